Source: an optimization exercise on an open RTL-to-GDS flow (aim: small area). Production flows keep margins and buffers that such runs may drop. Where RTL was checked, it was by simulation tests only, not by an equivalence proof against the original. Runs are listed by start time; runs that overlapped did not see each other's results, and the first one shown may already differ from the original design. Not every run is shown, and edits may drop behaviour that the tests do not exercise. No functional check of the RTL was part of runs 5 and 6. Power and IR drop assume default switching activity.

### design.v
module fsm
(
    input clk, reset,
    input start,
    input pfinish,
    input stop,
	output logic enable,
    output logic sresult,
    output logic rview,
    output logic [3:0] num,
    output logic [3:0] cnt
);
	typedef enum int unsigned {IDLE,
							   START,
                               VIEW,
                               NVIEW,
							   XXX} state_e;
	state_e state, next;
    always_ff @(posedge clk, posedge reset)
        if (reset)
            state <= IDLE;
        else
            state <= next;
    always_comb
    begin
        next = XXX;
        case (state)
            IDLE:       if (start)      next = START;
                        else            next = IDLE;
            START:      if ((pfinish && (num == 4'd9)) || stop)
                                        next = VIEW;
                        else            next = START;
            VIEW:       if (pfinish || stop)
                                        next = NVIEW;
                        else            next = VIEW;
            NVIEW:                      next = VIEW;
            default:                    next = XXX;
        endcase
    end
    always_ff @(posedge clk, posedge reset)
        if (reset)
        begin
            enable <= '0;
            sresult <= '0;
            rview <= '0;
            num <= '0;
            cnt <= '0;
        end
        else
        begin
			enable <= '0;
            sresult <= '0;
            rview <= '0;
			case (next)
				IDLE:		if (start)		    enable <= '1;
				START:		if (pfinish && num < 4'd9)
                                            begin
                                                sresult <= '1;
                                                cnt <= num;
								                num <= num + 1'b1;
                                                enable <= '1;
                                            end
                            else                enable <= '1;
                VIEW:       if ((state == START) && ((pfinish && num == 4'd9) || stop))
                                            begin
                                                sresult <= '1;
                                                cnt <= num;
                                                num <= num + 1'b1;
                                                rview <= '1;
                                            end
                            else                rview <= '1;
                NVIEW:      if (pfinish)    begin
                                                if (cnt == num - 1'b1)
                                                    cnt <= '0;
                                                else
                                                    cnt <= cnt + 1'b1;
                                                rview <= '1;
                                            end
                            else if (stop)  begin
                                                if (cnt == '0)
                                                    cnt <= num - 1'b1;
                                                else
                                                    cnt <= cnt - 1'b1;
                                                rview <= '1;
                                            end
			endcase
		end
endmodule
module counter
#(
	parameter MAX_VAL = 4'd9
)
(
	input logic clk,
	input logic inc_cnt,
	input logic reset,
	input logic enable,
	output logic [3:0] cnt,
	output logic cout
);
	assign cout = enable && inc_cnt && (cnt == MAX_VAL);
	always_ff @(posedge clk, posedge reset)
		if (reset)
			cnt <= '0;
		else
			if (enable && inc_cnt)
				if (cnt == MAX_VAL)
					cnt <= '0;
				else
					cnt <= cnt + 1'b1;
endmodule
module counters
(
	input logic clk,
	input logic tick,
	input logic reset,
	input logic enable,
	output logic [23:0] data
);
	logic cout0, cout1, cout2, cout3, cout4, cout5;
	counter dc0 (.clk(clk), .inc_cnt(tick), .reset(reset), .enable(enable), .cnt(data[3:0]), .cout(cout0));
	counter dc1 (.clk(clk), .inc_cnt(cout0), .reset(reset), .enable(enable), .cnt(data[7:4]), .cout(cout1));
	counter dc2 (.clk(clk), .inc_cnt(cout1), .reset(reset), .enable(enable), .cnt(data[11:8]), .cout(cout2));
	counter #(.MAX_VAL(4'd5)) dc3 (.clk(clk), .inc_cnt(cout2), .reset(reset), .enable(enable), .cnt(data[15:12]), .cout(cout3));
    counter dc4 (.clk(clk), .inc_cnt(cout3), .reset(reset), .enable(enable), .cnt(data[19:16]), .cout(cout4));
    counter #(.MAX_VAL(4'd5)) dc5 (.clk(clk), .inc_cnt(cout4), .reset(reset), .enable(enable), .cnt(data[23:20]), .cout(cout5));
endmodule
module clk_div
(
	input logic clk, reset, enable,
	output logic clk_10ms
);
	localparam T10MS = 19'd9;
	logic [18:0] cnt;
	always_ff @(posedge clk, posedge reset)
        if (reset)
            begin
				cnt <= '0;
				clk_10ms <= '0;
			end
        else
            if (enable)
                if (cnt == T10MS)
                    begin
                        cnt <= '0;
                        clk_10ms <= '1;
                    end
                else
                    begin
                        cnt <= cnt + 1'b1;
                        clk_10ms <= '0;
                    end
endmodule
module blinkgen
(
    input clk,
    input reset,
    output logic blink
);
    logic [7:0] cnt;
    always_ff @(posedge clk, posedge reset)
        if (reset)
            cnt <= '0;
        else
            cnt <= cnt + 1'b1;
    assign blink = cnt[7];
endmodule
module res_mem
(
    input clk,
    input [3:0] addr,
    input [23:0] wrdata,
    input we,
    output [23:0] rddata
);
    logic [23:0] data [0:9];
    always_ff @(posedge clk)
        if (we)
            data[addr] <= wrdata;
    assign rddata = we ? wrdata : data[addr];
endmodule
module view_led
(
    input [3:0] num, cnt,
    input blink,
    input rview,
    output logic [9:0] led
);
    genvar i;
    generate
        for (i = 0; i < 10; i++)
        begin: ledassign
            assign led[i] = num > i ? (rview && (cnt == i) ? blink : '1) : '0;
        end
    endgenerate
endmodule
module dig2seg
(
	input logic [3:0] dig,
	output logic [6:0] seg
);
	always_comb
		begin
			case (dig)
				4'd0: seg[6:0] = ~7'b0111111;
				4'd1: seg[6:0] = ~7'b0000110;
				4'd2: seg[6:0] = ~7'b1011011;
				4'd3: seg[6:0] = ~7'b1001111;
				4'd4: seg[6:0] = ~7'b1100110;
				4'd5: seg[6:0] = ~7'b1101101;
				4'd6: seg[6:0] = ~7'b1111101;
				4'd7: seg[6:0] = ~7'b0000111;
				4'd8: seg[6:0] = ~7'b1111111;
				4'd9: seg[6:0] = ~7'b1101111;
				default: seg[6:0] = 7'h7F;
			endcase
		end
endmodule
module display
(
	input logic [23:0] data,
	output logic [6:0] hex0,
    output logic [6:0] hex1,
    output logic [6:0] hex2,
    output logic [6:0] hex3,
    output logic [6:0] hex4,
    output logic [6:0] hex5
);
	dig2seg ds1 (.dig(data[3:0]), .seg(hex0));
    dig2seg ds2 (.dig(data[7:4]), .seg(hex1));
    dig2seg ds3 (.dig(data[11:8]), .seg(hex2));
    dig2seg ds4 (.dig(data[15:12]), .seg(hex3));
    dig2seg ds5 (.dig(data[19:16]), .seg(hex4));
    dig2seg ds6 (.dig(data[23:20]), .seg(hex5));
endmodule
module stopwatch
(
    input clk,
    input reset,
    input start,
    input pfinish,
    input stop,
    output [6:0] hex0,
    output [6:0] hex1,
    output [6:0] hex2,
    output [6:0] hex3,
    output [6:0] hex4,
    output [6:0] hex5,
    output [9:0] led
);
    logic enable, sresult, chview, rview;
    logic pfinish_ff, stop_ff, blink;
    logic [3:0] num, cnt;
    logic clk_10ms;
    logic [23:0] data;
    logic [23:0] res_data;
    logic [23:0] disp_data;
    always_ff @(posedge clk)
    begin
        pfinish_ff <= pfinish;
        stop_ff <= stop;
    end
    fsm fsm
    (
        .clk(clk),
        .reset(reset),
        .start(start),
        .pfinish(pfinish & ~pfinish_ff),
        .stop(stop & ~stop_ff),
        .enable(enable),
        .sresult(sresult),
        .rview(rview),
        .num(num),
        .cnt(cnt)
    );
    blinkgen bl (.clk(clk), .reset(reset), .blink(blink));
    view_led vl (.num(num), .cnt(cnt), .blink(blink), .rview(rview), .led(led));
    clk_div cdiv (.clk(clk), .reset(reset), .enable(enable), .clk_10ms(clk_10ms));
    counters c (.clk(clk), .tick(clk_10ms), .reset(reset), .enable(enable), .data(data));
    display d (.data(disp_data), .hex0(hex0), .hex1(hex1), .hex2(hex2), .hex3(hex3), .hex4(hex4), .hex5(hex5));
    res_mem rm (.clk(clk), .addr(cnt), .wrdata(data), .we(sresult), .rddata(res_data));
    assign disp_data = rview ? res_data : data;
endmodule
### run.sh
#!/bin/bash
# synth_recipe.tcl (not shown) runs the flow's synth.tcl, then flattens the netlist and writes it again
# the make line also repeats each setting of config.mk as NAME=value (left out here)
make -C /OpenROAD-flow-scripts/flow DESIGN_CONFIG=/design/flow/config.mk WORK_HOME=/design/flow/orfs CLKGATE_MAP_FILE= SYNTH_SCRIPT=/design/flow/synth_recipe.tcl finish
### config.mk
export PLATFORM = sky130hd
export DESIGN_NAME = stopwatch
export DESIGN_NICKNAME = stopwatch
export VERILOG_FILES = /design/flow/design.v
export SDC_FILE = /design/flow/constraint.sdc
export NUM_CORES = 4
export LEC_CHECK = 0
export CAP_MARGIN = 20
export CORE_MARGIN = 2
export CORE_UTILIZATION = 40
export SLEW_MARGIN = 20
### constraint.sdc
create_clock -name core_clock -period 10.0 [get_ports {clk}]
set_input_delay 2.0000 -clock core_clock [delete_from_list [all_inputs] [get_ports {clk}]]
set_output_delay 2.0000 -clock core_clock [all_outputs]
set_load 0.01 [all_outputs]
==> impl_metrics.tcl, run 1 <==
set metrics [dict create \
    fillers 3202 \
    place.gp.congestion 0.800 \
    fin_hold_ws_ps 470 \
    synth.largest_area_cell "edfxtp_1" \
    grt_overflow 0 \
    post_cts_buffers 0 \
    arrival_ps 4530 \
    power.density_nw_per_um2 283 \
    dp_hpwl_mm 18.8 \
    fp.dieH_um 195 \
    synth-main-ff-cell "edfxtp_1" \
    rr_startpoint "fsm.cnt[1]" \
    synthTopCellsByArea "edfxtp_1, dfrtp_1, mux2i_1" \
    utilization 0.466 \
    hold_path_class "register to register" \
    core_area_um2 35700 \
    path_buf_inv 3 \
    holdPathStages 1 \
    slew_headroom 0.380 \
    critical-path-max-stage-delay_ps 980 \
    insertion_delay_ps 500 \
    reg2reg_depth 9 \
    track_usage 0.169 \
    htreeDepth 2 \
    critPathKind "register to output port" \
    max_freq_mhz 153 \
    fin_crit_ps 6530 \
    ir_drop_uv 168 \
    fin_nets 1152 \
    drtIter0Drc 547 \
    firstDrtPassIters 5 \
    row_count 69 \
    grt_start_max_net_pins 67 \
    portBuffers 56 \
    grt_pass1_vias 8594 \
    hold_violations 0 \
    finClkSkew_ps 10.2 \
    ff2ff_setup_slack_ps 6300 \
    die_x_um 195 \
    syn_to_final_growth_pct 14.4 \
    min_from "bl.cnt[0]" \
    cts_root_buffer "clkbuf_16" \
    fin_crit_sh 0.653 \
    timing.rr.end "fsm.cnt[0]" \
    end_kind "output port" \
    path_max_fanout 48 \
    synth_top_area_frac 0.495 \
    numPlacedInstances 1530 \
    routed_wl_mm 32.0 \
    remaining_drc_errors 0 \
    rsz0062_at_grt "no" \
    final.setup.tns_ps 0 \
    cp-start-kind "register" \
    fin_area_um2 16700 \
    crit_path_cell_trace "buf_4 > mux2_2 > nand2_1 > o21ai_0 > o31ai_2 > inv_2 > ha_1 > mux2_1 > mux2i_1 > clkdlybuf4s50_1" \
    setup_violations 0 \
    min_to "bl.cnt[0]" \
    cts_buffer_depth 3 \
    ant_nets 0 \
    cp_data_required_time_ps 8000 \
    vias 8607 \
    synthArstFlopShare 0.214 \
    synth.yosys.seq_area_share 0.611 \
    antenna_found_initial 1 \
    clock-sinks 308 \
    slowest_stage "dfrtp_4" \
    slew_viol_final 0 \
    status "finished clean" \
    tightest_slew_ps 930 \
    cp_top_family "buffers and inverters" \
    wl_per_cell_um 20.1 \
    leakage_nw 5.78 \
    io_pins 57 \
    synth_edf_count 240 \
    drv_cap 0 \
    cts.reportedPaths.clkPinSlew_ps 60 \
    dpl_cell_area_um2 15600 \
    syn_area_um2 14600 \
    die-area_um2 38000 \
    avgSynthCellArea_um2 14.0 \
    cts-resized-gates 0 \
    antenna_cells 0 \
    synth_cell_types 79 \
    cts_buffers 34 \
    ys_ff_latch 308 \
    grt_pass1_wl_mm 49.9 \
    via_per_inst 5.41 \
    cts_tree "built" \
    fin_cells 1591 \
    synth_cells 1039 \
    drive_above_1_share 0.133 \
    hold_buffers 0 \
    yosysWarnings 8 \
    worst-path-stages 10 \
    start_util 0.408 \
]
where the power goes:
| part | switching (mW) | internal (mW) | leakage (nW) | total, mW |
|---|---|---|---|---|
| clock network | 0.480 | 0.711 | 0.519 | 1.19 |
| registers | 0.111 | 1.40 | 2.64 | 1.51 |
| logic | 1.07 | 0.939 | 2.62 | 2.01 |
through the flow:
stage	worst slack, ps	total power [mW]
global placement	3990	3.55
detailed placement	3960	3.57
floorplan	5540	2.87
finish	3470	4.72
CTS	3420	4.76
global route	3190	5.00
routing by layer:
layer | wire [µm] | GRT usage
met4 | 488 | 0.0351
met3 | 1390 | 0.0245
met2 | 15900 | 0.293
met1 | 14200 | 0.228
met5 | 0 | 0
cells in the mapped netlist, types with 4 or more instances:
cell	instances
inv_1	38
a31oi_1	6
nor2_2	6
mux2_2	29
buf_4	8
a22o_1	4
mux4_2	12
a21oi_1	39
o21ai_1	10
mux2_1	5
nand2_1	61
nand2b_1	16
ha_1	42
a211oi_1	5
nor3b_1	7
nand4_1	11
o22ai_1	6
dfrtp_1	66
clkbuf_1	14
nor2b_1	12
mux2i_1	116
a21o_1	4
nand3_1	13
inv_2	4
nand3b_1	4
and3_1	12
xor2_1	17
buf_2	12
edfxtp_1	240
buf_6	9
and2_1	9
a22oi_1	10
a221oi_1	11
nor3_1	10
nor2_1	42
o21ai_0	30
xnor2_1	31
layout make-up:
type                    count  area (µm²)  area share
clock buffers              53         993      0.0596
clock inverters             8        77.6     0.00466
inverters                  43         161     0.00969
multi-input cells         643        5240       0.315
flip-flops and latches    308        8900       0.534
well taps                 461         577      0.0346
repair buffers             75         703      0.0422
flip-flops by register name (all words and copies together) (netlist names):
signal,flops
cdiv.clk_10ms,1
fsm.sresult,1
c.dc4.cnt,4
fsm.state,3
fsm.rview,1
c.dc0.cnt,4
c.dc3.cnt,4
c.dc1.cnt,4
fsm.enable,1
fsm.num,4
bl.cnt,8
stop_ff,1
c.dc5.cnt,4
c.dc2.cnt,4
cdiv.cnt,19
fsm.cnt,4
rm.data,240
pfinish_ff,1
worst reg2reg max path: stages, from the launching register on:
cell     delay [ps]
dfrtp_4         980
buf_4           740
inv_1           180
ha_1            350
nor3b_1         280
nor2_1          150
a21oi_1          50
o22ai_1         160
mux2i_1         110
mux2i_1         530
worst max path at each step:
stage / to / from / slack (ps)
final: hex1[4] / fsm.cnt[1] / 3470
after floorplan: hex0[3] / fsm.cnt[0] / 5540
after global routing: hex1[4] / fsm.cnt[1] / 3190
after detailed placement: hex1[3] / fsm.cnt[1] / 3960
after CTS: hex1[3] / fsm.cnt[1] / 3420
after global placement: hex1[3] / fsm.cnt[1] / 3990
cell families after synthesis:
kind of cell / Yosys count / share of synthesized area
xor gates and xnor gates: 48 / 0.0289
buffers and inverters: 88 / 0.0304
muxes: 162 / 0.125
and+or+nand+nor: 223 / 0.0840
adders and majority gates: 42 / 0.0361
DFF: 308 / 0.611
AOI/OAI and AO/OA: 168 / 0.0853
cell usage in the layout (no fill, tap or decap), types with 35 or more instances in the layout:
cell	instances
a21oi_1	39
clkbuf_16	35
clkdlybuf4s50_1	56
dfrtp_1	64
edfxtp_1	240
ha_1	42
inv_1	37
mux2i_1	116
nand2_1	61
nor2_1	41
==> run 2: changes to the inputs <==
==> design.v (replaced) <==
module stopwatch
(
    input clk,
    input reset,
    input start,
    input pfinish,
    input stop,
    output [6:0] hex0,
    output [6:0] hex1,
    output [6:0] hex2,
    output [6:0] hex3,
    output [6:0] hex4,
    output [6:0] hex5,
    output [9:0] led
);
    logic pf_ff, st_ff;
    always_ff @(posedge clk)
    begin
        pf_ff <= pfinish;
        st_ff <= stop;
    end
    wire pe = pfinish & ~pf_ff;
    wire se = stop & ~st_ff;
    logic run, view, wr;
    logic [3:0] num, cnt;
    wire enable = run & ~view;
    wire num9 = (num == 4'd9);
    wire fin = se | (pe & num9);
    wire last = (cnt + 4'd1 == num);
    always_ff @(posedge clk, posedge reset)
        if (reset)
        begin
            run <= 1'b0;
            view <= 1'b0;
            num <= '0;
            cnt <= '0;
        end
        else
        begin
            if (view)
            begin
                run <= ~run & (pe | se);
                if (~run)
                begin
                    if (pe)
                        cnt <= last ? 4'd0 : cnt + 4'd1;
                    else if (se)
                        cnt <= (cnt == 4'd0) ? num - 4'd1 : cnt - 4'd1;
                end
            end
            else if (run)
            begin
                if (fin)
                begin
                    run <= 1'b0;
                    view <= 1'b1;
                end
                if (fin | pe)
                begin
                    cnt <= num;
                    num <= num + 4'd1;
                end
            end
            else if (start)
            begin
                run <= 1'b1;
                if (pe)
                begin
                    cnt <= num;
                    num <= num + 4'd1;
                end
            end
        end
    always_ff @(posedge clk)
        wr <= ~view & (run | start) & pe & ~(run & fin);
    logic [3:0] d;
    wire tick = d[3] & d[1];
    always_ff @(posedge clk, posedge reset)
        if (reset)
            d <= '0;
        else if (enable)
            d <= tick ? 4'd1 : d + 4'd1;
    logic [3:0] h0, h1, s0, m0;
    logic [2:0] s1, m1;
    wire c0 = enable & tick;
    wire c1 = c0 & (h0 == 4'd9);
    wire c2 = c1 & (h1 == 4'd9);
    wire c3 = c2 & (s0 == 4'd9);
    wire c4 = c3 & (s1 == 3'd5);
    wire c5 = c4 & (m0 == 4'd9);
    always_ff @(posedge clk, posedge reset)
        if (reset)
        begin
            h0 <= '0; h1 <= '0; s0 <= '0; s1 <= '0; m0 <= '0; m1 <= '0;
        end
        else
        begin
            if (c0) h0 <= (h0 == 4'd9) ? 4'd0 : h0 + 4'd1;
            if (c1) h1 <= (h1 == 4'd9) ? 4'd0 : h1 + 4'd1;
            if (c2) s0 <= (s0 == 4'd9) ? 4'd0 : s0 + 4'd1;
            if (c3) s1 <= (s1 == 3'd5) ? 3'd0 : s1 + 3'd1;
            if (c4) m0 <= (m0 == 4'd9) ? 4'd0 : m0 + 4'd1;
            if (c5) m1 <= (m1 == 3'd5) ? 3'd0 : m1 + 3'd1;
        end
    logic [7:0] bc;
    always_ff @(posedge clk, posedge reset)
        if (reset)
            bc <= '0;
        else
            bc <= bc + 8'd1;
    wire blink = bc[7];
    function automatic [6:0] enc7(input [3:0] a, input [3:0] b);
        if (~a[3] & ~b[3])
            enc7 = {1'b0, a[2:0], b[2:0]};
        else if (a[3])
            enc7 = {2'b11, a[0], b[3:0]};
        else
            enc7 = {3'b100, a[2:0], b[0]};
    endfunction
    function automatic [7:0] dec7(input [6:0] c);
        if (~c[6])
            dec7 = {1'b0, c[5:3], 1'b0, c[2:0]};
        else if (c[5])
            dec7 = {3'b100, c[4], c[3:0]};
        else
            dec7 = {1'b0, c[3:1], 3'b100, c[0]};
    endfunction
    function automatic [5:0] enc6(input [2:0] t, input [3:0] u);
        enc6 = u[3] ? {2'b11, t, u[0]} : {t, u[2:0]};
    endfunction
    function automatic [6:0] dec6(input [5:0] c);
        dec6 = (c[5] & c[4]) ? {c[3:1], 3'b100, c[0]} : {c[5:3], 1'b0, c[2:0]};
    endfunction
    wire [18:0] wdata = {enc6(m1, m0), enc6(s1, s0), enc7(h1, h0)};
    logic [18:0] mem [0:8];
    always_ff @(posedge clk)
        for (int i = 0; i < 9; i++)
            if (wr && cnt == i)
                mem[i] <= wdata;
    wire [18:0] rdata = cnt[3] ? mem[8] : mem[cnt[2:0]];
    wire [7:0] rh = dec7(rdata[6:0]);
    wire [6:0] rs = dec6(rdata[12:7]);
    wire [6:0] rm = dec6(rdata[18:13]);
    wire selm = view & ~last;
    wire [3:0] dh0 = selm ? rh[3:0] : h0;
    wire [3:0] dh1 = selm ? rh[7:4] : h1;
    wire [3:0] ds0 = selm ? rs[3:0] : s0;
    wire [2:0] ds1 = selm ? rs[6:4] : s1;
    wire [3:0] dm0 = selm ? rm[3:0] : m0;
    wire [2:0] dm1 = selm ? rm[6:4] : m1;
    function automatic [6:0] seg(input [3:0] dig);
        case (dig)
            4'd0: seg = 7'b1000000;
            4'd1: seg = 7'b1111001;
            4'd2: seg = 7'b0100100;
            4'd3: seg = 7'b0110000;
            4'd4: seg = 7'b0011001;
            4'd5: seg = 7'b0010010;
            4'd6: seg = 7'b0000010;
            4'd7: seg = 7'b1111000;
            4'd8: seg = 7'b0000000;
            4'd9: seg = 7'b0010000;
            default: seg = 7'h7F;
        endcase
    endfunction
    assign hex0 = seg(dh0);
    assign hex1 = seg(dh1);
    assign hex2 = seg(ds0);
    assign hex3 = seg({1'b0, ds1});
    assign hex4 = seg(dm0);
    assign hex5 = seg({1'b0, dm1});
    genvar i;
    generate
        for (i = 0; i < 10; i++)
        begin: ledassign
            assign led[i] = (num > i) & ~(view & (cnt == i) & ~blink);
        end
    endgenerate
endmodule
==> impl_metrics.tcl, run 2 <==
set metrics [dict create \
    place_ws_ps 3100 \
    yosysWarnings 2 \
    dp_hpwl_mm 16.1 \
    drv_cap 0 \
    clock-sinks 218 \
    fillers 2311 \
    hold_path_class "register to register" \
    met1Wirelength_mm 11.4 \
    ir_drop_uv 189 \
    place.gp.congestion 0.812 \
    cts_buffers 24 \
    setup_violations 0 \
    fp.dieH_um 168 \
    p_comb_frac 0.592 \
    ant_nets 0 \
    synth_top_area_frac 0.479 \
    track_usage 0.182 \
    io_pins 57 \
    grt_overflow 0 \
    top_regs "mem x171, bc x8" \
    hold_buffers 0 \
    cts_root_buffer "clkbuf_16" \
    vias 7389 \
    die_x_um 168 \
    fin_area_um2 12300 \
    fin_cells 1293 \
    dpl_cell_area_um2 11600 \
    via_per_inst 5.71 \
    die-area_um2 28100 \
    routed_wl_mm 25.3 \
    utilization 0.471 \
    antenna_found_initial 0 \
    ys_top_cells_by_count "edfxtp_1, nand2_1, nor2_1, o21ai_0, dfrtp_1" \
    p_seq_frac 0.227 \
    synth.largest_area_cell "edfxtp_1" \
    ff2ff_setup_slack_ps 6790 \
    arrival_ps 5450 \
    cp-start-kind "register" \
    max_freq_mhz 134 \
    fin_nets 981 \
    antenna_cells 0 \
    insertion_delay_ps 520 \
    synth-main-ff-cell "edfxtp_1" \
    cts_buffer_depth 3 \
    final.setup.tns_ps 0 \
    top_layer_used "met4" \
    row_count 59 \
    route.met3.wl_mm 1.50 \
    cp_data_required_time_ps 8000 \
    cts.reportedPaths.clkPinSlew_ps 60 \
    ys_ff_latch 218 \
    synth_cell_types 74 \
    fin_crit_sh 0.745 \
    start_util 0.409 \
    slew_headroom 0.292 \
    fin_crit_ps 7450 \
    clock_power_share 0.181 \
    core_area_um2 26200 \
    multi_input_area_um2 4050 \
    tightest_slew_ps 1060 \
    power.density_nw_per_um2 375 \
    layout_setup_ws_ps 2550 \
    end_kind "output port" \
    synth_cells 900 \
    synth.yosys.seq_area_share 0.587 \
    syn_to_final_growth_pct 15.1 \
    portBuffers 56 \
    power.switching_mw 1.84 \
    fin_hold_ws_ps 470 \
    wl_per_cell_um 19.6 \
    critPathKind "register to output port" \
    rsz0062_at_grt "no" \
    grt_pass1_wl_mm 40.2 \
    path_max_fanout 37 \
    final_common_cell "edfxtp_1" \
    largest_register_ffs 171 \
    total_power_mw 4.63 \
    post_cts_buffers 0 \
    cts-resized-gates 0 \
    remaining_drc_errors 0 \
    ff_latch_area_um2 6300 \
    regMostFlops "mem" \
    avgSynthCellArea_um2 11.9 \
    leakage_nw 4.29 \
    grt_pass1_vias 7136 \
    p_sw_frac 0.397 \
    syn_area_um2 10700 \
    firstDrtPassIters 8 \
    slew_viol_final 0 \
    synth_edf_count 171 \
    grt_start_max_net_pins 50 \
    drtIter0Drc 622 \
    synthTopCellsByArea "edfxtp_1, dfrtp_1, ha_1" \
    status "finished clean" \
    final_cell_mix "edfxtp_1, nand2_1, clkdlybuf4s50_1, nor2_1, o21ai_0" \
    numPlacedInstances 1250 \
    cts_tree "built" \
    finClkSkew_ps 15.9 \
    hold_violations 0 \
    yosysMostFrequentCell "edfxtp_1" \
    wl_met2_mm 11.7 \
    drive_above_1_share 0.0950 \
    internal_power_mw 2.79 \
    synthArstFlopShare 0.202 \
    htreeDepth 1 \
]
run 2: cell count changes after synthesis, sizes merged, moves of 13 or more:
cell	before	now
a222oi	2	15
a22oi	10	31
clkbuf	14	35
dfrtp	66	44
edfxtp	240	171
mux2	34	15
mux2i	116	14
nand2	61	80
run 2: worst max-delay path, cell delays in order, from the launching register on:
cell             delay (ps)
dfrtp_1                 580
inv_1                   200
ha_2                    470
buf_4                   470
or3_1                   660
nand3_1                 190
o221ai_1                480
mux2_2                  400
o211ai_1                320
inv_1                   120
ha_1                    330
nand2_1                  60
a21o_1                  110
clkdlybuf4s50_1         530
run 2: power groups by stage:
stage / clock network [mW] / logic [mW] / registers [mW]
6_report: 0.838 / 2.74 / 1.05
5_1_grt: 0.886 / 3.01 / 1.06
4_1_cts: 0.852 / 2.76 / 1.05
3_5_place_dp: 0 / 2.75 / 1.07
3_3_place_gp: 0 / 2.74 / 1.07
2_1_floorplan: 0 / 1.68 / 1.04
run 2: cells by family (layout without fill, tap and decap cells):
group           Yosys count  after routing  synth area share
buf+inv                  94            152            0.0358
simple gates            249            249             0.117
xor+xnor                 27             27            0.0233
compound gates          248            248             0.167
mux                      29             29            0.0288
flops                   218            218             0.587
fa+ha+maj                35             35            0.0408
run 2: worst paths after layout:
path,start,end,depth (start not counted)
max reg2reg,view,m1[1],7
min reg2reg,bc[0],bc[0],1
min in group asynchronous,reset,m1[2],2
max,cnt[1],hex1[1],13
max in group asynchronous,reset,h0[0],3
min,bc[0],bc[0],1
run 2: metal layers:
layer | track usage | vias up
met1 | 0.254 | 3615
met5 | 0 | -
met2 | 0.296 | 234
met3 | 0.0279 | 44
li1 | - | 3496
met4 | 0.0522 | 0
run 2: layout make-up:
cell class | instances | area share
inverters | 39 | 0.0119
clock inverters | 14 | 0.0103
clock buffers | 29 | 0.0502
flip-flops and latches | 218 | 0.510
repair buffers | 70 | 0.0550
well taps | 335 | 0.0340
multi-input cells | 588 | 0.328
==> run 3: changes to the inputs <==
==> design.v (replaced) <==
module fsm
(
    input clk, reset,
    input start,
    input pfinish,
    input stop,
    output logic enable,
    output logic wr,
    output logic view,
    output logic last,
    output logic [3:0] nint,
    output logic [9:0] sel
);
    logic pf_ff, st_ff;
    always_ff @(posedge clk)
    begin
        pf_ff <= pfinish;
        st_ff <= stop;
    end
    wire pe = pfinish & ~pf_ff;
    wire se = stop & ~st_ff;
    logic run;
    logic [3:0] cnt;
    assign enable = run & ~view;
    wire fin = se | (pe & (nint == 4'd9));
    assign last = (cnt == nint);
    wire go = ~view & (run | start);
    wire inter = go & pe & ~(run & fin);
    always_ff @(posedge clk, posedge reset)
        if (reset)
        begin
            run <= 1'b0;
            view <= 1'b0;
            nint <= '0;
            cnt <= '0;
        end
        else
        begin
            if (view)
            begin
                run <= ~run & (pe | se);
                if (~run)
                begin
                    if (pe)
                        cnt <= last ? 4'd0 : cnt + 4'd1;
                    else if (se)
                        cnt <= (cnt == 4'd0) ? nint : cnt - 4'd1;
                end
            end
            else
            begin
                if (run | start)
                    run <= ~fin | ~run;
                if (run & fin)
                    view <= 1'b1;
                if (inter | (run & fin))
                    cnt <= nint;
                if (inter)
                    nint <= nint + 4'd1;
            end
        end
    always_ff @(posedge clk)
        wr <= inter;
    genvar k;
    generate
        for (k = 0; k < 10; k++)
        begin: seldec
            assign sel[k] = (cnt == k);
        end
    endgenerate
endmodule
module enc7
(
    input [3:0] a, b,
    output logic [6:0] c
);
    always_comb
        if (~a[3] & ~b[3])
            c = {1'b0, a[2:0], b[2:0]};
        else if (a[3])
            c = {2'b11, a[0], b[3:0]};
        else
            c = {3'b100, a[2:0], b[0]};
endmodule
module dec7
(
    input [6:0] c,
    output logic [3:0] a, b
);
    always_comb
        if (~c[6])
            {a, b} = {1'b0, c[5:3], 1'b0, c[2:0]};
        else if (c[5])
            {a, b} = {3'b100, c[4], c[3:0]};
        else
            {a, b} = {1'b0, c[3:1], 3'b100, c[0]};
endmodule
module enc6
(
    input [2:0] t,
    input [3:0] u,
    output [5:0] c
);
    assign c = u[3] ? {2'b11, t, u[0]} : {t, u[2:0]};
endmodule
module dec6
(
    input [5:0] c,
    output [2:0] t,
    output [3:0] u
);
    assign {t, u} = (c[5] & c[4]) ? {c[3:1], 3'b100, c[0]} : {c[5:3], 1'b0, c[2:0]};
endmodule
module counters
(
    input logic clk,
    input logic tick,
    input logic reset,
    input logic enable,
    output logic [18:0] code
);
    logic [3:0] h0, h1, s0, m0;
    logic [2:0] s1, m1;
    wire c0 = enable & tick;
    wire c1 = c0 & (h0 == 4'd9);
    wire c2 = c1 & (h1 == 4'd9);
    wire c3 = c2 & (s0 == 4'd9);
    wire c4 = c3 & (s1 == 3'd5);
    wire c5 = c4 & (m0 == 4'd9);
    always_ff @(posedge clk, posedge reset)
        if (reset)
        begin
            h0 <= '0; h1 <= '0; s0 <= '0; s1 <= '0; m0 <= '0; m1 <= '0;
        end
        else
        begin
            if (c0) h0 <= (h0 == 4'd9) ? 4'd0 : h0 + 4'd1;
            if (c1) h1 <= (h1 == 4'd9) ? 4'd0 : h1 + 4'd1;
            if (c2) s0 <= (s0 == 4'd9) ? 4'd0 : s0 + 4'd1;
            if (c3) s1 <= (s1 == 3'd5) ? 3'd0 : s1 + 3'd1;
            if (c4) m0 <= (m0 == 4'd9) ? 4'd0 : m0 + 4'd1;
            if (c5) m1 <= (m1 == 3'd5) ? 3'd0 : m1 + 3'd1;
        end
    enc7 eh (.a(h1), .b(h0), .c(code[6:0]));
    enc6 es (.t(s1), .u(s0), .c(code[12:7]));
    enc6 em (.t(m1), .u(m0), .c(code[18:13]));
endmodule
module clk_div
(
    input logic clk, reset, enable,
    output logic tick
);
    logic [3:0] d;
    assign tick = d[3] & d[1];
    always_ff @(posedge clk, posedge reset)
        if (reset)
            d <= '0;
        else
            d <= ~enable ? 4'd0 : tick ? 4'd1 : d + 4'd1;
endmodule
module blinkgen
(
    input clk,
    input reset,
    output logic blink
);
    logic [6:0] s;
    wire z = (s[5:0] == 6'd0);
    always_ff @(posedge clk, posedge reset)
        if (reset)
        begin
            s <= '0;
            blink <= 1'b0;
        end
        else
        begin
            s <= {s[5:0], s[6] ^ s[5] ^ z};
            if (z & s[6])
                blink <= ~blink;
        end
endmodule
module res_mem
(
    input clk,
    input [9:0] sel,
    input [18:0] wrdata,
    input we,
    input rdmem,
    output logic [18:0] rddata
);
    logic [18:0] data [0:8];
    always_ff @(posedge clk)
        for (int i = 0; i < 9; i++)
            if (we && sel[i])
                data[i] <= wrdata;
    always_comb
    begin
        rddata = rdmem ? 19'd0 : wrdata;
        for (int j = 0; j < 9; j++)
            rddata = rddata | ({19{rdmem & sel[j]}} & data[j]);
    end
endmodule
module view_led
(
    input [3:0] nint,
    input [9:0] sel,
    input blink,
    input view,
    output logic [9:0] led
);
    genvar i;
    generate
        for (i = 0; i < 10; i++)
        begin: ledassign
            assign led[i] = ((nint > i) | (view & (nint == i))) & ~(view & sel[i] & ~blink);
        end
    endgenerate
endmodule
module dig2seg
(
    input logic [3:0] dig,
    output logic [6:0] seg
);
    always_comb
        case (dig)
            4'd0: seg = 7'b1000000;
            4'd1: seg = 7'b1111001;
            4'd2: seg = 7'b0100100;
            4'd3: seg = 7'b0110000;
            4'd4: seg = 7'b0011001;
            4'd5: seg = 7'b0010010;
            4'd6: seg = 7'b0000010;
            4'd7: seg = 7'b1111000;
            4'd8: seg = 7'b0000000;
            4'd9: seg = 7'b0010000;
            default: seg = 7'h7F;
        endcase
endmodule
module display
(
    input logic [18:0] code,
    output logic [6:0] hex0,
    output logic [6:0] hex1,
    output logic [6:0] hex2,
    output logic [6:0] hex3,
    output logic [6:0] hex4,
    output logic [6:0] hex5
);
    logic [3:0] h0, h1, s0, m0;
    logic [2:0] s1, m1;
    dec7 dh (.c(code[6:0]), .a(h1), .b(h0));
    dec6 ds (.c(code[12:7]), .t(s1), .u(s0));
    dec6 dm (.c(code[18:13]), .t(m1), .u(m0));
    dig2seg ds1 (.dig(h0), .seg(hex0));
    dig2seg ds2 (.dig(h1), .seg(hex1));
    dig2seg ds3 (.dig(s0), .seg(hex2));
    dig2seg ds4 (.dig({1'b0, s1}), .seg(hex3));
    dig2seg ds5 (.dig(m0), .seg(hex4));
    dig2seg ds6 (.dig({1'b0, m1}), .seg(hex5));
endmodule
module stopwatch
(
    input clk,
    input reset,
    input start,
    input pfinish,
    input stop,
    output [6:0] hex0,
    output [6:0] hex1,
    output [6:0] hex2,
    output [6:0] hex3,
    output [6:0] hex4,
    output [6:0] hex5,
    output [9:0] led
);
    logic enable, wr, view, last, blink, tick;
    logic [3:0] nint;
    logic [9:0] sel;
    logic [18:0] code, rcode;
    fsm fsm
    (
        .clk(clk),
        .reset(reset),
        .start(start),
        .pfinish(pfinish),
        .stop(stop),
        .enable(enable),
        .wr(wr),
        .view(view),
        .last(last),
        .nint(nint),
        .sel(sel)
    );
    blinkgen bl (.clk(clk), .reset(reset), .blink(blink));
    view_led vl (.nint(nint), .sel(sel), .blink(blink), .view(view), .led(led));
    clk_div cdiv (.clk(clk), .reset(reset), .enable(enable), .tick(tick));
    counters c (.clk(clk), .tick(tick), .reset(reset), .enable(enable), .code(code));
    res_mem rm (.clk(clk), .sel(sel), .wrdata(code), .we(wr), .rdmem(view & ~last), .rddata(rcode));
    display d (.code(rcode), .hex0(hex0), .hex1(hex1), .hex2(hex2), .hex3(hex3), .hex4(hex4), .hex5(hex5));
endmodule
==> flow/run.sh (new file) <==
#!/bin/bash
# Standard ORFS layout with area-oriented knobs: small port buffers, small
# clock buffers without dummy loads, abc buffers removed, power recovery
# (downsizing) after global routing.
set -euo pipefail
bash standard.sh \
  'BUFFER_PORTS_ARGS=-buffer_cell sky130_fd_sc_hd__buf_1' \
  'CTS_ARGS=-sink_clustering_enable -repair_clock_nets -dont_use_dummy_load -buf_list sky130_fd_sc_hd__clkbuf_8 -sink_clustering_size 18 -sink_clustering_max_diameter 60' \
  REMOVE_ABC_BUFFERS=1 \
  RECOVER_POWER=100 \
  finish > flow.log 2>&1
==> standard.sh (new file) <==
#!/bin/bash
# synth_recipe.tcl (not shown) runs the flow's synth.tcl, then flattens the netlist and writes it again
# the make line also repeats each setting of config.mk as NAME=value (left out here)
make -C /OpenROAD-flow-scripts/flow DESIGN_CONFIG=/design/flow/config.mk WORK_HOME=/design/flow/orfs CLKGATE_MAP_FILE= SYNTH_SCRIPT=/design/flow/synth_recipe.tcl "${@:-finish}"
--- a/config.mk
+++ b/config.mk
@@ -9,3 +9,3 @@
 export CORE_MARGIN = 2
-export CORE_UTILIZATION = 40
+export CORE_UTILIZATION = 65
 export SLEW_MARGIN = 20
removed: run.sh
==> impl_metrics.tcl, run 3 <==
set metrics [dict create \
    cts-resized-gates 0 \
    hold_buffers 0 \
    final.setup.tns_ps 0 \
    cp_data_required_time_ps 8000 \
    cts_buffers 16 \
    routed_wl_mm 24.9 \
    rsz0062_at_grt "no" \
    fillers 1135 \
    vias 7102 \
    synthTopCellsByArea "edfxtp_1, dfrtp_1, ha_1" \
    power.density_nw_per_um2 256 \
    timing.rr.end "rm.data[0][6]" \
    drive_above_1_share 0.0420 \
    cts_buffer_depth 3 \
    avgSynthCellArea_um2 12.4 \
    die-area_um2 16900 \
    status "finished with violations" \
    slew_viol_final 179 \
    htreeDepth 1 \
    place_ws_ps 4220 \
    cts_root_buffer "clkbuf_8" \
    hold_path_class "register to register" \
    path_max_fanout 24 \
    fin_crit_sh 0.783 \
    drtIter0Drc 953 \
    synthArstFlopShare 0.202 \
    firstDrtPassIters 5 \
    fin_hold_ws_ps 375 \
    synth_edf_count 171 \
    grt_pass1_wl_mm 38.3 \
    finClkSkew_ps 37.1 \
    clock-sinks 218 \
    arrival_ps 5830 \
    die_x_um 130 \
    cts.reportedPaths.clkPinSlew_ps 80 \
    fp.dieH_um 130 \
    rr_startpoint "fsm.cnt[1]" \
    grt_pass1_vias 6905 \
    hold_violations 0 \
    synth_top_area_frac 0.499 \
    remaining_drc_errors 0 \
    regMostFlops "rm.data" \
    total_power_mw 2.77 \
    max_freq_mhz 128 \
    drv_cap 9 \
    final_cell_mix "edfxtp_1, nand2_1, buf_1, a21oi_1, dfrtp_1" \
    fin_crit_ps 7830 \
    cts_tree "built" \
    reg2reg_depth 5 \
    start_util 0.672 \
    row_count 45 \
    setup_violations 0 \
    antenna_found_initial 0 \
    fin_nets 922 \
    grt_overflow 0 \
    largest_register_ffs 171 \
    grt_start_max_net_pins 45 \
    holdPathStages 0 \
    wl_per_cell_um 22.8 \
    layout_setup_ws_ps 2170 \
    synth.largest_area_cell "edfxtp_1" \
    min_to "bl.s[3]" \
    end_kind "output port" \
    cp-start-kind "register" \
    dp_hpwl_mm 15.5 \
    violatedChecks "max-capacitance violations, max-slew violations" \
    ff2ff_setup_slack_ps 4610 \
    portBuffers 56 \
    antenna_cells 0 \
    synth_cells 830 \
    final_common_cell "edfxtp_1" \
    critPathKind "register to output port" \
    io_pins 57 \
    slew_headroom -0.187 \
    synth_cell_types 75 \
    min_from "bl.s[2]" \
    ant_nets 0 \
    yosysMostFrequentCell "edfxtp_1" \
    tightest_slew_ps 1780 \
    track_usage 0.302 \
    place.gp.congestion 0.882 \
    leakage_nw 4.35 \
    synth.yosys.seq_area_share 0.612 \
    yosysWarnings 9 \
    post_cts_buffers 0 \
    via_per_inst 6.50 \
    synth-main-ff-cell "edfxtp_1" \
    top_regs "rm.data x171, bl.s x7" \
    ir_drop_uv 252 \
    syn_to_final_growth_pct 5.40 \
    ys_top_cells_by_count "edfxtp_1, nand2_1, a21oi_1, dfrtp_1" \
    core_area_um2 15300 \
    insertion_delay_ps 520 \
    syn_area_um2 10300 \
    ys_ff_latch 218 \
]
## run 3: worst max path at each step
stage,from,to,slack (ps)
floorplan,fsm.cnt[3],hex3[3],4620
global placement,fsm.cnt[0],hex1[5],4330
detailed placement,fsm.cnt[0],hex0[3],4220
CTS,fsm.cnt[0],hex0[3],3680
global route,fsm.cnt[0],hex0[3],1810
finish,fsm.cnt[0],hex0[3],2170
## run 3: cell type report
| class | count | area [µm²] | share of cell area |
|---|---|---|---|
| tap | 211 | 264 | 0.0243 |
| timing repair buffer | 76 | 302 | 0.0278 |
| clock buffer | 16 | 220 | 0.0203 |
| inverter | 42 | 158 | 0.0145 |
| sequential | 218 | 6300 | 0.581 |
| multi-input combinational | 530 | 3600 | 0.332 |
## run 3: routing by layer
metal / share of wire / GRT usage
met2: 0.49 / 0.515
met1: 0.42 / 0.417
met3: 0.080 / 0.0398
met5: 0 / 0
met4: 0.016 / 0.0797
## run 3: worst max-delay path: stages (launching register included)
cell	delay [ps]
dfrtp_1	480
inv_1	160
ha_1	160
clkbuf_1	1080
nor3b_1	1280
a222oi_1	310
a21boi_0	200
mux2i_1	480
and2_0	280
inv_1	100
ha_1	200
a21oi_1	130
o21ai_0	100
o211ai_1	130
a21oi_1	70
buf_1	130
## run 3: cells by family after synthesis
| group | after synthesis | synth area share |
|---|---|---|
| buffers and inverters | 82 | 0.0331 |
| AND/OR/NAND/NOR | 231 | 0.120 |
| flip-flops | 218 | 0.612 |
| AO/OA/AOI/OAI | 221 | 0.151 |
| adder cells (fa/ha/maj) | 33 | 0.0401 |
| multiplexers | 24 | 0.0253 |
| XOR/XNOR | 21 | 0.0179 |
## run 3: metrics by stage
step / std cells / util / cell area, µm²
detailed placement: 1076 / 0.701 / 10700
CTS: 1092 / 0.715 / 10900
global route: 1093 / 0.708 / 10800
finish: 1093 / 0.708 / 10800
floorplan: 790 / - / 10100
global placement: 1076 / 0.700 / 10700
## run 3: report_power, final
part	total [mW]	internal (mW)	switching [mW]
clock	0.408	0.145	0.263
sequential	1.02	0.984	0.0399
combinational	1.34	0.438	0.901
==> run 4: changes to the inputs <==
==> flow/run.sh (replaced) <==
#!/bin/bash
# Standard ORFS layout with area-oriented knobs:
#  - synthesis: the standard flow's synthesis script with the combinational mapping done by
#    an area-oriented ABC script (flow/area.abc) and no adder extraction;
#    registers are mapped exactly as in the standard synthesis
#  - small port buffers, small clock buffers without dummy loads
# Each tool's output goes to the ORFS logs under orfs/logs; make's output to flow.log.
set -euo pipefail
W=$(pwd)
export AREA_ABC_SCRIPT=$W/flow/area.abc
bash standard.sh \
  SYNTH_SCRIPT=$W/flow/mysynth.tcl \
  ADDER_MAP_FILE= \
  'BUFFER_PORTS_ARGS=-buffer_cell sky130_fd_sc_hd__buf_1' \
  'CTS_ARGS=-sink_clustering_enable -repair_clock_nets -dont_use_dummy_load -buf_list sky130_fd_sc_hd__clkbuf_8 -sink_clustering_size 18 -sink_clustering_max_diameter 60' \
  finish > flow.log 2>&1
==> flow/area.abc (new file) <==
strash
&get -n
&deepsyn -T 30
&dch -f
&nf -R 1000
&put
==> flow/mysynth.tcl (new file) <==
proc synth {args} { yosys synth -nofsm -noshare {*}$args }
# map the combinational logic with an area-oriented ABC script
proc abc {args} {
  set i [lsearch -exact $args -script]
  if {$i >= 0} { lset args [expr {$i + 1}] $::env(AREA_ABC_SCRIPT) }
  set j [lsearch -exact $args -D]
  if {$j >= 0} { set args [lreplace $args $j [expr {$j + 1}]] }
  yosys abc {*}$args
}
source $::env(SCRIPTS_DIR)/synth.tcl
# left out here: clear keep_hierarchy, flatten, clean up, hide names made inside functions, write 1_2_yosys.v
==> impl_metrics.tcl, run 4 <==
set metrics [dict create \
    hold_path_class "register to register" \
    routed_wl_mm 20.7 \
    drv_cap 0 \
    fin_crit_sh 0.653 \
    syn_area_um2 8900 \
    power.switching_mw 1.32 \
    ff2ff_setup_slack_ps 5310 \
    fin_nets 738 \
    portBuffers 56 \
    synth_top_area_frac 0.577 \
    synthTopCellsByArea "edfxtp_1, dfrtp_1, a222oi_1" \
    reg2reg_depth 18 \
    drive_above_1_share 0.0575 \
    dp_hpwl_mm 13.1 \
    total_power_mw 3.03 \
    clock_power_share 0.131 \
    yosysMostFrequentCell "edfxtp_1" \
    grt_pass1_vias 6013 \
    setup_violations 0 \
    firstDrtPassIters 8 \
    p_comb_frac 0.503 \
    start_util 0.669 \
    remaining_drc_errors 0 \
    ys_top_cells_by_count "edfxtp_1, nor2_1, nand2_1, dfrtp_1, a222oi_1" \
    final.setup.tns_ps 0 \
    regMostFlops "rm.data" \
    internal_power_mw 1.71 \
    hold_buffers 0 \
    min_from "bl.s[2]" \
    max_freq_mhz 153 \
    largest_register_ffs 171 \
    final_common_cell "edfxtp_1" \
    ir_drop_uv 254 \
    fillers 842 \
    slowest_stage "nor2_1" \
    synthArstFlopShare 0.202 \
    die_x_um 121 \
    drtIter0Drc 922 \
    crit_path_cell_trace "xnor2_1 > nand4_1 > and2_0 > nand2_1 > nor2_1 > buf_4 > a222oi_1 > and3_1 > nor2_1 > mux2_1 > nor2_1 > a211oi_1 > a21o_1 > nor2_1 > buf_1" \
    die-area_um2 14600 \
    place.gp.congestion 0.937 \
    grt_start_max_net_pins 45 \
    slew_headroom 0.338 \
    synth_cell_types 35 \
    io_pins 57 \
    antenna_cells 0 \
    synth.yosys.seq_area_share 0.708 \
    finClkSkew_ps 42.2 \
    cp_data_required_time_ps 8000 \
    core_area_um2 13300 \
    synth.largest_area_cell "edfxtp_1" \
    path_max_fanout 13 \
    htreeDepth 1 \
    leakage_nw 3.14 \
    ys_ff_latch 218 \
    p_seq_frac 0.366 \
    post_cts_buffers 0 \
    critPathKind "register to output port" \
    end_kind "output port" \
    hold_violations 0 \
    antenna_found_initial 0 \
    cts.reportedPaths.clkPinSlew_ps 90 \
    wl_per_cell_um 22.8 \
    timing.rr.end "c.m1[1]" \
    row_count 42 \
    cts_root_buffer "clkbuf_8" \
    final_cell_mix "edfxtp_1, nor2_1, buf_1, nand2_1, dfrtp_1" \
    cts-resized-gates 0 \
    track_usage 0.289 \
    grt_pass1_wl_mm 32.1 \
    fin_crit_ps 6530 \
    rsz0062_at_grt "no" \
    cts_buffers 16 \
    via_per_inst 6.63 \
    avgSynthCellArea_um2 13.8 \
    synth_cells 643 \
    power.density_nw_per_um2 313 \
    syn_to_final_growth_pct 8.90 \
    tightest_slew_ps 994 \
    critPathMostFrequentCell "nor2_1" \
    grt_overflow 0 \
    yosysWarnings 9 \
    min_to "bl.s[3]" \
    holdPathStages 0 \
    clock-sinks 218 \
    layout_setup_ws_ps 3470 \
    fp.dieH_um 121 \
    rr_startpoint "fsm.view" \
    status "finished clean" \
    p_sw_frac 0.435 \
    vias 6013 \
    top_regs "rm.data x171, bl.s x7" \
    ant_nets 0 \
    cts_tree "built" \
    cts_buffer_depth 3 \
    insertion_delay_ps 500 \
    cp-start-kind "register" \
    slew_viol_final 0 \
    arrival_ps 4530 \
    synth_edf_count 171 \
    synth-main-ff-cell "edfxtp_1" \
    place_ws_ps 4060 \
    critical-path-max-stage-delay_ps 600 \
]
[run 4: changes by cell type after synthesis, sizes merged, moves of 23 or more]
cell	delta
clkinv	+23
ha	-33
buf	-24
nor2	+28
inv	-41
nand2	-24
[run 4: layout make-up]
| type | instances | area [µm²] | area share |
|---|---|---|---|
| Sequential cell | 218 | 6300 | 0.650 |
| Inverter | 24 | 90.1 | 0.00930 |
| Timing Repair Buffer | 72 | 330 | 0.0341 |
| Tap cell | 176 | 220 | 0.0227 |
| Clock buffer | 16 | 220 | 0.0227 |
| Multi-Input combinational cell | 401 | 2530 | 0.261 |
[run 4: worst max-delay path by stage]
stage           startpoint      end  slack (ps)  cells after the start
2_1_floorplan  fsm.nint[0]  hex5[1]        4490                     13
5_1_grt        fsm.nint[3]  hex3[1]        3220                     15
3_3_place_gp   fsm.nint[0]  hex3[1]        4230                     15
4_1_cts        fsm.nint[0]  hex3[1]        3570                     15
6_report       fsm.nint[0]  hex3[1]        3470                     15
3_5_place_dp   fsm.nint[0]  hex3[1]        4060                     15
[run 4: logic make-up (layout without fill, tap and decap cells)]
family / count (synthesis) / count (layout) / share of synthesized area
flops: 218 / 218 / 0.708
simple gates: 209 / 209 / 0.111
compound gates: 162 / 162 / 0.138
buf+inv: 24 / 112 / 0.0101
xor+xnor: 18 / 18 / 0.0177
mux: 12 / 12 / 0.0150
[run 4: routing by layer]
| metal | routed length [µm] | global-route usage | vias to the layer above | part of all wire |
|---|---|---|---|---|
| li1 | - | - | 2709 | - |
| met2 | 10200 | 0.480 | 329 | 0.49 |
| met1 | 8080 | 0.398 | 2935 | 0.39 |
| met3 | 2020 | 0.0465 | 40 | 0.097 |
| met5 | 0 | 0 | - | 0 |
| met4 | 414 | 0.0879 | 0 | 0.020 |
[run 4: worst max-delay path: cells and delay by family, from the launching register on]
family / cells / cell delay (ps)
multiplexers: 1 / 430
buffers and inverters: 2 / 510
XOR/XNOR: 1 / 200
flip-flops: 1 / 540
AND/OR/NAND/NOR: 8 / 1950
AO/OA/AOI/OAI: 3 / 430
[run 4: through the flow]
| stage | util | cells | instance area, µm² | hold slack, ps |
|---|---|---|---|---|
| after CTS | 0.729 | 907 | 9690 | 387 |
| after global routing | 0.729 | 907 | 9690 | 413 |
| final | 0.729 | 907 | 9690 | 383 |
| after detailed placement | 0.712 | 891 | 9470 | 363 |
| after global placement | 0.712 | 891 | 9470 | 353 |
| after floorplan | - | 643 | 8900 | 346 |
[run 4: power groups by stage]
stage / sequential, mW / clock, mW / combinational, mW
2_1_floorplan: 1.11 / 0 / 1.01
3_3_place_gp: 1.12 / 0 / 1.46
3_5_place_dp: 1.13 / 0 / 1.51
4_1_cts: 1.11 / 0.401 / 1.52
5_1_grt: 1.12 / 0.438 / 1.67
6_report: 1.11 / 0.395 / 1.52
==> run 5: changes to the inputs <==
--- a/design.v
+++ b/design.v
@@ -121,2 +121,13 @@
 );
+    function automatic [3:0] inc9(input [3:0] d);
+        inc9 = {(d[3] & ~d[0]) | (d[2] & d[1] & d[0]),
+                d[2] ^ (d[1] & d[0]),
+                ~d[3] & (d[1] ^ d[0]),
+                ~d[0]};
+    endfunction
+    function automatic [2:0] inc5(input [2:0] t);
+        inc5 = {(t[1] & t[0]) | (t[2] & ~t[0]),
+                ~t[2] & (t[1] ^ t[0]),
+                ~t[0]};
+    endfunction
     logic [3:0] h0, h1, s0, m0;
@@ -124,7 +135,7 @@
     wire c0 = enable & tick;
-    wire c1 = c0 & (h0 == 4'd9);
-    wire c2 = c1 & (h1 == 4'd9);
-    wire c3 = c2 & (s0 == 4'd9);
-    wire c4 = c3 & (s1 == 3'd5);
-    wire c5 = c4 & (m0 == 4'd9);
+    wire c1 = c0 & h0[3] & h0[0];
+    wire c2 = c1 & h1[3] & h1[0];
+    wire c3 = c2 & s0[3] & s0[0];
+    wire c4 = c3 & s1[2] & s1[0];
+    wire c5 = c4 & m0[3] & m0[0];
     always_ff @(posedge clk, posedge reset)
@@ -136,8 +147,8 @@
         begin
-            if (c0) h0 <= (h0 == 4'd9) ? 4'd0 : h0 + 4'd1;
-            if (c1) h1 <= (h1 == 4'd9) ? 4'd0 : h1 + 4'd1;
-            if (c2) s0 <= (s0 == 4'd9) ? 4'd0 : s0 + 4'd1;
-            if (c3) s1 <= (s1 == 3'd5) ? 3'd0 : s1 + 3'd1;
-            if (c4) m0 <= (m0 == 4'd9) ? 4'd0 : m0 + 4'd1;
-            if (c5) m1 <= (m1 == 3'd5) ? 3'd0 : m1 + 3'd1;
+            if (c0) h0 <= inc9(h0);
+            if (c1) h1 <= inc9(h1);
+            if (c2) s0 <= inc9(s0);
+            if (c3) s1 <= inc5(s1);
+            if (c4) m0 <= inc9(m0);
+            if (c5) m1 <= inc5(m1);
         end
@@ -238,2 +249,75 @@
 endmodule
+module seg60
+(
+    input [5:0] c,
+    output logic [13:0] s
+);
+    always_comb
+        case (c)
+            6'd0: s = 14'd8256;
+            6'd1: s = 14'd8313;
+            6'd2: s = 14'd8228;
+            6'd3: s = 14'd8240;
+            6'd4: s = 14'd8217;
+            6'd5: s = 14'd8210;
+            6'd6: s = 14'd8194;
+            6'd7: s = 14'd8312;
+            6'd8: s = 14'd15552;
+            6'd9: s = 14'd15609;
+            6'd10: s = 14'd15524;
+            6'd11: s = 14'd15536;
+            6'd12: s = 14'd15513;
+            6'd13: s = 14'd15506;
+            6'd14: s = 14'd15490;
+            6'd15: s = 14'd15608;
+            6'd16: s = 14'd4672;
+            6'd17: s = 14'd4729;
+            6'd18: s = 14'd4644;
+            6'd19: s = 14'd4656;
+            6'd20: s = 14'd4633;
+            6'd21: s = 14'd4626;
+            6'd22: s = 14'd4610;
+            6'd23: s = 14'd4728;
+            6'd24: s = 14'd6208;
+            6'd25: s = 14'd6265;
+            6'd26: s = 14'd6180;
+            6'd27: s = 14'd6192;
+            6'd28: s = 14'd6169;
+            6'd29: s = 14'd6162;
+            6'd30: s = 14'd6146;
+            6'd31: s = 14'd6264;
+            6'd32: s = 14'd3264;
+            6'd33: s = 14'd3321;
+            6'd34: s = 14'd3236;
+            6'd35: s = 14'd3248;
+            6'd36: s = 14'd3225;
+            6'd37: s = 14'd3218;
+            6'd38: s = 14'd3202;
+            6'd39: s = 14'd3320;
+            6'd40: s = 14'd2368;
+            6'd41: s = 14'd2425;
+            6'd42: s = 14'd2340;
+            6'd43: s = 14'd2352;
+            6'd44: s = 14'd2329;
+            6'd45: s = 14'd2322;
+            6'd46: s = 14'd2306;
+            6'd47: s = 14'd2424;
+            6'd48: s = 14'd8192;
+            6'd49: s = 14'd8208;
+            6'd50: s = 14'd15488;
+            6'd51: s = 14'd15504;
+            6'd52: s = 14'd4608;
+            6'd53: s = 14'd4624;
+            6'd54: s = 14'd6144;
+            6'd55: s = 14'd6160;
+            6'd56: s = 14'd3200;
+            6'd57: s = 14'd3216;
+            6'd58: s = 14'd2304;
+            6'd59: s = 14'd2320;
+            6'd60: s = 14'd3200;
+            6'd61: s = 14'd3216;
+            6'd62: s = 14'd2304;
+            6'd63: s = 14'd2320;
+        endcase
+endmodule
 module display
@@ -248,13 +332,8 @@
 );
-    logic [3:0] h0, h1, s0, m0;
-    logic [2:0] s1, m1;
+    logic [3:0] h0, h1;
     dec7 dh (.c(code[6:0]), .a(h1), .b(h0));
-    dec6 ds (.c(code[12:7]), .t(s1), .u(s0));
-    dec6 dm (.c(code[18:13]), .t(m1), .u(m0));
     dig2seg ds1 (.dig(h0), .seg(hex0));
     dig2seg ds2 (.dig(h1), .seg(hex1));
-    dig2seg ds3 (.dig(s0), .seg(hex2));
-    dig2seg ds4 (.dig({1'b0, s1}), .seg(hex3));
-    dig2seg ds5 (.dig(m0), .seg(hex4));
-    dig2seg ds6 (.dig({1'b0, m1}), .seg(hex5));
+    seg60 ss (.c(code[12:7]), .s({hex3, hex2}));
+    seg60 sm (.c(code[18:13]), .s({hex5, hex4}));
 endmodule
--- a/config.mk
+++ b/config.mk
@@ -10,2 +10,3 @@
 export CORE_UTILIZATION = 65
+export GPL_TIMING_DRIVEN = 0
 export SLEW_MARGIN = 20
==> impl_metrics.tcl, run 5 <==
set metrics [dict create \
    syn_area_um2 8830 \
    fin_crit_sh 0.647 \
    track_usage 0.277 \
    holdPathStages 0 \
    drive_above_1_share 0.0627 \
    total_power_mw 3.15 \
    cts_tree "built" \
    synthArstFlopShare 0.202 \
    portBuffers 56 \
    cts-resized-gates 0 \
    remaining_drc_errors 0 \
    synth_cell_types 44 \
    start_util 0.667 \
    cts_root_buffer "clkbuf_8" \
    synth.yosys.seq_area_share 0.713 \
    ff2ff_setup_slack_ps 6400 \
    fin_nets 709 \
    ys_ff_latch 218 \
    grt_overflow 0 \
    setup_violations 0 \
    synth-main-ff-cell "edfxtp_1" \
    ys_top_cells_by_count "edfxtp_1, nor2_1, dfrtp_1, a222oi_1, nand2_1" \
    insertion_delay_ps 520 \
    grt_pass1_wl_mm 30.5 \
    slew_viol_final 0 \
    arrival_ps 4470 \
    routed_wl_mm 19.8 \
    finClkSkew_ps 44.4 \
    cts.reportedPaths.clkPinSlew_ps 100 \
    hold_path_class "register to register" \
    rsz0062_at_grt "no" \
    ant_nets 0 \
    slew_headroom 0.292 \
    fillers 898 \
    wl_per_cell_um 22.5 \
    largest_register_ffs 171 \
    cp-start-kind "register" \
    critPathKind "register to output port" \
    die-area_um2 14500 \
    fp.dieH_um 121 \
    synth.largest_area_cell "edfxtp_1" \
    cts_buffers 16 \
    synth_cells 622 \
    status "finished clean" \
    fin_crit_ps 6470 \
    die_x_um 121 \
    end_kind "output port" \
    rr_startpoint "fsm.view" \
    vias 5796 \
    cp_data_required_time_ps 8000 \
    via_per_inst 6.60 \
    drv_cap 0 \
    avgSynthCellArea_um2 14.2 \
    row_count 42 \
    final_common_cell "edfxtp_1" \
    min_from "bl.s[0]" \
    fin_hold_ws_ps 350 \
    drtIter0Drc 707 \
    antenna_cells 0 \
    top_regs "rm.data x171, bl.s x7" \
    core_area_um2 13200 \
    tightest_slew_ps 1060 \
    reg2reg_depth 10 \
    ir_drop_uv 276 \
    hold_violations 0 \
    antenna_found_initial 0 \
    final.setup.tns_ps 0 \
    firstDrtPassIters 6 \
    grt_start_max_net_pins 42 \
    leakage_nw 2.91 \
    fin_area_um2 9690 \
    final_cell_mix "edfxtp_1, buf_1, nor2_1, dfrtp_1" \
    regMostFlops "rm.data" \
    dp_hpwl_mm 12.3 \
    syn_to_final_growth_pct 9.66 \
    hold_buffers 0 \
    io_pins 57 \
    max_freq_mhz 154 \
    yosysWarnings 10 \
    synth_top_area_frac 0.581 \
    path_max_fanout 19 \
    dpl_cell_area_um2 9460 \
    htreeDepth 1 \
    synthTopCellsByArea "edfxtp_1, dfrtp_1, a222oi_1" \
    yosysMostFrequentCell "edfxtp_1" \
    cts_buffer_depth 3 \
    power.density_nw_per_um2 326 \
    place.gp.congestion 0.870 \
    grt_pass1_vias 5599 \
    synth_edf_count 171 \
    post_cts_buffers 0 \
    min_to "bl.s[1]" \
    clock-sinks 218 \
]
[run 5: cell count changes after synthesis, sizes merged, moves of 3 or more]
| cell | delta |
|---|---|
| nand2 | -13 |
| a22oi | -8 |
| nand3 | +8 |
| o21ai | -8 |
| xnor2 | +6 |
| clkinv | -5 |
| nor2b | -4 |
| a21boi | -3 |
| a21oi | +3 |
| nand4 | -3 |
| o22ai | -3 |
| or3 | -3 |
[run 5: critical path, cell delays in order, from the launching register on]
cell and delay, ps:
dfrtp_1 650, xnor2_1 120, nand4_1 190, and2_0 290, and3_1 920, a222oi_1 260
and3_1 220, and3_1 210, o21ai_0 290, nand2_1 160, o21ai_0 200, a21o_1 150
o31ai_1 90, nor2_1 90, buf_1 150
[run 5: kinds of logic after synthesis]
family | share of synthesized area
flip-flops | 0.713
AND/OR/NAND/NOR | 0.104
XOR/XNOR | 0.0218
multiplexers | 0.0140
buffers and inverters | 0.00977
AO/OA/AOI/OAI | 0.138
[run 5: per-stage QoR]
step	util	setup slack [ps]	cells
2_1_floorplan	-	4660	622
3_3_place_gp	0.699	3390	854
3_5_place_dp	0.715	4130	862
4_1_cts	0.731	3560	878
5_1_grt	0.731	3160	878
6_report	0.731	3530	878
[run 5: worst max path at each step]
| stage | slack (ps) | end | startpoint |
|---|---|---|---|
| CTS | 3560 | hex1[1] | fsm.nint[3] |
| detailed placement | 4130 | hex1[1] | fsm.nint[3] |
| global placement | 3390 | hex0[2] | fsm.nint[3] |
| floorplan | 4660 | hex1[1] | fsm.nint[3] |
| finish | 3530 | hex1[1] | fsm.nint[3] |
| global route | 3160 | hex1[1] | fsm.nint[3] |
[run 5: final cells by class]
class	instances	area [µm²]	area share
sequential	218	6300	0.650
multi-input combinational	383	2540	0.262
timing repair buffer	64	320	0.0331
clock buffer	16	220	0.0227
tap	176	220	0.0227
inverter	19	72.6	0.00749
buffer	2	15.0	0.00155
[run 5: power breakdown]
part           switching [mW]  total (mW)  internal, mW
registers              0.0204       0.992         0.972
clock network           0.255       0.400         0.145
logic                    1.10        1.76         0.659
[run 5: metal layers]
metal  routed length [µm]  GRT usage  vias up
met4                  321     0.0719        0
met2                 9700      0.462      277
li1                     -          -     2642
met3                 1690     0.0358       33
met5                    0          0        -
met1                 8070      0.395     2844
==> run 6: changes to the inputs <==
--- a/config.mk
+++ b/config.mk
@@ -7,3 +7,3 @@
 export LEC_CHECK = 0
-export CAP_MARGIN = 20
+export CAP_MARGIN = 5
 export CORE_MARGIN = 2
@@ -11,2 +11,2 @@
 export GPL_TIMING_DRIVEN = 0
-export SLEW_MARGIN = 20
+export SLEW_MARGIN = 5
==> impl_metrics.tcl, run 6 <==
set metrics [dict create \
    layout_setup_ws_ps 3560 \
    avgSynthCellArea_um2 14.2 \
    rsz0062_at_grt "no" \
    insertion_delay_ps 490 \
    final_cell_mix "edfxtp_1, buf_1, nor2_1, dfrtp_1" \
    fin_area_um2 9830 \
    synth_cells 622 \
    fin_crit_sh 0.644 \
    ir_drop_uv 276 \
    slew_viol_final 0 \
    critPathKind "register to output port" \
    ys_top_cells_by_count "edfxtp_1, nor2_1, dfrtp_1, a222oi_1, nand2_1" \
    synth-main-ff-cell "edfxtp_1" \
    yosysWarnings 10 \
    core_area_um2 13200 \
    vias 5884 \
    crit_path_cell_trace "xnor2_1 > nand4_1 > and2_0 > and3_1 > a222oi_1 > and3_1 > and3_1 > o21ai_0 > nand2_1 > o21ai_0 > a21o_1 > o31ai_1 > nor2_1 > buf_1" \
    tightest_slew_ps 1180 \
    io_pins 57 \
    slew_headroom 0.217 \
    regMostFlops "rm.data" \
    cts_buffer_depth 3 \
    fin_nets 716 \
    status "finished clean" \
    die_x_um 121 \
    drv_cap 0 \
    largest_register_ffs 171 \
    portBuffers 56 \
    fp.dieH_um 121 \
    syn_area_um2 8830 \
    remaining_drc_errors 0 \
    post_cts_buffers 0 \
    slowest_stage "and3_1" \
    path_buf_inv 1 \
    htreeDepth 1 \
    yosysMostFrequentCell "edfxtp_1" \
    cts_root_buffer "clkbuf_8" \
    path_max_fanout 19 \
    finClkSkew_ps 25.8 \
    row_count 42 \
    place_ws_ps 4160 \
    hold_violations 0 \
    setup_violations 0 \
    cts-resized-gates 0 \
    firstDrtPassIters 7 \
    leakage_nw 2.99 \
    dp_hpwl_mm 12.8 \
    track_usage 0.274 \
    arrival_ps 4440 \
    via_per_inst 6.65 \
    ant_nets 0 \
    synth_cell_types 44 \
    cp_data_required_time_ps 8000 \
    synth.yosys.seq_area_share 0.713 \
    fin_crit_ps 6440 \
    utilization 0.742 \
    syn_to_final_growth_pct 11.3 \
    critPathMostFrequentCell "and3_1" \
    synthTopCellsByArea "edfxtp_1, dfrtp_1, a222oi_1" \
    critical-path-max-stage-delay_ps 900 \
    hold_buffers 0 \
    start_util 0.667 \
    synth_edf_count 171 \
    dpl_cell_area_um2 9610 \
    final_common_cell "edfxtp_1" \
    routed_wl_mm 19.6 \
    drtIter0Drc 742 \
    drive_above_1_share 0.0705 \
    top_regs "rm.data x171, bl.s x7" \
    grt_pass1_vias 5596 \
    max_freq_mhz 155 \
    grt_start_max_net_pins 45 \
    cts.reportedPaths.clkPinSlew_ps 100 \
    end_kind "output port" \
    hold_path_class "register to register" \
    ys_ff_latch 218 \
    synth_top_area_frac 0.581 \
    clock-sinks 218 \
    cts_buffers 16 \
    cp_top_family "simple AND/OR/NAND/NOR gates" \
    place.gp.congestion 0.870 \
    antenna_found_initial 0 \
    grt_overflow 0 \
    antenna_cells 0 \
    synth.largest_area_cell "edfxtp_1" \
    synthArstFlopShare 0.202 \
    grt_pass1_wl_mm 30.3 \
    power.density_nw_per_um2 324 \
    die-area_um2 14500 \
    wl_per_cell_um 22.1 \
    cp-start-kind "register" \
    cts_tree "built" \
    final.setup.tns_ps 0 \
]
run 6: power by group:
group	total [mW]	leakage (nW)	switching (mW)	internal, mW
clock	0.397	0.115	0.252	0.145
combinational	1.80	1.09	1.11	0.689
sequential	0.992	1.78	0.0200	0.972
run 6: final cells by class:
type	instances	area (µm²)
buffer	2	15.0
timing repair buffer	71	510
tap	176	220
clock buffer	16	220
sequential	218	6300
fill	866	3410
inverter	19	72.6
multi-input combinational	383	2490
run 6: path summary, 6_finish.rpt:
check                                  from         end  slack, ps  depth (start not counted)
max in group asynchronous             reset  fsm.cnt[0]       7930                          2
min in group asynchronous             reset     c.s1[0]       1590                          2
worst max-delay path            fsm.nint[3]     hex1[1]       3560                         14
worst max register to register     fsm.view    register       6390                         10
worst min register to register      bl.s[0]     bl.s[1]        370                          0
worst min-delay path                bl.s[0]     bl.s[1]        370                          0
run 6: logic make-up (layout without fill, tap and decap cells):
logic type | Yosys count | after routing | share of synthesized area
DFF | 218 | 218 | 0.713
and+or+nand+nor | 193 | 193 | 0.104
muxes | 11 | 11 | 0.0140
AOI/OAI and AO/OA | 157 | 157 | 0.138
buffers and inverters | 21 | 108 | 0.00977
xor gates and xnor gates | 22 | 22 | 0.0218
run 6: per-stage QoR:
stage / total power, mW / std cells / hold WS (ps)
global placement: 2.67 / 854 / 358
CTS: 3.18 / 885 / 372
floorplan: 2.21 / 622 / 346
detailed placement: 2.80 / 869 / 360
finish: 3.19 / 885 / 370
global route: 3.39 / 885 / 375
run 6: per-layer routing:
metal	vias up	track usage	wire length, µm
li1	2656	-	-
met3	34	0.0335	1610
met5	-	0	0
met1	2922	0.389	7920
met2	272	0.451	9600
met4	0	0.0887	465
==> run 7: changes to the inputs <==
--- a/design.v
+++ b/design.v
@@ -55,4 +55,4 @@
                     view <= 1'b1;
-                if (inter | (run & fin))
-                    cnt <= nint;
+                if (wr)
+                    cnt <= cnt + 4'd1;
                 if (inter)
@@ -71,14 +71,68 @@
 endmodule
-module enc7
+module counter100
 (
-    input [3:0] a, b,
+    input logic clk, reset, inc,
     output logic [6:0] c
 );
-    always_comb
-        if (~a[3] & ~b[3])
-            c = {1'b0, a[2:0], b[2:0]};
-        else if (a[3])
-            c = {2'b11, a[0], b[3:0]};
-        else
-            c = {3'b100, a[2:0], b[0]};
+    function automatic [3:0] inc9(input [3:0] d);
+        inc9 = {(d[3] & ~d[0]) | (d[2] & d[1] & d[0]),
+                d[2] ^ (d[1] & d[0]),
+                ~d[3] & (d[1] ^ d[0]),
+                ~d[0]};
+    endfunction
+    always_ff @(posedge clk, posedge reset)
+        if (reset)
+            c <= '0;
+        else if (inc)
+        begin
+            if (~c[6])
+            begin
+                if (c[2:0] == 3'd7)
+                    c <= {3'b100, c[5:3], 1'b0};
+                else
+                    c[2:0] <= c[2:0] + 3'd1;
+            end
+            else if (~c[5])
+            begin
+                if (~c[0])
+                    c[0] <= 1'b1;
+                else if (c[3:1] == 3'd7)
+                    c <= 7'b1100000;
+                else
+                    c <= {1'b0, c[3:1] + 3'd1, 3'b000};
+            end
+            else
+            begin
+                if (~(c[3] & c[0]))
+                    c[3:0] <= inc9(c[3:0]);
+                else if (~c[4])
+                    c <= 7'b1110000;
+                else
+                    c <= 7'b0000000;
+            end
+        end
+endmodule
+module counter60
+(
+    input logic clk, reset, inc,
+    output logic [5:0] c
+);
+    wire [2:0] t = c[3:1];
+    always_ff @(posedge clk, posedge reset)
+        if (reset)
+            c <= '0;
+        else if (inc)
+        begin
+            if (~(c[5] & c[4]))
+            begin
+                if (c[2:0] == 3'd7)
+                    c <= {2'b11, c[5:3], 1'b0};
+                else
+                    c[2:0] <= c[2:0] + 3'd1;
+            end
+            else if (~c[0])
+                c[0] <= 1'b1;
+            else
+                c <= {(t[1] & t[0]) | (t[2] & ~t[0]), ~t[2] & (t[1] ^ t[0]), ~t[0], 3'b000};
+        end
 endmodule
@@ -97,18 +151,2 @@
 endmodule
-module enc6
-(
-    input [2:0] t,
-    input [3:0] u,
-    output [5:0] c
-);
-    assign c = u[3] ? {2'b11, t, u[0]} : {t, u[2:0]};
-endmodule
-module dec6
-(
-    input [5:0] c,
-    output [2:0] t,
-    output [3:0] u
-);
-    assign {t, u} = (c[5] & c[4]) ? {c[3:1], 3'b100, c[0]} : {c[5:3], 1'b0, c[2:0]};
-endmodule
 module counters
@@ -121,38 +159,11 @@
 );
-    function automatic [3:0] inc9(input [3:0] d);
-        inc9 = {(d[3] & ~d[0]) | (d[2] & d[1] & d[0]),
-                d[2] ^ (d[1] & d[0]),
-                ~d[3] & (d[1] ^ d[0]),
-                ~d[0]};
-    endfunction
-    function automatic [2:0] inc5(input [2:0] t);
-        inc5 = {(t[1] & t[0]) | (t[2] & ~t[0]),
-                ~t[2] & (t[1] ^ t[0]),
-                ~t[0]};
-    endfunction
-    logic [3:0] h0, h1, s0, m0;
-    logic [2:0] s1, m1;
+    logic [6:0] h;
+    logic [5:0] s, m;
     wire c0 = enable & tick;
-    wire c1 = c0 & h0[3] & h0[0];
-    wire c2 = c1 & h1[3] & h1[0];
-    wire c3 = c2 & s0[3] & s0[0];
-    wire c4 = c3 & s1[2] & s1[0];
-    wire c5 = c4 & m0[3] & m0[0];
-    always_ff @(posedge clk, posedge reset)
-        if (reset)
-        begin
-            h0 <= '0; h1 <= '0; s0 <= '0; s1 <= '0; m0 <= '0; m1 <= '0;
-        end
-        else
-        begin
-            if (c0) h0 <= inc9(h0);
-            if (c1) h1 <= inc9(h1);
-            if (c2) s0 <= inc9(s0);
-            if (c3) s1 <= inc5(s1);
-            if (c4) m0 <= inc9(m0);
-            if (c5) m1 <= inc5(m1);
-        end
-    enc7 eh (.a(h1), .b(h0), .c(code[6:0]));
-    enc6 es (.t(s1), .u(s0), .c(code[12:7]));
-    enc6 em (.t(m1), .u(m0), .c(code[18:13]));
+    wire c1 = c0 & h[6] & h[5] & h[4] & h[3] & h[0];
+    wire c2 = c1 & s[5] & s[4] & s[3] & s[1] & s[0];
+    counter100 ch (.clk(clk), .reset(reset), .inc(c0), .c(h));
+    counter60 cs (.clk(clk), .reset(reset), .inc(c1), .c(s));
+    counter60 cm (.clk(clk), .reset(reset), .inc(c2), .c(m));
+    assign code = {m, s, h};
 endmodule
@@ -160,3 +171,3 @@
 (
-    input logic clk, reset, enable,
+    input logic clk, enable,
     output logic tick
@@ -165,7 +176,4 @@
     assign tick = d[3] & d[1];
-    always_ff @(posedge clk, posedge reset)
-        if (reset)
-            d <= '0;
-        else
-            d <= ~enable ? 4'd0 : tick ? 4'd1 : d + 4'd1;
+    always_ff @(posedge clk)
+        d <= ~enable ? 4'd0 : tick ? 4'd1 : d + 4'd1;
 endmodule
@@ -374,3 +382,3 @@
     view_led vl (.nint(nint), .sel(sel), .blink(blink), .view(view), .led(led));
-    clk_div cdiv (.clk(clk), .reset(reset), .enable(enable), .tick(tick));
+    clk_div cdiv (.clk(clk), .enable(enable), .tick(tick));
     counters c (.clk(clk), .tick(tick), .reset(reset), .enable(enable), .code(code));
--- a/config.mk
+++ b/config.mk
@@ -7,6 +7,5 @@
 export LEC_CHECK = 0
-export CAP_MARGIN = 5
+export CAP_MARGIN = 20
 export CORE_MARGIN = 2
 export CORE_UTILIZATION = 65
-export GPL_TIMING_DRIVEN = 0
-export SLEW_MARGIN = 5
+export SLEW_MARGIN = 20
==> impl_metrics.tcl, run 7 <==
set metrics [dict create \
    cts.reportedPaths.clkPinSlew_ps 110 \
    insertion_delay_ps 500 \
    dp_hpwl_mm 12.8 \
    max_freq_mhz 137 \
    cts_buffer_depth 3 \
    grt_pass1_wl_mm 31.2 \
    fin_crit_sh 0.728 \
    clock-sinks 215 \
    end_kind "output port" \
    ir_drop_uv 181 \
    synth.largest_area_cell "edfxtp_1" \
    path_max_fanout 24 \
    slew_headroom 0.245 \
    fin_nets 725 \
    met1Wirelength_mm 7.76 \
    hold_buffers 0 \
    portBuffers 56 \
    via_per_inst 6.76 \
    cts_tree "built" \
    row_count 42 \
    regMostFlops "rm.data" \
    power.density_nw_per_um2 277 \
    drtIter0Drc 780 \
    vias 6041 \
    drv_cap 0 \
    track_usage 0.285 \
    synthArstFlopShare 0.172 \
    final_common_cell "edfxtp_1" \
    synth_top_area_frac 0.590 \
    synth-main-ff-cell "edfxtp_1" \
    synth_cells 633 \
    hold_path_class "register to register" \
    firstDrtPassIters 8 \
    fin_crit_ps 7280 \
    status "finished clean" \
    post_cts_buffers 0 \
    finClkSkew_ps 45.4 \
    antenna_found_initial 0 \
    cts-resized-gates 0 \
    cts_buffers 16 \
    avgSynthCellArea_um2 13.7 \
    ant_nets 0 \
    cts_root_buffer "clkbuf_8" \
    antenna_cells 0 \
    place_ws_ps 3350 \
    cp-start-kind "register" \
    grt_start_max_net_pins 38 \
    die_x_um 120 \
    synth_edf_count 171 \
    layout_setup_ws_ps 2720 \
    cp_data_required_time_ps 8000 \
    ys_top_cells_by_count "edfxtp_1, nor2_1, nand2_1, dfrtp_1, a222oi_1" \
    final_cell_mix "edfxtp_1, nor2_1, nand2_1, buf_1, dfrtp_1" \
    ys_ff_latch 215 \
    place.gp.congestion 0.893 \
    htreeDepth 1 \
    final.setup.tns_ps 0 \
    io_pins 57 \
    critPathKind "register to output port" \
    wl_met2_mm 10.3 \
    setup_violations 0 \
    yosysMostFrequentCell "edfxtp_1" \
    synth_cell_types 44 \
    fp.dieH_um 120 \
    synthTopCellsByArea "edfxtp_1, dfrtp_1, a222oi_1" \
    die-area_um2 14300 \
    remaining_drc_errors 0 \
    leakage_nw 3.43 \
    tightest_slew_ps 1130 \
    syn_to_final_growth_pct 9.00 \
    largest_register_ffs 171 \
    top_layer_used "met4" \
    grt_overflow 0 \
    slew_viol_final 0 \
    rsz0062_at_grt "no" \
    routed_wl_mm 20.4 \
    drive_above_1_share 0.0543 \
    yosysWarnings 10 \
    grt_pass1_vias 5769 \
    syn_area_um2 8700 \
    start_util 0.662 \
    top_regs "rm.data x171, bl.s x7, c.ch.c x7" \
    core_area_um2 13100 \
    synth.yosys.seq_area_share 0.713 \
    hold_violations 0 \
    route.met3.wl_mm 1.81 \
    wl_per_cell_um 22.8 \
    arrival_ps 5280 \
]
## run 7: layout make-up
type	count	area, µm²
Sequential cell	215	6200
Fill cell	881	3660
Multi-Input combinational cell	403	2470
Timing Repair Buffer	71	323
Tap cell	176	220
Clock buffer	16	220
Inverter	13	48.8
## run 7: power by group
group	total, mW	leakage [nW]	internal, mW	switching [mW]
Clock	0.394	0.115	0.145	0.249
Sequential	1.01	2.28	0.968	0.0418
Combinational	1.23	1.04	0.409	0.817
## run 7: worst max-delay path, stage by stage, from the launching register on
cell and delay (ps):
dfrtp_1 630, xnor2_1 130, nand4_1 150, nand2_1 670, nor4_2 950, buf_4 350, a221oi_1 90, and3_1 200
nor2b_1 180, a22oi_1 340, and2_0 260, nor2_1 70, o32ai_1 290, and2_0 210, nand2b_1 110, buf_1 150
## run 7: routing by layer
metal / vias to the layer above / global-route usage
li1: 2688 / -
met1: 2933 / 0.387
met2: 367 / 0.489
met3: 53 / 0.0366
met4: 0 / 0.0868
met5: - / 0
## run 7: worst paths after layout
kind | from | to | slack, ps | cells past startpoint
max | fsm.cnt[3] | hex1[4] | 2720 | 15
min | bl.s[4] | bl.s[5] | 390 | 0
max reg2reg | fsm.view | c.cm.c[3] | 6420 | 9
min reg2reg | bl.s[4] | bl.s[5] | 390 | 0
max in group asynchronous | reset | c.ch.c[2] | 8000 | 3
min in group asynchronous | reset | bl.s[4] | 1580 | 3
## run 7: kinds of logic after synthesis
group	synth area share
AND/OR/NAND/NOR	0.130
AO/OA/AOI/OAI	0.133
flip-flops	0.713
XOR/XNOR	0.0131
multiplexers	0.00388
buffers and inverters	0.00734
## run 7: stage by stage
stage               instances  utilization  cell area, µm²  hold slack (ps)  total power [mW]
finish                    894        0.722            9480              386              2.63
global route              894        0.722            9480              405              2.77
CTS                       894        0.722            9480              384              2.61
detailed placement        878        0.705            9260              353              2.23
global placement          878        0.705            9260              359              2.19
floorplan                 633            -            8700              346              1.82
==> run 8: changes to the inputs <==
--- a/design.v
+++ b/design.v
@@ -61,4 +61,7 @@
         end
-    always_ff @(posedge clk)
-        wr <= inter;
+    always_ff @(posedge clk, posedge reset)
+        if (reset)
+            wr <= 1'b0;
+        else
+            wr <= inter;
     genvar k;
@@ -242,16 +245,10 @@
 );
-    always_comb
-        case (dig)
-            4'd0: seg = 7'b1000000;
-            4'd1: seg = 7'b1111001;
-            4'd2: seg = 7'b0100100;
-            4'd3: seg = 7'b0110000;
-            4'd4: seg = 7'b0011001;
-            4'd5: seg = 7'b0010010;
-            4'd6: seg = 7'b0000010;
-            4'd7: seg = 7'b1111000;
-            4'd8: seg = 7'b0000000;
-            4'd9: seg = 7'b0010000;
-            default: seg = 7'h7F;
-        endcase
+    wire A = dig[3], B = dig[2], C = dig[1], D = dig[0];
+    assign seg[0] = ~(A | C | (B & D) | (~B & ~D));
+    assign seg[1] = ~(~B | (~C & ~D) | (C & D));
+    assign seg[2] = ~(B | ~C | D);
+    assign seg[3] = ~(A | (~B & ~D) | (~B & C) | (C & ~D) | (B & ~C & D));
+    assign seg[4] = ~((~B & ~D) | (C & ~D));
+    assign seg[5] = ~(A | (~C & ~D) | (B & ~C) | (B & ~D));
+    assign seg[6] = ~(A | (~B & C) | (B & ~C) | (C & ~D));
 endmodule
==> impl_metrics.tcl, run 8 <==
set metrics [dict create \
    status "finished clean" \
    fillers 882 \
    grt_overflow 0 \
    vias 5877 \
    place_ws_ps 3150 \
    grt_start_max_net_pins 39 \
    finClkSkew_ps 42.5 \
    via_per_inst 6.62 \
    hold_path_class "register to register" \
    crit_path_cell_trace "xor2_1 > a221oi_1 > o2111ai_1 > nand2_1 > or2_0 > nor2_1 > buf_4 > a221o_1 > a21oi_1 > and3_1 > nor2b_1 > mux2i_1 > nor2_1 > or2_0 > a21oi_1 > buf_1" \
    critical-path-max-stage-delay_ps 600 \
    hold_buffers 0 \
    worst-path-stages 16 \
    path_buf_inv 2 \
    io_pins 57 \
    setup_violations 0 \
    clock-sinks 215 \
    syn_to_final_growth_pct 9.33 \
    slew_headroom 0.391 \
    cts.reportedPaths.clkPinSlew_ps 90 \
    cp_top_family "simple AND/OR/NAND/NOR gates" \
    reg2reg_depth 10 \
    crit_start "fsm.cnt[1]" \
    synth_top_area_frac 0.594 \
    remaining_drc_errors 0 \
    synth.largest_area_cell "edfxtp_1" \
    grt_pass1_wl_mm 30.7 \
    tightest_slew_ps 906 \
    holdPathStages 0 \
    drive_above_1_share 0.0604 \
    arrival_ps 5410 \
    avgSynthCellArea_um2 13.8 \
    ff2ff_setup_slack_ps 6810 \
    antenna_found_initial 0 \
    drtIter0Drc 863 \
    place.gp.congestion 0.919 \
    syn_area_um2 8640 \
    hold_violations 0 \
    ir_drop_uv 192 \
    cts_buffers 16 \
    die_x_um 119 \
    final_common_cell "edfxtp_1" \
    cts-resized-gates 0 \
    synth_cells 624 \
    cts_root_buffer "clkbuf_8" \
    firstDrtPassIters 7 \
    rr_startpoint "fsm.view" \
    portBuffers 56 \
    start_util 0.660 \
    track_usage 0.280 \
    leakage_nw 3.42 \
    slowest_stage "nor2_1" \
    die-area_um2 14200 \
    critPathKind "register to output port" \
    path_max_fanout 20 \
    end_kind "output port" \
    htreeDepth 1 \
    routed_wl_mm 19.3 \
    final.setup.tns_ps 0 \
    dpl_cell_area_um2 9220 \
    final_cell_mix "edfxtp_1, nor2_1, buf_1, a222oi_1" \
    grt_pass1_vias 5709 \
    fin_crit_ps 7410 \
    cp-start-kind "register" \
    synthArstFlopShare 0.177 \
    power.density_nw_per_um2 221 \
    critPathCapture "hex1[6]" \
    fp.dieH_um 119 \
    row_count 42 \
    fin_crit_sh 0.741 \
    fin_nets 719 \
    synth_cell_types 41 \
    yosysWarnings 9 \
    rsz0062_at_grt "no" \
    synthTopCellsByArea "edfxtp_1, dfrtp_1, a222oi_1" \
    core_area_um2 13100 \
    post_cts_buffers 0 \
    slew_viol_final 0 \
    cp_data_required_time_ps 8000 \
    synth_edf_count 171 \
    synth.yosys.seq_area_share 0.718 \
    wl_per_cell_um 21.7 \
    max_freq_mhz 135 \
    timing.rr.end "c.cm.c[3]" \
    ys_top_cells_by_count "edfxtp_1, nor2_1, a222oi_1, dfrtp_1, nand2_1" \
    drv_cap 0 \
    cts_buffer_depth 3 \
    cts_tree "built" \
    regMostFlops "rm.data" \
    largest_register_ffs 171 \
    insertion_delay_ps 500 \
    layout_setup_ws_ps 2590 \
    top_regs "rm.data x171, bl.s x7, c.ch.c x7" \
    synth-main-ff-cell "edfxtp_1" \
    ant_nets 0 \
    ys_ff_latch 215 \
    fin_area_um2 9450 \
    dp_hpwl_mm 11.9 \
    antenna_cells 0 \
    yosysMostFrequentCell "edfxtp_1" \
]
run 8: cell types whose count changed after synthesis, moves of 5 or more:
cell / change
nand2_1: -24
a22oi_1: -21
nor2_1: +15
o21ai_0: +12
a222oi_1: +11
a21boi_0: +9
nand4_1: -6
a21oi_1: -5
or3_1: +5
run 8: how the worst min path moves through the flow:
stage                        from      end  slack [ps]
after floorplan           bl.s[2]  bl.s[3]         350
after global placement    bl.s[1]  bl.s[2]         350
after detailed placement  bl.s[0]  bl.s[1]         360
after CTS                 bl.s[0]  bl.s[1]         380
after global routing      bl.s[0]  bl.s[1]         390
final                     bl.s[0]  bl.s[1]         380
run 8: report_power, final:
group | leakage, nW | switching, mW | internal [mW] | total, mW
clock network | 0.115 | 0.246 | 0.145 | 0.390
registers | 2.36 | 0.0349 | 0.969 | 1.00
logic | 0.946 | 0.472 | 0.225 | 0.697
run 8: logic make-up after synthesis:
logic type,Yosys count,share of synthesized area
xor gates and xnor gates,13,0.0132
and+or+nand+nor,220,0.120
muxes,1,0.00116
AOI/OAI and AO/OA,156,0.138
DFF,215,0.718
buffers and inverters,19,0.00912
run 8: final cells by class:
type	instances	area [µm²]	share of cell area
timing repair buffer	74	353	0.0374
inverter	17	63.8	0.00676
multi-input combinational	390	2380	0.252
tap	176	220	0.0233
sequential	215	6210	0.657
clock buffer	16	220	0.0233
run 8: through the flow:
stage | power (mW) | cells | hold slack, ps | util
2_1_floorplan | 1.47 | 624 | 346 | -
3_3_place_gp | 1.69 | 871 | 353 | 0.703
3_5_place_dp | 1.71 | 872 | 362 | 0.705
4_1_cts | 2.09 | 888 | 384 | 0.721
5_1_grt | 2.20 | 888 | 393 | 0.722
6_report | 2.09 | 888 | 379 | 0.722
run 8: metal layers:
layer | routed length [µm] | vias to the layer above | track usage
met5 | 0 | - | 0
met4 | 351 | 0 | 0.0831
met3 | 1600 | 31 | 0.0388
met2 | 9500 | 286 | 0.463
met1 | 7830 | 2905 | 0.396
li1 | - | 2655 | -
==> run 9: changes to the inputs <==
--- a/config.mk
+++ b/config.mk
@@ -9,3 +9,4 @@
 export CORE_MARGIN = 2
-export CORE_UTILIZATION = 65
+export CORE_UTILIZATION = 70
+export PLACE_DENSITY = 0.85
 export SLEW_MARGIN = 20
==> impl_metrics.tcl, run 9 <==
set metrics [dict create \
    status "finished clean" \
    fp.dieH_um 115 \
    cts_buffers 16 \
    routed_wl_mm 19.8 \
    final_cell_mix "edfxtp_1, nor2_1, buf_1, a222oi_1" \
    antenna_cells 0 \
    avgSynthCellArea_um2 13.8 \
    ys_top_cells_by_count "edfxtp_1, nor2_1, a222oi_1, dfrtp_1, nand2_1" \
    syn_area_um2 8640 \
    grt_overflow 0 \
    synth.mux.area_fraction 0.00116 \
    dp_hpwl_mm 12.2 \
    reg2reg_depth 10 \
    synth_cell_types 41 \
    multi_input_area_um2 2360 \
    antenna_found_initial 0 \
    row_count 40 \
    holdPathStages 0 \
    post_cts_buffers 0 \
    min_to "bl.s[6]" \
    remaining_drc_errors 0 \
    yosys.area_share.adder 0 \
    syn_to_final_growth_pct 8.65 \
    tightest_slew_ps 1070 \
    htreeDepth 1 \
    hold_path_class "register to register" \
    max_freq_mhz 135 \
    fin_cells 860 \
    slew_headroom 0.287 \
    track_usage 0.304 \
    synth_edf_count 171 \
    firstDrtPassIters 8 \
    synth.largest_area_cell "edfxtp_1" \
    fin_crit_sh 0.739 \
    yosysMostFrequentCell "edfxtp_1" \
    utilization 0.781 \
    leakage_nw 3.43 \
    portBuffers 56 \
    cts_root_buffer "clkbuf_8" \
    synth-simple-area-share 0.120 \
    timing.rr.end "c.cm.c[3]" \
    end_kind "output port" \
    drv_cap 0 \
    synthTopCellsByArea "edfxtp_1, dfrtp_1, a222oi_1" \
    dpl_cell_area_um2 9170 \
    slowest_stage "nor2_1" \
    synth_top_family_by_area "compound AO/OA/AOI/OAI gates" \
    ff_latch_area_um2 6210 \
    cp_data_required_time_ps 8000 \
    ir_drop_uv 159 \
    critPathKind "register to output port" \
    hold_violations 0 \
    ant_nets 0 \
    synth-main-ff-cell "edfxtp_1" \
    fin_nets 720 \
    finClkSkew_ps 62.9 \
    power.density_nw_per_um2 223 \
    synth_cells 624 \
    synth_top_area_frac 0.594 \
    slew_viol_final 0 \
    fillers 715 \
    clock-sinks 215 \
    crit_path_cell_trace "xor2_1 > a221oi_1 > o2111ai_1 > nand2_1 > or2_0 > nor2_1 > buf_4 > a22oi_1 > and3_1 > nor2b_1 > mux2i_1 > nor2_1 > or2_0 > a21oi_1 > buf_1" \
    layout_setup_ws_ps 2610 \
    drtIter0Drc 911 \
    ys_ff_latch 215 \
    synth-compound-area-share 0.138 \
    cp_top_family "simple AND/OR/NAND/NOR gates" \
    insertion_delay_ps 510 \
    final_common_cell "edfxtp_1" \
    final.setup.tns_ps 0 \
    rsz0062_at_grt "no" \
    cts_buffer_depth 3 \
    numPlacedInstances 844 \
    vias 5991 \
    place.gp.congestion 0.907 \
    start_util 0.719 \
    min_from "bl.s[5]" \
    top_regs "rm.data x171, bl.s x7, c.ch.c x7" \
    setup_violations 0 \
    cts.reportedPaths.clkPinSlew_ps 110 \
    regMostFlops "rm.data" \
    cp-start-kind "register" \
    place_ws_ps 3220 \
    cts_tree "built" \
    fin_crit_ps 7390 \
    arrival_ps 5390 \
    yosysWarnings 9 \
    die-area_um2 13200 \
    total_power_mw 2.09 \
    ff2ff_setup_slack_ps 6760 \
    path_max_fanout 20 \
    synth.yosys.seq_area_share 0.718 \
    hold_buffers 0 \
    cts-resized-gates 0 \
    critical-path-max-stage-delay_ps 720 \
    synthXorXnorAreaFrac 0.0132 \
    via_per_inst 6.97 \
    fin_area_um2 9390 \
    largest_register_ffs 171 \
    fin_hold_ws_ps 334 \
    drive_above_1_share 0.0519 \
    path_buf_inv 2 \
    die_x_um 115 \
    io_pins 57 \
    rr_startpoint "fsm.view" \
    synthArstFlopShare 0.177 \
    grt_start_max_net_pins 39 \
    grt_pass1_vias 5741 \
    grt_pass1_wl_mm 30.2 \
    core_area_um2 12000 \
    wl_per_cell_um 23.0 \
]
## run 9: routing by layer
metal | track usage | wire length (µm)
met2 | 0.507 | 10000
met3 | 0.0443 | 1900
met5 | 0 | 0
met1 | 0.415 | 7290
met4 | 0.117 | 589
## run 9: power breakdown
group          switching, mW  total (mW)  internal, mW
registers             0.0347        1.00         0.969
logic                  0.470       0.695         0.225
clock network          0.251       0.396         0.145
## run 9: cell families (layout without fill, tap and decap cells)
logic type / after synthesis / after routing
AND/OR/NAND/NOR: 220 / 220
buffers and inverters: 19 / 108
AO/OA/AOI/OAI: 156 / 156
multiplexers: 1 / 1
flip-flops: 215 / 215
XOR/XNOR: 13 / 13
## run 9: area by class of cell
| class | instances | area share |
|---|---|---|
| multi-input combinational | 390 | 0.251 |
| tap | 147 | 0.0196 |
| clock buffer | 16 | 0.0235 |
| inverter | 17 | 0.00680 |
| timing repair buffer | 75 | 0.0376 |
| sequential | 215 | 0.661 |
## run 9: how the worst max path moves through the flow
| stage | start | to | slack, ps | depth (start not counted) |
|---|---|---|---|---|
| finish | fsm.cnt[1] | hex1[6] | 2610 | 15 |
| global route | fsm.nint[3] | hex1[6] | 2300 | 16 |
| global placement | fsm.cnt[1] | hex1[6] | 3560 | 15 |
| CTS | fsm.nint[3] | hex1[6] | 2740 | 16 |
| detailed placement | fsm.nint[3] | hex1[6] | 3220 | 16 |
| floorplan | fsm.cnt[1] | hex1[6] | 4140 | 14 |
## run 9: worst reg2reg max path: cells and delay by family (launching register included)
kind	cells	cell delay, ps
AOI/OAI and AO/OA	1	240
DFF	1	530
and+or+nand+nor	9	2380
==> run 10: changes to the inputs <==
--- a/config.mk
+++ b/config.mk
@@ -7,6 +7,6 @@
 export LEC_CHECK = 0
-export CAP_MARGIN = 20
+export CAP_MARGIN = 0
 export CORE_MARGIN = 2
-export CORE_UTILIZATION = 70
-export PLACE_DENSITY = 0.85
-export SLEW_MARGIN = 20
+export CORE_UTILIZATION = 65
+export GPL_TIMING_DRIVEN = 0
+export SLEW_MARGIN = 0
==> impl_metrics.tcl, run 10 <==
set metrics [dict create \
    avgSynthCellArea_um2 13.8 \
    ant_nets 0 \
    insertion_delay_ps 510 \
    max_freq_mhz 130 \
    critPathKind "register to output port" \
    synthTopCellsByArea "edfxtp_1, dfrtp_1, a222oi_1" \
    track_usage 0.287 \
    p_seq_frac 0.468 \
    slowest_stage "nand2_1" \
    ir_drop_uv 162 \
    cts_buffers 16 \
    post_cts_buffers 0 \
    antenna_found_initial 0 \
    clock-sinks 215 \
    rsz0062_at_grt "no" \
    final.setup.tns_ps 0 \
    hold_buffers 0 \
    drv_cap 0 \
    wl_per_cell_um 22.5 \
    antenna_cells 0 \
    cts-resized-gates 0 \
    leakage_nw 3.50 \
    drive_above_1_share 0.0770 \
    vias 5991 \
    arrival_ps 5700 \
    reg2reg_depth 10 \
    clock_power_share 0.183 \
    end_kind "output port" \
    cp-start-kind "register" \
    power.switching_mw 0.782 \
    top_regs "rm.data x171, bl.s x7, c.ch.c x7" \
    die_x_um 119 \
    path_buf_inv 3 \
    cts_tree "built" \
    critical-path-max-stage-delay_ps 860 \
    crit_path_cell_trace "clkinv_1 > a221oi_1 > o2111ai_1 > nand2_1 > or2_0 > nor2_2 > buf_16 > a221o_1 > a21oi_1 > and3_1 > nor2b_1 > mux2i_1 > nor2_1 > xor2_1 > nor2b_1 > buf_1" \
    synth_edf_count 171 \
    synth_cells 624 \
    hold_violations 0 \
    ys_ff_latch 215 \
    cp_data_required_time_ps 8000 \
    firstDrtPassIters 7 \
    synthArstFlopShare 0.177 \
    fin_crit_ps 7700 \
    rr_startpoint "fsm.view" \
    core_area_um2 13100 \
    fp.dieH_um 119 \
    status "finished clean" \
    cts_root_buffer "clkbuf_8" \
    setup_violations 0 \
    largest_register_ffs 171 \
    remaining_drc_errors 0 \
    timing.rr.end "c.cm.c[3]" \
    drtIter0Drc 772 \
    ff2ff_setup_slack_ps 6780 \
    syn_area_um2 8640 \
    hold_path_class "register to register" \
    regMostFlops "rm.data" \
    synth-main-ff-cell "edfxtp_1" \
    cp_top_family "simple AND/OR/NAND/NOR gates" \
    p_sw_frac 0.364 \
    min_to "bl.s[2]" \
    final_common_cell "edfxtp_1" \
    yosysMostFrequentCell "edfxtp_1" \
    critPathMostFrequentCell "nor2b_1" \
    numPlacedInstances 874 \
    fin_crit_sh 0.770 \
    tightest_slew_ps 1100 \
    fin_nets 721 \
    synth.yosys.seq_area_share 0.718 \
    internal_power_mw 1.37 \
    finClkSkew_ps 50.3 \
    portBuffers 56 \
    start_util 0.660 \
    via_per_inst 6.73 \
    yosysWarnings 9 \
    row_count 42 \
    grt_start_max_net_pins 39 \
    synth.largest_area_cell "edfxtp_1" \
    die-area_um2 14200 \
    slew_headroom 0.266 \
    power.density_nw_per_um2 222 \
    p_comb_frac 0.349 \
    place.gp.congestion 0.886 \
    htreeDepth 1 \
    grt_pass1_vias 5689 \
    fin_cells 890 \
    min_from "bl.s[1]" \
    cts_buffer_depth 3 \
    final_cell_mix "edfxtp_1, nor2_1, buf_1, a222oi_1" \
    holdPathStages 0 \
    ys_top_cells_by_count "edfxtp_1, nor2_1, a222oi_1, dfrtp_1, nand2_1" \
    synth_top_area_frac 0.594 \
    path_max_fanout 20 \
    synth_cell_types 41 \
    syn_to_final_growth_pct 12.3 \
    cts.reportedPaths.clkPinSlew_ps 100 \
    slew_viol_final 0 \
    routed_wl_mm 20.1 \
    grt_pass1_wl_mm 31.1 \
    io_pins 57 \
    dp_hpwl_mm 13.1 \
    grt_overflow 0 \
]
-- run 10: how the worst max path moves through the flow --
stage	end	depth (start not counted)	slack, ps	from
final	hex1[1]	16	2300	fsm.nint[3]
after global routing	hex1[5]	16	1810	fsm.nint[3]
after CTS	hex1[6]	16	2360	fsm.nint[3]
after detailed placement	hex1[1]	16	2880	fsm.nint[3]
after global placement	hex1[6]	15	2400	fsm.cnt[1]
after floorplan	hex1[6]	14	4140	fsm.cnt[1]
-- run 10: per-layer routing --
metal	vias up	wire (µm)	GRT usage	part of all wire
met5	-	0	0	0
met4	0	454	0.0787	0.023
met3	39	1960	0.0450	0.098
li1	2663	-	-	-
met2	329	9720	0.469	0.48
met1	2960	7910	0.409	0.39
-- run 10: cell type report --
| class | instances | area (µm²) |
|---|---|---|
| inverters | 17 | 65.1 |
| plain buffers | 2 | 15.0 |
| fillers | 845 | 3390 |
| well taps | 176 | 220 |
| repair buffers | 74 | 573 |
| multi-input cells | 390 | 2400 |
| clock buffers | 16 | 220 |
| flip-flops and latches | 215 | 6210 |
-- run 10: power groups by stage --
stage          Combinational (mW)  Sequential, mW  Clock (mW)
6_report                    0.750            1.01       0.394
5_1_grt                     0.817            1.01       0.428
4_1_cts                     0.743            1.00       0.395
3_5_place_dp                0.740            1.02           0
3_3_place_gp                0.666            1.02           0
2_1_floorplan               0.456            1.01           0
-- run 10: kinds of logic (layout without fill, tap and decap cells) --
kind of cell,count (synthesis),after routing,share of synthesized area
and+or+nand+nor,220,220,0.120
DFF,215,215,0.718
AOI/OAI and AO/OA,156,156,0.138
buffers and inverters,19,109,0.00912
xor gates and xnor gates,13,13,0.0132
muxes,1,1,0.00116
-- run 10: per-stage QoR --
step                utilization  cell area [µm²]  setup WS (ps)  power, mW  hold slack [ps]
finish                    0.741             9700           2300       2.15              341
global route              0.741             9700           1810       2.26              331
CTS                       0.741             9700           2360       2.14              352
detailed placement        0.724             9480           2880       1.76              370
global placement          0.693             9070           2400       1.69              358
floorplan                     -             8640           4140       1.47              346
==> run 11: changes to the inputs <==
--- a/design.v
+++ b/design.v
@@ -24,3 +24,3 @@
     assign enable = run & ~view;
-    wire fin = se | (pe & (nint == 4'd9));
+    wire fin = se | (pe & nint[3] & nint[0]);   
     assign last = (cnt == nint);
@@ -66,9 +66,12 @@
             wr <= inter;
-    genvar k;
-    generate
-        for (k = 0; k < 10; k++)
-        begin: seldec
-            assign sel[k] = (cnt == k);
-        end
-    endgenerate
+    assign sel[0] = ~cnt[3] & ~cnt[2] & ~cnt[1] & ~cnt[0];
+    assign sel[1] = ~cnt[3] & ~cnt[2] & ~cnt[1] & cnt[0];
+    assign sel[2] = ~cnt[2] & cnt[1] & ~cnt[0];
+    assign sel[3] = ~cnt[2] & cnt[1] & cnt[0];
+    assign sel[4] = cnt[2] & ~cnt[1] & ~cnt[0];
+    assign sel[5] = cnt[2] & ~cnt[1] & cnt[0];
+    assign sel[6] = cnt[2] & cnt[1] & ~cnt[0];
+    assign sel[7] = cnt[2] & cnt[1] & cnt[0];
+    assign sel[8] = cnt[3] & ~cnt[0];
+    assign sel[9] = cnt[3] & cnt[0];
 endmodule
--- a/flow/run.sh
+++ b/flow/run.sh
@@ -15,2 +15,4 @@
   'CTS_ARGS=-sink_clustering_enable -repair_clock_nets -dont_use_dummy_load -buf_list sky130_fd_sc_hd__clkbuf_8 -sink_clustering_size 18 -sink_clustering_max_diameter 60' \
+  "DONT_USE_CELLS=sky130_fd_sc_hd__probe_p_8 sky130_fd_sc_hd__probec_p_8 sky130_fd_sc_hd__lpflow_bleeder_1 sky130_fd_sc_hd__lpflow_clkbufkapwr_1 sky130_fd_sc_hd__lpflow_clkbufkapwr_16 sky130_fd_sc_hd__lpflow_clkbufkapwr_2 sky130_fd_sc_hd__lpflow_clkbufkapwr_4 sky130_fd_sc_hd__lpflow_clkbufkapwr_8 sky130_fd_sc_hd__lpflow_clkinvkapwr_1 sky130_fd_sc_hd__lpflow_clkinvkapwr_16 sky130_fd_sc_hd__lpflow_clkinvkapwr_2 sky130_fd_sc_hd__lpflow_clkinvkapwr_4 sky130_fd_sc_hd__lpflow_clkinvkapwr_8 sky130_fd_sc_hd__lpflow_decapkapwr_12 sky130_fd_sc_hd__lpflow_decapkapwr_3 sky130_fd_sc_hd__lpflow_decapkapwr_4 sky130_fd_sc_hd__lpflow_decapkapwr_6 sky130_fd_sc_hd__lpflow_decapkapwr_8 sky130_fd_sc_hd__lpflow_inputiso0n_1 sky130_fd_sc_hd__lpflow_inputiso0p_1 sky130_fd_sc_hd__lpflow_inputiso1n_1 sky130_fd_sc_hd__lpflow_inputiso1p_1 sky130_fd_sc_hd__lpflow_inputisolatch_1 sky130_fd_sc_hd__lpflow_isobufsrc_1 sky130_fd_sc_hd__lpflow_isobufsrc_16 sky130_fd_sc_hd__lpflow_isobufsrc_2 sky130_fd_sc_hd__lpflow_isobufsrc_4 sky130_fd_sc_hd__lpflow_isobufsrc_8 sky130_fd_sc_hd__lpflow_isobufsrckapwr_16 sky130_fd_sc_hd__lpflow_lsbuf_lh_hl_isowell_tap_1 sky130_fd_sc_hd__lpflow_lsbuf_lh_hl_isowell_tap_2 sky130_fd_sc_hd__lpflow_lsbuf_lh_hl_isowell_tap_4 sky130_fd_sc_hd__lpflow_lsbuf_lh_isowell_4 sky130_fd_sc_hd__lpflow_lsbuf_lh_isowell_tap_1 sky130_fd_sc_hd__lpflow_lsbuf_lh_isowell_tap_2 sky130_fd_sc_hd__lpflow_lsbuf_lh_isowell_tap_4 sky130_fd_sc_hd__buf_4 sky130_fd_sc_hd__buf_6 sky130_fd_sc_hd__buf_8 sky130_fd_sc_hd__buf_12 sky130_fd_sc_hd__buf_16" \
+  'MIN_BUF_CELL_AND_PORTS=sky130_fd_sc_hd__buf_2 A X' \
   finish > flow.log 2>&1
--- a/config.mk
+++ b/config.mk
@@ -7,6 +7,5 @@
 export LEC_CHECK = 0
-export CAP_MARGIN = 0
+export CAP_MARGIN = 20
 export CORE_MARGIN = 2
 export CORE_UTILIZATION = 65
-export GPL_TIMING_DRIVEN = 0
-export SLEW_MARGIN = 0
+export SLEW_MARGIN = 20
==> impl_metrics.tcl, run 11 <==
set metrics [dict create \
    synth_cells 624 \
    dp_hpwl_mm 12.8 \
    synth_top_area_frac 0.594 \
    wl_per_cell_um 22.3 \
    slowest_stage "dlygate4sd1_1" \
    post_cts_buffers 0 \
    track_usage 0.282 \
    cts.reportedPaths.clkPinSlew_ps 100 \
    leakage_nw 3.35 \
    fin_cells 888 \
    max_freq_mhz 132 \
    rsz0062_at_grt "no" \
    clock-sinks 215 \
    fin_crit_sh 0.757 \
    core_area_um2 13100 \
    portBuffers 56 \
    yosysMostFrequentCell "edfxtp_1" \
    firstDrtPassIters 8 \
    largest_register_ffs 171 \
    avgSynthCellArea_um2 13.9 \
    cp-start-kind "register" \
    drive_above_1_share 0.0365 \
    synth.yosys.seq_area_share 0.717 \
    status "finished clean" \
    ys_top_cells_by_count "edfxtp_1, nor2_1, a222oi_1, dfrtp_1, nand2_1" \
    grt_overflow 0 \
    grt_start_max_net_pins 22 \
    hold_buffers 0 \
    drtIter0Drc 908 \
    end_kind "output port" \
    holdPathStages 0 \
    vias 5878 \
    slew_headroom 0.300 \
    fp.dieH_um 119 \
    die_x_um 119 \
    grt_pass1_wl_mm 30.3 \
    top_regs "rm.data x171, bl.s x7, c.ch.c x7" \
    remaining_drc_errors 0 \
    via_per_inst 6.62 \
    critPathKind "register to output port" \
    synth-main-ff-cell "edfxtp_1" \
    row_count 42 \
    synth.largest_area_cell "edfxtp_1" \
    insertion_delay_ps 510 \
    cp_data_required_time_ps 8000 \
    die-area_um2 14200 \
    synthArstFlopShare 0.177 \
    antenna_found_initial 0 \
    drv_cap 0 \
    fin_crit_ps 7570 \
    synth_cell_types 43 \
    ant_nets 0 \
    synthTopCellsByArea "edfxtp_1, dfrtp_1, a222oi_1" \
    min_to "bl.s[3]" \
    dpl_cell_area_um2 9270 \
    fin_area_um2 9490 \
    start_util 0.658 \
    cts_tree "built" \
    routed_wl_mm 19.8 \
    cp_top_family "simple AND/OR/NAND/NOR gates" \
    path_buf_inv 2 \
    hold_violations 0 \
    numPlacedInstances 872 \
    htreeDepth 1 \
    cts-resized-gates 0 \
    finClkSkew_ps 49.7 \
    syn_area_um2 8650 \
    ir_drop_uv 220 \
    hold_path_class "register to register" \
    final_cell_mix "edfxtp_1, nor2_1, buf_1, a222oi_1, dfrtp_1" \
    yosysWarnings 9 \
    path_max_fanout 20 \
    final_common_cell "edfxtp_1" \
    regMostFlops "rm.data" \
    ys_ff_latch 215 \
    cts_buffers 16 \
    arrival_ps 5570 \
    ff2ff_setup_slack_ps 6870 \
    grt_pass1_vias 5574 \
    critPathMostFrequentCell "nor2_1" \
    rr_startpoint "fsm.view" \
    total_power_mw 2.94 \
    tightest_slew_ps 1050 \
    crit_path_cell_trace "xnor2_1 > nand4_1 > nand2_1 > or2_0 > nor2_1 > dlygate4sd1_1 > a22oi_1 > nand2_1 > a21oi_1 > and3_1 > nand2b_1 > mux2i_1 > nor2_1 > or2_0 > nor3b_1 > a21o_1 > nor2_1 > buf_1" \
    final.setup.tns_ps 0 \
    utilization 0.722 \
    syn_to_final_growth_pct 9.72 \
    antenna_cells 0 \
    cts_buffer_depth 3 \
    fin_nets 719 \
    power.density_nw_per_um2 310 \
    io_pins 57 \
    critical-path-max-stage-delay_ps 820 \
    setup_violations 0 \
    slew_viol_final 0 \
    synth_edf_count 171 \
    cts_root_buffer "clkbuf_8" \
    timing.rr.end "c.cm.c[3]" \
    place.gp.congestion 0.934 \
    min_from "bl.s[2]" \
    reg2reg_depth 10 \
]
[run 11: cell count changes in the layout (fill, tap and decap cells not counted), sizes merged, moves of 5 or more]
cell / delta
dlygate4sd1: +17
a21oi: +16
nand2b: +5
o21ai: -7
buf: -20
nand3: -5
a211oi: -5
[run 11: through the flow]
stage,setup WS [ps],hold slack (ps)
CTS,2550,382
finish,2430,382
detailed placement,3100,358
global placement,3250,358
floorplan,3990,346
global route,2040,394
[run 11: final cells by class]
cell class | instances | area (µm²)
multi-input cells | 392 | 2410
clock buffers | 16 | 220
well taps | 176 | 220
inverters | 15 | 56.3
repair buffers | 74 | 378
flip-flops and latches | 215 | 6210
fillers | 900 | 3650
[run 11: power breakdown]
part / total [mW] / leakage (nW) / switching (mW) / internal, mW
sequential: 1.05 / 2.19 / 0.0610 / 0.989
combinational: 1.50 / 1.05 / 0.969 / 0.530
clock: 0.389 / 0.115 / 0.245 / 0.145
[run 11: worst max-delay path by stage]
stage | from | endpoint | depth (start not counted)
after floorplan | fsm.nint[0] | hex1[1] | 16
after global placement | fsm.nint[0] | hex1[1] | 15
after detailed placement | fsm.nint[0] | hex1[1] | 18
after CTS | fsm.cnt[1] | hex1[1] | 18
after global routing | fsm.nint[0] | hex1[1] | 18
final | fsm.cnt[1] | hex1[1] | 18
[run 11: cells by family (layout without fill, tap and decap cells)]
| group | Yosys count | after routing | synth area share |
|---|---|---|---|
| AND/OR/NAND/NOR | 223 | 223 | 0.127 |
| flip-flops | 215 | 215 | 0.717 |
| AO/OA/AOI/OAI | 157 | 157 | 0.136 |
| buffers and inverters | 17 | 105 | 0.00767 |
| XOR/XNOR | 11 | 11 | 0.0111 |
| multiplexers | 1 | 1 | 0.00116 |
[run 11: routing by layer]
metal	wire length, µm	up-vias	GRT usage
met1	8030	2893	0.408
met2	9730	310	0.462
met5	0	-	0
met4	287	0	0.0706
met3	1800	28	0.0407
li1	-	2647	-
==> run 12: changes to the inputs <==
==> flow/run.sh (replaced) <==
#!/bin/bash
# Standard ORFS layout with area-oriented knobs:
#  - synthesis: the standard flow's synthesis script with the combinational mapping done by
#    an area-oriented ABC script (flow/area.abc) and no adder extraction;
#    registers are mapped exactly as in the standard synthesis
#  - small port buffers, small clock buffers without dummy loads
# Each tool's output goes to the ORFS logs under orfs/logs; make's output to flow.log.
set -euo pipefail
W=$(pwd)
export AREA_ABC_SCRIPT=$W/flow/area.abc
bash standard.sh \
  SYNTH_SCRIPT=$W/flow/mysynth.tcl \
  ADDER_MAP_FILE= \
  'BUFFER_PORTS_ARGS=-buffer_cell sky130_fd_sc_hd__buf_1' \
  'CTS_ARGS=-sink_clustering_enable -repair_clock_nets -dont_use_dummy_load -buf_list sky130_fd_sc_hd__clkbuf_8 -sink_clustering_size 18 -sink_clustering_max_diameter 60' \
  finish > flow.log 2>&1
--- a/config.mk
+++ b/config.mk
@@ -9,3 +9,4 @@
 export CORE_MARGIN = 2
-export CORE_UTILIZATION = 65
+export CORE_UTILIZATION = 70
+export PLACE_DENSITY = 0.85
 export SLEW_MARGIN = 20
==> impl_metrics.tcl, run 12 <==
set metrics [dict create \
    yosysMostFrequentCell "edfxtp_1" \
    cts-resized-gates 0 \
    power.density_nw_per_um2 313 \
    max_freq_mhz 137 \
    vias 5976 \
    ant_nets 0 \
    slew_headroom 0.293 \
    cp-start-kind "register" \
    dp_hpwl_mm 12.2 \
    syn_area_um2 8650 \
    io_pins 57 \
    cp_data_required_time_ps 8000 \
    drv_cap 0 \
    synth_cell_types 43 \
    post_cts_buffers 0 \
    fin_crit_sh 0.728 \
    multi_input_area_um2 2390 \
    die-area_um2 13300 \
    drive_above_1_share 0.0534 \
    final_cell_mix "edfxtp_1, nor2_1, buf_1, a222oi_1, dfrtp_1" \
    routed_wl_mm 19.8 \
    track_usage 0.308 \
    synth_top_family_by_area "compound AO/OA/AOI/OAI gates" \
    largest_register_ffs 171 \
    cts.reportedPaths.clkPinSlew_ps 100 \
    synthTopCellsByArea "edfxtp_1, dfrtp_1, a222oi_1" \
    ys_top_cells_by_count "edfxtp_1, nor2_1, a222oi_1, dfrtp_1, nand2_1" \
    status "finished clean" \
    htreeDepth 1 \
    top_regs "rm.data x171, bl.s x7, c.ch.c x7" \
    via_per_inst 6.79 \
    layout_setup_ws_ps 2720 \
    cts_buffer_depth 3 \
    grt_pass1_vias 5812 \
    ir_drop_uv 210 \
    ys_ff_latch 215 \
    fin_nets 719 \
    ff_latch_area_um2 6210 \
    remaining_drc_errors 0 \
    core_area_um2 12100 \
    setup_violations 0 \
    hold_buffers 0 \
    end_kind "output port" \
    place_ws_ps 3350 \
    final_common_cell "edfxtp_1" \
    path_max_fanout 20 \
    synth-compound-area-share 0.136 \
    tightest_slew_ps 1060 \
    wl_per_cell_um 22.5 \
    total_power_mw 2.95 \
    yosys.area_share.adder 0 \
    final.setup.tns_ps 0 \
    syn_to_final_growth_pct 8.91 \
    grt_overflow 0 \
    portBuffers 56 \
    synth.yosys.seq_area_share 0.717 \
    cts_tree "built" \
    grt_pass1_wl_mm 30.9 \
    synth-main-ff-cell "edfxtp_1" \
    grt_start_max_net_pins 39 \
    rsz0062_at_grt "no" \
    fillers 720 \
    synth.mux.area_fraction 0.00116 \
    synth_edf_count 171 \
    start_util 0.718 \
    hold_path_class "register to register" \
    regMostFlops "rm.data" \
    leakage_nw 3.29 \
    critical-path-max-stage-delay_ps 830 \
    crit_path_cell_trace "xnor2_1 > nand4_1 > nand2_1 > or2_0 > nor2_2 > a22oi_1 > and3_1 > nand2b_1 > mux2i_1 > nor2_1 > or2_0 > nor3b_1 > a21o_1 > nor2_1 > buf_1" \
    synth_top_area_frac 0.593 \
    critPathKind "register to output port" \
    arrival_ps 5280 \
    yosysWarnings 9 \
    fp.dieH_um 115 \
    synth_cells 624 \
    antenna_cells 0 \
    synthArstFlopShare 0.177 \
    cts_root_buffer "clkbuf_8" \
    slowest_stage "nor2_2" \
    place.gp.congestion 0.858 \
    hold_violations 0 \
    synth-simple-area-share 0.127 \
    slew_viol_final 0 \
    insertion_delay_ps 500 \
    synth.largest_area_cell "edfxtp_1" \
    row_count 40 \
    die_x_um 115 \
    firstDrtPassIters 9 \
    antenna_found_initial 0 \
    synthXorXnorAreaFrac 0.0111 \
    fin_crit_ps 7280 \
    finClkSkew_ps 46.2 \
    clock-sinks 215 \
    avgSynthCellArea_um2 13.9 \
    cts_buffers 16 \
    drtIter0Drc 944 \
]
-- run 12: worst max-delay path: cells and delay by family (launching register included) --
kind	cells	cell delay, ps
compound gates	2	380
xor+xnor	1	190
buf+inv	1	150
flops	1	530
mux	1	380
simple gates	10	3130
-- run 12: final timing paths --
check                      startpoint         end  slack [ps]  cells past startpoint
min in group asynchronous       reset     bl.s[5]        1590                      3
setup reg to reg             fsm.view   c.cm.c[3]        6850                     10
hold reg to reg               bl.s[4]     bl.s[5]         350                      0
max in group asynchronous       reset  fsm.cnt[3]        8000                      3
hold / removal                bl.s[4]     bl.s[5]         350                      0
setup / recovery           fsm.cnt[1]     hex1[1]        2720                     15
-- run 12: layout make-up --
type                            count  area share
Inverter                           15     0.00597
Multi-Input combinational cell    392       0.253
Clock buffer                       16      0.0234
Tap cell                          168      0.0223
Timing Repair Buffer               74      0.0366
Sequential cell                   215       0.658
-- run 12: cell families (layout without fill, tap and decap cells) --
kind of cell / after synthesis / in the layout
buffers and inverters: 17 / 105
and+or+nand+nor: 223 / 223
AOI/OAI and AO/OA: 157 / 157
xor gates and xnor gates: 11 / 11
DFF: 215 / 215
muxes: 1 / 1
-- run 12: stage by stage --
stage | hold slack [ps] | util | std cells | area, µm²
floorplan | 346 | - | 624 | 8650
global placement | 361 | 0.763 | 864 | 9210
detailed placement | 361 | 0.763 | 864 | 9210
finish | 345 | 0.781 | 880 | 9430
CTS | 353 | 0.781 | 880 | 9430
global route | 352 | 0.781 | 880 | 9430
-- run 12: power by group --
group / switching (mW) / leakage, nW / internal (mW)
Clock: 0.247 / 0.115 / 0.145
Combinational: 0.976 / 0.992 / 0.534
Sequential: 0.0610 / 2.19 / 0.988
-- run 12: metal layers --
layer / up-vias / track usage / share of wire
li1: 2649 / - / -
met1: 2866 / 0.418 / 0.37
met2: 406 / 0.514 / 0.50
met3: 55 / 0.0522 / 0.11
met4: 0 / 0.108 / 0.026
met5: - / 0 / 0
==> run 13: changes to the inputs <==
--- a/config.mk
+++ b/config.mk
@@ -7,6 +7,6 @@
 export LEC_CHECK = 0
-export CAP_MARGIN = 20
+export CAP_MARGIN = 10
 export CORE_MARGIN = 2
-export CORE_UTILIZATION = 70
-export PLACE_DENSITY = 0.85
-export SLEW_MARGIN = 20
+export CORE_UTILIZATION = 75
+export PLACE_DENSITY = 0.9
+export SLEW_MARGIN = 10
==> impl_metrics.tcl, run 13 <==
set metrics [dict create \
    synth_cells 624 \
    cts_root_buffer "clkbuf_8" \
    regMostFlops "rm.data" \
    synth_cell_types 43 \
    final_common_cell "edfxtp_1" \
    grt_pass1_wl_mm 32.5 \
    fin_nets 719 \
    hold_buffers 0 \
    crit_start "fsm.nint[3]" \
    drv_cap 0 \
    syn_area_um2 8650 \
    reg2reg_depth 10 \
    utilization 0.829 \
    ys_top_cells_by_count "edfxtp_1, nor2_1, a222oi_1, dfrtp_1, nand2_1" \
    track_usage 0.340 \
    finClkSkew_ps 20.2 \
    core_area_um2 11300 \
    die_x_um 111 \
    final.setup.tns_ps 0 \
    routed_wl_mm 21.0 \
    via_per_inst 7.19 \
    power.density_nw_per_um2 316 \
    synthTopCellsByArea "edfxtp_1, dfrtp_1, a222oi_1" \
    grt_overflow 0 \
    drive_above_1_share 0.0492 \
    cp_data_required_time_ps 8000 \
    die-area_um2 12400 \
    start_util 0.764 \
    ys_ff_latch 215 \
    remaining_drc_errors 0 \
    tightest_slew_ps 991 \
    syn_to_final_growth_pct 8.39 \
    insertion_delay_ps 500 \
    drtIter0Drc 1046 \
    leakage_nw 3.29 \
    largest_register_ffs 171 \
    post_cts_buffers 0 \
    holdPathStages 0 \
    path_max_fanout 20 \
    ff_latch_area_um2 6210 \
    critPathKind "register to output port" \
    hold_violations 0 \
    synth-main-ff-cell "edfxtp_1" \
    fin_area_um2 9380 \
    ff2ff_setup_slack_ps 6910 \
    min_from "bl.s[2]" \
    portBuffers 56 \
    grt_start_max_net_pins 39 \
    end_kind "output port" \
    fp.dieH_um 111 \
    avgSynthCellArea_um2 13.9 \
    row_count 39 \
    dpl_cell_area_um2 9170 \
    synth.largest_area_cell "edfxtp_1" \
    ant_nets 0 \
    arrival_ps 5690 \
    slew_viol_final 0 \
    max_freq_mhz 130 \
    place.gp.congestion 0.928 \
    htreeDepth 1 \
    vias 6148 \
    synth.yosys.seq_area_share 0.717 \
    yosysMostFrequentCell "edfxtp_1" \
    grt_pass1_vias 5952 \
    synthArstFlopShare 0.177 \
    io_pins 57 \
    fillers 568 \
    fin_hold_ws_ps 385 \
    status "finished clean" \
    yosysWarnings 9 \
    cts_buffers 15 \
    fin_crit_ps 7690 \
    antenna_cells 0 \
    cts-resized-gates 0 \
    min_to "bl.s[3]" \
    wl_per_cell_um 24.5 \
    hold_path_class "register to register" \
    cts.reportedPaths.clkPinSlew_ps 100 \
    dp_hpwl_mm 12.7 \
    synth_edf_count 171 \
    final_cell_mix "edfxtp_1, nor2_1, buf_1, a222oi_1, dfrtp_1" \
    clock-sinks 215 \
    multi_input_area_um2 2380 \
    firstDrtPassIters 7 \
    setup_violations 0 \
    rsz0062_at_grt "no" \
    cts_tree "built" \
    fin_crit_sh 0.769 \
    antenna_found_initial 0 \
    rr_startpoint "fsm.view" \
    slew_headroom 0.337 \
    top_regs "rm.data x171, bl.s x7, c.ch.c x7" \
    cts_buffer_depth 3 \
    timing.rr.end "c.cm.c[3]" \
    synth_top_area_frac 0.593 \
    cp-start-kind "register" \
    ir_drop_uv 304 \
]
run 13: cell counts after synthesis:
Identical to the previous run, type by type.
run 13: layout make-up:
cell class,instances,area share
Sequential cell,215,0.662
Multi-Input combinational cell,392,0.254
Timing Repair Buffer,75,0.0376
Clock buffer,15,0.0220
Tap cell,143,0.0191
Inverter,15,0.00600
run 13: through the flow:
stage / cells / setup slack [ps] / power, mW
after detailed placement: 840 / 3070 / 2.56
after global placement: 840 / 3410 / 2.48
final: 855 / 2310 / 2.97
after floorplan: 624 / 3990 / 2.07
after CTS: 855 / 2490 / 2.93
after global routing: 855 / 1950 / 3.12
run 13: cell families after synthesis:
| logic type | after synthesis | share of synthesized area |
|---|---|---|
| and+or+nand+nor | 223 | 0.127 |
| DFF | 215 | 0.717 |
| xor gates and xnor gates | 11 | 0.0111 |
| AOI/OAI and AO/OA | 157 | 0.136 |
| buffers and inverters | 17 | 0.00824 |
| muxes | 1 | 0.00116 |
run 13: power by group:
group | internal [mW] | switching [mW]
Sequential | 0.988 | 0.0626
Combinational | 0.535 | 0.996
Clock | 0.136 | 0.247
run 13: worst max path at each step:
stage	endpoint	slack (ps)	cells past startpoint
after global placement	hex1[1]	3410	18
after global routing	hex1[1]	1950	18
after CTS	hex1[1]	2490	18
after floorplan	hex1[1]	3990	16
final	hex1[1]	2310	18
after detailed placement	hex1[1]	3070	18
run 13: critical path: stages, from the launching register on:
cell and delay [ps]:
dfrtp_1 540, xnor2_1 190, nand4_1 140, nand2_1 590, or2_0 540, nor2_1 760, buf_4 330, a22o_1 160
a221o_1 100, a21oi_1 40, and3_1 270, nand2b_1 150, mux2i_1 440, nor2_1 100, or2_0 240, nor3b_1 160
a21o_1 190, nor2_1 80, buf_1 160
run 13: per-layer routing:
metal	routed length [µm]	vias to the layer above	track usage
met5	0	-	0
met4	492	0	0.109
met3	2640	51	0.0561
met2	10600	516	0.571
met1	7190	2925	0.469
li1	-	2656	-
==> run 14: changes to the inputs <==
--- a/config.mk
+++ b/config.mk
@@ -7,3 +7,3 @@
 export LEC_CHECK = 0
-export CAP_MARGIN = 10
+export CAP_MARGIN = 20
 export CORE_MARGIN = 2
@@ -11,2 +11,2 @@
 export PLACE_DENSITY = 0.9
-export SLEW_MARGIN = 10
+export SLEW_MARGIN = 20
==> impl_metrics.tcl, run 14 <==
set metrics [dict create \
    fin_crit_ps 7120 \
    setup_violations 0 \
    synth.largest_area_cell "edfxtp_1" \
    fin_crit_sh 0.712 \
    synth_cell_types 45 \
    synth.yosys.seq_area_share 0.720 \
    ir_drop_uv 337 \
    arrival_ps 5120 \
    cp_top_family "simple AND/OR/NAND/NOR gates" \
    grt_overflow 0 \
    synthTopCellsByArea "edfxtp_1, dfrtp_1, a222oi_1" \
    grt_pass1_wl_mm 31.4 \
    status "finished clean" \
    tightest_slew_ps 835 \
    ys_ff_latch 215 \
    avgSynthCellArea_um2 14.1 \
    end_kind "output port" \
    path_buf_inv 2 \
    grt_pass1_vias 5984 \
    hold_violations 0 \
    yosys.area_share.adder 0 \
    ant_nets 0 \
    fp.dieH_um 111 \
    htreeDepth 1 \
    fin_area_um2 9370 \
    hold_buffers 0 \
    p_sw_frac 0.441 \
    clock_power_share 0.132 \
    die_x_um 111 \
    synth_top_family_by_area "compound AO/OA/AOI/OAI gates" \
    leakage_nw 3.18 \
    dpl_cell_area_um2 9150 \
    antenna_found_initial 0 \
    portBuffers 56 \
    post_cts_buffers 0 \
    synth_cells 613 \
    worst-path-stages 17 \
    insertion_delay_ps 500 \
    antenna_cells 0 \
    io_pins 57 \
    reg2reg_depth 9 \
    final_common_cell "edfxtp_1" \
    core_area_um2 11300 \
    power.switching_mw 1.31 \
    cts_root_buffer "clkbuf_8" \
    slowest_stage "nand2_1" \
    dp_hpwl_mm 12.6 \
    cts.reportedPaths.clkPinSlew_ps 90 \
    regMostFlops "rm.data" \
    hold_path_class "register to register" \
    yosysMostFrequentCell "edfxtp_1" \
    ys_top_cells_by_count "edfxtp_1, nor2_1, a222oi_1, dfrtp_1, nand2_1" \
    drv_cap 0 \
    cp-start-kind "register" \
    final_cell_mix "edfxtp_1, nor2_1, buf_1, a222oi_1, dfrtp_1" \
    largest_register_ffs 171 \
    top_regs "rm.data x171, bl.s x7, c.ch.c x7" \
    finClkSkew_ps 34.5 \
    syn_area_um2 8620 \
    wl_per_cell_um 23.7 \
    p_seq_frac 0.353 \
    cp_data_required_time_ps 8000 \
    rsz0062_at_grt "no" \
    critPathMostFrequentCell "nor2_1" \
    cts-resized-gates 0 \
    track_usage 0.326 \
    synth-main-ff-cell "edfxtp_1" \
    row_count 39 \
    final.setup.tns_ps 0 \
    via_per_inst 7.17 \
    remaining_drc_errors 0 \
    firstDrtPassIters 9 \
    slew_viol_final 0 \
    cts_buffers 16 \
    synth_top_area_frac 0.596 \
    max_freq_mhz 141 \
    place.gp.congestion 0.893 \
    synth_edf_count 171 \
    internal_power_mw 1.66 \
    power.density_nw_per_um2 317 \
    synthXorXnorAreaFrac 0.0142 \
    p_comb_frac 0.516 \
    die-area_um2 12400 \
    cts_tree "built" \
    holdPathStages 0 \
    critical-path-max-stage-delay_ps 660 \
    routed_wl_mm 20.0 \
    start_util 0.762 \
    grt_start_max_net_pins 39 \
    path_max_fanout 20 \
    synthArstFlopShare 0.177 \
    vias 6050 \
    syn_to_final_growth_pct 8.72 \
    slew_headroom 0.441 \
    cts_buffer_depth 3 \
    crit_path_cell_trace "xnor2_1 > nand4_1 > nand2_1 > or2_0 > nor2_1 > buf_4 > a222oi_1 > a21boi_0 > and3_1 > nor2_1 > a21oi_1 > o21ai_0 > or2_0 > nor3b_1 > a21o_1 > nor2_1 > buf_1" \
    yosysWarnings 9 \
    fin_nets 708 \
    critPathKind "register to output port" \
    drive_above_1_share 0.0542 \
    synth.mux.area_fraction 0.00232 \
    synth-simple-area-share 0.117 \
    drtIter0Drc 900 \
    clock-sinks 215 \
    synth-compound-area-share 0.138 \
]
[run 14: cell types whose count changed in the layout (fill, tap and decap cells not counted), moves of 4 or more]
cell,delta
a21oi_1,-8
nor2_1,-15
a211oi_1,+4
nand2b_1,-4
o21ai_0,+4
[run 14: cell type report]
class                           count  area [µm²]
Fill cell                         560        1950
Sequential cell                   215        6210
Multi-Input combinational cell    378        2350
Timing Repair Buffer               74         353
Tap cell                          143         179
Clock buffer                       16         220
Inverter                           18        67.6
[run 14: worst register-to-register path: stages (launching register included)]
cell	delay, ps
dfrtp_1	530
nor2b_1	240
nand3_1	250
nor3_1	660
and2_0	460
and3_1	270
and4_1	420
and3_1	310
nor3_1	80
a211oi_1	260
[run 14: through the flow]
step | hold slack, ps | setup slack (ps) | power [mW] | utilization | std cells
after global placement | 354 | 3860 | 2.47 | 0.807 | 827
final | 383 | 2880 | 2.97 | 0.828 | 844
after floorplan | 346 | 4050 | 2.06 | - | 613
after global routing | 391 | 2510 | 3.13 | 0.828 | 844
after CTS | 383 | 3040 | 2.95 | 0.828 | 844
after detailed placement | 366 | 3620 | 2.57 | 0.809 | 828
[run 14: final timing paths]
check	end	slack [ps]	start
max	hex1[1]	2880	fsm.cnt[1]
min	bl.s[1]	380	bl.s[0]
max reg2reg	c.cm.c[3]	6430	fsm.view
min reg2reg	bl.s[1]	380	bl.s[0]
max in group asynchronous	fsm.cnt[0]	8050	reset
min in group asynchronous	bl.blink	1580	reset
[run 14: logic make-up (layout without fill, tap and decap cells)]
group	after synthesis	in the layout
flops	215	215
xor+xnor	14	14
compound gates	157	157
simple gates	205	205
buf+inv	20	108
mux	2	2
[run 14: routing by layer]
metal | track usage | up-vias | wire, µm
met1 | 0.442 | 2841 | 6860
met2 | 0.531 | 517 | 9980
li1 | - | 2608 | -
met3 | 0.0558 | 84 | 2390
met5 | 0 | - | 0
met4 | 0.147 | 0 | 767
[run 14: power groups by stage]
| stage | Combinational [mW] | Clock (mW) | Sequential, mW |
|---|---|---|---|
| final | 1.53 | 0.391 | 1.05 |
| after global routing | 1.65 | 0.421 | 1.05 |
| after CTS | 1.51 | 0.391 | 1.05 |
| after detailed placement | 1.51 | 0 | 1.06 |
| after global placement | 1.41 | 0 | 1.06 |
| after floorplan | 1.01 | 0 | 1.05 |
==> run 15: changes to the inputs <==
--- a/config.mk
+++ b/config.mk
@@ -8,5 +8,7 @@
 export CAP_MARGIN = 20
+export CELL_PAD_IN_SITES_DETAIL_PLACEMENT = 0
+export CELL_PAD_IN_SITES_GLOBAL_PLACEMENT = 0
 export CORE_MARGIN = 2
-export CORE_UTILIZATION = 75
-export PLACE_DENSITY = 0.9
+export CORE_UTILIZATION = 80
+export PLACE_DENSITY = 0.95
 export SLEW_MARGIN = 20
==> impl_metrics.tcl, run 15 <==
set metrics [dict create \
    rr_startpoint "fsm.view" \
    fin_crit_ps 7790 \
    routed_wl_mm 23.1 \
    place_ws_ps 2940 \
    cts-resized-gates 0 \
    cts_buffers 15 \
    final_common_cell "edfxtp_1" \
    power.density_nw_per_um2 330 \
    fp.dieH_um 108 \
    grt_pass1_vias 6315 \
    end_kind "output port" \
    cp-start-kind "register" \
    largest_register_ffs 171 \
    rsz0062_at_grt "no" \
    grt_pass1_wl_mm 34.8 \
    final_cell_mix "edfxtp_1, nor2_1, buf_1, a222oi_1, dfrtp_1" \
    synth_edf_count 171 \
    setup_violations 0 \
    internal_power_mw 1.66 \
    post_cts_buffers 0 \
    ys_ff_latch 215 \
    hold_path_class "register to register" \
    leakage_nw 3.30 \
    insertion_delay_ps 500 \
    max_freq_mhz 128 \
    utilization 0.901 \
    dp_hpwl_mm 14.5 \
    cp_data_required_time_ps 8000 \
    ant_nets 0 \
    drive_above_1_share 0.0561 \
    wl_per_cell_um 27.2 \
    slew_headroom 0.246 \
    htreeDepth 1 \
    firstDrtPassIters 9 \
    p_seq_frac 0.339 \
    ys_top_cells_by_count "edfxtp_1, nor2_1, a222oi_1, dfrtp_1, nand2_1" \
    hold_violations 0 \
    synthTopCellsByArea "edfxtp_1, dfrtp_1, a222oi_1" \
    finClkSkew_ps 49.0 \
    synth_cells 624 \
    path_max_fanout 20 \
    antenna_found_initial 0 \
    fin_crit_sh 0.779 \
    yosysMostFrequentCell "edfxtp_1" \
    synth_cell_types 43 \
    grt_start_max_net_pins 39 \
    clock_power_share 0.124 \
    min_from "bl.s[2]" \
    syn_area_um2 8650 \
    vias 6504 \
    core_area_um2 10400 \
    cts_root_buffer "clkbuf_8" \
    cts_tree "built" \
    via_per_inst 7.66 \
    fin_nets 720 \
    antenna_cells 0 \
    syn_to_final_growth_pct 8.49 \
    place.gp.congestion 0.920 \
    layout_setup_ws_ps 2210 \
    clock-sinks 215 \
    ir_drop_uv 337 \
    remaining_drc_errors 0 \
    cts_buffer_depth 3 \
    io_pins 57 \
    grt_overflow 0 \
    cts.reportedPaths.clkPinSlew_ps 100 \
    p_comb_frac 0.536 \
    crit_start "fsm.nint[0]" \
    arrival_ps 5790 \
    die_x_um 108 \
    power.switching_mw 1.44 \
    tightest_slew_ps 1130 \
    synth-main-ff-cell "edfxtp_1" \
    portBuffers 56 \
    avgSynthCellArea_um2 13.9 \
    die-area_um2 11700 \
    drv_cap 0 \
    critPathKind "register to output port" \
    drtIter0Drc 1416 \
    synthArstFlopShare 0.177 \
    row_count 37 \
    p_sw_frac 0.464 \
    yosysWarnings 9 \
    status "finished clean" \
    hold_buffers 0 \
    slew_viol_final 0 \
    track_usage 0.410 \
    synth.largest_area_cell "edfxtp_1" \
    synth_top_area_frac 0.593 \
    synth.yosys.seq_area_share 0.717 \
    regMostFlops "rm.data" \
    final.setup.tns_ps 0 \
    top_regs "rm.data x171, bl.s x7, c.ch.c x7" \
    start_util 0.831 \
]
run 15: cell count changes in the layout (fill, tap and decap cells not counted), sizes merged, moves of 3 or more:
| cell | before | now |
|---|---|---|
| nor2 | 65 | 77 |
| a21oi | 27 | 35 |
| a211oi | 5 | 1 |
| nand2b | 11 | 15 |
| o21ai | 24 | 20 |
| a222oi | 48 | 45 |
| a22o | 4 | 7 |
| clkinv | 18 | 15 |
| nand3 | 16 | 13 |
| nor2b | 6 | 9 |
run 15: kinds of logic (layout without fill, tap and decap cells):
| logic type | Yosys count | in the layout | synth area share |
|---|---|---|---|
| AOI/OAI and AO/OA | 157 | 157 | 0.136 |
| xor gates and xnor gates | 11 | 11 | 0.0111 |
| muxes | 1 | 1 | 0.00116 |
| buffers and inverters | 17 | 106 | 0.00824 |
| DFF | 215 | 215 | 0.717 |
| and+or+nand+nor | 223 | 223 | 0.127 |
run 15: path summary, 6_finish.rpt:
kind	endpoint	slack, ps	depth (start not counted)
max in group asynchronous	bl.s[5]	8040	3
worst min register to register	bl.s[3]	390	0
worst max-delay path	hex1[1]	2210	18
min in group asynchronous	fsm.cnt[2]	1570	3
worst min-delay path	bl.s[3]	390	0
worst max register to register	c.cm.c[3]	6700	10
run 15: worst max-delay path, cell delays in order, from the launching register on:
cell and delay, ps:
dfrtp_1 520, xnor2_1 190, nand4_1 140, nand2_1 580
or2_0 540, nor2_1 550, buf_4 340, a22o_1 180
a221o_1 110, a21oi_1 50, and3_1 230, nand2b_1 160
mux2i_1 480, nor2_1 150, or2_0 290, nor3b_1 190
a21o_1 210, nor2_1 140, buf_1 220
run 15: final cells by class:
type	count	area, µm²
clock buffer	15	206
fill	366	1030
inverter	15	56.3
multi-input combinational	392	2390
sequential	215	6210
tap	136	170
timing repair buffer	76	360
run 15: power by group through the flow:
stage,sequential (mW),combinational [mW],clock [mW]
2_1_floorplan,1.05,1.02,0
3_3_place_gp,1.06,1.42,0
3_5_place_dp,1.07,1.58,0
4_1_cts,1.05,1.61,0.376
5_1_grt,1.06,1.75,0.408
6_report,1.05,1.66,0.386
run 15: through the flow:
| stage | total power [mW] | hold WS [ps] | cell area (µm²) | instances |
|---|---|---|---|---|
| final | 3.10 | 387 | 9390 | 849 |
| after global routing | 3.21 | 399 | 9390 | 849 |
| after CTS | 3.03 | 390 | 9380 | 848 |
| after detailed placement | 2.65 | 372 | 9170 | 833 |
| after global placement | 2.49 | 359 | 9170 | 833 |
| after floorplan | 2.07 | 346 | 8650 | 624 |
run 15: metal layers:
metal  global-route usage  vias up  part of all wire  wire (µm)
li1                     -     2638                 -          -
met1                0.527     2988              0.32       7330
met2                0.663      722              0.48      11200
met3                0.115      156              0.14       3310
met4                0.190        0             0.055       1260
met5                    0        -                 0          0
==> run 16: changes to the inputs <==
--- a/flow/run.sh
+++ b/flow/run.sh
@@ -10,7 +10,10 @@
 export AREA_ABC_SCRIPT=$W/flow/area.abc
-bash standard.sh \
-  SYNTH_SCRIPT=$W/flow/mysynth.tcl \
-  ADDER_MAP_FILE= \
-  'BUFFER_PORTS_ARGS=-buffer_cell sky130_fd_sc_hd__buf_1' \
-  'CTS_ARGS=-sink_clustering_enable -repair_clock_nets -dont_use_dummy_load -buf_list sky130_fd_sc_hd__clkbuf_8 -sink_clustering_size 18 -sink_clustering_max_diameter 60' \
-  finish > flow.log 2>&1
+ARGS=(
+  SYNTH_SCRIPT=$W/flow/mysynth.tcl
+  ADDER_MAP_FILE=
+  'BUFFER_PORTS_ARGS=-buffer_cell sky130_fd_sc_hd__buf_1'
+  'CTS_ARGS=-sink_clustering_enable -repair_clock_nets -dont_use_dummy_load -buf_list sky130_fd_sc_hd__clkbuf_8 -sink_clustering_size 18 -sink_clustering_max_diameter 60'
+)
+bash standard.sh "${ARGS[@]}" floorplan > flow_floorplan.log 2>&1
+ODB=$W/orfs/results/$FLOW_PLATFORM/stopwatch/base/2_floorplan.odb openroad -no_init -exit $W/flow/upsize.tcl > upsize.log 2>&1
+bash standard.sh "${ARGS[@]}" finish > flow.log 2>&1
==> flow/upsize.tcl (new file) <==
# Before placement: give each single-strength gate that drives 12 or more pins
# its double-strength version, so that placement need not buffer those nets.
read_db $::env(ODB)
set db [ord::get_db]
set block [ord::get_db_block]
set count 0
foreach inst [$block getInsts] {
  set m [[$inst getMaster] getName]
  if {![regexp {^(sky130_fd_sc_hd__[a-z0-9]+)_1$} $m -> base]} { continue }
  if {[string match *df* $base] || [string match *clk* $base]} { continue }
  foreach it [$inst getITerms] {
    if {![$it isOutputSignal]} { continue }
    set net [$it getNet]
    if {$net eq "NULL"} { continue }
    set fanout [expr {[llength [$net getITerms]] - 1}]
    if {$fanout >= 12} {
      set new [$db findMaster ${base}_2]
      if {$new ne "NULL"} {
        puts "upsize [$inst getName] $m -> ${base}_2 (fanout $fanout)"
        $inst swapMaster $new
        incr count
      }
    }
  }
}
puts "upsized $count instances"
write_db $::env(ODB)
--- a/config.mk
+++ b/config.mk
@@ -8,7 +8,5 @@
 export CAP_MARGIN = 20
-export CELL_PAD_IN_SITES_DETAIL_PLACEMENT = 0
-export CELL_PAD_IN_SITES_GLOBAL_PLACEMENT = 0
 export CORE_MARGIN = 2
-export CORE_UTILIZATION = 80
-export PLACE_DENSITY = 0.95
+export CORE_UTILIZATION = 75
+export PLACE_DENSITY = 0.9
 export SLEW_MARGIN = 20
==> impl_metrics.tcl, run 16 <==
set metrics [dict create \
    largest_register_ffs 171 \
    post_cts_buffers 0 \
    avgSynthCellArea_um2 13.9 \
    min_to "bl.s[3]" \
    grt_pass1_wl_mm 30.7 \
    portBuffers 56 \
    max_freq_mhz 137 \
    synthXorXnorAreaFrac 0.0111 \
    cts_buffer_depth 3 \
    crit_path_cell_trace "xnor2_1 > nand4_1 > nand2_2 > or2_0 > nor2_2 > a22oi_1 > nand2_1 > a21oi_1 > and3_1 > nand2b_1 > mux2i_1 > nor2_1 > or2_0 > nor3b_1 > a21o_1 > nor2_1 > buf_1" \
    grt_overflow 0 \
    synth_edf_count 171 \
    p_comb_frac 0.514 \
    place.gp.congestion 0.927 \
    fillers 590 \
    synth_cell_types 43 \
    die-area_um2 12400 \
    cts-resized-gates 0 \
    yosysWarnings 9 \
    cp_top_family "simple AND/OR/NAND/NOR gates" \
    ys_top_cells_by_count "edfxtp_1, nor2_1, a222oi_1, dfrtp_1, nand2_1" \
    critPathKind "register to output port" \
    fp.dieH_um 111 \
    end_kind "output port" \
    internal_power_mw 1.66 \
    grt_start_max_net_pins 39 \
    fin_crit_ps 7290 \
    drv_cap 0 \
    syn_to_final_growth_pct 8.34 \
    status "finished clean" \
    hold_buffers 0 \
    synthTopCellsByArea "edfxtp_1, dfrtp_1, a222oi_1" \
    hold_path_class "register to register" \
    fin_nets 709 \
    synth.largest_area_cell "edfxtp_1" \
    ff2ff_setup_slack_ps 6850 \
    synth-main-ff-cell "edfxtp_1" \
    slowest_stage "nor2_2" \
    routed_wl_mm 19.7 \
    drive_above_1_share 0.0613 \
    row_count 39 \
    reg2reg_depth 10 \
    rsz0062_at_grt "no" \
    clock_power_share 0.132 \
    ir_drop_uv 285 \
    utilization 0.828 \
    dpl_cell_area_um2 9140 \
    total_power_mw 2.96 \
    synthArstFlopShare 0.177 \
    p_seq_frac 0.355 \
    synth_top_family_by_area "compound AO/OA/AOI/OAI gates" \
    cp-start-kind "register" \
    cts_tree "built" \
    grt_pass1_vias 5839 \
    grt_busiest_layer "met2" \
    synth_cells 624 \
    holdPathStages 0 \
    via_per_inst 7.10 \
    die_x_um 111 \
    met2_usage 0.527 \
    path_max_fanout 20 \
    cts.reportedPaths.clkPinSlew_ps 100 \
    antenna_cells 0 \
    critical-path-max-stage-delay_ps 810 \
    final_cell_mix "edfxtp_1, nor2_1, buf_1, a222oi_1, dfrtp_1" \
    power.switching_mw 1.30 \
    final_common_cell "edfxtp_1" \
    fin_crit_sh 0.729 \
    vias 5996 \
    insertion_delay_ps 500 \
    fin_area_um2 9380 \
    arrival_ps 5290 \
    cts_root_buffer "clkbuf_8" \
    firstDrtPassIters 9 \
    synth-simple-area-share 0.127 \
    clock-sinks 215 \
    leakage_nw 3.24 \
    wl_per_cell_um 23.4 \
    synth.yosys.seq_area_share 0.717 \
    rr_startpoint "fsm.view" \
    grtUsageMet3 0.0463 \
    cp_data_required_time_ps 8000 \
    remaining_drc_errors 0 \
    drtIter0Drc 944 \
    ys_ff_latch 215 \
    cts_buffers 16 \
    core_area_um2 11300 \
    slew_viol_final 0 \
    path_buf_inv 1 \
    slew_headroom 0.242 \
    hold_violations 0 \
    use_met1 0.442 \
    syn_area_um2 8650 \
    tightest_slew_ps 1140 \
    ant_nets 0 \
    start_util 0.764 \
    setup_violations 0 \
    dp_hpwl_mm 12.3 \
    yosys.area_share.adder 0 \
    synth_top_area_frac 0.593 \
    regMostFlops "rm.data" \
    top_regs "rm.data x171, bl.s x7, c.ch.c x7" \
    synth-compound-area-share 0.136 \
    final.setup.tns_ps 0 \
    synth.mux.area_fraction 0.00116 \
    antenna_found_initial 0 \
    timing.rr.end "c.cm.c[3]" \
    io_pins 57 \
    power.density_nw_per_um2 316 \
    fin_hold_ws_ps 392 \
    p_sw_frac 0.440 \
    min_from "bl.s[2]" \
    yosysMostFrequentCell "edfxtp_1" \
    track_usage 0.321 \
    finClkSkew_ps 57.2 \
    htreeDepth 1 \
]
-- run 16: changes by cell type in the layout (fill, tap and decap cells not counted) --
cell | previous run | this run
nor2_4 | 0 | 4
nor2_2 | 5 | 14
nand2_1 | 36 | 35
buf_4 | 20 | 8
nor2_1 | 72 | 59
nand2_2 | 0 | 1
clkbuf_8 | 15 | 16
-- run 16: stage by stage --
stage | cells | setup WS [ps]
global route | 845 | 2460
global placement | 829 | 3700
floorplan | 624 | 3990
detailed placement | 829 | 3370
CTS | 845 | 2840
finish | 845 | 2710
-- run 16: how the worst max path moves through the flow --
stage	from	end	slack [ps]	cells after the start
floorplan	fsm.nint[0]	hex1[1]	3990	16
global placement	fsm.nint[0]	hex1[1]	3700	17
detailed placement	fsm.nint[3]	hex1[1]	3370	17
CTS	fsm.nint[0]	hex1[1]	2840	17
global route	fsm.nint[0]	hex1[1]	2460	17
finish	fsm.nint[0]	hex1[1]	2710	17
-- run 16: logic make-up after synthesis --
family / count (synthesis)
compound gates: 157
xor+xnor: 11
buf+inv: 17
flops: 215
mux: 1
simple gates: 223
-- run 16: metal layers --
layer / share of wire / vias up / routed length, µm
met3: 0.11 / 57 / 2200
met4: 0.032 / 0 / 630
met2: 0.50 / 461 / 9840
met5: 0 / - / 0
li1: - / 2627 / -
met1: 0.36 / 2851 / 7080
-- run 16: power by group through the flow --
stage          registers (mW)  logic [mW]  clock network (mW)
5_1_grt                  1.06        1.65               0.419
3_5_place_dp             1.07        1.49                   0
4_1_cts                  1.05        1.50               0.389
6_report                 1.05        1.52               0.390
3_3_place_gp             1.06        1.42                   0
2_1_floorplan            1.05        1.02                   0
-- run 16: layout make-up --
class,count,area (µm²),share of cell area
flip-flops and latches,215,6210,0.662
multi-input cells,392,2440,0.261
repair buffers,64,270,0.0288
clock buffers,16,220,0.0235
well taps,143,179,0.0191
inverters,15,56.3,0.00600

[separate check: timing with driven ports]
Ports are ideal in the flow. The routed layouts listed here were re-timed in OpenROAD. Step 1, drivers: a clkbuf_16 drives clk and a buf_2 each remaining input, both assumed. Step 2, shift: input delay + t, output delay - t, t = (earliest + latest rising clock arrival at the registers) / 2. This alone moves slack from input paths to output paths. Three values: no drivers, after step 1, after step 2; two values: the first two.
run	t (ns)	setup slack, ns	worst register clock-pin slew, ns	worst data-port slew with drivers (ns)
run 1	0.537	3.466 / 3.420 / 3.957	0.06 / 0.06	0.03
run 2	0.562	2.551 / 2.502 / 3.064	0.06 / 0.06	0.03
run 3	0.547	2.171 / 2.131 / 2.678	0.11 / 0.11	0.03
run 4	0.512	3.474 / 3.437 / 3.948	0.11 / 0.11	0.04
run 5	0.530	3.527 / 3.489 / 4.019	0.11 / 0.11	0.03
run 6	0.519	3.565 / 3.527 / 4.046	0.11 / 0.11	0.03
run 7	0.512	2.716 / 2.681 / 3.193	0.11 / 0.11	0.03
run 8	0.508	2.586 / 2.551 / 3.060	0.11 / 0.11	0.03
run 9	0.514	2.605 / 2.567 / 3.081	0.11 / 0.11	0.03
run 10	0.522	2.303 / 2.263 / 2.785	0.12 / 0.12	0.03
run 11	0.521	2.425 / 2.387 / 2.908	0.10 / 0.10	0.03
run 12	0.513	2.723 / 2.688 / 3.201	0.11 / 0.11	0.03
run 13	0.529	2.308 / 2.270 / 2.799	0.11 / 0.11	0.03
run 14	0.512	2.883 / 2.848 / 3.360	0.12 / 0.12	0.03
run 15	0.510	2.212 / 2.179 / 2.689	0.12 / 0.12	0.03
run 16	0.504	2.710 / 2.673 / 3.178	0.10 / 0.10	0.03
